This is an optimization exercise on Yosys and OpenROAD, whose aim is small area, a short achievable clock period and few clock cycles per item, not a production implementation. In this exercise RTL edits were held to simulation tests only and were not proved equivalent to the original. Order is by start time. A run may have started before the one above it ended, and the first run may already hold edits. Not every run is shown, and edits may drop behaviour that the tests do not exercise. In runs 16 to 22 the design's own scripts or RTL, not TritonCTS, make the clock network. The clock input has no modelled driver; a real chip could not lean on it and would need a root buffer or a full tree.

--- flow/config.mk ---
export PLATFORM = sky130hd
export DESIGN_NAME = RCL
export DESIGN_NICKNAME = RCL
export VERILOG_FILES = /design/flow/design.v
export SDC_FILE = /design/flow/constraint.sdc
export NUM_CORES = 4
export LEC_CHECK = 0
export CAP_MARGIN = 20
export CORE_MARGIN = 2
export CORE_UTILIZATION = 40
export SLEW_MARGIN = 20
--- flow/constraint.sdc ---
create_clock -name core_clock -period 80.0 [get_ports {clk}]
set_input_delay 16.0000 -clock core_clock [delete_from_list [all_inputs] [get_ports {clk}]]
set_output_delay 16.0000 -clock core_clock [all_outputs]
set_load 0.01 [all_outputs]
--- flow/design.v ---
module RCL(clk, rst_n, in_valid, coef_Q, coef_L, out_valid, out);
input clk,rst_n,in_valid;
input [4:0] coef_Q,coef_L;
output reg out_valid;
output reg [1:0] out;
reg [4:0] l1, l2, l3, q1, q2, q3;
always @(posedge clk) begin
	l1 <= coef_L; l2 <= l1; l3 <= l2;
	q1 <= coef_Q; q2 <= q1; q3 <= q2;
end
reg v1, v2, t3;
always @(posedge clk or negedge rst_n) begin
	if (!rst_n) begin v1 <= 1'b0; v2 <= 1'b0; t3 <= 1'b0; end
	else begin v1 <= in_valid; v2 <= in_valid & v1; t3 <= in_valid & v2; end
end
wire signed [4:0] a = l3, b = l2, c = l1, m = q3, n = q2;
wire [4:0] k = q1;
wire lt, eq;
always @(posedge clk or negedge rst_n) begin
	if (!rst_n) begin out_valid <= 1'b0; out <= 2'd0; end
	else begin out_valid <= t3; out <= t3 ? {lt, eq} : 2'd0; end
end
wire signed [9:0] am = a*m;
wire signed [9:0] bn = b*n;
wire signed [10:0] s = am + bn + c;
wire [8:0] aa = a*a;
wire [8:0] bb = b*b;
wire [9:0] d = aa + bb;
wire big = !(s[10:7] == 4'b0000 || s[10:7] == 4'b1111);
wire signed [7:0] s8 = s[7:0];
wire [14:0] sq = s8*s8;
wire [13:0] kd = k*d;
assign lt = !big && (sq < kd);
assign eq = !big && (sq == kd);
endmodule
--- flow/run.sh ---
#!/bin/bash
# synth_recipe.tcl (not shown) runs the flow's synth.tcl, then flattens the netlist and writes it again
# the make line also repeats each setting of config.mk as NAME=value (left out here)
make -C /OpenROAD-flow-scripts/flow DESIGN_CONFIG=/design/flow/config.mk WORK_HOME=/design/flow/orfs CLKGATE_MAP_FILE= SYNTH_SCRIPT=/design/flow/synth_recipe.tcl finish
==> results.toml, run 1 <==
[cts]
clk_latency_ns = 0.29
cts_hold_buf = 0
clock_path_buffers = 2
ctsRootBufferMaster = "clkbuf_16"
tritoncts = "yes"
postCtsSetupBuffers = 0
cts-buffers-inserted = 5
clkSlewWorstSetupHoldPaths_ns = 0.06
clock_sink_count = 36
cts.htree.levels = 2
cts-resized-gates = 0

[routing]
maxUsedRoutingLayer = "met4"
initialDrtViolationCount = 183
wl_met2_um = 7420
remaining_drc_errors = 0
drtPass1Iterations = 4
totalWireLength_um = 15000
via_count = 5432
wl_met1_um = 7270
drtAntennaViolNets = 0
via_per_inst = 4.62
wl_per_cell_um = 12.8
dr_wl_met3_um = 309

[job]
maxCapViolations = 0

[global_route]
antenna_found_initial = 0
grt_use_total_pct = 15.5
grt_pass1_wl_um = 27800
overflow = 0
grt_pass1_vias = 6016
grt_max_degree = 16

[yosys]
syn_inst = 895
synth_seq_cells = 36
avgSynthCellArea_um2 = 9.28
async_reset_ff_share_pct = 16.7
synth_cell_types = 43
yosysSeqAreaShare_pct = 9.04
ys_warn_count = 1
synth-edff-count = 0
syn-cell-area_um2 = 8300
synthFlopType = "dfxtp_1"

[setup_path]
reg2reg_from = "l2[4]"
cp_max_fo = 1
r2r_cells = 34
cp_top_family = "buffers and inverters"
r2r_slack_ns = 70.35
r2r-end = "out[0]"
crit_path_end_kind = "output port"
crit_buf_inv = 1
startpoint_type = "register"
cp.required_ns = 64.00
critPathKind = "reg2out"
cp_slowest_cell = "clkdlybuf4s50_1"
critical-path-max-stage-delay_ns = 0.52
arrival_ns = 1.12
path_cells = "clkdlybuf4s50_1"

[layout]
fillers = 2051
final_nets = 1182
final_cell_mix = "inv_1, fa_1, ha_1"
multiInputGateArea_um2 = 6680
n_antenna_cell = 0
drive_above_1_share_pct = 1.54
regArea_um2 = 751
syn_to_final_growth_pct = 7.19
final_common_cell = "inv_1"

[die]
fp.dieH_um = 148
rows = 52
ios = 16
die_w_um = 148
core_area_um2 = 20300
start_util_pct = 40.9
die-area_um2 = 21900

[worst_hold_path]
holdPathStages = 0
hold_path_end = "l2[0]"
hold_start = "l1[0]"
hold_path.class = "reg2reg"

[placed_design]
numPortBuffers = 15
gp_congestion = 0.785
hpwl_um = 13000

[timing]
drv_slew = 0
rsz0062_at_grt = "false"
slew_headroom_pct = 48.0
fin_crit_ns = 17.12
worst_pin_slew_ns = 0.775
finalHoldViolCount = 0
clock_skew_ns = 0.00628
setup_viol = 0
fmax_ghz = 0.0584
period_share_pct = 21.4
tns_ns = 0

[outcome]
outcome = "complete, no violations"
[synth_stat cells (5+ instances only)]
cell | count | area, um2
nor2b_1 | 14 | 87.6
o21a_1 | 5 | 37.5
ha_1 | 112 | 1400
clkbuf_1 | 14 | 52.6
dfrtp_1 | 6 | 150
nor2_1 | 30 | 113
nand2b_1 | 11 | 68.8
a21o_1 | 17 | 128
fa_1 | 151 | 3020
nand2_1 | 61 | 229
dfxtp_1 | 30 | 601
a211oi_1 | 6 | 45.0
inv_1 | 219 | 822
xnor2_1 | 47 | 412
a21oi_1 | 29 | 145
xor2_1 | 18 | 158
o21bai_1 | 7 | 52.6
and2_1 | 76 | 475
o21ai_0 | 8 | 40.0
[kinds of logic (layout without fill, tap and decap cells)]
group,Yosys count,count (layout),share of synthesized area [%]
compound gates,82,82,6.40
xor+xnor,66,66,7.19
fa+ha+maj,263,263,53.3
buf+inv,234,244,10.6
flops,36,36,9.04
other cells,2,4,0.0904
simple gates,212,212,13.4
[metal layers]
| metal | global-route usage [%] | vias up |
|---|---|---|
| li1 | - | 2717 |
| met4 | 1.14 | 0 |
| met2 | 27.0 | 40 |
| met5 | 0 | - |
| met3 | 2.12 | 4 |
| met1 | 21.5 | 2671 |
[worst max-delay path by stage]
stage                   start   endpoint  slack (ns)  cells past startpoint
finish              out_valid  out_valid       62.88                      1
global route           out[0]     out[0]       62.83                      1
CTS                 out_valid  out_valid       62.86                      1
detailed placement  out_valid  out_valid       63.18                      1
global placement    out_valid  out_valid       63.18                      1
floorplan              out[0]     out[0]       63.62                      0
[layout make-up]
class                   instances  share of cell area, %
flip-flops and latches         36                   8.43
well taps                     270                   3.80
repair buffers                 16                   1.77
multi-input cells             627                   75.0
clock inverters                 3                  0.239
inverters                     220                   9.31
clock buffers                   5                   1.41
[through the flow]
| step | hold WS (ns) | area, um2 | instances | setup slack [ns] | utilization [%] |
|---|---|---|---|---|---|
| floorplan | 0.329 | 8310 | 897 | 63.62 | - |
| global placement | 0.390 | 8750 | 1169 | 63.18 | 43.1 |
| detailed placement | 0.381 | 8750 | 1169 | 63.18 | 43.1 |
| CTS | 0.396 | 8900 | 1177 | 62.86 | 43.8 |
| global route | 0.408 | 8900 | 1177 | 62.83 | 43.8 |
| finish | 0.396 | 8900 | 1177 | 62.88 | 43.8 |
[registers in the layout (all words and copies together) (netlist names), 2 cells and up]
name and count:
l1 5, l2 5, l3 5, q1 5, q2 5, q3 5
out 2
Testbench counts, summed over its fixed seeds: cycles 11,992, items 2,400.
Power of run 1 is not shown: default switching activity piles up to over one toggle a cycle in this logic, so the estimate is an artifact.
==> run 2, diff against run 1 <==
==> flow/design.v (replaced) <==
module RCL(
    clk,
    rst_n,
    in_valid,
    coef_Q,
    coef_L,
    out_valid,
    out
);
input clk, rst_n, in_valid;
input [4:0] coef_Q, coef_L;
output reg out_valid;
output reg [1:0] out;
reg [4:0] l1, q1;
reg [9:0] x, d;
reg [1:0] cnt;
wire first = cnt[0] & ~cnt[1];    
wire third = cnt[0] & cnt[1];     
wire [9:0] x_next, d_next;
wire [2:0] s_hi;
wire [14:0] f;
wire n1 = ~(q1[0] | third);
wire n2 = ~(q1[1] & ~third);
wire n3 = ~(q1[2] & ~third);
wire n4 = ~(q1[3] & ~third);
wire n5 = ~(q1[4] & ~third);
wire n6 = (l1[0] & ~n1);
wire n7 = (l1[0] & ~n2);
wire n8 = (l1[0] & ~n3);
wire n9 = (l1[0] & ~n4);
wire n10 = (l1[0] & ~n5);
wire n11 = (l1[1] & ~n1);
wire n12 = (l1[1] & ~n2);
wire n13 = (l1[1] & ~n3);
wire n14 = (l1[1] & ~n4);
wire n15 = (l1[1] & ~n5);
wire n16 = (l1[2] & ~n1);
wire n17 = (l1[2] & ~n2);
wire n18 = (l1[2] & ~n3);
wire n19 = (l1[2] & ~n4);
wire n20 = (l1[2] & ~n5);
wire n21 = (l1[3] & ~n1);
wire n22 = (l1[3] & ~n2);
wire n23 = (l1[3] & ~n3);
wire n24 = (l1[3] & ~n4);
wire n25 = (l1[3] & ~n5);
wire n26 = (l1[4] & ~n1);
wire n27 = (l1[4] & ~n2);
wire n28 = (l1[4] & ~n3);
wire n29 = (l1[4] & ~n4);
wire n30 = (l1[4] & ~n5);
wire n31 = (x[0] & ~first);
wire n32 = (x[1] & ~first);
wire n33 = (x[2] & ~first);
wire n34 = (x[3] & ~first);
wire n35 = ~(x[4] | first);
wire n36 = (x[5] & ~first);
wire n37 = (x[6] & ~first);
wire n38 = (x[7] & ~first);
wire n39 = (x[8] & ~first);
wire n40 = ~(x[9] | first);
wire n41 = n31 ^ n6;
wire n42 = n31 & n6;
wire n43 = n32 ^ n11 ^ n7;
wire n44 = (n32 & n11) | (n32 & n7) | (n11 & n7);
wire n45 = n42 ^ n43;
wire n46 = n42 & n43;
wire n47 = n33 ^ n12 ^ n16;
wire n48 = (n33 & n12) | (n33 & n16) | (n12 & n16);
wire n49 = n8 ^ n44 ^ n47;
wire n50 = (n8 & n44) | (n8 & n47) | (n44 & n47);
wire n51 = n46 ^ n49;
wire n52 = n46 & n49;
wire n53 = n34 ^ n13 ^ n17;
wire n54 = (n34 & n13) | (n34 & n17) | (n13 & n17);
wire n55 = n21 ^ n9 ^ n48;
wire n56 = (n21 & n9) | (n21 & n48) | (n9 & n48);
wire n57 = n53 ^ n50 ^ n55;
wire n58 = (n53 & n50) | (n53 & n55) | (n50 & n55);
wire n59 = n52 ^ n57;
wire n60 = n52 & n57;
wire n61 = n35 ^ n14 ^ n18;
wire n62 = (n35 & n14) | (n35 & n18) | (n14 & n18);
wire n63 = ~n22;
wire n64 = n10 ^ n63 ^ n26;
wire n65 = (n10 & n63) | (n10 & n26) | (n63 & n26);
wire n66 = n54 ^ n61 ^ n56;
wire n67 = (n54 & n61) | (n54 & n56) | (n61 & n56);
wire n68 = n58 ^ n66 ^ n60;
wire n69 = (n58 & n66) | (n58 & n60) | (n66 & n60);
wire n70 = n68 ^ n64;
wire n71 = n68 & ~n64;
wire n72 = n36 ^ n19;
wire n73 = ~(n36 | n19);
wire n74 = n15 ^ n27 ^ n72;
wire n75 = (n15 & n27) | (n15 & n72) | (n27 & n72);
wire n76 = ~n65;
wire n77 = n23 ^ n62 ^ n76;
wire n78 = (n23 & n62) | (n23 & n76) | (n62 & n76);
wire n79 = ~n74;
wire n80 = n79 ^ n77 ^ n67;
wire n81 = (n79 & n77) | (n79 & n67) | (n77 & n67);
wire n82 = n80 ^ n69 ^ n71;
wire n83 = (n80 & n69) | (n80 & n71) | (n69 & n71);
wire n84 = n20 ^ n28 ^ n73;
wire n85 = (n20 & n28) | (n20 & n73) | (n28 & n73);
wire n86 = ~n75;
wire n87 = n37 ^ n24 ^ n86;
wire n88 = (n37 & n24) | (n37 & n86) | (n24 & n86);
wire n89 = ~n84;
wire n90 = n89 ^ n78 ^ n87;
wire n91 = (n89 & n78) | (n89 & n87) | (n78 & n87);
wire n92 = n81 ^ n90 ^ n83;
wire n93 = (n81 & n90) | (n81 & n83) | (n90 & n83);
wire n94 = ~n38;
wire n95 = n94 ^ n25 ^ n29;
wire n96 = (n94 & n25) | (n94 & n29) | (n25 & n29);
wire n97 = ~n88;
wire n98 = n95 ^ n85 ^ n97;
wire n99 = (n95 & n85) | (n95 & n97) | (n85 & n97);
wire n100 = ~n98;
wire n101 = n91 ^ n100 ^ n93;
wire n102 = (n91 & n100) | (n91 & n93) | (n100 & n93);
wire n103 = ~n96;
wire n104 = n39 ^ n30 ^ n103;
wire n105 = (n39 & n30) | (n39 & n103) | (n30 & n103);
wire n106 = ~n99;
wire n107 = n104 ^ n106 ^ n102;
wire n108 = (n104 & n106) | (n104 & n102) | (n106 & n102);
wire n109 = n40 ^ n105;
wire n110 = n108 ^ n109;
wire n111 = ~(l1[0] & l1[1]);
wire n112 = ~(l1[0] & l1[2]);
wire n113 = ~(l1[0] & l1[3]);
wire n114 = ~(l1[0] & l1[4]);
wire n115 = ~(l1[1] & l1[2]);
wire n116 = ~(l1[1] & l1[3]);
wire n117 = ~(l1[1] & l1[4]);
wire n118 = ~(l1[2] & l1[3]);
wire n119 = ~(l1[2] & l1[4]);
wire n120 = ~(l1[3] & l1[4]);
wire n121 = (d[0] & ~first);
wire n122 = (d[1] & ~first);
wire n123 = (d[2] & ~first);
wire n124 = ~(d[3] | first);
wire n125 = ~(d[4] | first);
wire n126 = (d[5] & ~first);
wire n127 = ~(d[6] | first);
wire n128 = ~(d[7] | first);
wire n129 = (d[8] & ~first);
wire n130 = ~(d[9] | first);
wire n131 = l1[0] ^ n121;
wire n132 = l1[0] & n121;
wire n133 = n122 ^ n132;
wire n134 = n122 & n132;
wire n135 = ~n111;
wire n136 = l1[1] ^ n135 ^ n123;
wire n137 = (l1[1] & n135) | (l1[1] & n123) | (n135 & n123);
wire n138 = n136 ^ n134;
wire n139 = n136 & n134;
wire n140 = n124 ^ n137 ^ n139;
wire n141 = (n124 & n137) | (n124 & n139) | (n137 & n139);
wire n142 = n140 ^ n112;
wire n143 = n140 & ~n112;
wire n144 = ~l1[2];
wire n145 = n144 ^ n113 ^ n115;
wire n146 = (n144 & n113) | (n144 & n115) | (n113 & n115);
wire n147 = n125 ^ n141 ^ n143;
wire n148 = (n125 & n141) | (n125 & n143) | (n141 & n143);
wire n149 = n147 ^ n145;
wire n150 = n147 & ~n145;
wire n151 = n114 ^ n126;
wire n152 = ~(n114 | n126);
wire n153 = n116 ^ n151 ^ n146;
wire n154 = (n116 & n151) | (n116 & n146) | (n151 & n146);
wire n155 = ~n153;
wire n156 = n155 ^ n148 ^ n150;
wire n157 = (n155 & n148) | (n155 & n150) | (n148 & n150);
wire n158 = l1[3] ^ n117 ^ n127;
wire n159 = (l1[3] & n117) | (l1[3] & n127) | (n117 & n127);
wire n160 = ~n158;
wire n161 = n118 ^ n152 ^ n160;
wire n162 = (n118 & n152) | (n118 & n160) | (n152 & n160);
wire n163 = ~n157;
wire n164 = n154 ^ n161 ^ n163;
wire n165 = (n154 & n161) | (n154 & n163) | (n161 & n163);
wire n166 = n119 ^ n128 ^ n159;
wire n167 = (n119 & n128) | (n119 & n159) | (n128 & n159);
wire n168 = ~n166;
wire n169 = n168 ^ n162 ^ n165;
wire n170 = (n168 & n162) | (n168 & n165) | (n162 & n165);
wire n171 = l1[4] ^ n120 ^ n129;
wire n172 = (l1[4] & n120) | (l1[4] & n129) | (n120 & n129);
wire n173 = ~n170;
wire n174 = n171 ^ n167 ^ n173;
wire n175 = (n171 & n167) | (n171 & n173) | (n167 & n173);
wire n176 = n130 ^ n172;
wire n177 = n175 ^ n176;
wire n178 = ~(n41 & n45);
wire n179 = ~(n41 & n51);
wire n180 = ~(n41 & n59);
wire n181 = (n41 & ~n70);
wire n182 = ~(n41 & n82);
wire n183 = ~(n41 & n92);
wire n184 = ~(n41 & n101);
wire n185 = ~(n45 & n51);
wire n186 = ~(n45 & n59);
wire n187 = (n45 & ~n70);
wire n188 = ~(n45 & n82);
wire n189 = ~(n45 & n92);
wire n190 = ~(n45 & n101);
wire n191 = ~(n51 & n59);
wire n192 = (n51 & ~n70);
wire n193 = ~(n51 & n82);
wire n194 = ~(n51 & n92);
wire n195 = ~(n51 & n101);
wire n196 = (n59 & ~n70);
wire n197 = ~(n59 & n82);
wire n198 = ~(n59 & n92);
wire n199 = ~(n59 & n101);
wire n200 = (~n70 & n82);
wire n201 = (~n70 & n92);
wire n202 = (~n70 & n101);
wire n203 = ~(n82 & n92);
wire n204 = ~(n82 & n101);
wire n205 = ~(n92 & n101);
wire n206 = ~(q1[0] & d[0]);
wire n207 = ~(q1[0] & d[1]);
wire n208 = ~(q1[0] & d[2]);
wire n209 = (q1[0] & ~d[3]);
wire n210 = (q1[0] & ~d[4]);
wire n211 = ~(q1[0] & d[5]);
wire n212 = (q1[0] & ~d[6]);
wire n213 = (q1[0] & ~d[7]);
wire n214 = ~(q1[0] & d[8]);
wire n215 = (q1[0] & ~d[9]);
wire n216 = ~(q1[1] & d[0]);
wire n217 = ~(q1[1] & d[1]);
wire n218 = ~(q1[1] & d[2]);
wire n219 = (q1[1] & ~d[3]);
wire n220 = (q1[1] & ~d[4]);
wire n221 = ~(q1[1] & d[5]);
wire n222 = (q1[1] & ~d[6]);
wire n223 = (q1[1] & ~d[7]);
wire n224 = ~(q1[1] & d[8]);
wire n225 = (q1[1] & ~d[9]);
wire n226 = ~(q1[2] & d[0]);
wire n227 = ~(q1[2] & d[1]);
wire n228 = ~(q1[2] & d[2]);
wire n229 = (q1[2] & ~d[3]);
wire n230 = (q1[2] & ~d[4]);
wire n231 = ~(q1[2] & d[5]);
wire n232 = (q1[2] & ~d[6]);
wire n233 = (q1[2] & ~d[7]);
wire n234 = ~(q1[2] & d[8]);
wire n235 = (q1[2] & ~d[9]);
wire n236 = ~(q1[3] & d[0]);
wire n237 = ~(q1[3] & d[1]);
wire n238 = ~(q1[3] & d[2]);
wire n239 = (q1[3] & ~d[3]);
wire n240 = (q1[3] & ~d[4]);
wire n241 = ~(q1[3] & d[5]);
wire n242 = (q1[3] & ~d[6]);
wire n243 = (q1[3] & ~d[7]);
wire n244 = ~(q1[3] & d[8]);
wire n245 = (q1[3] & ~d[9]);
wire n246 = ~(q1[4] & d[0]);
wire n247 = ~(q1[4] & d[1]);
wire n248 = ~(q1[4] & d[2]);
wire n249 = (q1[4] & ~d[3]);
wire n250 = (q1[4] & ~d[4]);
wire n251 = ~(q1[4] & d[5]);
wire n252 = (q1[4] & ~d[6]);
wire n253 = (q1[4] & ~d[7]);
wire n254 = ~(q1[4] & d[8]);
wire n255 = (q1[4] & ~d[9]);
wire n256 = n206 ^ n41;
wire n257 = ~(n206 | n41);
wire n258 = n207 ^ n216;
wire n259 = ~(n207 | n216);
wire n260 = n258 ^ n257;
wire n261 = ~(n258 | n257);
wire n262 = n208 ^ n217;
wire n263 = ~(n208 | n217);
wire n264 = ~n226;
wire n265 = n264 ^ n259 ^ n262;
wire n266 = (n264 & n259) | (n264 & n262) | (n259 & n262);
wire n267 = ~n45;
wire n268 = n265 ^ n267 ^ n178;
wire n269 = (n265 & n267) | (n265 & n178) | (n267 & n178);
wire n270 = n261 ^ n268;
wire n271 = n261 & ~n268;
wire n272 = n218 ^ n227;
wire n273 = ~(n218 | n227);
wire n274 = n209 ^ n263 ^ n272;
wire n275 = (n209 & n263) | (n209 & n272) | (n263 & n272);
wire n276 = ~n236;
wire n277 = n276 ^ n266 ^ n274;
wire n278 = (n276 & n266) | (n276 & n274) | (n266 & n274);
wire n279 = n277 ^ n179 ^ n269;
wire n280 = (n277 & n179) | (n277 & n269) | (n179 & n269);
wire n281 = n271 ^ n279;
wire n282 = n271 & ~n279;
wire n283 = n210 ^ n219;
wire n284 = n210 & n219;
wire n285 = n228 ^ n237 ^ n246;
wire n286 = (n228 & n237) | (n228 & n246) | (n237 & n246);
wire n287 = n273 ^ n283 ^ n275;
wire n288 = (n273 & n283) | (n273 & n275) | (n283 & n275);
wire n289 = n278 ^ n287 ^ n185;
wire n290 = (n278 & n287) | (n278 & n185) | (n287 & n185);
wire n291 = n180 ^ n280 ^ n289;
wire n292 = (n180 & n280) | (n180 & n289) | (n280 & n289);
wire n293 = n285 ^ n51 ^ n282;
wire n294 = (n285 & n51) | (n285 & n282) | (n51 & n282);
wire n295 = n293 ^ n291;
wire n296 = n293 & ~n291;
wire n297 = n211 ^ n238 ^ n247;
wire n298 = (n211 & n238) | (n211 & n247) | (n238 & n247);
wire n299 = n220 ^ n229 ^ n284;
wire n300 = (n220 & n229) | (n220 & n284) | (n229 & n284);
wire n301 = ~n299;
wire n302 = n286 ^ n297 ^ n301;
wire n303 = (n286 & n297) | (n286 & n301) | (n297 & n301);
wire n304 = n288 ^ n186 ^ n290;
wire n305 = (n288 & n186) | (n288 & n290) | (n186 & n290);
wire n306 = n302 ^ n181 ^ n294;
wire n307 = (n302 & n181) | (n302 & n294) | (n181 & n294);
wire n308 = ~n296;
wire n309 = n292 ^ n304 ^ n308;
wire n310 = (n292 & n304) | (n292 & n308) | (n304 & n308);
wire n311 = n306 ^ n309;
wire n312 = n306 & ~n309;
wire n313 = n212 ^ n230 ^ n239;
wire n314 = (n212 & n230) | (n212 & n239) | (n230 & n239);
wire n315 = n221 ^ n248 ^ n298;
wire n316 = (n221 & n248) | (n221 & n298) | (n248 & n298);
wire n317 = ~n315;
wire n318 = n313 ^ n300 ^ n317;
wire n319 = (n313 & n300) | (n313 & n317) | (n300 & n317);
wire n320 = ~n318;
wire n321 = n303 ^ n320 ^ n59;
wire n322 = (n303 & n320) | (n303 & n59) | (n320 & n59);
wire n323 = ~n321;
wire n324 = n191 ^ n323 ^ n305;
wire n325 = (n191 & n323) | (n191 & n305) | (n323 & n305);
wire n326 = ~n187;
wire n327 = n326 ^ n324 ^ n182;
wire n328 = (n326 & n324) | (n326 & n182) | (n324 & n182);
wire n329 = ~n307;
wire n330 = n329 ^ n310 ^ n327;
wire n331 = (n329 & n310) | (n329 & n327) | (n310 & n327);
wire n332 = n312 ^ n330;
wire n333 = n312 & ~n330;
wire n334 = n213 ^ n222 ^ n240;
wire n335 = (n213 & n222) | (n213 & n240) | (n222 & n240);
wire n336 = n249 ^ n314 ^ n334;
wire n337 = (n249 & n314) | (n249 & n334) | (n314 & n334);
wire n338 = ~n336;
wire n339 = n231 ^ n316 ^ n338;
wire n340 = (n231 & n316) | (n231 & n338) | (n316 & n338);
wire n341 = ~n319;
wire n342 = n341 ^ n339 ^ n322;
wire n343 = (n341 & n339) | (n341 & n322) | (n339 & n322);
wire n344 = ~n325;
wire n345 = n192 ^ n342 ^ n344;
wire n346 = (n192 & n342) | (n192 & n344) | (n342 & n344);
wire n347 = n188 ^ n183 ^ n328;
wire n348 = (n188 & n183) | (n188 & n328) | (n183 & n328);
wire n349 = ~n345;
wire n350 = n349 ^ n331 ^ n347;
wire n351 = (n349 & n331) | (n349 & n347) | (n331 & n347);
wire n352 = n333 ^ n350;
wire n353 = n333 & ~n350;
wire n354 = n214 ^ n241;
wire n355 = ~(n214 | n241);
wire n356 = n223 ^ n232 ^ n250;
wire n357 = (n223 & n232) | (n223 & n250) | (n232 & n250);
wire n358 = n354 ^ n335 ^ n356;
wire n359 = (n354 & n335) | (n354 & n356) | (n335 & n356);
wire n360 = ~n340;
wire n361 = n337 ^ n358 ^ n360;
wire n362 = (n337 & n358) | (n337 & n360) | (n358 & n360);
wire n363 = ~n196;
wire n364 = n361 ^ n70 ^ n363;
wire n365 = (n361 & n70) | (n361 & n363) | (n70 & n363);
wire n366 = n193 ^ n364 ^ n189;
wire n367 = (n193 & n364) | (n193 & n189) | (n364 & n189);
wire n368 = n343 ^ n346 ^ n184;
wire n369 = (n343 & n346) | (n343 & n184) | (n346 & n184);
wire n370 = n348 ^ n366 ^ n351;
wire n371 = (n348 & n366) | (n348 & n351) | (n366 & n351);
wire n372 = ~n370;
wire n373 = n368 ^ n353 ^ n372;
wire n374 = (n368 & n353) | (n368 & n372) | (n353 & n372);
wire n375 = n215 ^ n233 ^ n242;
wire n376 = (n215 & n233) | (n215 & n242) | (n233 & n242);
wire n377 = n355 ^ n357 ^ n375;
wire n378 = (n355 & n357) | (n355 & n375) | (n357 & n375);
wire n379 = ~n359;
wire n380 = n224 ^ n251 ^ n379;
wire n381 = (n224 & n251) | (n224 & n379) | (n251 & n379);
wire n382 = ~n380;
wire n383 = n377 ^ n382 ^ n362;
wire n384 = (n377 & n382) | (n377 & n362) | (n382 & n362);
wire n385 = n383 ^ n197 ^ n365;
wire n386 = (n383 & n197) | (n383 & n365) | (n197 & n365);
wire n387 = n194 ^ n385 ^ n367;
wire n388 = (n194 & n385) | (n194 & n367) | (n385 & n367);
wire n389 = ~n387;
wire n390 = n190 ^ n369 ^ n389;
wire n391 = (n190 & n369) | (n190 & n389) | (n369 & n389);
wire n392 = ~n371;
wire n393 = n392 ^ n390 ^ n374;
wire n394 = (n392 & n390) | (n392 & n374) | (n390 & n374);
wire n395 = n225 ^ n243;
wire n396 = n225 & n243;
wire n397 = n252 ^ n395 ^ n376;
wire n398 = (n252 & n395) | (n252 & n376) | (n395 & n376);
wire n399 = ~n234;
wire n400 = n399 ^ n378 ^ n397;
wire n401 = (n399 & n378) | (n399 & n397) | (n378 & n397);
wire n402 = ~n381;
wire n403 = n400 ^ n402 ^ n384;
wire n404 = (n400 & n402) | (n400 & n384) | (n402 & n384);
wire n405 = ~n403;
wire n406 = n405 ^ n82 ^ n200;
wire n407 = (n405 & n82) | (n405 & n200) | (n82 & n200);
wire n408 = ~n406;
wire n409 = n198 ^ n408 ^ n386;
wire n410 = (n198 & n408) | (n198 & n386) | (n408 & n386);
wire n411 = ~n195;
wire n412 = n411 ^ n409 ^ n388;
wire n413 = (n411 & n409) | (n411 & n388) | (n409 & n388);
wire n414 = ~n412;
wire n415 = n414 ^ n391 ^ n394;
wire n416 = (n414 & n391) | (n414 & n394) | (n391 & n394);
wire n417 = n235 ^ n253 ^ n396;
wire n418 = (n235 & n253) | (n235 & n396) | (n253 & n396);
wire n419 = ~n244;
wire n420 = n419 ^ n417 ^ n398;
wire n421 = (n419 & n417) | (n419 & n398) | (n417 & n398);
wire n422 = n401 ^ n420 ^ n404;
wire n423 = (n401 & n420) | (n401 & n404) | (n420 & n404);
wire n424 = ~n422;
wire n425 = n424 ^ n201 ^ n407;
wire n426 = (n424 & n201) | (n424 & n407) | (n201 & n407);
wire n427 = ~n410;
wire n428 = n199 ^ n425 ^ n427;
wire n429 = (n199 & n425) | (n199 & n427) | (n425 & n427);
wire n430 = ~n413;
wire n431 = n428 ^ n430 ^ n416;
wire n432 = (n428 & n430) | (n428 & n416) | (n430 & n416);
wire n433 = ~n254;
wire n434 = n245 ^ n433 ^ n418;
wire n435 = (n245 & n433) | (n245 & n418) | (n433 & n418);
wire n436 = n434 ^ n421 ^ n423;
wire n437 = (n434 & n421) | (n434 & n423) | (n421 & n423);
wire n438 = n203 ^ n436 ^ n202;
wire n439 = (n203 & n436) | (n203 & n202) | (n436 & n202);
wire n440 = n92 ^ n426 ^ n429;
wire n441 = (n92 & n426) | (n92 & n429) | (n426 & n429);
wire n442 = ~n438;
wire n443 = n442 ^ n440 ^ n432;
wire n444 = (n442 & n440) | (n442 & n432) | (n440 & n432);
wire n445 = n255 ^ n435 ^ n437;
wire n446 = (n255 & n435) | (n255 & n437) | (n435 & n437);
wire n447 = ~n204;
wire n448 = n447 ^ n445 ^ n439;
wire n449 = (n447 & n445) | (n447 & n439) | (n445 & n439);
wire n450 = ~n448;
wire n451 = n450 ^ n441 ^ n444;
wire n452 = (n450 & n441) | (n450 & n444) | (n441 & n444);
wire n453 = ~n446;
wire n454 = n101 ^ n205 ^ n453;
wire n455 = ~n449;
wire n456 = n454 ^ n455 ^ n452;
assign x_next = {n110, n107, n101, n92, n82, n70, n59, n51, n45, n41};
assign d_next = {n177, n174, n169, n164, n156, n149, n142, n138, n133, n131};
assign s_hi = {~n110, n107, n101};
assign f = {n456, n451, n443, n431, n415, n393, n373, ~n352, ~n332, ~n311, ~n295, ~n281, ~n270, n260, ~n256};
wire big = ~((s_hi == 3'b000) | (s_hi == 3'b111));
wire lt = ~big & f[14];
wire eq = ~big & (f == 15'd0);
always @(posedge clk) begin
	l1 <= coef_L;
	q1 <= coef_Q;
	x <= x_next;
	d <= d_next;
end
always @(posedge clk or negedge rst_n) begin
	if (!rst_n) begin
		cnt <= 2'd0;
		out_valid <= 1'b0;
		out <= 2'd0;
	end else begin
		cnt <= in_valid ? cnt + 2'd1 : 2'd0;
		out_valid <= third;
		out <= third ? {lt, eq} : 2'd0;
	end
end
endmodule
==> run 2 against run 1 <==
Against the previous run: via count is 50% lower; flip-flop and latch count is 1 lower; setup slack worse by 0.056 ns; first-iteration DRC count is 63% lower; maximum frequency is 0.33% lower; largest cell class unchanged.
==> results.toml, run 2 <==
[cts]
clock_path_buffers = 2
clk_latency_ns = 0.30
cts-resized-gates = 0
ctsRootBufferMaster = "clkbuf_8"
postCtsSetupBuffers = 0
clkSlewWorstSetupHoldPaths_ns = 0.09
cts_hold_buf = 0
cts.htree.levels = 2
clock_sink_count = 35
cts-buffers-inserted = 5
tritoncts = "yes"

[yosys]
avgSynthCellArea_um2 = 10.3
synth_top_area_share_pct = 44.6
synth_common_cells = "fa_1, inv_1, and2_1"
synth_seq_cells = 35
synth_top_cell_by_area = "fa_1"
syn-cell-area_um2 = 4450
ys_top_cells_by_area = "fa_1, dfxtp_1, ha_1"
yosysSeqAreaShare_pct = 16.3
async_reset_ff_share_pct = 14.3
yosysMostFrequentCell = "fa_1"
synthFlopType = "dfxtp_1"
syn_inst = 431
synth_cell_types = 25
synth-edff-count = 0
ys_warn_count = 1

[layout]
fillers = 1054
final_nets = 588
fin_util_pct = 44.9
syn_to_final_growth_pct = 9.43
stdcell_area_um2 = 4870
n_antenna_cell = 0
final_cell_mix = "fa_1, inv_1, and2_1"
reg_top3 = "d x10, x x10"
final_common_cell = "fa_1"
drive_above_1_share_pct = 3.13

[outcome]
outcome = "complete, no violations"

[setup_path]
crit_path_end_kind = "output port"
cp_slowest_cell = "clkdlybuf4s50_1"
arrival_ns = 1.18
startpoint_type = "register"
cp_max_fo = 1
critical-path-max-stage-delay_ns = 0.54
crit_buf_inv = 1
path_cells = "clkdlybuf4s50_1"
critPathKind = "reg2out"
cp.required_ns = 64.00
cp_top_family = "buffers and inverters"

[die]
die_w_um = 109
fp.dieH_um = 109
die-area_um2 = 12000
ios = 16
rows = 38
start_util_pct = 41.0
core_area_um2 = 10800

[global_route]
grt_pass1_vias = 3065
grt_max_degree = 22
overflow = 0
grt_pass1_wl_um = 14400
antenna_found_initial = 0
grt_use_total_pct = 15.8

[routing]
totalWireLength_um = 8080
via_count = 2727
drtAntennaViolNets = 0
wl_per_cell_um = 13.7
initialDrtViolationCount = 68
drtPass1Iterations = 4
via_per_inst = 4.64
remaining_drc_errors = 0

[timing]
drv_slew = 0
rsz0062_at_grt = "false"
finalHoldViolCount = 0
tns_ns = 0
fmax_ghz = 0.0582
whs_ns = 0.469
setup_viol = 0
slew_headroom_pct = 69.8
clock_skew_ns = 0.0132
period_share_pct = 21.5
worst_pin_slew_ns = 0.453
fin_crit_ns = 17.18

[placed_design]
gp_congestion = 0.732
hpwl_um = 6660
numPortBuffers = 15
placed_cell_area_um2 = 4750

[job]
maxCapViolations = 0

[worst_hold_path]
hold_path.class = "reg2reg"
[run 2: changes by cell type after synthesis, moves of 27 or more]
cell,before,now
nand2_1,61,26
a21oi_1,29,2
inv_1,219,93
ha_1,112,29
xnor2_1,47,9
fa_1,151,99
[run 2: path summary, 6_finish.rpt]
check	startpoint	slack (ns)	to	cells after the start
min in group asynchronous	rst_n	15.91	out[0]	1
hold / removal	cnt[0]	0.47	cnt[0]	1
setup / recovery	out[1]	62.82	out[1]	1
hold reg to reg	cnt[0]	0.47	cnt[0]	1
max in group asynchronous	rst_n	63.90	cnt[1]	1
setup reg to reg	cnt[0]	70.15	out[0]	29
[run 2: metrics by stage]
stage | worst slack, ns | instances
2_1_floorplan | 63.62 | 431
3_3_place_gp | 63.18 | 580
3_5_place_dp | 63.14 | 580
4_1_cts | 62.80 | 588
5_1_grt | 62.79 | 588
6_report | 62.82 | 588
[run 2: metal layers]
metal  vias up  wire length [um]  GRT usage (%)
li1       1275                 -              -
met1      1421              3590           20.6
met2        24              4230           28.0
met3         7               181           2.31
met4         0                80           3.16
met5         -                 0              0
[run 2: cell families after synthesis]
family	count (synthesis)	synth area share (%)
xor gates and xnor gates	10	1.97
buffers and inverters	100	8.44
muxes	1	0.225
adders and majority gates	128	52.7
AOI/OAI and AO/OA	5	0.647
DFF	35	16.3
and+or+nand+nor	152	19.7
[run 2: final cells by class]
| class | count | area (um2) | area share (%) |
|---|---|---|---|
| clock inverter | 3 | 43.8 | 0.900 |
| tap | 140 | 175 | 3.60 |
| clock buffer | 5 | 68.8 | 1.41 |
| sequential | 35 | 726 | 14.9 |
| inverter | 93 | 349 | 7.17 |
| timing repair buffer | 16 | 158 | 3.24 |
| multi-input combinational | 296 | 3350 | 68.8 |
Testbench counts for the RTL of run 2, summed over its fixed seeds: cycles 11,992, items 2,400.
Power of run 2 is left out for the same reason.
==> run 3, diff against run 2 <==
--- a/flow/design.v
+++ b/flow/design.v
@@ -18,6 +18,7 @@
 wire third = cnt[0] & cnt[1];     
 wire [9:0] x_next, d_next;
 wire [2:0] s_hi;
+wire [6:0] s_lo;
 wire [14:0] f;
 wire n1 = ~(q1[0] | third);
 wire n2 = ~(q1[1] & ~third);
@@ -478,8 +479,9 @@
 assign x_next = {n110, n107, n101, n92, n82, n70, n59, n51, n45, n41};
 assign d_next = {n177, n174, n169, n164, n156, n149, n142, n138, n133, n131};
 assign s_hi = {~n110, n107, n101};
+assign s_lo = {n92, n82, ~n70, n59, n51, n45, n41};
 assign f = {n456, n451, n443, n431, n415, n393, n373, ~n352, ~n332, ~n311, ~n295, ~n281, ~n270, n260, ~n256};
-wire big = ~((s_hi == 3'b000) | (s_hi == 3'b111));
+wire big = ~((s_hi == 3'b000) | ((s_hi == 3'b111) & (s_lo != 7'd0)));
 wire lt = ~big & f[14];
 wire eq = ~big & (f == 15'd0);
 always @(posedge clk) begin
==> run 3 against run 2 <==
Against the previous run: synthesized cell count grew 1.9%; sequential share of layout area is essentially flat; still clean; routed wire length shrank 0.38%; cell area grew 0.15%; non-clock buffer count shrank 1; setup slack gained 0.034 ns.
==> results.toml, run 3 <==
[die]
rows = 38
ios = 16
start_util_pct = 41.3
core_area_um2 = 10900
die_w_um = 110
die-area_um2 = 12100
fp.dieH_um = 110

[timing]
worst_pin_slew_ns = 0.837
setup_viol = 0
drv_slew = 0
fmax_ghz = 0.0583
fin_crit_ns = 17.15
period_share_pct = 21.4
clock_skew_ns = 0.00838
rsz0062_at_grt = "false"
finalHoldViolCount = 0
fin_ws_ns = 62.85
tns_ns = 0
slew_headroom_pct = 44.2

[yosys]
synth_top_cell_by_area = "fa_1"
yosysSeqAreaShare_pct = 16.1
avgSynthCellArea_um2 = 10.2
ys_warn_count = 1
yosysMostFrequentCell = "fa_1"
synth-edff-count = 0
syn-cell-area_um2 = 4490
synth_cell_types = 28
synth_seq_cells = 35
synth_common_cells = "fa_1, inv_1, and2_1"
async_reset_ff_share_pct = 14.3
synthFlopType = "dfxtp_1"
synth_top_area_share_pct = 44.1
syn_inst = 439
ys_top_cells_by_area = "fa_1, dfxtp_1, inv_1"

[layout]
final_nets = 594
fillers = 1052
finalNonFillerCells = 594
final_common_cell = "fa_1"
final_cell_mix = "fa_1, inv_1, and2_1"
stdcell_area_um2 = 4870
syn_to_final_growth_pct = 8.44
n_antenna_cell = 0
reg_top3 = "d x10, x x10"
drive_above_1_share_pct = 3.08

[global_route]
grt_use_total_pct = 15.5
grt_pass1_wl_um = 14500
overflow = 0
grt_pass1_vias = 3095
antenna_found_initial = 0
grt_max_degree = 22

[setup_path]
cp_top_family = "buffers and inverters"
cp_max_fo = 1
r2r_slack_ns = 69.89
cp.required_ns = 64.00
r2r_cells = 29
critical-path-max-stage-delay_ns = 0.53
crit_buf_inv = 1
reg2reg_from = "cnt[1]"
path_cells = "clkdlybuf4s50_1"
critPathKind = "reg2out"
crit_path_start = "out[0]"
crit_path_end_kind = "output port"
arrival_ns = 1.15
r2r-end = "out[0]"
cp_slowest_cell = "clkdlybuf4s50_1"
startpoint_type = "register"

[cts]
clock_sink_count = 35
cts-buffers-inserted = 5
tritoncts = "yes"
cts_hold_buf = 0
clk_latency_ns = 0.29
cts.htree.levels = 2
clkSlewWorstSetupHoldPaths_ns = 0.08
clock_path_buffers = 2
postCtsSetupBuffers = 0
ctsRootBufferMaster = "clkbuf_8"
cts-resized-gates = 0

[routing]
wl_per_cell_um = 13.6
via_per_inst = 4.65
via_count = 2762
drtAntennaViolNets = 0
remaining_drc_errors = 0
drtPass1Iterations = 4
totalWireLength_um = 8050
initialDrtViolationCount = 79

[worst_hold_path]
hold_start = "cnt[0]"
holdPathStages = 1
hold_path_end = "cnt[0]"
hold_path.class = "reg2reg"

[placed_design]
place_inst = 586
placed_cell_area_um2 = 4780
place_ws_ns = 63.16
hpwl_um = 6700
numPortBuffers = 15
gp_congestion = 0.761

[outcome]
outcome = "complete, no violations"

[job]
maxCapViolations = 0
==> run 3: cell families after synthesis <==
kind of cell / after synthesis / share of synthesized area, %
xor gates and xnor gates: 10 / 1.95
and+or+nand+nor: 153 / 19.5
DFF: 35 / 16.1
muxes: 1 / 0.251
buffers and inverters: 106 / 9.02
adders and majority gates: 128 / 52.2
AOI/OAI and AO/OA: 6 / 1.00
==> run 3: cell type report <==
type                       count  area, um2  share of cell area (%)
sequential                    35        726                    14.9
clock buffer                   7       86.3                    1.77
tap                          140        175                    3.59
timing repair buffer          15        150                    3.08
multi-input combinational    298       3360                    69.0
clock inverter                 1       5.00                   0.103
inverter                      98        368                    7.55
==> run 3: worst max path at each step <==
stage | endpoint | slack (ns) | cells after the start
floorplan | out[0] | 63.62 | 0
global placement | out[0] | 63.18 | 1
detailed placement | out[0] | 63.16 | 1
CTS | out[0] | 62.84 | 1
global route | out[0] | 62.81 | 1
finish | out[0] | 62.85 | 1
==> run 3: per-layer routing <==
metal	GRT usage [%]	vias to the layer above	part of all wire, %
li1	-	1293	-
met1	21.2	1439	45
met2	26.9	22	52
met3	1.82	8	1.5
met4	2.80	0	1.1
met5	0	-	0
==> run 3: through the flow <==
stage          util [%]  hold slack, ns
2_1_floorplan         -           0.437
3_3_place_gp       43.9           0.452
3_5_place_dp       43.9           0.462
4_1_cts            44.8           0.473
5_1_grt            44.8           0.493
6_report           44.8           0.467
==> run 3: worst reg2reg max path: cells and delay by family (launching register included) <==
| family | cells | cell delay [ns] |
|---|---|---|
| adders and majority gates | 18 | 8.23 |
| and+or+nand+nor | 6 | 1.11 |
| DFF | 1 | 0.39 |
| buffers and inverters | 5 | 0.25 |
Testbench counts for the RTL of run 3, summed over its fixed seeds: cycles 11,992, items 2,400.
Power of run 3 is left out for the same reason.
==> run 4, diff against run 3 <==
==> flow/design.v (replaced) <==
module RCL(
    clk,
    rst_n,
    in_valid,
    coef_Q,
    coef_L,
    out_valid,
    out
);
input clk, rst_n, in_valid;
input [4:0] coef_Q, coef_L;
output reg out_valid;
output reg [1:0] out;
reg [4:0] l1, q1;
reg [9:0] x, d;
reg [1:0] cnt;
wire first = cnt[0] & ~cnt[1];    
wire third = cnt[0] & cnt[1];     
wire nfirst = ~first;
wire [4:0] qm = third ? 5'd1 : q1;
wire [9:0] x_next, d_next;
wire [2:0] s_hi;
wire [6:0] s_lo;
wire [14:0] f;
wire n1 = ~(x[0] & nfirst);
wire n2 = ~(l1[0] & qm[0]);
wire n3 = n1 ^ n2;
wire n4 = ~(n1 | n2);
wire n5 = ~(x[1] & nfirst);
wire n6 = ~(l1[0] & qm[1]);
wire n7 = ~(l1[1] & qm[0]);
wire n8, n9;
RCL_fa un8 (.a(n5), .b(n6), .c(n7), .s(n8), .co(n9));
wire n10 = ~n4;
wire n11 = n10 ^ n8;
wire n12 = ~(n10 | n8);
wire n13 = ~(x[2] & nfirst);
wire n14 = ~(l1[0] & qm[2]);
wire n15, n16;
RCL_fa un15 (.a(n13), .b(n14), .c(n9), .s(n15), .co(n16));
wire n17 = ~(l1[1] & qm[1]);
wire n18 = ~(l1[2] & qm[0]);
wire n19, n20;
RCL_fa un19 (.a(n17), .b(n18), .c(n15), .s(n19), .co(n20));
wire n21 = ~n12;
wire n22 = n21 ^ n19;
wire n23 = ~(n21 | n19);
wire n24 = ~(x[3] & nfirst);
wire n25, n26;
RCL_fa un25 (.a(n24), .b(n16), .c(n20), .s(n25), .co(n26));
wire n27 = ~(l1[0] & qm[3]);
wire n28 = ~(l1[1] & qm[2]);
wire n29, n30;
RCL_fa un29 (.a(n27), .b(n28), .c(n25), .s(n29), .co(n30));
wire n31 = ~(l1[2] & qm[1]);
wire n32 = ~(l1[3] & qm[0]);
wire n33, n34;
RCL_fa un33 (.a(n31), .b(n32), .c(n29), .s(n33), .co(n34));
wire n35 = ~n23;
wire n36 = n35 ^ n33;
wire n37 = ~(n35 | n33);
wire n38 = ~(x[4] & nfirst);
wire n39 = ~(l1[1] & qm[3]);
wire n40, n41;
RCL_fa un40 (.a(n38), .b(n39), .c(n26), .s(n40), .co(n41));
wire n42, n43;
RCL_fa un42 (.a(n30), .b(n40), .c(n34), .s(n42), .co(n43));
wire n44 = ~(l1[0] & qm[4]);
wire n45 = ~(l1[4] & qm[0]);
wire n46, n47;
RCL_fa un46 (.a(n44), .b(n45), .c(n37), .s(n46), .co(n47));
wire n48 = ~(l1[2] & qm[2]);
wire n49 = ~(l1[3] & qm[1]);
wire n50, n51;
RCL_fa un50 (.a(n48), .b(n49), .c(n42), .s(n50), .co(n51));
wire n52 = ~n46;
wire n53 = n52 ^ n50;
wire n54 = ~(n52 | n50);
wire n55, n56;
RCL_ha un55 (.a(n41), .b(n43), .s(n55), .co(n56));
wire n57 = ~(x[5] & nfirst);
wire n58 = ~(l1[2] & qm[3]);
wire n59 = ~(l1[3] & qm[2]);
wire n60, n61;
RCL_fa un60 (.a(n57), .b(n58), .c(n59), .s(n60), .co(n61));
wire n62, n63;
RCL_fa un62 (.a(n60), .b(n55), .c(n51), .s(n62), .co(n63));
wire n64 = ~(l1[1] & qm[4]);
wire n65, n66;
RCL_fa un65 (.a(n64), .b(n47), .c(n54), .s(n65), .co(n66));
wire n67 = ~(l1[4] & qm[1]);
wire n68 = ~n62;
wire n69, n70;
RCL_fa un69 (.a(n67), .b(n68), .c(n65), .s(n69), .co(n70));
wire n71, n72;
RCL_fa un71 (.a(n61), .b(n56), .c(n63), .s(n71), .co(n72));
wire n73 = ~(l1[2] & qm[4]);
wire n74, n75;
RCL_fa un74 (.a(n73), .b(n66), .c(n70), .s(n74), .co(n75));
wire n76 = ~(x[6] & nfirst);
wire n77 = ~(l1[3] & qm[3]);
wire n78, n79;
RCL_fa un78 (.a(n76), .b(n77), .c(n71), .s(n78), .co(n79));
wire n80 = ~(l1[4] & qm[2]);
wire n81 = ~n78;
wire n82, n83;
RCL_fa un82 (.a(n80), .b(n81), .c(n74), .s(n82), .co(n83));
wire n84 = ~(x[7] & nfirst);
wire n85, n86;
RCL_fa un85 (.a(n84), .b(n72), .c(n79), .s(n85), .co(n86));
wire n87 = ~(l1[3] & qm[4]);
wire n88, n89;
RCL_fa un88 (.a(n87), .b(n75), .c(n83), .s(n88), .co(n89));
wire n90 = ~(l1[4] & qm[3]);
wire n91 = ~n85;
wire n92, n93;
RCL_fa un92 (.a(n90), .b(n91), .c(n88), .s(n92), .co(n93));
wire n94 = ~n86;
wire n95, n96;
RCL_fa un95 (.a(n94), .b(n89), .c(n93), .s(n95), .co(n96));
wire n97 = ~(x[8] & nfirst);
wire n98 = ~(l1[4] & qm[4]);
wire n99 = ~n95;
wire n100, n101;
RCL_fa un100 (.a(n97), .b(n98), .c(n99), .s(n100), .co(n101));
wire n102 = ~(x[9] & nfirst);
wire n103 = n102 ^ n101;
wire n104 = ~n96;
wire n105 = n104 ^ n103;
wire n106 = (d[0] & nfirst);
wire n107, n108;
RCL_ha un107 (.a(l1[0]), .b(n106), .s(n107), .co(n108));
wire n109 = (d[1] & nfirst);
wire n110, n111;
RCL_ha un110 (.a(n109), .b(n108), .s(n110), .co(n111));
wire n112 = (l1[0] & l1[1]);
wire n113, n114;
RCL_fa un113 (.a(l1[1]), .b(n112), .c(n111), .s(n113), .co(n114));
wire n115 = (d[2] & nfirst);
wire n116, n117;
RCL_ha un116 (.a(n115), .b(n113), .s(n116), .co(n117));
wire n118 = (l1[0] & l1[2]);
wire n119, n120;
RCL_fa un119 (.a(n118), .b(n114), .c(n117), .s(n119), .co(n120));
wire n121 = (d[3] & nfirst);
wire n122, n123;
RCL_ha un122 (.a(n121), .b(n119), .s(n122), .co(n123));
wire n124, n125;
RCL_fa un124 (.a(l1[2]), .b(n120), .c(n123), .s(n124), .co(n125));
wire n126 = ~(l1[0] & l1[3]);
wire n127 = ~(l1[1] & l1[2]);
wire n128 = ~(d[4] & nfirst);
wire n129, n130;
RCL_fa un129 (.a(n126), .b(n127), .c(n128), .s(n129), .co(n130));
wire n131 = ~n129;
wire n132, n133;
RCL_ha un132 (.a(n131), .b(n124), .s(n132), .co(n133));
wire n134 = n125 ^ n133;
wire n135 = ~(n125 | n133);
wire n136 = ~(l1[1] & l1[3]);
wire n137, n138;
RCL_fa un137 (.a(n136), .b(n130), .c(n134), .s(n137), .co(n138));
wire n139 = (l1[0] & l1[4]);
wire n140 = ~(~d[5] & nfirst);
wire n141, n142;
RCL_fa un141 (.a(n139), .b(n140), .c(n137), .s(n141), .co(n142));
wire n143, n144;
RCL_fa un143 (.a(n135), .b(n138), .c(n142), .s(n143), .co(n144));
wire n145 = ~(l1[1] & l1[4]);
wire n146 = (l1[2] & l1[3]);
wire n147, n148;
RCL_fa un147 (.a(l1[3]), .b(n145), .c(n146), .s(n147), .co(n148));
wire n149 = ~(~d[6] & nfirst);
wire n150 = ~n147;
wire n151, n152;
RCL_fa un151 (.a(n149), .b(n150), .c(n143), .s(n151), .co(n152));
wire n153 = ~(d[7] & nfirst);
wire n154, n155;
RCL_fa un154 (.a(n153), .b(n144), .c(n152), .s(n154), .co(n155));
wire n156 = ~(l1[2] & l1[4]);
wire n157 = ~n154;
wire n158, n159;
RCL_fa un158 (.a(n156), .b(n148), .c(n157), .s(n158), .co(n159));
wire n160 = ~(l1[3] & l1[4]);
wire n161 = (d[8] & nfirst);
wire n162, n163;
RCL_fa un162 (.a(l1[4]), .b(n160), .c(n161), .s(n162), .co(n163));
wire n164 = ~n155;
wire n165, n166;
RCL_fa un165 (.a(n162), .b(n164), .c(n159), .s(n165), .co(n166));
wire n167 = (d[9] & nfirst);
wire n168 = n167 ^ n163;
wire n169 = ~n168;
wire n170 = n169 ^ n166;
wire n171 = ~(q1[0] & d[0]);
wire n172 = n171 ^ n3;
wire n173 = ~(n171 | n3);
wire n174 = (q1[0] & d[1]);
wire n175, n176;
RCL_ha un175 (.a(n174), .b(n173), .s(n175), .co(n176));
wire n177 = (q1[1] & d[0]);
wire n178 = n177 ^ n175;
wire n179 = ~(n177 | n175);
wire n180 = n11 ^ n179;
wire n181 = ~(n11 | n179);
wire n182 = ~(n3 & n11);
wire n183, n184;
RCL_fa un183 (.a(n182), .b(n176), .c(n180), .s(n183), .co(n184));
wire n185 = ~(q1[0] & d[2]);
wire n186 = ~(q1[1] & d[1]);
wire n187 = ~(q1[2] & d[0]);
wire n188, n189;
RCL_fa un188 (.a(n185), .b(n186), .c(n187), .s(n188), .co(n189));
wire n190 = ~n188;
wire n191 = n190 ^ n183;
wire n192 = ~(n190 | n183);
wire n193 = ~(q1[0] & d[3]);
wire n194 = n193 ^ n189;
wire n195 = ~(n193 | n189);
wire n196, n197;
RCL_fa un196 (.a(n194), .b(n181), .c(n184), .s(n196), .co(n197));
wire n198 = ~(q1[1] & d[2]);
wire n199 = ~(q1[2] & d[1]);
wire n200, n201;
RCL_fa un200 (.a(n198), .b(n199), .c(n192), .s(n200), .co(n201));
wire n202 = ~(q1[3] & d[0]);
wire n203 = ~n196;
wire n204, n205;
RCL_fa un204 (.a(n202), .b(n203), .c(n200), .s(n204), .co(n205));
wire n206 = (n3 & n22);
wire n207, n208;
RCL_ha un207 (.a(n206), .b(n204), .s(n207), .co(n208));
wire n209 = ~(q1[0] & d[4]);
wire n210 = n209 ^ n22;
wire n211 = ~(n209 | n22);
wire n212 = ~(n11 & n22);
wire n213, n214;
RCL_fa un213 (.a(n195), .b(n212), .c(n210), .s(n213), .co(n214));
wire n215 = ~n201;
wire n216, n217;
RCL_fa un216 (.a(n213), .b(n197), .c(n215), .s(n216), .co(n217));
wire n218 = ~(q1[1] & d[3]);
wire n219 = ~(q1[2] & d[2]);
wire n220 = ~(q1[3] & d[1]);
wire n221, n222;
RCL_fa un221 (.a(n218), .b(n219), .c(n220), .s(n221), .co(n222));
wire n223, n224;
RCL_fa un223 (.a(n221), .b(n205), .c(n208), .s(n223), .co(n224));
wire n225 = ~(q1[4] & d[0]);
wire n226 = ~n216;
wire n227, n228;
RCL_fa un227 (.a(n225), .b(n226), .c(n223), .s(n227), .co(n228));
wire n229 = (n3 & n36);
wire n230, n231;
RCL_ha un230 (.a(n229), .b(n227), .s(n230), .co(n231));
wire n232 = ~(q1[1] & d[4]);
wire n233 = ~(q1[2] & d[3]);
wire n234, n235;
RCL_fa un234 (.a(n232), .b(n233), .c(n222), .s(n234), .co(n235));
wire n236 = ~n234;
wire n237, n238;
RCL_fa un237 (.a(n236), .b(n211), .c(n214), .s(n237), .co(n238));
wire n239 = ~(n11 & n36);
wire n240, n241;
RCL_fa un240 (.a(n237), .b(n239), .c(n217), .s(n240), .co(n241));
wire n242 = ~(q1[3] & d[2]);
wire n243, n244;
RCL_fa un243 (.a(n242), .b(n224), .c(n228), .s(n243), .co(n244));
wire n245 = ~(q1[4] & d[1]);
wire n246, n247;
RCL_fa un246 (.a(n245), .b(n231), .c(n243), .s(n246), .co(n247));
wire n248 = ~(n3 & n53);
wire n249 = ~n246;
wire n250, n251;
RCL_fa un250 (.a(n240), .b(n248), .c(n249), .s(n250), .co(n251));
wire n252 = (q1[0] & ~d[5]);
wire n253 = n252 ^ n250;
wire n254 = ~(n252 | n250);
wire n255 = ~(q1[2] & d[4]);
wire n256 = ~(q1[3] & d[3]);
wire n257, n258;
RCL_fa un257 (.a(n255), .b(n256), .c(n235), .s(n257), .co(n258));
wire n259 = ~(q1[4] & d[2]);
wire n260, n261;
RCL_fa un260 (.a(n259), .b(n257), .c(n36), .s(n260), .co(n261));
wire n262 = ~(n22 & n36);
wire n263, n264;
RCL_fa un263 (.a(n238), .b(n262), .c(n241), .s(n263), .co(n264));
wire n265 = ~n263;
wire n266, n267;
RCL_fa un266 (.a(n260), .b(n265), .c(n244), .s(n266), .co(n267));
wire n268 = ~n251;
wire n269, n270;
RCL_fa un269 (.a(n247), .b(n266), .c(n268), .s(n269), .co(n270));
wire n271 = ~(q1[0] & ~d[6]);
wire n272, n273;
RCL_fa un272 (.a(n271), .b(n254), .c(n269), .s(n272), .co(n273));
wire n274 = ~(n11 & n53);
wire n275 = ~(n3 & n69);
wire n276 = ~n272;
wire n277, n278;
RCL_fa un277 (.a(n274), .b(n275), .c(n276), .s(n277), .co(n278));
wire n279 = (q1[1] & ~d[5]);
wire n280 = n279 ^ n277;
wire n281 = ~(n279 | n277);
wire n282 = ~(q1[0] & d[7]);
wire n283, n284;
RCL_fa un283 (.a(n282), .b(n258), .c(n261), .s(n283), .co(n284));
wire n285 = ~(q1[3] & d[4]);
wire n286 = ~(q1[4] & d[3]);
wire n287, n288;
RCL_fa un287 (.a(n285), .b(n286), .c(n283), .s(n287), .co(n288));
wire n289 = ~n264;
wire n290, n291;
RCL_fa un290 (.a(n289), .b(n287), .c(n267), .s(n290), .co(n291));
wire n292 = ~(q1[1] & ~d[6]);
wire n293, n294;
RCL_fa un293 (.a(n292), .b(n290), .c(n270), .s(n293), .co(n294));
wire n295 = ~n278;
wire n296, n297;
RCL_fa un296 (.a(n273), .b(n293), .c(n295), .s(n296), .co(n297));
wire n298 = ~(q1[2] & ~d[5]);
wire n299, n300;
RCL_fa un299 (.a(n298), .b(n281), .c(n296), .s(n299), .co(n300));
wire n301 = ~(n22 & n53);
wire n302 = ~(n11 & n69);
wire n303 = ~(n3 & n82);
wire n304, n305;
RCL_fa un304 (.a(n301), .b(n302), .c(n303), .s(n304), .co(n305));
wire n306 = ~n304;
wire n307, n308;
RCL_ha un307 (.a(n306), .b(n299), .s(n307), .co(n308));
wire n309 = n53 ^ n284;
wire n310 = ~(n53 | n284);
wire n311 = ~(q1[0] & d[8]);
wire n312 = ~(q1[1] & d[7]);
wire n313 = ~(q1[4] & d[4]);
wire n314, n315;
RCL_fa un314 (.a(n311), .b(n312), .c(n313), .s(n314), .co(n315));
wire n316 = ~n309;
wire n317, n318;
RCL_fa un317 (.a(n314), .b(n316), .c(n288), .s(n317), .co(n318));
wire n319 = ~(q1[2] & ~d[6]);
wire n320, n321;
RCL_fa un320 (.a(n319), .b(n317), .c(n291), .s(n320), .co(n321));
wire n322 = ~(n36 & n53);
wire n323 = ~(n22 & n69);
wire n324, n325;
RCL_fa un324 (.a(n322), .b(n323), .c(n305), .s(n324), .co(n325));
wire n326, n327;
RCL_fa un326 (.a(n320), .b(n294), .c(n297), .s(n326), .co(n327));
wire n328, n329;
RCL_fa un328 (.a(n300), .b(n326), .c(n308), .s(n328), .co(n329));
wire n330 = (q1[3] & ~d[5]);
wire n331 = ~(n11 & n82);
wire n332, n333;
RCL_fa un332 (.a(n330), .b(n331), .c(n324), .s(n332), .co(n333));
wire n334 = ~(n3 & n92);
wire n335 = ~n332;
wire n336, n337;
RCL_fa un336 (.a(n334), .b(n335), .c(n328), .s(n336), .co(n337));
wire n338 = ~(q1[0] & d[9]);
wire n339 = ~(q1[1] & d[8]);
wire n340, n341;
RCL_fa un340 (.a(n338), .b(n339), .c(n315), .s(n340), .co(n341));
wire n342 = ~(q1[2] & d[7]);
wire n343, n344;
RCL_fa un343 (.a(n342), .b(n340), .c(n318), .s(n343), .co(n344));
wire n345 = ~n310;
wire n346, n347;
RCL_fa un346 (.a(n345), .b(n343), .c(n321), .s(n346), .co(n347));
wire n348 = ~(n36 & n69);
wire n349 = ~(n22 & n82);
wire n350, n351;
RCL_fa un350 (.a(n348), .b(n349), .c(n325), .s(n350), .co(n351));
wire n352 = ~n346;
wire n353, n354;
RCL_fa un353 (.a(n352), .b(n333), .c(n350), .s(n353), .co(n354));
wire n355, n356;
RCL_fa un355 (.a(n327), .b(n329), .c(n337), .s(n355), .co(n356));
wire n357 = ~(n11 & n92);
wire n358 = ~n353;
wire n359, n360;
RCL_fa un359 (.a(n357), .b(n358), .c(n355), .s(n359), .co(n360));
wire n361 = ~(q1[3] & ~d[6]);
wire n362 = ~(q1[4] & ~d[5]);
wire n363, n364;
RCL_fa un363 (.a(n361), .b(n362), .c(n359), .s(n363), .co(n364));
wire n365 = ~(q1[1] & d[9]);
wire n366 = n365 ^ n341;
wire n367 = ~(n365 | n341);
wire n368 = ~(q1[2] & d[8]);
wire n369, n370;
RCL_fa un369 (.a(n368), .b(n69), .c(n344), .s(n369), .co(n370));
wire n371 = ~(q1[3] & d[7]);
wire n372, n373;
RCL_fa un372 (.a(n371), .b(n369), .c(n347), .s(n372), .co(n373));
wire n374 = ~(n53 & n69);
wire n375, n376;
RCL_fa un375 (.a(n366), .b(n374), .c(n351), .s(n375), .co(n376));
wire n377 = ~(n36 & n82);
wire n378, n379;
RCL_fa un378 (.a(n377), .b(n354), .c(n375), .s(n378), .co(n379));
wire n380, n381;
RCL_fa un380 (.a(n372), .b(n356), .c(n360), .s(n380), .co(n381));
wire n382 = ~(n22 & n92);
wire n383, n384;
RCL_fa un383 (.a(n382), .b(n364), .c(n380), .s(n383), .co(n384));
wire n385 = ~(q1[4] & ~d[6]);
wire n386 = ~n378;
wire n387, n388;
RCL_fa un387 (.a(n385), .b(n386), .c(n383), .s(n387), .co(n388));
wire n389 = ~(q1[2] & d[9]);
wire n390 = ~(q1[3] & d[8]);
wire n391 = ~(q1[4] & d[7]);
wire n392, n393;
RCL_fa un392 (.a(n389), .b(n390), .c(n391), .s(n392), .co(n393));
wire n394, n395;
RCL_fa un394 (.a(n392), .b(n370), .c(n373), .s(n394), .co(n395));
wire n396, n397;
RCL_fa un396 (.a(n367), .b(n376), .c(n379), .s(n396), .co(n397));
wire n398, n399;
RCL_fa un398 (.a(n394), .b(n381), .c(n384), .s(n398), .co(n399));
wire n400 = ~(n36 & n92);
wire n401, n402;
RCL_fa un401 (.a(n400), .b(n388), .c(n398), .s(n401), .co(n402));
wire n403 = ~(n53 & n82);
wire n404 = ~n401;
wire n405, n406;
RCL_fa un405 (.a(n403), .b(n396), .c(n404), .s(n405), .co(n406));
wire n407 = ~(q1[3] & d[9]);
wire n408 = ~(q1[4] & d[8]);
wire n409, n410;
RCL_fa un409 (.a(n407), .b(n408), .c(n393), .s(n409), .co(n410));
wire n411, n412;
RCL_fa un411 (.a(n409), .b(n82), .c(n395), .s(n411), .co(n412));
wire n413, n414;
RCL_fa un413 (.a(n411), .b(n399), .c(n402), .s(n413), .co(n414));
wire n415 = ~(n69 & n82);
wire n416, n417;
RCL_fa un416 (.a(n415), .b(n397), .c(n406), .s(n416), .co(n417));
wire n418 = ~(n53 & n92);
wire n419 = ~n416;
wire n420, n421;
RCL_fa un420 (.a(n418), .b(n413), .c(n419), .s(n420), .co(n421));
wire n422 = ~(q1[4] & d[9]);
wire n423, n424;
RCL_fa un423 (.a(n422), .b(n410), .c(n412), .s(n423), .co(n424));
wire n425, n426;
RCL_fa un425 (.a(n423), .b(n414), .c(n421), .s(n425), .co(n426));
wire n427 = ~(n69 & n92);
wire n428 = ~n417;
wire n429, n430;
RCL_fa un429 (.a(n427), .b(n428), .c(n425), .s(n429), .co(n430));
wire n431 = ~(n82 & n92);
wire n432 = n92 ^ n431 ^ n424;
wire n433 = n432 ^ n426 ^ n430;
wire n434 = ~n100;
assign x_next = {n105, n434, n92, n82, n69, n53, n36, n22, n11, n3};
assign d_next = {n170, n165, n158, n151, n141, n132, n122, n116, n110, n107};
assign s_hi = {n105, ~n100, n92};
assign s_lo = {n82, n69, n53, n36, n22, n11, n3};
assign f = {n433, n429, n420, ~n405, n387, n363, n336, n307, n280, n253, n230, n207, n191, n178, ~n172};
wire big = ~((s_hi == 3'b000) | ((s_hi == 3'b111) & (s_lo != 7'd0)));
wire lt = ~big & f[14];
wire eq = ~big & (f == 15'd0);
always @(posedge clk) begin
	l1 <= coef_L;
	q1 <= coef_Q;
	x <= x_next;
	d <= d_next;
end
always @(posedge clk or negedge rst_n) begin
	if (!rst_n) begin
		cnt <= 2'd0;
		out_valid <= 1'b0;
		out <= 2'd0;
	end else begin
		cnt <= in_valid ? cnt + 2'd1 : 2'd0;
		out_valid <= third;
		out <= third ? {lt, eq} : 2'd0;
	end
end
endmodule
module RCL_fa(a, b, c, s, co);
input a, b, c;
output s, co;
assign s = a ^ b ^ c;
assign co = (a & b) | (a & c) | (b & c);
endmodule
module RCL_ha(a, b, s, co);
input a, b;
output s, co;
assign s = a ^ b;
assign co = a & b;
endmodule
--- a/flow/config.mk
+++ b/flow/config.mk
@@ -9,3 +9,4 @@
 export CORE_MARGIN = 2
 export CORE_UTILIZATION = 40
 export SLEW_MARGIN = 20
+export SYNTH_HIERARCHICAL = 1
==> run 4 against run 3 <==
Against the previous run: still clean; setup slack got worse by 0.0019 ns; first-iteration DRC count is 34% lower; synthesized area decreased by 6.5%; register-to-register slack worse by 6.3 ns; via count is 8.1% lower.
==> results.toml, run 4 <==
[setup_path]
critPathKind = "reg2out"
cp_max_fo = 1
crit_buf_inv = 1
arrival_ns = 1.15
path_cells = "clkdlybuf4s50_1"
critical-path-max-stage-delay_ns = 0.53
cp.required_ns = 64.00
startpoint_type = "register"
cp_slowest_cell = "clkdlybuf4s50_1"
crit_path_end_kind = "output port"
cp_top_family = "buffers and inverters"

[die]
die-area_um2 = 11300
ios = 16
start_util_pct = 40.9
fp.dieH_um = 107
die_w_um = 107
rows = 37
core_area_um2 = 10300

[routing]
via_count = 2539
initialDrtViolationCount = 52
drtPass1Iterations = 4
remaining_drc_errors = 0
wl_per_cell_um = 14.3
via_per_inst = 4.72
totalWireLength_um = 7710
drtAntennaViolNets = 0

[timing]
clock_skew_ns = 0.0140
rsz0062_at_grt = "false"
drv_slew = 0
worst_pin_slew_ns = 0.661
tns_ns = 0
fmax_ghz = 0.0583
setup_viol = 0
fin_crit_ns = 17.15
period_share_pct = 21.4
finalHoldViolCount = 0
slew_headroom_pct = 55.9

[yosys]
synth_seq_cells = 35
synth_cell_types = 28
synth_top_cell_by_area = "fa_1"
ys_top_cells_by_area = "fa_1, dfxtp_1, ha_1"
synth_top_area_share_pct = 49.1
syn-cell-area_um2 = 4200
avgSynthCellArea_um2 = 10.8
synth_common_cells = "fa_1, nand2_1, inv_1"
synthFlopType = "dfxtp_1"
synth-compound-area-share_pct = 0.774
yosysMostFrequentCell = "fa_1"
syn_inst = 390
synth-simple-area-share_pct = 16.8
ys_warn_count = 7
synthMuxAreaShare_pct = 0.238
yosysSeqAreaShare_pct = 17.3
synth_top_family_by_area = "adder cells"
synth-xor-area-share_pct = 1.64
synthAdderAreaFrac_pct = 57.4
async_reset_ff_share_pct = 14.3
synth-edff-count = 0

[placed_design]
gp_congestion = 0.768
numPortBuffers = 15
hpwl_um = 6250
placed_cell_area_um2 = 4480

[cts]
clock_path_buffers = 2
cts-buffers-inserted = 5
tritoncts = "yes"
clkSlewWorstSetupHoldPaths_ns = 0.08
cts.htree.levels = 2
cts-resized-gates = 0
postCtsSetupBuffers = 0
clk_latency_ns = 0.29
clock_sink_count = 35
ctsRootBufferMaster = "clkbuf_8"
cts_hold_buf = 0

[layout]
reg_top3 = "d x10, x x10"
stdcell_area_um2 = 4570
final_cell_mix = "fa_1, nand2_1, inv_1"
drive_above_1_share_pct = 3.23
n_antenna_cell = 0
syn_to_final_growth_pct = 8.69
multiInputGateArea_um2 = 3230
final_common_cell = "fa_1"
final_nets = 545
fillers = 1009
regArea_um2 = 726

[global_route]
grt_pass1_vias = 2774
grt_max_degree = 21
overflow = 0
grt_pass1_wl_um = 13800
antenna_found_initial = 0
grt_use_total_pct = 15.7

[worst_hold_path]
hold_path.class = "reg2reg"

[job]
maxCapViolations = 0

[outcome]
outcome = "complete, no violations"
run 4: changes by cell type after synthesis, moves of 4 or more:
cell and delta:
buf_2 +5, nor2_1 -8, nor2b_1 -23, nand2b_1 +7, nand2_1 +58, and2_1 -39
fa_1 +4, inv_1 -49
run 4: cell type report:
| cell class | instances | share of cell area (%) |
|---|---|---|
| sequential | 35 | 15.9 |
| timing repair buffer | 18 | 3.78 |
| clock buffer | 6 | 1.59 |
| inverter | 49 | 4.03 |
| tap | 136 | 3.73 |
| multi-input combinational | 292 | 70.7 |
| clock inverter | 2 | 0.274 |
run 4: path summary, 6_finish.rpt:
kind,startpoint,end,slack [ns],cells after the start
hold / removal,cnt[0],cnt[0],0.47,1
setup reg to reg,cnt[0],out[0],63.63,47
max in group asynchronous,rst_n,out[1],63.91,1
setup / recovery,out[1],out[1],62.85,1
min in group asynchronous,rst_n,cnt[0],15.91,1
hold reg to reg,cnt[0],cnt[0],0.47,1
run 4: cell families after synthesis:
logic type | count (synthesis)
AOI/OAI and AO/OA | 6
xor gates and xnor gates | 7
adders and majority gates | 131
buffers and inverters | 63
DFF | 35
muxes | 1
and+or+nand+nor | 147
run 4: worst reg2reg max path, delay by kind of cell, from the launching register on:
kind,cells,cell delay (ns)
AND/OR/NAND/NOR,5,1.48
flip-flops,1,0.41
adder cells (fa/ha/maj),33,13.85
buffers and inverters,9,0.53
run 4: per-stage QoR:
stage	util (%)	hold slack (ns)	setup slack [ns]	std cells
after global routing	44.4	0.507	62.81	538
final	44.4	0.470	62.85	538
after detailed placement	43.6	0.468	63.16	530
after CTS	44.4	0.482	62.84	538
after global placement	43.6	0.457	63.17	530
after floorplan	-	0.437	63.62	390
run 4: layer usage:
layer / GRT usage [%] / part of all wire, %
met4: 2.88 / 0.91
met1: 21.6 / 43
met5: 0 / 0
met2: 27.0 / 52
met3: 1.78 / 3.4
run 4: per-module statistics from Yosys (local to each module, per instance):
module | cell area, um2 | flip-flops and latches | cells | copies in the design
RCL | 2020 | 35 | 277 | 1
RCL_fa | 20.0 | 0 | 1 | 103
RCL_ha | 12.5 | 0 | 1 | 10
Testbench counts for the RTL of run 4, summed over its fixed seeds: cycles 11,992, items 2,400.
Power of run 4 is left out for the same reason.
==> run 5, diff against run 4 <==
--- a/flow/config.mk
+++ b/flow/config.mk
@@ -8,5 +8,7 @@
 export CAP_MARGIN = 20
 export CORE_MARGIN = 2
 export CORE_UTILIZATION = 40
+export CTS_CLUSTER_DIAMETER = 500
+export CTS_CLUSTER_SIZE = 50
 export SLEW_MARGIN = 20
 export SYNTH_HIERARCHICAL = 1
==> run 5 against run 4 <==
Against the previous run: highest routed layer unchanged; synthesized cell count unchanged; global-route usage did not move; critical endpoint unchanged; count of clock-buffer cells in the layout stayed put; routed wire length did not move; register-to-register slack hardly changed; worst hold slack unchanged; cell area unchanged; flip-flop and latch count unchanged.
==> results.toml, run 5 <==
[layout]
drive_above_1_share_pct = 3.23
final_nets = 545
final_common_cell = "fa_1"
fillers = 1009
syn_to_final_growth_pct = 8.69
final_cell_mix = "fa_1, nand2_1, inv_1"
reg_top3 = "d x10, x x10"
n_antenna_cell = 0

[setup_path]
cp.required_ns = 64.00
path_cells = "clkdlybuf4s50_1"
cp_num_cells = 1
cp_max_fo = 1
cp_top_family = "buffers and inverters"
startpoint_type = "register"
critPathKind = "reg2out"
arrival_ns = 1.15
r2r_slack_ns = 63.63
crit_buf_inv = 1
critical-path-max-stage-delay_ns = 0.53
crit_path_end_kind = "output port"
cp_slowest_cell = "clkdlybuf4s50_1"
reg2reg_from = "cnt[0]"
r2r_cells = 47
r2r-end = "out[0]"

[routing]
via_count = 2539
remaining_drc_errors = 0
totalWireLength_um = 7710
drtAntennaViolNets = 0
initialDrtViolationCount = 52
via_per_inst = 4.72
drtPass1Iterations = 4
wl_per_cell_um = 14.3

[die]
die_w_um = 107
start_util_pct = 40.9
ios = 16
fp.dieH_um = 107
die-area_um2 = 11300
core_area_um2 = 10300
rows = 37

[timing]
fmax_ghz = 0.0583
slew_headroom_pct = 55.9
tns_ns = 0
worst_pin_slew_ns = 0.661
period_share_pct = 21.4
clock_skew_ns = 0.0140
finalHoldViolCount = 0
rsz0062_at_grt = "false"
setup_viol = 0
drv_slew = 0
fin_crit_ns = 17.15

[cts]
cts.htree.levels = 2
clock_path_buffers = 2
tritoncts = "yes"
postCtsSetupBuffers = 0
cts-buffers-inserted = 5
clkSlewWorstSetupHoldPaths_ns = 0.08
ctsRootBufferMaster = "clkbuf_8"
clk_latency_ns = 0.29
clock_sink_count = 35
cts-resized-gates = 0
cts_hold_buf = 0

[yosys]
yosysSeqAreaShare_pct = 17.3
syn_inst = 390
synthFlopType = "dfxtp_1"
ys_top_cells_by_area = "fa_1, dfxtp_1, ha_1"
yosysMostFrequentCell = "fa_1"
ys_warn_count = 7
async_reset_ff_share_pct = 14.3
synth_common_cells = "fa_1, nand2_1, inv_1"
syn-cell-area_um2 = 4200
synth_seq_cells = 35
synth_top_area_share_pct = 49.1
avgSynthCellArea_um2 = 10.8
synth-edff-count = 0
synth_top_cell_by_area = "fa_1"
synth_cell_types = 28

[global_route]
antenna_found_initial = 0
busiest_layer = "met2"
grtUsageMet1_pct = 21.6
grt_pass1_wl_um = 13800
grt_max_degree = 21
grt_use_met2_pct = 27.0
overflow = 0
grt_use_met3_pct = 1.78
grt_pass1_vias = 2774
grt_use_total_pct = 15.7

[placed_design]
hpwl_um = 6250
numPortBuffers = 15
gp_congestion = 0.768

[worst_hold_path]
holdPathStages = 1
hold_start = "cnt[0]"
hold_path.class = "reg2reg"
hold_path_end = "cnt[0]"

[job]
maxCapViolations = 0

[outcome]
outcome = "complete, no violations"
-- run 5: cell counts after synthesis --
Identical to the previous run, type by type.
-- run 5: per-layer routing --
layer | share of wire (%) | vias up | routed length [um]
li1 | - | 1179 | -
met1 | 43 | 1315 | 3350
met2 | 52 | 38 | 4020
met3 | 3.4 | 7 | 261
met4 | 0.91 | 0 | 70
met5 | 0 | - | 0
-- run 5: logic make-up after synthesis --
group	count (synthesis)	share of synthesized area [%]
AOI/OAI and AO/OA	6	0.774
xor gates and xnor gates	7	1.64
adders and majority gates	131	57.4
buffers and inverters	63	5.86
DFF	35	17.3
muxes	1	0.238
and+or+nand+nor	147	16.8
-- run 5: per-module statistics from Yosys, one instance, submodules excluded --
module  area (um2)  cells inside  flip-flops and latches  copies in the design
RCL           2020           277                      35                     1
RCL_fa        20.0             1                       0                   103
RCL_ha        12.5             1                       0                    10
-- run 5: worst max path at each step --
stage / from / to / slack (ns)
after global routing: out[1] / out[1] / 62.81
after global placement: out[0] / out[0] / 63.17
final: out[1] / out[1] / 62.85
after CTS: out[1] / out[1] / 62.84
after floorplan: out[0] / out[0] / 63.62
after detailed placement: out[1] / out[1] / 63.16
-- run 5: area by class of cell --
class	count	area (um2)	share of cell area [%]
Sequential cell	35	726	15.9
Inverter	49	184	4.03
Clock buffer	6	72.6	1.59
Clock inverter	2	12.5	0.274
Timing Repair Buffer	18	173	3.78
Multi-Input combinational cell	292	3230	70.7
Tap cell	136	170	3.73
-- run 5: metrics by stage --
stage	hold slack [ns]	area (um2)	setup WS (ns)	instances	utilization [%]
floorplan	0.437	4200	63.62	390	-
global placement	0.457	4480	63.17	530	43.6
detailed placement	0.468	4480	63.16	530	43.6
CTS	0.482	4570	62.84	538	44.4
global route	0.507	4570	62.81	538	44.4
finish	0.470	4570	62.85	538	44.4
Power of run 5 is left out for the same reason.
==> run 6, diff against run 5 <==
==> flow/flow/run.sh (new file) <==
#!/bin/bash
# Standard layout, with the port buffers made of sky130_fd_sc_hd__buf_1 cells.
set -euo pipefail
echo 'export BUFFER_PORTS_ARGS = -buffer_cell sky130_fd_sc_hd__buf_1' >> config.mk
bash standard.sh > standard.log 2>&1
==> flow/standard.sh (new file) <==
#!/bin/bash
# synth_recipe.tcl (not shown) runs the flow's synth.tcl, then flattens the netlist and writes it again
# the make line also repeats each setting of config.mk as NAME=value (left out here)
make -C /OpenROAD-flow-scripts/flow DESIGN_CONFIG=/design/flow/config.mk WORK_HOME=/design/flow/orfs CLKGATE_MAP_FILE= SYNTH_SCRIPT=/design/flow/synth_recipe.tcl "${@:-finish}"
--- a/flow/config.mk
+++ b/flow/config.mk
@@ -8,7 +8,6 @@
 export CAP_MARGIN = 20
 export CORE_MARGIN = 2
 export CORE_UTILIZATION = 40
-export CTS_CLUSTER_DIAMETER = 500
-export CTS_CLUSTER_SIZE = 50
 export SLEW_MARGIN = 20
 export SYNTH_HIERARCHICAL = 1
+export BUFFER_PORTS_ARGS = -buffer_cell sky130_fd_sc_hd__buf_1
removed: flow/run.sh
==> run 6 against run 5 <==
Against the previous run: synthesized cell count unchanged; via count up 0.24%; setup slack improved by 0.36 ns; final cell count down 0.19%; non-clock buffer count shrank 1; sequential share of layout area is 0.36 points higher; maximum frequency up 2.1%; die area unchanged; worst hold slack improved by 0.0024 ns; count of clock-buffer cells in the layout is the same.
==> results.toml, run 6 <==
[timing]
tns_ns = 0
slew_headroom_pct = 53.7
period_share_pct = 21.0
worst_pin_slew_ns = 0.693
fin_crit_ns = 16.79
clock_skew_ns = 0.0135
setup_viol = 0
rsz0062_at_grt = "false"
drv_slew = 0
finalHoldViolCount = 0
fmax_ghz = 0.0596
fin_ws_ns = 63.21

[setup_path]
crit_buf_inv = 1
arrival_ns = 0.79
cp_top_family = "flip-flops"
cp_slowest_cell = "dfrtp_1"
crit_path_start = "out[0]"
critical-path-max-stage-delay_ns = 0.36
reg2reg_from = "cnt[0]"
path_cells = "buf_1"
critPathKind = "reg2out"
cp_max_fo = 1
cp.required_ns = 64.00
startpoint_type = "register"
crit_path_end_kind = "output port"

[placed_design]
numPortBuffers = 15
hpwl_um = 6320
gp_congestion = 0.779
place_ws_ns = 63.54
placed_cell_area_um2 = 4380

[yosys]
synth_top_cell_by_area = "fa_1"
synth-xor-area-share_pct = 1.64
synth-compound-area-share_pct = 0.774
async_reset_ff_share_pct = 14.3
synth-simple-area-share_pct = 16.8
avgSynthCellArea_um2 = 10.8
syn-cell-area_um2 = 4200
synth_seq_cells = 35
synthMuxAreaShare_pct = 0.238
yosysMostFrequentCell = "fa_1"
synth_common_cells = "fa_1, nand2_1, inv_1"
synthAdderAreaFrac_pct = 57.4
syn_inst = 390
synth_top_area_share_pct = 49.1
synth-edff-count = 0
ys_top_cells_by_area = "fa_1, dfxtp_1, ha_1"
yosysSeqAreaShare_pct = 17.3
synth_cell_types = 28
synth_top_family_by_area = "adder cells"
synthFlopType = "dfxtp_1"
ys_warn_count = 7

[routing]
drtPass1Iterations = 4
wl_per_cell_um = 14.6
totalWireLength_um = 7820
initialDrtViolationCount = 70
drtAntennaViolNets = 0
remaining_drc_errors = 0
via_per_inst = 4.74
via_count = 2545

[cts]
clock_sink_count = 35
clkSlewWorstSetupHoldPaths_ns = 0.08
cts-resized-gates = 0
tritoncts = "yes"
cts_hold_buf = 0
ctsRootBufferMaster = "clkbuf_8"
clock_path_buffers = 2
clk_latency_ns = 0.31
postCtsSetupBuffers = 0
cts.htree.levels = 2
cts-buffers-inserted = 5

[die]
die_w_um = 107
ios = 16
rows = 37
core_area_um2 = 10300
die-area_um2 = 11300
fp.dieH_um = 107
start_util_pct = 40.9

[worst_hold_path]
hold_start = "cnt[0]"
hold_path.class = "reg2reg"

[global_route]
antenna_found_initial = 0
grt_pass1_vias = 2868
grt_pass1_wl_um = 14000
overflow = 0
grt_max_degree = 21
grt_use_total_pct = 16.1

[layout]
final_common_cell = "fa_1"
stdcell_area_um2 = 4470
reg_top3 = "d x10, x x10"
final_cell_mix = "fa_1, nand2_1, inv_1"
final_nets = 544
n_antenna_cell = 0
syn_to_final_growth_pct = 6.28
drive_above_1_share_pct = 2.99

[outcome]
outcome = "complete, no violations"

[job]
maxCapViolations = 0
-- run 6: cell counts after synthesis --
Identical to the previous run, type by type.
-- run 6: final cells by class --
type / count / area, um2
inverters: 49 / 184
fillers: 1037 / 5810
multi-input cells: 292 / 3230
well taps: 136 / 170
flip-flops and latches: 35 / 726
repair buffers: 17 / 71.3
clock inverters: 2 / 12.5
clock buffers: 6 / 72.6
-- run 6: per-module statistics from Yosys, one instance, submodules excluded --
module  cells  flip-flops and latches
RCL_ha      1                       0
RCL_fa      1                       0
RCL       277                      35
-- run 6: logic make-up after synthesis --
kind of cell,after synthesis
and+or+nand+nor,147
buffers and inverters,63
DFF,35
adders and majority gates,131
AOI/OAI and AO/OA,6
xor gates and xnor gates,7
muxes,1
-- run 6: layer usage --
| layer | global-route usage [%] | wire length, um | share of wire, % | up-vias |
|---|---|---|---|---|
| met5 | 0 | 0 | 0 | - |
| met4 | 3.90 | 89 | 1.1 | 0 |
| met3 | 2.27 | 172 | 2.2 | 7 |
| met2 | 28.3 | 4070 | 52 | 22 |
| met1 | 21.1 | 3490 | 45 | 1335 |
| li1 | - | - | - | 1181 |
-- run 6: worst paths after layout --
kind | to | slack [ns] | cells after the start
worst max register to register | out[0] | 63.86 | 47
worst min register to register | cnt[0] | 0.47 | 1
worst min-delay path | cnt[0] | 0.47 | 1
worst max-delay path | out[0] | 63.21 | 1
min in group asynchronous | out[1] | 15.53 | 1
max in group asynchronous | cnt[1] | 64.25 | 1
-- run 6: through the flow --
step	util, %	hold slack, ns	instances
detailed placement	42.6	0.467	529
finish	43.5	0.472	537
global route	43.5	0.518	537
floorplan	-	0.437	390
CTS	43.5	0.478	537
global placement	42.6	0.455	529
Power of run 6 is left out for the same reason.
==> run 7, diff against run 6 <==
==> flow/flow/run.sh (replaced) <==
#!/bin/bash
# Standard layout, with the port buffers made of sky130_fd_sc_hd__buf_2 cells.
set -euo pipefail
echo 'export BUFFER_PORTS_ARGS = -buffer_cell sky130_fd_sc_hd__buf_2' >> config.mk
bash standard.sh > standard.log 2>&1
--- a/flow/config.mk
+++ b/flow/config.mk
@@ -10,4 +10,4 @@
 export CORE_UTILIZATION = 40
 export SLEW_MARGIN = 20
 export SYNTH_HIERARCHICAL = 1
-export BUFFER_PORTS_ARGS = -buffer_cell sky130_fd_sc_hd__buf_1
+export BUFFER_PORTS_ARGS = -buffer_cell sky130_fd_sc_hd__buf_2
==> run 7 against run 6 <==
Against the previous run: count of clock-buffer cells in the layout unchanged; worst hold slack worse by 0.011 ns; maximum frequency hardly changed; die area stayed put; synthesized area stayed put; critical path depth is the same; critical path type unchanged; critical endpoint is now out[1].
==> results.toml, run 7 <==
[global_route]
overflow = 0
grt_max_degree = 21
grt_use_total_pct = 15.9
antenna_found_initial = 0
grt_pass1_wl_um = 13800
grt_pass1_vias = 2850

[setup_path]
cp_max_fo = 1
crit_buf_inv = 1
r2r_slack_ns = 63.75
path_cells = "buf_2"
cp_slowest_cell = "dfrtp_1"
critPathKind = "reg2out"
r2r_cells = 47
cp_top_family = "flip-flops"
arrival_ns = 0.80
crit_path_end_kind = "output port"
reg2reg_from = "cnt[0]"
critical-path-max-stage-delay_ns = 0.36
startpoint_type = "register"
r2r-end = "out[0]"
cp.required_ns = 64.00

[routing]
remaining_drc_errors = 0
drtAntennaViolNets = 0
via_per_inst = 4.75
drtPass1Iterations = 4
wl_per_cell_um = 14.6
via_count = 2553
initialDrtViolationCount = 100
totalWireLength_um = 7860

[layout]
finalNonFillerCells = 538
syn_to_final_growth_pct = 6.91
n_antenna_cell = 0
reg_top3 = "d x10, x x10"
stdcell_area_um2 = 4490
fillers = 1011
drive_above_1_share_pct = 6.97
final_common_cell = "fa_1"
final_nets = 545
final_cell_mix = "fa_1, nand2_1, inv_1"

[die]
rows = 37
start_util_pct = 40.9
ios = 16
fp.dieH_um = 107
die-area_um2 = 11300
core_area_um2 = 10300
die_w_um = 107

[placed_design]
place_ws_ns = 63.53
placed_cell_area_um2 = 4410
hpwl_um = 6360
numPortBuffers = 15
gp_congestion = 0.786
place_inst = 530

[timing]
tns_ns = 0
period_share_pct = 21.0
rsz0062_at_grt = "false"
fmax_ghz = 0.0595
drv_slew = 0
slew_headroom_pct = 55.6
setup_viol = 0
worst_pin_slew_ns = 0.666
fin_crit_ns = 16.80
clock_skew_ns = 0.0142
finalHoldViolCount = 0
fin_ws_ns = 63.20

[cts]
clk_latency_ns = 0.30
cts.htree.levels = 2
tritoncts = "yes"
cts_hold_buf = 0
cts-resized-gates = 0
clock_sink_count = 35
ctsRootBufferMaster = "clkbuf_8"
cts-buffers-inserted = 5
postCtsSetupBuffers = 0
clkSlewWorstSetupHoldPaths_ns = 0.09
clock_path_buffers = 2

[yosys]
ys_warn_count = 7
synth_top_family_by_area = "adder cells"
yosysSeqAreaShare_pct = 17.3
synth-compound-area-share_pct = 0.774
synthMuxAreaShare_pct = 0.238
synth-simple-area-share_pct = 16.8
syn-cell-area_um2 = 4200
synth-edff-count = 0
async_reset_ff_share_pct = 14.3
synthAdderAreaFrac_pct = 57.4
synth_seq_cells = 35
synth_cell_types = 28
syn_inst = 390
ys_top_cells_by_area = "fa_1, dfxtp_1, ha_1"
synth_common_cells = "fa_1, nand2_1, inv_1"
yosysMostFrequentCell = "fa_1"
synth_top_area_share_pct = 49.1
synthFlopType = "dfxtp_1"
avgSynthCellArea_um2 = 10.8
synth_top_cell_by_area = "fa_1"
synth-xor-area-share_pct = 1.64

[worst_hold_path]
hold_path.class = "reg2reg"
holdPathStages = 1
hold_path_end = "cnt[0]"
hold_start = "cnt[0]"

[job]
maxCapViolations = 0

[outcome]
outcome = "complete, no violations"
## run 7: cell counts after synthesis
Identical to the previous run, type by type.
## run 7: stage by stage
stage               hold WS (ns)  utilization [%]
finish                     0.461             43.7
CTS                        0.470             43.7
global route               0.503             43.7
detailed placement         0.459             42.9
floorplan                  0.437                -
global placement           0.456             42.9
## run 7: cells by family after synthesis
kind of cell	Yosys count
and+or+nand+nor	147
adders and majority gates	131
buffers and inverters	63
DFF	35
xor gates and xnor gates	7
AOI/OAI and AO/OA	6
muxes	1
## run 7: worst max-delay path by stage
| stage | from | to | cells after the start |
|---|---|---|---|
| 2_1_floorplan | out[0] | out[0] | 0 |
| 3_3_place_gp | out[0] | out[0] | 1 |
| 3_5_place_dp | out[1] | out[1] | 1 |
| 4_1_cts | out[1] | out[1] | 1 |
| 5_1_grt | cnt[0] | out[0] | 47 |
| 6_report | out[1] | out[1] | 1 |
## run 7: final cells by class
| cell class | count | area (um2) | area share, % |
|---|---|---|---|
| inverter | 49 | 184 | 4.09 |
| multi-input combinational | 292 | 3230 | 71.9 |
| sequential | 35 | 726 | 16.2 |
| clock inverter | 2 | 12.5 | 0.278 |
| timing repair buffer | 18 | 97.6 | 2.17 |
| clock buffer | 6 | 72.6 | 1.62 |
| tap | 136 | 170 | 3.79 |
## run 7: per-layer routing
metal	track usage, %	vias up	routed length [um]
li1	-	1178	-
met1	20.2	1330	3470
met2	27.8	38	4080
met3	2.58	7	189
met4	4.92	0	117
met5	0	-	0
## run 7: Yosys stat by module (local to each module, per instance)
module | times used | flops+latches | area [um2]
RCL | 1 | 35 | 2020
RCL_fa | 103 | 0 | 20.0
RCL_ha | 10 | 0 | 12.5
Power of run 7 is left out for the same reason.
==> run 8, diff against run 7 <==
==> flow/design.v (replaced) <==
module RCL(
    clk,
    rst_n,
    in_valid,
    coef_Q,
    coef_L,
    out_valid,
    out
);
input clk, rst_n, in_valid;
input [4:0] coef_Q, coef_L;
output reg out_valid;
output reg [1:0] out;
reg [4:0] l1, q1;
reg [9:0] x, d;
reg [1:0] cnt;
wire first = cnt[0] & ~cnt[1];    
wire third = cnt[0] & cnt[1];     
wire nfirst = ~first;
wire [4:0] qm = third ? 5'd1 : q1;
wire [9:0] x_next, d_next;
wire [2:0] s_hi;
wire [6:0] s_lo;
wire [14:0] f;
wire n1 = ~(x[0] & nfirst);
wire n2 = ~(l1[0] & qm[0]);
wire n3;
RCL_x2 un3 (.a(n1), .b(n2), .y(n3));
wire n4 = ~(x[1] & nfirst);
wire n5 = ~(l1[0] & qm[1]);
wire n6 = ~(l1[1] & qm[0]);
wire n7, n8;
RCL_fa un7 (.a(n4), .b(n5), .c(n6), .s(n7), .co(n8));
wire n9 = ~(n1 | n2);
wire n10;
RCL_xn un10 (.a(n9), .b(n7), .y(n10));
wire n11 = ~(x[2] & nfirst);
wire n12 = ~(l1[0] & qm[2]);
wire n13, n14;
RCL_fa un13 (.a(n11), .b(n12), .c(n8), .s(n13), .co(n14));
wire n15 = ~(l1[1] & qm[1]);
wire n16 = ~(l1[2] & qm[0]);
wire n17, n18;
RCL_fa un17 (.a(n15), .b(n16), .c(n13), .s(n17), .co(n18));
wire n19 = (n9 & ~n7);
wire n20;
RCL_xn un20 (.a(n19), .b(n17), .y(n20));
wire n21 = ~(x[3] & nfirst);
wire n22, n23;
RCL_fa un22 (.a(n21), .b(n14), .c(n18), .s(n22), .co(n23));
wire n24 = ~(l1[0] & qm[3]);
wire n25 = ~(l1[1] & qm[2]);
wire n26, n27;
RCL_fa un26 (.a(n24), .b(n25), .c(n22), .s(n26), .co(n27));
wire n28 = ~(l1[2] & qm[1]);
wire n29 = ~(l1[3] & qm[0]);
wire n30, n31;
RCL_fa un30 (.a(n28), .b(n29), .c(n26), .s(n30), .co(n31));
wire n32 = (n19 & ~n17);
wire n33;
RCL_xn un33 (.a(n32), .b(n30), .y(n33));
wire n34 = ~(x[4] & nfirst);
wire n35 = ~(l1[1] & qm[3]);
wire n36, n37;
RCL_fa un36 (.a(n34), .b(n35), .c(n23), .s(n36), .co(n37));
wire n38, n39;
RCL_fa un38 (.a(n27), .b(n36), .c(n31), .s(n38), .co(n39));
wire n40 = ~(l1[2] & qm[2]);
wire n41 = ~(l1[3] & qm[1]);
wire n42, n43;
RCL_fa un42 (.a(n40), .b(n41), .c(n38), .s(n42), .co(n43));
wire n44 = ~(l1[0] & qm[4]);
wire n45 = ~(l1[4] & qm[0]);
wire n46 = ~n42;
wire n47, n48;
RCL_fa un47 (.a(n44), .b(n45), .c(n46), .s(n47), .co(n48));
wire n49 = (n32 & ~n30);
wire n50;
RCL_x2 un50 (.a(n49), .b(n47), .y(n50));
wire n51 = ~(l1[2] & qm[3]);
wire n52 = ~(l1[3] & qm[2]);
wire n53, n54;
RCL_fa un53 (.a(n51), .b(n52), .c(n43), .s(n53), .co(n54));
wire n55 = ~(l1[1] & qm[4]);
wire n56 = ~(l1[4] & qm[1]);
wire n57, n58;
RCL_fa un57 (.a(n55), .b(n56), .c(n48), .s(n57), .co(n58));
wire n59 = ~(n49 & n47);
wire n60 = ~n57;
wire n61, n62;
RCL_fa un61 (.a(n53), .b(n59), .c(n60), .s(n61), .co(n62));
wire n63 = ~(~x[5] & nfirst);
wire n64;
RCL_x2 un64 (.a(n37), .b(n39), .y(n64));
wire n65, n66;
RCL_fa un65 (.a(n63), .b(n64), .c(n61), .s(n65), .co(n66));
wire n67 = ~(x[6] & nfirst);
wire n68 = ~(l1[3] & qm[3]);
wire n69, n70;
RCL_fa un69 (.a(n67), .b(n68), .c(n54), .s(n69), .co(n70));
wire n71, n72;
RCL_fa un71 (.a(n69), .b(n62), .c(n66), .s(n71), .co(n72));
wire n73 = ~(l1[2] & qm[4]);
wire n74 = ~(l1[4] & qm[2]);
wire n75, n76;
RCL_fa un75 (.a(n73), .b(n74), .c(n58), .s(n75), .co(n76));
wire n77 = ~(n37 & n39);
wire n78 = ~n71;
wire n79, n80;
RCL_fa un79 (.a(n77), .b(n75), .c(n78), .s(n79), .co(n80));
wire n81 = ~(x[7] & nfirst);
wire n82, n83;
RCL_fa un82 (.a(n81), .b(n70), .c(n72), .s(n82), .co(n83));
wire n84 = ~(l1[3] & qm[4]);
wire n85, n86;
RCL_fa un85 (.a(n84), .b(n76), .c(n80), .s(n85), .co(n86));
wire n87 = ~(l1[4] & qm[3]);
wire n88 = ~n82;
wire n89, n90;
RCL_fa un89 (.a(n87), .b(n88), .c(n85), .s(n89), .co(n90));
wire n91 = ~n83;
wire n92, n93;
RCL_fa un92 (.a(n91), .b(n86), .c(n90), .s(n92), .co(n93));
wire n94 = ~(x[8] & nfirst);
wire n95 = ~(l1[4] & qm[4]);
wire n96 = ~n92;
wire n97, n98;
RCL_fa un97 (.a(n94), .b(n95), .c(n96), .s(n97), .co(n98));
wire n99 = ~(x[9] & nfirst);
wire n100;
RCL_xn un100 (.a(n99), .b(n98), .y(n100));
wire n101;
RCL_x2 un101 (.a(n93), .b(n100), .y(n101));
wire n102 = ~(d[0] & nfirst);
wire n103;
RCL_xn un103 (.a(l1[0]), .b(n102), .y(n103));
wire n104 = ~(d[1] & nfirst);
wire n105 = (l1[0] & ~n102);
wire n106;
RCL_xn un106 (.a(n104), .b(n105), .y(n106));
wire n107 = ~l1[1];
wire n108 = ~(l1[0] & l1[1]);
wire n109 = ~(d[2] & nfirst);
wire n110, n111;
RCL_fa un110 (.a(n107), .b(n108), .c(n109), .s(n110), .co(n111));
wire n112 = (~n104 & n105);
wire n113;
RCL_xn un113 (.a(n110), .b(n112), .y(n113));
wire n114 = ~(l1[0] & l1[2]);
wire n115 = ~(d[3] & nfirst);
wire n116, n117;
RCL_fa un116 (.a(n114), .b(n115), .c(n111), .s(n116), .co(n117));
wire n118 = (~n110 & n112);
wire n119;
RCL_xn un119 (.a(n116), .b(n118), .y(n119));
wire n120 = ~l1[2];
wire n121 = ~(l1[0] & l1[3]);
wire n122, n123;
RCL_fa un122 (.a(n120), .b(n121), .c(n117), .s(n122), .co(n123));
wire n124 = ~(l1[1] & l1[2]);
wire n125 = ~(d[4] & nfirst);
wire n126, n127;
RCL_fa un126 (.a(n124), .b(n125), .c(n122), .s(n126), .co(n127));
wire n128 = (~n116 & n118);
wire n129;
RCL_xn un129 (.a(n128), .b(n126), .y(n129));
wire n130 = (l1[0] & l1[4]);
wire n131 = ~(l1[1] & l1[3]);
wire n132 = ~(d[5] & nfirst);
wire n133, n134;
RCL_fa un133 (.a(n130), .b(n131), .c(n132), .s(n133), .co(n134));
wire n135 = ~(n128 & ~n126);
wire n136;
RCL_x2 un136 (.a(n123), .b(n127), .y(n136));
wire n137, n138;
RCL_fa un137 (.a(n133), .b(n135), .c(n136), .s(n137), .co(n138));
wire n139 = ~l1[3];
wire n140, n141;
RCL_fa un140 (.a(n139), .b(n134), .c(n138), .s(n140), .co(n141));
wire n142 = ~(l1[2] & l1[3]);
wire n143 = ~(d[6] & nfirst);
wire n144, n145;
RCL_fa un144 (.a(n142), .b(n143), .c(n140), .s(n144), .co(n145));
wire n146 = ~(l1[1] & l1[4]);
wire n147 = ~(n123 & n127);
wire n148 = ~n144;
wire n149, n150;
RCL_fa un149 (.a(n146), .b(n147), .c(n148), .s(n149), .co(n150));
wire n151 = ~(d[7] & nfirst);
wire n152, n153;
RCL_fa un152 (.a(n151), .b(n141), .c(n145), .s(n152), .co(n153));
wire n154 = ~(l1[2] & l1[4]);
wire n155 = ~n152;
wire n156, n157;
RCL_fa un156 (.a(n154), .b(n155), .c(n150), .s(n156), .co(n157));
wire n158 = ~(l1[3] & l1[4]);
wire n159, n160;
RCL_fa un159 (.a(l1[4]), .b(n158), .c(n157), .s(n159), .co(n160));
wire n161 = ~(d[8] & nfirst);
wire n162 = ~n159;
wire n163, n164;
RCL_fa un163 (.a(n161), .b(n153), .c(n162), .s(n163), .co(n164));
wire n165 = ~(d[9] & nfirst);
wire n166;
RCL_xn un166 (.a(n165), .b(n164), .y(n166));
wire n167;
RCL_x2 un167 (.a(n160), .b(n166), .y(n167));
wire n168 = ~(q1[0] & d[0]);
wire n169;
RCL_xn un169 (.a(n168), .b(n3), .y(n169));
wire n170 = ~(q1[0] & d[1]);
wire n171 = ~(q1[1] & d[0]);
wire n172;
RCL_xn un172 (.a(n170), .b(n171), .y(n172));
wire n173 = ~(n168 | n3);
wire n174;
RCL_xn un174 (.a(n172), .b(n173), .y(n174));
wire n175 = ~(q1[0] & d[2]);
wire n176 = ~(q1[1] & d[1]);
wire n177 = ~(q1[2] & d[0]);
wire n178 = ~(~n170 & ~n171);
wire n179, n180;
RCL_fa un179 (.a(n176), .b(n177), .c(n178), .s(n179), .co(n180));
wire n181 = (n3 & n10);
wire n182 = (n172 & ~n173);
wire n183, n184;
RCL_fa un183 (.a(n179), .b(n181), .c(n182), .s(n183), .co(n184));
wire n185;
RCL_xn un185 (.a(n175), .b(n10), .y(n185));
wire n186;
RCL_x2 un186 (.a(n185), .b(n183), .y(n186));
wire n187 = ~(q1[0] & d[3]);
wire n188 = ~(q1[1] & d[2]);
wire n189 = ~(q1[2] & d[1]);
wire n190, n191;
RCL_fa un190 (.a(n187), .b(n188), .c(n189), .s(n190), .co(n191));
wire n192 = ~(q1[3] & d[0]);
wire n193 = ~(~n175 & ~n10);
wire n194, n195;
RCL_fa un194 (.a(n192), .b(n190), .c(n193), .s(n194), .co(n195));
wire n196 = ~n194;
wire n197 = ~(n185 & n183);
wire n198 = ~(n3 & n20);
wire n199, n200;
RCL_fa un199 (.a(n196), .b(n197), .c(n198), .s(n199), .co(n200));
wire n201;
RCL_xn un201 (.a(n180), .b(n184), .y(n201));
wire n202;
RCL_xn un202 (.a(n201), .b(n199), .y(n202));
wire n203 = ~(q1[0] & d[4]);
wire n204 = ~(q1[1] & d[3]);
wire n205, n206;
RCL_fa un205 (.a(n203), .b(n204), .c(n20), .s(n205), .co(n206));
wire n207 = ~(q1[2] & d[2]);
wire n208 = ~(q1[3] & d[1]);
wire n209, n210;
RCL_fa un209 (.a(n207), .b(n208), .c(n205), .s(n209), .co(n210));
wire n211 = ~(n180 | n184);
wire n212 = ~(n10 & n20);
wire n213, n214;
RCL_fa un213 (.a(n211), .b(n212), .c(n200), .s(n213), .co(n214));
wire n215 = ~(q1[4] & d[0]);
wire n216 = ~n213;
wire n217, n218;
RCL_fa un217 (.a(n215), .b(n209), .c(n216), .s(n217), .co(n218));
wire n219 = (n201 & ~n199);
wire n220 = (n3 & n33);
wire n221, n222;
RCL_fa un221 (.a(n219), .b(n220), .c(n217), .s(n221), .co(n222));
wire n223;
RCL_xn un223 (.a(n191), .b(n195), .y(n223));
wire n224;
RCL_x2 un224 (.a(n223), .b(n221), .y(n224));
wire n225 = ~(q1[0] & d[5]);
wire n226 = ~(q1[1] & d[4]);
wire n227, n228;
RCL_fa un227 (.a(n225), .b(n226), .c(n206), .s(n227), .co(n228));
wire n229 = ~(q1[2] & d[3]);
wire n230, n231;
RCL_fa un230 (.a(n229), .b(n210), .c(n227), .s(n230), .co(n231));
wire n232 = ~(q1[3] & d[2]);
wire n233, n234;
RCL_fa un233 (.a(n232), .b(n230), .c(n218), .s(n233), .co(n234));
wire n235 = ~(q1[4] & d[1]);
wire n236, n237;
RCL_fa un236 (.a(n235), .b(n222), .c(n233), .s(n236), .co(n237));
wire n238 = ~(n191 | n195);
wire n239 = ~(n10 & n33);
wire n240, n241;
RCL_fa un240 (.a(n238), .b(n214), .c(n239), .s(n240), .co(n241));
wire n242 = ~(n223 & n221);
wire n243 = ~n236;
wire n244, n245;
RCL_fa un244 (.a(n240), .b(n242), .c(n243), .s(n244), .co(n245));
wire n246 = ~(n3 & n50);
wire n247;
RCL_x2 un247 (.a(n246), .b(n244), .y(n247));
wire n248 = ~(q1[0] & d[6]);
wire n249, n250;
RCL_fa un249 (.a(n248), .b(n228), .c(n33), .s(n249), .co(n250));
wire n251 = ~(q1[1] & d[5]);
wire n252, n253;
RCL_fa un252 (.a(n251), .b(n231), .c(n249), .s(n252), .co(n253));
wire n254 = ~(q1[2] & d[4]);
wire n255, n256;
RCL_fa un255 (.a(n254), .b(n234), .c(n252), .s(n255), .co(n256));
wire n257 = ~(q1[3] & d[3]);
wire n258, n259;
RCL_fa un258 (.a(n257), .b(n237), .c(n255), .s(n258), .co(n259));
wire n260 = ~(n20 & n33);
wire n261, n262;
RCL_fa un261 (.a(n260), .b(n241), .c(n245), .s(n261), .co(n262));
wire n263 = ~(q1[4] & d[2]);
wire n264 = ~(n246 | n244);
wire n265, n266;
RCL_fa un265 (.a(n263), .b(n258), .c(n264), .s(n265), .co(n266));
wire n267 = ~(n10 & n50);
wire n268 = ~n265;
wire n269, n270;
RCL_fa un269 (.a(n267), .b(n261), .c(n268), .s(n269), .co(n270));
wire n271 = (n3 & ~n65);
wire n272;
RCL_xn un272 (.a(n271), .b(n269), .y(n272));
wire n273 = ~(q1[0] & d[7]);
wire n274, n275;
RCL_fa un274 (.a(n273), .b(n250), .c(n253), .s(n274), .co(n275));
wire n276 = ~(q1[1] & d[6]);
wire n277, n278;
RCL_fa un277 (.a(n276), .b(n256), .c(n274), .s(n277), .co(n278));
wire n279 = ~(q1[2] & d[5]);
wire n280, n281;
RCL_fa un280 (.a(n279), .b(n259), .c(n277), .s(n280), .co(n281));
wire n282 = ~(q1[3] & d[4]);
wire n283, n284;
RCL_fa un283 (.a(n282), .b(n280), .c(n266), .s(n283), .co(n284));
wire n285 = ~(n20 & n50);
wire n286, n287;
RCL_fa un286 (.a(n285), .b(n262), .c(n270), .s(n286), .co(n287));
wire n288 = ~(q1[4] & d[3]);
wire n289 = ~n286;
wire n290, n291;
RCL_fa un290 (.a(n288), .b(n283), .c(n289), .s(n290), .co(n291));
wire n292 = (n10 & ~n65);
wire n293 = (n271 & ~n269);
wire n294, n295;
RCL_fa un294 (.a(n292), .b(n293), .c(n290), .s(n294), .co(n295));
wire n296 = ~(n3 & n79);
wire n297;
RCL_xn un297 (.a(n296), .b(n294), .y(n297));
wire n298 = ~(q1[0] & d[8]);
wire n299 = ~(q1[1] & d[7]);
wire n300 = ~(q1[2] & d[6]);
wire n301, n302;
RCL_fa un301 (.a(n298), .b(n299), .c(n300), .s(n301), .co(n302));
wire n303, n304;
RCL_fa un303 (.a(n301), .b(n278), .c(n281), .s(n303), .co(n304));
wire n305 = ~(q1[3] & d[5]);
wire n306, n307;
RCL_fa un306 (.a(n305), .b(n303), .c(n284), .s(n306), .co(n307));
wire n308 = ~(n33 & n50);
wire n309 = ~n306;
wire n310, n311;
RCL_fa un310 (.a(n308), .b(n309), .c(n287), .s(n310), .co(n311));
wire n312 = ~(q1[4] & d[4]);
wire n313, n314;
RCL_fa un313 (.a(n312), .b(n291), .c(n295), .s(n313), .co(n314));
wire n315 = ~n310;
wire n316 = ~(n3 & n89);
wire n317, n318;
RCL_fa un317 (.a(n315), .b(n316), .c(n313), .s(n317), .co(n318));
wire n319 = (n20 & ~n65);
wire n320 = (n10 & n79);
wire n321, n322;
RCL_fa un321 (.a(n319), .b(n320), .c(n317), .s(n321), .co(n322));
wire n323;
RCL_xn un323 (.a(n275), .b(n50), .y(n323));
wire n324 = (~n296 & n294);
wire n325, n326;
RCL_fa un325 (.a(n323), .b(n324), .c(n321), .s(n325), .co(n326));
wire n327 = ~(q1[0] & d[9]);
wire n328 = ~(q1[1] & d[8]);
wire n329, n330;
RCL_fa un329 (.a(n327), .b(n328), .c(n302), .s(n329), .co(n330));
wire n331 = ~(q1[2] & d[7]);
wire n332, n333;
RCL_fa un332 (.a(n331), .b(n329), .c(n304), .s(n332), .co(n333));
wire n334 = ~(q1[3] & d[6]);
wire n335, n336;
RCL_fa un335 (.a(n334), .b(n332), .c(n307), .s(n335), .co(n336));
wire n337 = ~(n275 | n50);
wire n338 = ~(n20 & n79);
wire n339, n340;
RCL_fa un339 (.a(n337), .b(n338), .c(n311), .s(n339), .co(n340));
wire n341, n342;
RCL_fa un341 (.a(n335), .b(n314), .c(n318), .s(n341), .co(n342));
wire n343, n344;
RCL_fa un343 (.a(n322), .b(n341), .c(n326), .s(n343), .co(n344));
wire n345 = ~(q1[4] & d[5]);
wire n346 = ~n339;
wire n347, n348;
RCL_fa un347 (.a(n345), .b(n346), .c(n343), .s(n347), .co(n348));
wire n349 = (n33 & ~n65);
wire n350 = ~(n10 & n89);
wire n351, n352;
RCL_fa un351 (.a(n349), .b(n350), .c(n347), .s(n351), .co(n352));
wire n353 = ~(q1[1] & d[9]);
wire n354 = ~(q1[2] & d[8]);
wire n355 = ~(q1[3] & d[7]);
wire n356 = ~(q1[4] & d[6]);
wire n357, n358;
RCL_fa un357 (.a(n354), .b(n355), .c(n356), .s(n357), .co(n358));
wire n359, n360;
RCL_fa un359 (.a(n357), .b(n333), .c(n336), .s(n359), .co(n360));
wire n361 = ~(n33 & n79);
wire n362, n363;
RCL_fa un362 (.a(n65), .b(n361), .c(n340), .s(n362), .co(n363));
wire n364, n365;
RCL_fa un364 (.a(n359), .b(n342), .c(n344), .s(n364), .co(n365));
wire n366, n367;
RCL_fa un366 (.a(n348), .b(n364), .c(n352), .s(n366), .co(n367));
wire n368 = ~(n20 & n89);
wire n369 = ~n362;
wire n370, n371;
RCL_fa un370 (.a(n368), .b(n369), .c(n366), .s(n370), .co(n371));
wire n372;
RCL_xn un372 (.a(n353), .b(n330), .y(n372));
wire n373 = (n50 & ~n65);
wire n374, n375;
RCL_fa un374 (.a(n372), .b(n373), .c(n370), .s(n374), .co(n375));
wire n376 = ~(q1[2] & d[9]);
wire n377 = ~(q1[3] & d[8]);
wire n378, n379;
RCL_fa un378 (.a(n376), .b(n377), .c(n358), .s(n378), .co(n379));
wire n380 = ~(q1[4] & d[7]);
wire n381, n382;
RCL_fa un381 (.a(n380), .b(n378), .c(n360), .s(n381), .co(n382));
wire n383, n384;
RCL_fa un383 (.a(n381), .b(n365), .c(n367), .s(n383), .co(n384));
wire n385, n386;
RCL_fa un385 (.a(n371), .b(n383), .c(n375), .s(n385), .co(n386));
wire n387 = ~(n353 | n330);
wire n388 = ~(n50 & n79);
wire n389, n390;
RCL_fa un389 (.a(n387), .b(n388), .c(n363), .s(n389), .co(n390));
wire n391 = ~(n33 & n89);
wire n392 = ~n389;
wire n393, n394;
RCL_fa un393 (.a(n391), .b(n392), .c(n385), .s(n393), .co(n394));
wire n395, n396;
RCL_fa un395 (.a(n379), .b(n79), .c(n382), .s(n395), .co(n396));
wire n397 = ~(q1[3] & d[9]);
wire n398, n399;
RCL_fa un398 (.a(n397), .b(n395), .c(n384), .s(n398), .co(n399));
wire n400, n401;
RCL_fa un400 (.a(n398), .b(n386), .c(n394), .s(n400), .co(n401));
wire n402 = ~(q1[4] & d[8]);
wire n403 = ~(n50 & n89);
wire n404, n405;
RCL_fa un404 (.a(n402), .b(n403), .c(n400), .s(n404), .co(n405));
wire n406 = (~n65 & n79);
wire n407 = ~n390;
wire n408, n409;
RCL_fa un408 (.a(n406), .b(n407), .c(n404), .s(n408), .co(n409));
wire n410, n411;
RCL_fa un410 (.a(n396), .b(n399), .c(n401), .s(n410), .co(n411));
wire n412, n413;
RCL_fa un412 (.a(n405), .b(n410), .c(n409), .s(n412), .co(n413));
wire n414 = ~(q1[4] & d[9]);
wire n415 = ~(~n65 & n89);
wire n416, n417;
RCL_fa un416 (.a(n414), .b(n415), .c(n412), .s(n416), .co(n417));
wire n418 = n89 ^ n411 ^ n413;
wire n419 = ~(n79 & n89);
wire n420 = n419 ^ n417 ^ n418;
wire n421 = ~n97;
wire n422 = ~n137;
wire n423 = ~n163;
assign x_next = {n101, n421, n89, n79, n65, n50, n33, n20, n10, n3};
assign d_next = {n167, n423, n156, n149, n422, n129, n119, n113, n106, n103};
assign s_hi = {n101, ~n97, n89};
assign s_lo = {n79, ~n65, n50, n33, n20, n10, n3};
assign f = {n420, n416, n408, n393, n374, n351, n325, n297, n272, n247, n224, n202, n186, n174, n169};
wire big = ~((s_hi == 3'b000) | ((s_hi == 3'b111) & (s_lo != 7'd0)));
wire lt = ~big & f[14];
wire eq = ~big & (f == 15'd0);
always @(posedge clk) begin
	l1 <= coef_L;
	q1 <= coef_Q;
	x <= x_next;
	d <= d_next;
end
always @(posedge clk or negedge rst_n) begin
	if (!rst_n) begin
		cnt <= 2'd0;
		out_valid <= 1'b0;
		out <= 2'd0;
	end else begin
		cnt <= in_valid ? cnt + 2'd1 : 2'd0;
		out_valid <= third;
		out <= third ? {lt, eq} : 2'd0;
	end
end
endmodule
module RCL_fa(a, b, c, s, co);
input a, b, c;
output s, co;
assign s = a ^ b ^ c;
assign co = (a & b) | (a & c) | (b & c);
endmodule
module RCL_x2(a, b, y);
input a, b;
output y;
assign y = a ^ b;
endmodule
module RCL_xn(a, b, y);
input a, b;
output y;
assign y = ~(a ^ b);
endmodule
module RCL_ha(a, b, s, co);
input a, b;
output s, co;
assign s = a ^ b;
assign co = a & b;
endmodule
==> flow/flow/run.sh (replaced) <==
#!/bin/bash
# Standard layout, with the port buffers made of sky130_fd_sc_hd__buf_1 cells.
set -euo pipefail
echo 'export BUFFER_PORTS_ARGS = -buffer_cell sky130_fd_sc_hd__buf_1' >> config.mk
bash standard.sh > standard.log 2>&1
--- a/flow/config.mk
+++ b/flow/config.mk
@@ -10,4 +10,4 @@
 export CORE_UTILIZATION = 40
 export SLEW_MARGIN = 20
 export SYNTH_HIERARCHICAL = 1
-export BUFFER_PORTS_ARGS = -buffer_cell sky130_fd_sc_hd__buf_2
+export BUFFER_PORTS_ARGS = -buffer_cell sky130_fd_sc_hd__buf_1
==> run 8 against run 7 <==
Against the previous run: first-iteration DRC count shrank 23%; utilization grew 0.23 points; largest cell class unchanged; critical path depth grew 40; count of clock-buffer cells in the layout is the same; non-clock buffer count grew 3; flip-flop and latch count is the same; sequential share of layout area grew 0.063 points; register-to-register slack lost 1.1 ns; worst hold slack gained 0.011 ns.
==> results.toml, run 8 <==
[yosys]
avgSynthCellArea_um2 = 10.5
synth_cell_types = 31
synth_common_cells = "fa_1, nand2_1, dfxtp_1, inv_1, xnor2_1"
syn-cell-area_um2 = 4140
syn_inst = 395
yosysSeqAreaShare_pct = 17.5
synth-edff-count = 0
synthFlopType = "dfxtp_1"
ys_warn_count = 7
synth_top_area_share_pct = 49.8
yosysMostFrequentCell = "fa_1"
synth_seq_cells = 35
ys_top_cells_by_area = "fa_1, dfxtp_1, nand2_1"
synth_top_cell_by_area = "fa_1"
async_reset_ff_share_pct = 14.3

[setup_path]
arrival_ns = 17.53
cp_slowest_cell = "xnor2_1"
r2r-end = "out[0]"
r2r_cells = 41
critPathKind = "reg2reg"
startpoint_type = "register"
cp_max_fo = 13
reg2reg_from = "cnt[0]"
critical-path-max-stage-delay_ns = 0.69
cp.required_ns = 80.19
crit_path_end_kind = "register"
crit_path_frequent_cell = "fa_1"
r2r_slack_ns = 62.66

[routing]
initialDrtViolationCount = 77
drtAntennaViolNets = 0
via_count = 2647
via_per_inst = 4.83
drtPass1Iterations = 4
totalWireLength_um = 8370
remaining_drc_errors = 0
wl_per_cell_um = 15.3

[global_route]
grt_pass1_vias = 2947
grt_max_degree = 21
overflow = 0
antenna_found_initial = 0
grt_pass1_wl_um = 14900
grt_use_total_pct = 17.2

[layout]
n_antenna_cell = 0
final_nets = 529
final_common_cell = "fa_1"
regArea_um2 = 726
multiInputGateArea_um2 = 3250
fillers = 1011
finalNonFillerCells = 548
reg_top3 = "d x10, x x10"
final_cell_mix = "fa_1, nand2_1, inv_1, dfxtp_1, xnor2_1"
syn_to_final_growth_pct = 8.13
drive_above_1_share_pct = 4.61

[cts]
postCtsSetupBuffers = 0
cts_hold_buf = 0
tritoncts = "yes"
clk_latency_ns = 0.29
clkSlewWorstSetupHoldPaths_ns = 0.08
cts.htree.levels = 2
cts-resized-gates = 0
ctsRootBufferMaster = "clkbuf_8"
clock_path_buffers = 2
cts-buffers-inserted = 5
clock_sink_count = 35

[timing]
clock_skew_ns = 0.0108
fmax_ghz = 0.0577
tns_ns = 0
finalHoldViolCount = 0
worst_pin_slew_ns = 0.821
drv_slew = 0
setup_viol = 0
rsz0062_at_grt = "false"
period_share_pct = 21.7
slew_headroom_pct = 44.9
fin_crit_ns = 17.34

[placed_design]
hpwl_um = 6840
gp_congestion = 0.831
place_inst = 540
numPortBuffers = 15

[job]
maxCapViolations = 0

[die]
rows = 37
start_util_pct = 40.6
fp.dieH_um = 106
die_w_um = 106
core_area_um2 = 10200
die-area_um2 = 11200
ios = 16

[worst_hold_path]
holdPathStages = 1
hold_path_end = "cnt[0]"
hold_path.class = "reg2reg"
hold_start = "cnt[0]"

[outcome]
outcome = "complete, no violations"
run 8: cell count changes after synthesis, sizes merged, moves of 2 or more:
cell    delta
or3        +3
nand2     +15
inv       -19
ha        -26
clkbuf     +3
xnor2     +16
nor4b      -2
and2       -6
nor2      +11
xor2       +8
or4        +2
buf        -5
nor2b      -2
run 8: how the worst max path moves through the flow:
stage            from  endpoint  slack [ns]
6_report       cnt[0]    out[0]       62.66
5_1_grt        cnt[0]    out[0]       62.10
4_1_cts        cnt[0]    out[0]       62.57
3_5_place_dp   cnt[0]    out[0]       62.64
3_3_place_gp   cnt[0]    out[0]       63.07
2_1_floorplan  cnt[0]    out[0]       63.48
run 8: layout make-up:
class	count	share of cell area [%]
clock buffer	6	1.85
clock inverter	2	0.783
inverter	30	2.52
multi-input combinational	318	72.6
sequential	35	16.2
tap	136	3.80
timing repair buffer	21	2.26
run 8: Yosys stat by module (local to each module, per instance):
module	copies in the design	flip-flops and latches
RCL_x2	9	0
RCL_xn	21	0
RCL_fa	103	0
RCL	1	35
run 8: critical path, delay by kind of cell (launching register included):
kind / cells / cell delay, ns
DFF: 1 / 0.40
xor gates and xnor gates: 1 / 0.69
adders and majority gates: 33 / 14.84
AOI/OAI and AO/OA: 1 / 0.37
buffers and inverters: 2 / 0.10
and+or+nand+nor: 4 / 0.85
run 8: layer usage:
metal	global-route usage (%)	vias up	wire length, um
met1	23.9	1393	4020
met5	0	-	0
met4	3.10	0	55
met3	2.60	7	170
li1	-	1219	-
met2	29.0	28	4120
run 8: kinds of logic (layout without fill, tap and decap cells):
kind of cell    Yosys count  in the layout  share of synthesized area, %
fa+ha+maj               105            105                          50.4
buf+inv                  42             59                          3.99
compound gates            9              9                          1.66
flops                    35             35                          17.5
simple gates            172            172                          19.3
xor+xnor                 32             32                          7.10
run 8: through the flow:
stage | util, % | area, um2 | hold slack (ns) | worst slack, ns
floorplan | - | 4140 | 0.437 | 63.48
global placement | 42.8 | 4360 | 0.448 | 63.07
detailed placement | 42.8 | 4360 | 0.460 | 62.64
CTS | 43.9 | 4480 | 0.472 | 62.57
global route | 43.9 | 4480 | 0.490 | 62.10
finish | 43.9 | 4480 | 0.471 | 62.66
Testbench counts for the RTL of run 8, summed over its fixed seeds: cycles 11,992, items 2,400.
Power of run 8 is left out for the same reason.
==> run 9, diff against run 8 <==
==> flow/design.v (replaced) <==
module RCL(
    clk,
    rst_n,
    in_valid,
    coef_Q,
    coef_L,
    out_valid,
    out
);
input clk, rst_n, in_valid;
input [4:0] coef_Q, coef_L;
output reg out_valid;
output reg [1:0] out;
reg [4:0] l1, q1;
reg [9:0] x, d;
reg [1:0] cnt;
wire first = cnt[0] & ~cnt[1];    
wire third = cnt[0] & cnt[1];     
wire nfirst = ~first;
wire [4:0] qm = third ? 5'd1 : q1;
wire [9:0] x_next, d_next;
wire [2:0] s_hi;
wire [6:0] s_lo;
wire [14:0] f;
wire n1 = ~(x[0] & nfirst);
wire n2 = ~(l1[0] & qm[0]);
wire n3;
RCL_x2 un3 (.a(n1), .b(n2), .y(n3));
wire n4 = ~(x[1] & nfirst);
wire n5 = ~(l1[0] & qm[1]);
wire n6 = ~(l1[1] & qm[0]);
wire n7, n8;
RCL_fa un7 (.a(n4), .b(n5), .c(n6), .s(n7), .co(n8));
wire n9 = ~(n1 | n2);
wire n10;
RCL_xn un10 (.a(n9), .b(n7), .y(n10));
wire n11 = ~(l1[0] & qm[2]);
wire n12 = ~(l1[1] & qm[1]);
wire n13, n14;
RCL_fa un13 (.a(n11), .b(n12), .c(n8), .s(n13), .co(n14));
wire n15 = ~(x[2] & nfirst);
wire n16 = ~(l1[2] & qm[0]);
wire n17, n18;
RCL_fa un17 (.a(n15), .b(n16), .c(n13), .s(n17), .co(n18));
wire n19 = (n9 & ~n7);
wire n20;
RCL_xn un20 (.a(n19), .b(n17), .y(n20));
wire n21 = ~(l1[0] & qm[3]);
wire n22, n23;
RCL_fa un22 (.a(n21), .b(n14), .c(n18), .s(n22), .co(n23));
wire n24 = ~(x[3] & nfirst);
wire n25 = ~(l1[2] & qm[1]);
wire n26 = ~(l1[3] & qm[0]);
wire n27, n28;
RCL_fa un27 (.a(n24), .b(n25), .c(n26), .s(n27), .co(n28));
wire n29 = ~(l1[1] & qm[2]);
wire n30, n31;
RCL_fa un30 (.a(n29), .b(n27), .c(n22), .s(n30), .co(n31));
wire n32 = (n19 & ~n17);
wire n33;
RCL_xn un33 (.a(n32), .b(n30), .y(n33));
wire n34 = ~(l1[2] & qm[2]);
wire n35 = ~(l1[3] & qm[1]);
wire n36, n37;
RCL_fa un36 (.a(n34), .b(n35), .c(n28), .s(n36), .co(n37));
wire n38, n39;
RCL_fa un38 (.a(n36), .b(n23), .c(n31), .s(n38), .co(n39));
wire n40 = (x[4] & nfirst);
wire n41 = ~(l1[0] & qm[4]);
wire n42 = ~(l1[4] & qm[0]);
wire n43, n44;
RCL_fa un43 (.a(n40), .b(n41), .c(n42), .s(n43), .co(n44));
wire n45 = ~(l1[1] & qm[3]);
wire n46 = ~n43;
wire n47, n48;
RCL_fa un47 (.a(n45), .b(n46), .c(n38), .s(n47), .co(n48));
wire n49 = (n32 & ~n30);
wire n50;
RCL_xn un50 (.a(n49), .b(n47), .y(n50));
wire n51 = ~(l1[4] & qm[1]);
wire n52 = ~(l1[2] & qm[3]);
wire n53 = ~(l1[3] & qm[2]);
wire n54, n55;
RCL_fa un54 (.a(n52), .b(n53), .c(n37), .s(n54), .co(n55));
wire n56, n57;
RCL_fa un56 (.a(n54), .b(n39), .c(n48), .s(n56), .co(n57));
wire n58 = (~x[5] & nfirst);
wire n59 = ~(l1[1] & qm[4]);
wire n60;
RCL_xn un60 (.a(n51), .b(n44), .y(n60));
wire n61, n62;
RCL_fa un61 (.a(n58), .b(n59), .c(n60), .s(n61), .co(n62));
wire n63 = ~n61;
wire n64 = ~(n49 & ~n47);
wire n65, n66;
RCL_fa un65 (.a(n63), .b(n64), .c(n56), .s(n65), .co(n66));
wire n67 = ~(l1[2] & qm[4]);
wire n68 = ~(l1[4] & qm[2]);
wire n69, n70;
RCL_fa un69 (.a(n67), .b(n68), .c(n62), .s(n69), .co(n70));
wire n71, n72;
RCL_fa un71 (.a(n55), .b(n57), .c(n66), .s(n71), .co(n72));
wire n73 = ~(~x[6] & nfirst);
wire n74 = ~(l1[3] & qm[3]);
wire n75 = ~(n51 | n44);
wire n76, n77;
RCL_fa un76 (.a(n73), .b(n74), .c(n75), .s(n76), .co(n77));
wire n78 = ~n69;
wire n79, n80;
RCL_fa un79 (.a(n76), .b(n78), .c(n71), .s(n79), .co(n80));
wire n81 = ~(l1[3] & qm[4]);
wire n82 = ~(l1[4] & qm[3]);
wire n83, n84;
RCL_fa un83 (.a(n81), .b(n82), .c(n70), .s(n83), .co(n84));
wire n85, n86;
RCL_fa un85 (.a(n77), .b(n72), .c(n80), .s(n85), .co(n86));
wire n87 = ~(~x[7] & nfirst);
wire n88 = ~n83;
wire n89, n90;
RCL_fa un89 (.a(n87), .b(n88), .c(n85), .s(n89), .co(n90));
wire n91 = (~x[8] & nfirst);
wire n92 = (l1[4] & qm[4]);
wire n93, n94;
RCL_fa un93 (.a(n91), .b(n92), .c(n84), .s(n93), .co(n94));
wire n95 = ~n93;
wire n96, n97;
RCL_fa un96 (.a(n95), .b(n86), .c(n90), .s(n96), .co(n97));
wire n98 = (x[9] & nfirst);
wire n99;
RCL_xn un99 (.a(n98), .b(n94), .y(n99));
wire n100;
RCL_xn un100 (.a(n99), .b(n97), .y(n100));
wire n101 = ~(d[0] & nfirst);
wire n102;
RCL_xn un102 (.a(l1[0]), .b(n101), .y(n102));
wire n103 = ~(d[1] & nfirst);
wire n104 = (l1[0] & ~n101);
wire n105;
RCL_xn un105 (.a(n103), .b(n104), .y(n105));
wire n106 = ~l1[1];
wire n107 = ~(l1[0] & l1[1]);
wire n108 = ~(d[2] & nfirst);
wire n109, n110;
RCL_fa un109 (.a(n106), .b(n107), .c(n108), .s(n109), .co(n110));
wire n111 = (~n103 & n104);
wire n112;
RCL_xn un112 (.a(n109), .b(n111), .y(n112));
wire n113 = ~(l1[0] & l1[2]);
wire n114 = ~(d[3] & nfirst);
wire n115, n116;
RCL_fa un115 (.a(n113), .b(n114), .c(n110), .s(n115), .co(n116));
wire n117 = (~n109 & n111);
wire n118;
RCL_xn un118 (.a(n115), .b(n117), .y(n118));
wire n119 = ~(l1[0] & l1[3]);
wire n120 = ~(l1[1] & l1[2]);
wire n121, n122;
RCL_fa un121 (.a(n119), .b(n120), .c(n116), .s(n121), .co(n122));
wire n123 = ~l1[2];
wire n124 = ~(d[4] & nfirst);
wire n125, n126;
RCL_fa un125 (.a(n123), .b(n124), .c(n121), .s(n125), .co(n126));
wire n127 = (~n115 & n117);
wire n128;
RCL_xn un128 (.a(n127), .b(n125), .y(n128));
wire n129 = (l1[0] & l1[4]);
wire n130 = ~(l1[1] & l1[3]);
wire n131 = ~(d[5] & nfirst);
wire n132, n133;
RCL_fa un132 (.a(n129), .b(n130), .c(n131), .s(n132), .co(n133));
wire n134 = ~(n127 & ~n125);
wire n135;
RCL_x2 un135 (.a(n122), .b(n126), .y(n135));
wire n136, n137;
RCL_fa un136 (.a(n132), .b(n134), .c(n135), .s(n136), .co(n137));
wire n138 = ~l1[3];
wire n139 = ~(d[6] & nfirst);
wire n140, n141;
RCL_fa un140 (.a(n138), .b(n139), .c(n133), .s(n140), .co(n141));
wire n142 = ~(l1[2] & l1[3]);
wire n143, n144;
RCL_fa un143 (.a(n142), .b(n140), .c(n137), .s(n143), .co(n144));
wire n145 = ~(l1[1] & l1[4]);
wire n146 = ~(n122 & n126);
wire n147 = ~n143;
wire n148, n149;
RCL_fa un148 (.a(n145), .b(n146), .c(n147), .s(n148), .co(n149));
wire n150 = ~(d[7] & nfirst);
wire n151, n152;
RCL_fa un151 (.a(n150), .b(n141), .c(n144), .s(n151), .co(n152));
wire n153 = ~(l1[2] & l1[4]);
wire n154 = ~n151;
wire n155, n156;
RCL_fa un155 (.a(n153), .b(n154), .c(n149), .s(n155), .co(n156));
wire n157 = ~(l1[3] & l1[4]);
wire n158 = (d[8] & nfirst);
wire n159, n160;
RCL_fa un159 (.a(l1[4]), .b(n157), .c(n158), .s(n159), .co(n160));
wire n161 = ~n152;
wire n162, n163;
RCL_fa un162 (.a(n159), .b(n161), .c(n156), .s(n162), .co(n163));
wire n164 = (d[9] & nfirst);
wire n165;
RCL_xn un165 (.a(n164), .b(n160), .y(n165));
wire n166;
RCL_x2 un166 (.a(n165), .b(n163), .y(n166));
wire n167 = ~(q1[0] & d[0]);
wire n168;
RCL_xn un168 (.a(n167), .b(n3), .y(n168));
wire n169 = ~(q1[0] & d[1]);
wire n170 = ~(q1[1] & d[0]);
wire n171;
RCL_xn un171 (.a(n169), .b(n170), .y(n171));
wire n172 = ~(n167 | n3);
wire n173;
RCL_xn un173 (.a(n171), .b(n172), .y(n173));
wire n174 = ~(q1[0] & d[2]);
wire n175 = ~(q1[1] & d[1]);
wire n176 = ~(q1[2] & d[0]);
wire n177 = ~(~n169 & ~n170);
wire n178, n179;
RCL_fa un178 (.a(n175), .b(n176), .c(n177), .s(n178), .co(n179));
wire n180 = (n3 & n10);
wire n181 = (n171 & ~n172);
wire n182, n183;
RCL_fa un182 (.a(n178), .b(n180), .c(n181), .s(n182), .co(n183));
wire n184;
RCL_xn un184 (.a(n174), .b(n10), .y(n184));
wire n185;
RCL_x2 un185 (.a(n184), .b(n182), .y(n185));
wire n186 = ~(q1[1] & d[2]);
wire n187 = ~(q1[2] & d[1]);
wire n188 = ~(q1[3] & d[0]);
wire n189, n190;
RCL_fa un189 (.a(n186), .b(n187), .c(n188), .s(n189), .co(n190));
wire n191 = ~(q1[0] & d[3]);
wire n192 = ~(~n174 & ~n10);
wire n193, n194;
RCL_fa un193 (.a(n191), .b(n189), .c(n192), .s(n193), .co(n194));
wire n195 = ~n193;
wire n196 = ~(n184 & n182);
wire n197 = ~(n3 & n20);
wire n198, n199;
RCL_fa un198 (.a(n195), .b(n196), .c(n197), .s(n198), .co(n199));
wire n200;
RCL_xn un200 (.a(n179), .b(n183), .y(n200));
wire n201;
RCL_xn un201 (.a(n200), .b(n198), .y(n201));
wire n202 = ~(q1[0] & d[4]);
wire n203 = ~(q1[1] & d[3]);
wire n204, n205;
RCL_fa un204 (.a(n203), .b(n194), .c(n20), .s(n204), .co(n205));
wire n206 = ~(q1[2] & d[2]);
wire n207 = ~(q1[3] & d[1]);
wire n208 = ~(q1[4] & d[0]);
wire n209, n210;
RCL_fa un209 (.a(n206), .b(n207), .c(n208), .s(n209), .co(n210));
wire n211 = ~n199;
wire n212, n213;
RCL_fa un212 (.a(n209), .b(n204), .c(n211), .s(n212), .co(n213));
wire n214 = ~(n179 | n183);
wire n215 = ~(n10 & n20);
wire n216 = ~(n3 & n33);
wire n217, n218;
RCL_fa un217 (.a(n214), .b(n215), .c(n216), .s(n217), .co(n218));
wire n219 = ~(n200 & ~n198);
wire n220 = ~n212;
wire n221, n222;
RCL_fa un221 (.a(n219), .b(n220), .c(n217), .s(n221), .co(n222));
wire n223;
RCL_xn un223 (.a(n202), .b(n190), .y(n223));
wire n224;
RCL_xn un224 (.a(n223), .b(n221), .y(n224));
wire n225 = ~(q1[0] & d[5]);
wire n226 = ~(q1[2] & d[3]);
wire n227, n228;
RCL_fa un227 (.a(n225), .b(n226), .c(n210), .s(n227), .co(n228));
wire n229 = ~(q1[1] & d[4]);
wire n230, n231;
RCL_fa un230 (.a(n229), .b(n227), .c(n205), .s(n230), .co(n231));
wire n232 = ~(q1[3] & d[2]);
wire n233, n234;
RCL_fa un233 (.a(n232), .b(n230), .c(n213), .s(n233), .co(n234));
wire n235 = ~(n202 | n190);
wire n236, n237;
RCL_fa un236 (.a(n235), .b(n218), .c(n222), .s(n236), .co(n237));
wire n238 = ~n233;
wire n239 = ~(n3 & n50);
wire n240, n241;
RCL_fa un240 (.a(n238), .b(n239), .c(n236), .s(n240), .co(n241));
wire n242 = ~(n10 & n33);
wire n243 = ~(n223 & ~n221);
wire n244, n245;
RCL_fa un244 (.a(n242), .b(n243), .c(n240), .s(n244), .co(n245));
wire n246 = ~(q1[4] & d[1]);
wire n247;
RCL_xn un247 (.a(n246), .b(n244), .y(n247));
wire n248 = ~(q1[0] & d[6]);
wire n249 = ~(q1[2] & d[4]);
wire n250, n251;
RCL_fa un250 (.a(n248), .b(n249), .c(n228), .s(n250), .co(n251));
wire n252, n253;
RCL_fa un252 (.a(n250), .b(n33), .c(n231), .s(n252), .co(n253));
wire n254 = ~(q1[1] & d[5]);
wire n255 = ~(q1[3] & d[3]);
wire n256 = ~(q1[4] & d[2]);
wire n257, n258;
RCL_fa un257 (.a(n254), .b(n255), .c(n256), .s(n257), .co(n258));
wire n259, n260;
RCL_fa un259 (.a(n257), .b(n252), .c(n234), .s(n259), .co(n260));
wire n261, n262;
RCL_fa un261 (.a(n237), .b(n241), .c(n245), .s(n261), .co(n262));
wire n263 = ~(n20 & n33);
wire n264 = ~(n10 & n50);
wire n265 = ~n259;
wire n266, n267;
RCL_fa un266 (.a(n263), .b(n264), .c(n265), .s(n266), .co(n267));
wire n268 = ~(n246 & ~n244);
wire n269, n270;
RCL_fa un269 (.a(n266), .b(n268), .c(n261), .s(n269), .co(n270));
wire n271 = (n3 & ~n65);
wire n272;
RCL_xn un272 (.a(n271), .b(n269), .y(n272));
wire n273 = ~(q1[1] & d[6]);
wire n274, n275;
RCL_fa un274 (.a(n273), .b(n258), .c(n251), .s(n274), .co(n275));
wire n276 = ~(q1[2] & d[5]);
wire n277 = ~(q1[3] & d[4]);
wire n278 = ~(q1[4] & d[3]);
wire n279, n280;
RCL_fa un279 (.a(n276), .b(n277), .c(n278), .s(n279), .co(n280));
wire n281 = ~(q1[0] & d[7]);
wire n282, n283;
RCL_fa un282 (.a(n281), .b(n279), .c(n274), .s(n282), .co(n283));
wire n284, n285;
RCL_fa un284 (.a(n282), .b(n253), .c(n260), .s(n284), .co(n285));
wire n286, n287;
RCL_fa un286 (.a(n267), .b(n262), .c(n270), .s(n286), .co(n287));
wire n288 = (n20 & n50);
wire n289 = (n10 & ~n65);
wire n290, n291;
RCL_fa un290 (.a(n288), .b(n284), .c(n289), .s(n290), .co(n291));
wire n292 = (n271 & ~n269);
wire n293 = ~n286;
wire n294, n295;
RCL_fa un294 (.a(n290), .b(n292), .c(n293), .s(n294), .co(n295));
wire n296 = (n3 & ~n79);
wire n297;
RCL_x2 un297 (.a(n296), .b(n294), .y(n297));
wire n298 = ~(q1[1] & d[7]);
wire n299 = ~(q1[3] & d[5]);
wire n300, n301;
RCL_fa un300 (.a(n299), .b(n275), .c(n283), .s(n300), .co(n301));
wire n302 = ~(q1[0] & d[8]);
wire n303 = ~(q1[2] & d[6]);
wire n304 = ~(q1[4] & d[4]);
wire n305, n306;
RCL_fa un305 (.a(n302), .b(n303), .c(n304), .s(n305), .co(n306));
wire n307, n308;
RCL_fa un307 (.a(n305), .b(n300), .c(n50), .s(n307), .co(n308));
wire n309, n310;
RCL_fa un309 (.a(n307), .b(n285), .c(n291), .s(n309), .co(n310));
wire n311 = ~(n33 & n50);
wire n312 = ~n309;
wire n313, n314;
RCL_fa un313 (.a(n311), .b(n312), .c(n287), .s(n313), .co(n314));
wire n315 = ~n295;
wire n316 = ~(n296 & n294);
wire n317, n318;
RCL_fa un317 (.a(n313), .b(n315), .c(n316), .s(n317), .co(n318));
wire n319 = ~(n20 & ~n65);
wire n320 = ~(n10 & ~n79);
wire n321, n322;
RCL_fa un321 (.a(n319), .b(n320), .c(n317), .s(n321), .co(n322));
wire n323;
RCL_x2 un323 (.a(n298), .b(n280), .y(n323));
wire n324 = (n3 & ~n89);
wire n325, n326;
RCL_fa un325 (.a(n323), .b(n324), .c(n321), .s(n325), .co(n326));
wire n327 = ~(q1[1] & d[8]);
wire n328 = ~(q1[2] & d[7]);
wire n329, n330;
RCL_fa un329 (.a(n327), .b(n328), .c(n306), .s(n329), .co(n330));
wire n331 = ~(q1[0] & d[9]);
wire n332 = ~(q1[4] & d[5]);
wire n333, n334;
RCL_fa un333 (.a(n331), .b(n332), .c(n329), .s(n333), .co(n334));
wire n335, n336;
RCL_fa un335 (.a(n333), .b(n301), .c(n308), .s(n335), .co(n336));
wire n337 = ~(q1[3] & d[6]);
wire n338, n339;
RCL_fa un338 (.a(n337), .b(n335), .c(n310), .s(n338), .co(n339));
wire n340 = ~(n298 | n280);
wire n341, n342;
RCL_fa un341 (.a(n340), .b(n314), .c(n318), .s(n341), .co(n342));
wire n343, n344;
RCL_fa un343 (.a(n322), .b(n341), .c(n326), .s(n343), .co(n344));
wire n345 = (n33 & ~n65);
wire n346 = (n20 & ~n79);
wire n347, n348;
RCL_fa un347 (.a(n345), .b(n346), .c(n338), .s(n347), .co(n348));
wire n349 = (n10 & ~n89);
wire n350 = ~n347;
wire n351, n352;
RCL_fa un351 (.a(n349), .b(n350), .c(n343), .s(n351), .co(n352));
wire n353 = ~(q1[1] & d[9]);
wire n354 = ~(q1[2] & d[8]);
wire n355 = ~(q1[4] & d[6]);
wire n356, n357;
RCL_fa un356 (.a(n353), .b(n354), .c(n355), .s(n356), .co(n357));
wire n358 = ~(q1[3] & d[7]);
wire n359, n360;
RCL_fa un359 (.a(n358), .b(n356), .c(n336), .s(n359), .co(n360));
wire n361 = ~n65;
wire n362, n363;
RCL_fa un362 (.a(n361), .b(n359), .c(n339), .s(n362), .co(n363));
wire n364 = (n33 & ~n79);
wire n365, n366;
RCL_fa un365 (.a(n364), .b(n348), .c(n362), .s(n365), .co(n366));
wire n367, n368;
RCL_fa un367 (.a(n342), .b(n344), .c(n352), .s(n367), .co(n368));
wire n369 = (n50 & ~n65);
wire n370 = ~(n20 & ~n89);
wire n371, n372;
RCL_fa un371 (.a(n369), .b(n370), .c(n365), .s(n371), .co(n372));
wire n373;
RCL_xn un373 (.a(n330), .b(n334), .y(n373));
wire n374 = ~n367;
wire n375, n376;
RCL_fa un375 (.a(n373), .b(n371), .c(n374), .s(n375), .co(n376));
wire n377 = ~(q1[2] & d[9]);
wire n378 = ~(q1[4] & d[7]);
wire n379, n380;
RCL_fa un379 (.a(n377), .b(n378), .c(n357), .s(n379), .co(n380));
wire n381 = ~(q1[3] & d[8]);
wire n382 = ~(~n330 & ~n334);
wire n383, n384;
RCL_fa un383 (.a(n381), .b(n379), .c(n382), .s(n383), .co(n384));
wire n385, n386;
RCL_fa un385 (.a(n383), .b(n360), .c(n363), .s(n385), .co(n386));
wire n387, n388;
RCL_fa un387 (.a(n366), .b(n385), .c(n372), .s(n387), .co(n388));
wire n389 = ~n368;
wire n390, n391;
RCL_fa un390 (.a(n387), .b(n389), .c(n376), .s(n390), .co(n391));
wire n392 = (n50 & ~n79);
wire n393 = ~(n33 & ~n89);
wire n394, n395;
RCL_fa un394 (.a(n392), .b(n393), .c(n390), .s(n394), .co(n395));
wire n396 = ~(q1[4] & d[8]);
wire n397, n398;
RCL_fa un397 (.a(n396), .b(n380), .c(n384), .s(n397), .co(n398));
wire n399, n400;
RCL_fa un399 (.a(n397), .b(n386), .c(n388), .s(n399), .co(n400));
wire n401 = ~(q1[3] & d[9]);
wire n402 = ~n79;
wire n403 = ~(n65 | n79);
wire n404, n405;
RCL_fa un404 (.a(n401), .b(n402), .c(n403), .s(n404), .co(n405));
wire n406 = ~(n50 & ~n89);
wire n407, n408;
RCL_fa un407 (.a(n404), .b(n406), .c(n399), .s(n407), .co(n408));
wire n409, n410;
RCL_fa un409 (.a(n407), .b(n391), .c(n395), .s(n409), .co(n410));
wire n411 = ~(q1[4] & d[9]);
wire n412, n413;
RCL_fa un412 (.a(n411), .b(n398), .c(n405), .s(n412), .co(n413));
wire n414, n415;
RCL_fa un414 (.a(n412), .b(n400), .c(n408), .s(n414), .co(n415));
wire n416 = ~(~n65 & ~n89);
wire n417, n418;
RCL_fa un417 (.a(n416), .b(n414), .c(n410), .s(n417), .co(n418));
wire n419 = ~(n79 | n89);
wire n420 = ~n413;
wire n421 = n89 ^ n419 ^ n420;
wire n422 = ~n421;
wire n423 = n422 ^ n415 ^ n418;
wire n424 = ~n136;
assign x_next = {n100, n96, n89, n79, n65, n50, n33, n20, n10, n3};
assign d_next = {n166, n162, n155, n148, n424, n128, n118, n112, n105, n102};
assign s_hi = {n100, ~n96, ~n89};
assign s_lo = {~n79, ~n65, n50, n33, n20, n10, n3};
assign f = {n423, n417, n409, n394, n375, ~n351, ~n325, n297, n272, n247, n224, n201, n185, n173, n168};
wire big = ~((s_hi == 3'b000) | ((s_hi == 3'b111) & (s_lo != 7'd0)));
wire lt = ~big & f[14];
wire eq = ~big & (f == 15'd0);
always @(posedge clk) begin
	l1 <= coef_L;
	q1 <= coef_Q;
	x <= x_next;
	d <= d_next;
end
always @(posedge clk or negedge rst_n) begin
	if (!rst_n) begin
		cnt <= 2'd0;
		out_valid <= 1'b0;
		out <= 2'd0;
	end else begin
		cnt <= in_valid ? cnt + 2'd1 : 2'd0;
		out_valid <= third;
		out <= third ? {lt, eq} : 2'd0;
	end
end
endmodule
module RCL_fa(a, b, c, s, co);
input a, b, c;
output s, co;
assign s = a ^ b ^ c;
assign co = (a & b) | (a & c) | (b & c);
endmodule
module RCL_x2(a, b, y);
input a, b;
output y;
assign y = a ^ b;
endmodule
module RCL_xn(a, b, y);
input a, b;
output y;
assign y = ~(a ^ b);
endmodule
module RCL_ha(a, b, s, co);
input a, b;
output s, co;
assign s = a ^ b;
assign co = a & b;
endmodule
==> run 9 against run 8 <==
Against the previous run: global-route usage up 0.084 points; count of clock-buffer cells in the layout down 1; maximum frequency up 3.3%; synthesized cell count down 0.76%; worst hold slack better by 0.0084 ns; utilization up 0.27 points; critical path type is now reg2out; critical endpoint is now out[0].
==> results.toml, run 9 <==
[outcome]
outcome = "complete, no violations"

[yosys]
synth_seq_cells = 35
avgSynthCellArea_um2 = 10.6
ys_warn_count = 7
synth_cell_types = 30
syn_inst = 392
async_reset_ff_share_pct = 14.3
yosysSeqAreaShare_pct = 17.5
ys_top_cells_by_area = "fa_1, dfxtp_1, nand2_1"
syn-cell-area_um2 = 4150
synth_common_cells = "fa_1, nand2_1, dfxtp_1"
yosysMostFrequentCell = "fa_1"
synth_top_cell_by_area = "fa_1"
synth-edff-count = 0
synthFlopType = "dfxtp_1"
synth_top_area_share_pct = 49.7

[routing]
drtAntennaViolNets = 0
wl_per_cell_um = 14.9
via_per_inst = 4.80
remaining_drc_errors = 0
via_count = 2633
initialDrtViolationCount = 103
totalWireLength_um = 8170
drtPass1Iterations = 4

[layout]
final_common_cell = "fa_1"
syn_to_final_growth_pct = 8.63
reg_top3 = "d x10, x x10"
final_nets = 529
fillers = 995
n_antenna_cell = 0
drive_above_1_share_pct = 5.58
final_cell_mix = "fa_1, nand2_1, dfxtp_1"

[setup_path]
arrival_ns = 0.79
critPathKind = "reg2out"
cp_slowest_cell = "dfrtp_1"
reg2reg_from = "cnt[0]"
startpoint_type = "register"
critical-path-max-stage-delay_ns = 0.38
path_cells = "buf_1"
r2r-end = "out[0]"
r2r_slack_ns = 65.86
crit_path_end_kind = "output port"
cp.required_ns = 64.00
crit_path_start = "out[0]"
r2r_cells = 37
crit_end = "out[0]"
cp_max_fo = 1
crit_buf_inv = 1
cp_top_family = "flip-flops"
cp_num_cells = 1

[timing]
drv_slew = 0
slew_headroom_pct = 54.8
rsz0062_at_grt = "false"
fin_crit_ns = 16.79
worst_pin_slew_ns = 0.677
fmax_ghz = 0.0596
clock_skew_ns = 0.00560
period_share_pct = 21.0
setup_viol = 0
tns_ns = 0
finalHoldViolCount = 0

[cts]
clkSlewWorstSetupHoldPaths_ns = 0.08
cts_hold_buf = 0
cts-resized-gates = 0
postCtsSetupBuffers = 0
cts-buffers-inserted = 5
clock_sink_count = 35
clk_latency_ns = 0.29
tritoncts = "yes"
ctsRootBufferMaster = "clkbuf_8"
cts.htree.levels = 2
clock_path_buffers = 2

[worst_hold_path]
hold_start = "cnt[0]"
hold_path.class = "reg2reg"

[die]
start_util_pct = 40.7
rows = 37
ios = 16
core_area_um2 = 10200
die-area_um2 = 11200
die_w_um = 106
fp.dieH_um = 106

[global_route]
grt_pass1_vias = 3065
grt_max_degree = 22
antenna_found_initial = 0
overflow = 0
grt_use_total_pct = 17.3
grt_pass1_wl_um = 15200

[placed_design]
gp_congestion = 0.795
hpwl_um = 6570
numPortBuffers = 15

[job]
maxCapViolations = 0
run 9: worst min path at each step:
stage | endpoint | slack (ns) | cells past startpoint
after floorplan | cnt[0] | 0.44 | 1
after global placement | cnt[0] | 0.45 | 1
after detailed placement | cnt[0] | 0.47 | 1
after CTS | cnt[0] | 0.48 | 1
after global routing | cnt[0] | 0.50 | 1
final | cnt[0] | 0.48 | 1
run 9: metal layers:
metal | routed length [um] | up-vias | global-route usage (%) | part of all wire [%]
met5 | 0 | - | 0 | 0
met4 | 109 | 0 | 4.42 | 1.3
met3 | 197 | 9 | 2.41 | 2.4
met2 | 4020 | 37 | 28.2 | 49
met1 | 3850 | 1370 | 24.4 | 47
li1 | - | 1217 | - | -
run 9: worst register-to-register path, delay by kind of cell, from the launching register on:
family / cells / cell delay [ns]
adders and majority gates: 26 / 11.51
DFF: 1 / 0.41
AOI/OAI and AO/OA: 1 / 0.41
xor gates and xnor gates: 1 / 0.18
buffers and inverters: 3 / 0.31
and+or+nand+nor: 6 / 1.19
run 9: per-stage QoR:
stage	utilization (%)	std cells	hold slack [ns]	setup slack, ns	instance area [um2]
2_1_floorplan	-	392	0.437	63.62	4150
3_3_place_gp	43.0	540	0.450	63.54	4380
3_5_place_dp	43.0	540	0.468	63.54	4380
4_1_cts	44.1	548	0.483	63.20	4500
5_1_grt	44.2	548	0.500	63.19	4500
6_report	44.2	548	0.480	63.21	4500
run 9: kinds of logic after synthesis:
group / after synthesis / share of synthesized area (%)
and+or+nand+nor: 173 / 20.0
adders and majority gates: 105 / 50.3
buffers and inverters: 38 / 3.44
DFF: 35 / 17.5
xor gates and xnor gates: 32 / 7.09
AOI/OAI and AO/OA: 9 / 1.60
run 9: layout make-up:
type | count | area (um2) | share of cell area [%]
clock buffers | 5 | 68.8 | 1.53
clock inverters | 3 | 43.8 | 0.972
inverters | 29 | 109 | 2.42
multi-input cells | 319 | 3280 | 72.9
flip-flops and latches | 35 | 726 | 16.1
well taps | 136 | 170 | 3.78
repair buffers | 21 | 101 | 2.25
run 9: modules after synthesis, one instance, submodules excluded:
module	copies in the design	flip-flops and latches	cells inside	cell area, um2
RCL_xn	24	0	1	8.76
RCL	1	35	259	1820
RCL_x2	6	0	1	8.76
RCL_fa	103	0	1	20.0
Testbench counts for the RTL of run 9, summed over its fixed seeds: cycles 11,992, items 2,400.
Power of run 9 is left out for the same reason.
==> run 10, diff against run 9 <==
--- a/flow/config.mk
+++ b/flow/config.mk
@@ -8,6 +8,7 @@
 export CAP_MARGIN = 20
 export CORE_MARGIN = 2
 export CORE_UTILIZATION = 40
+export GPL_TIMING_DRIVEN = 0
 export SLEW_MARGIN = 20
 export SYNTH_HIERARCHICAL = 1
 export BUFFER_PORTS_ARGS = -buffer_cell sky130_fd_sc_hd__buf_1
==> run 10 against run 9 <==
Against the previous run: synthesized area is the same; flip-flop and latch count is the same; non-clock buffer count grew 3; still clean on timing, DRC and antenna; highest routed layer unchanged; register-to-register slack lost 0.41 ns; final cell count grew 0.55%; setup slack lost 0.0036 ns; cell area shrank 0.33%; largest cell class unchanged.
==> results.toml, run 10 <==
[yosys]
synth_top_area_share_pct = 49.7
syn_inst = 392
ys_top_cells_by_area = "fa_1, dfxtp_1, nand2_1"
synth_cell_types = 30
synthMuxAreaShare_pct = 0
yosysMostFrequentCell = "fa_1"
synth-edff-count = 0
synthAdderAreaFrac_pct = 50.3
yosysSeqAreaShare_pct = 17.5
syn-cell-area_um2 = 4150
synth-xor-area-share_pct = 7.09
avgSynthCellArea_um2 = 10.6
synth_top_cell_by_area = "fa_1"
synth-compound-area-share_pct = 1.60
synth_seq_cells = 35
synthFlopType = "dfxtp_1"
synth_top_family_by_area = "adder cells"
synth_common_cells = "fa_1, nand2_1, dfxtp_1"
ys_warn_count = 7
synth-simple-area-share_pct = 20.0
async_reset_ff_share_pct = 14.3

[timing]
setup_viol = 0
fin_crit_ns = 16.79
drv_slew = 0
clock_skew_ns = 0.00669
fmax_ghz = 0.0596
finalHoldViolCount = 0
rsz0062_at_grt = "false"
whs_ns = 0.472
slew_headroom_pct = 31.0
tns_ns = 0
fin_ws_ns = 63.21
worst_pin_slew_ns = 1.03
period_share_pct = 21.0

[placed_design]
place_ws_ns = 63.52
numPortBuffers = 15
hpwl_um = 6880
gp_congestion = 0.805

[cts]
clock_sink_count = 35
cts_hold_buf = 0
clkSlewWorstSetupHoldPaths_ns = 0.08
clk_latency_ns = 0.29
cts.htree.levels = 2
tritoncts = "yes"
cts-buffers-inserted = 5
ctsRootBufferMaster = "clkbuf_8"
postCtsSetupBuffers = 0
clock_path_buffers = 2
cts-resized-gates = 0

[routing]
drtPass1Iterations = 4
remaining_drc_errors = 0
via_per_inst = 4.88
via_count = 2687
drtAntennaViolNets = 0
wl_per_cell_um = 15.4
totalWireLength_um = 8490
initialDrtViolationCount = 97

[layout]
final_nets = 532
reg_top3 = "d x10, x x10"
regArea_um2 = 726
fillers = 1028
multiInputGateArea_um2 = 3310
n_antenna_cell = 0
fin_util_pct = 44.1
final_cell_mix = "fa_1, nand2_1, dfxtp_1"
drive_above_1_share_pct = 4.58
final_common_cell = "fa_1"
syn_to_final_growth_pct = 8.27

[die]
fp.dieH_um = 106
rows = 37
die_w_um = 106
start_util_pct = 40.7
core_area_um2 = 10200
ios = 16
die-area_um2 = 11200

[setup_path]
r2r_cells = 37
cp_slowest_cell = "dfrtp_1"
crit_buf_inv = 1
critical-path-max-stage-delay_ns = 0.38
cp_num_cells = 1
path_cells = "buf_1"
reg2reg_from = "cnt[0]"
cp.required_ns = 64.00
arrival_ns = 0.79
r2r_slack_ns = 65.45
r2r-end = "out[0]"
crit_path_end_kind = "output port"
crit_end = "out[0]"
crit_path_start = "out[0]"
startpoint_type = "register"
cp_top_family = "flip-flops"
cp_max_fo = 1
critPathKind = "reg2out"

[job]
maxCapViolations = 0

[global_route]
grt_use_total_pct = 17.7
grt_pass1_wl_um = 15500
overflow = 0
antenna_found_initial = 0
grt_pass1_vias = 3147
grt_max_degree = 13

[worst_hold_path]
hold_start = "cnt[0]"
hold_path.class = "reg2reg"

[outcome]
outcome = "complete, no violations"
[run 10: cell counts after synthesis]
Identical to the previous run, type by type.
[run 10: how the worst min path moves through the flow]
stage / endpoint / cells past startpoint
finish: cnt[0] / 1
global route: cnt[0] / 1
CTS: cnt[0] / 1
detailed placement: cnt[0] / 1
global placement: cnt[0] / 1
floorplan: cnt[0] / 1
[run 10: cell families (layout without fill, tap and decap cells)]
logic type / after synthesis / after routing
and+or+nand+nor: 173 / 173
AOI/OAI and AO/OA: 9 / 9
xor gates and xnor gates: 32 / 32
buffers and inverters: 38 / 61
DFF: 35 / 35
adders and majority gates: 105 / 105
[run 10: area by class of cell]
class                   count  area share [%]
plain buffers               9           0.753
clock buffers               6            1.62
clock inverters             2           0.307
inverters                  29            2.43
multi-input cells         319            73.7
flip-flops and latches     35            16.2
well taps                 136            3.79
repair buffers             15            1.25
[run 10: per-stage QoR]
| step | cell area, um2 | instances |
|---|---|---|
| 4_1_cts | 4460 | 551 |
| 3_5_place_dp | 4370 | 543 |
| 5_1_grt | 4490 | 551 |
| 6_report | 4490 | 551 |
| 3_3_place_gp | 4370 | 543 |
| 2_1_floorplan | 4150 | 392 |
[run 10: routing by layer]
metal	vias to the layer above	global-route usage, %	share of wire (%)
li1	1220	-	-
met4	0	3.95	1.4
met2	65	29.5	49
met3	11	3.09	4.3
met1	1391	24.3	45
met5	-	0	0
[run 10: modules after synthesis, one instance, submodules excluded]
module,flip-flops and latches,copies in the design
RCL_fa,0,103
RCL_x2,0,6
RCL,35,1
RCL_xn,0,24
Power of run 10 is left out for the same reason.
==> run 11, diff against run 10 <==
==> flow/flow/run.sh (replaced) <==
#!/bin/bash
# Standard layout, with the port buffers made of sky130_fd_sc_hd__buf_1 cells
# and a clock tree without dummy loads.
set -euo pipefail
echo 'export BUFFER_PORTS_ARGS = -buffer_cell sky130_fd_sc_hd__buf_1' >> config.mk
export CTS_ARGS="-sink_clustering_enable -repair_clock_nets -dont_use_dummy_load"
bash standard.sh > standard.log 2>&1
==> run 11 against run 10 <==
Against the previous run: first-iteration DRC count grew 12%; still clean on timing, DRC and antenna; register-to-register slack lost 0.02 ns; via count shrank 0.48%; sequential share of layout area grew 0.063 points; non-clock buffer count is the same; synthesized cell count is the same; global-route usage is essentially flat; critical path depth is the same; maximum frequency is essentially flat.
==> results.toml, run 11 <==
[timing]
tns_ns = 0
fin_ws_ns = 63.21
fin_crit_ns = 16.79
worst_pin_slew_ns = 1.04
fmax_ghz = 0.0596
setup_viol = 0
whs_ns = 0.469
slew_headroom_pct = 30.2
rsz0062_at_grt = "false"
clock_skew_ns = 0.0169
finalHoldViolCount = 0
period_share_pct = 21.0
drv_slew = 0

[setup_path]
cp_max_fo = 1
arrival_ns = 0.79
cp.required_ns = 64.00
path_cells = "buf_1"
cp_top_family = "flip-flops"
critical-path-max-stage-delay_ns = 0.38
crit_buf_inv = 1
startpoint_type = "register"
crit_path_end_kind = "output port"
cp_slowest_cell = "dfrtp_1"
critPathKind = "reg2out"

[yosys]
synth_cell_types = 30
yosysMostFrequentCell = "fa_1"
avgSynthCellArea_um2 = 10.6
synth_seq_cells = 35
syn_inst = 392
synth_common_cells = "fa_1, nand2_1, dfxtp_1"
syn-cell-area_um2 = 4150
synth-edff-count = 0
yosysSeqAreaShare_pct = 17.5
synth_top_area_share_pct = 49.7
synth_top_cell_by_area = "fa_1"
synthFlopType = "dfxtp_1"
ys_top_cells_by_area = "fa_1, dfxtp_1, nand2_1"
async_reset_ff_share_pct = 14.3
ys_warn_count = 7

[cts]
clock_sink_count = 35
postCtsSetupBuffers = 0
cts_hold_buf = 0
clock_path_buffers = 2
cts-buffers-inserted = 5
ctsRootBufferMaster = "clkbuf_8"
cts.htree.levels = 2
cts-resized-gates = 0
clk_latency_ns = 0.28
tritoncts = "yes"
clkSlewWorstSetupHoldPaths_ns = 0.07

[global_route]
grtUsageMet1_pct = 24.1
grt_use_met3_pct = 3.46
grt_use_met2_pct = 29.4
busiest_layer = "met2"
grt_max_degree = 12
antenna_found_initial = 0
overflow = 0
grt_pass1_vias = 3138
grt_use_total_pct = 17.7
grt_pass1_wl_um = 15500

[layout]
final_nets = 532
fillers = 1029
final_cell_mix = "fa_1, nand2_1, dfxtp_1"
reg_top3 = "d x10, x x10"
drive_above_1_share_pct = 4.13
final_common_cell = "fa_1"
finalNonFillerCells = 548
multiInputGateArea_um2 = 3310
regArea_um2 = 726
syn_to_final_growth_pct = 7.85
n_antenna_cell = 0

[routing]
wl_per_cell_um = 15.4
via_per_inst = 4.88
totalWireLength_um = 8450
remaining_drc_errors = 0
initialDrtViolationCount = 109
via_count = 2674
drtAntennaViolNets = 0
drtPass1Iterations = 4

[placed_design]
place_ws_ns = 63.52
gp_congestion = 0.805
place_inst = 543
numPortBuffers = 15
hpwl_um = 6880

[die]
die-area_um2 = 11200
die_w_um = 106
start_util_pct = 40.7
ios = 16
fp.dieH_um = 106
rows = 37
core_area_um2 = 10200

[job]
maxCapViolations = 0

[outcome]
outcome = "complete, no violations"

[worst_hold_path]
hold_path.class = "reg2reg"
==> run 11: area by class of cell <==
class                      count  area share [%]
sequential                    35            16.2
clock buffer                   5            1.54
buffer                         9           0.756
inverter                      29            2.43
timing repair buffer          15            1.26
multi-input combinational    319            74.0
tap                          136            3.81
==> run 11: cells by family (layout without fill, tap and decap cells) <==
group	count (synthesis)	in the layout	share of synthesized area (%)
xor+xnor	32	32	7.09
fa+ha+maj	105	105	50.3
compound gates	9	9	1.60
simple gates	173	173	20.0
flops	35	35	17.5
buf+inv	38	58	3.44
==> run 11: per-module statistics from Yosys (local to each module, per instance) <==
module  flops+latches  times used
RCL                35           1
RCL_fa              0         103
RCL_x2              0           6
RCL_xn              0          24
==> run 11: per-layer routing <==
metal / part of all wire, % / routed length, um
met1: 45 / 3780
met3: 5.2 / 436
met2: 49 / 4170
met5: 0 / 0
met4: 0.78 / 66
==> run 11: worst paths after layout <==
kind	end	slack [ns]	cells after the start	from
min reg2reg	cnt[0]	0.47	1	cnt[0]
min	cnt[0]	0.47	1	cnt[0]
max	out[0]	63.21	1	out[0]
max reg2reg	out[0]	65.43	37	cnt[0]
max in group asynchronous	out_valid	64.24	1	rst_n
min in group asynchronous	cnt[1]	15.55	1	rst_n
==> run 11: through the flow <==
step	instance area, um2	utilization [%]
4_1_cts	4440	43.6
5_1_grt	4470	43.9
3_5_place_dp	4370	42.9
6_report	4470	43.9
2_1_floorplan	4150	-
3_3_place_gp	4370	42.9
Power of run 11 is left out for the same reason.
==> run 12, diff against run 11 <==
==> flow/flow/run.sh (replaced) <==
#!/bin/bash
# Standard layout, with the port buffers made of sky130_fd_sc_hd__buf_1 cells
# and a clock tree without dummy loads, in larger sink clusters.
set -euo pipefail
echo 'export BUFFER_PORTS_ARGS = -buffer_cell sky130_fd_sc_hd__buf_1' >> config.mk
export CTS_ARGS="-sink_clustering_enable -repair_clock_nets -dont_use_dummy_load -sink_clustering_size 40 -sink_clustering_max_diameter 500 -balance_levels"
bash standard.sh > standard.log 2>&1
==> run 12 against run 11 <==
Against the previous run: final cell count is the same; via count did not move; synthesized cell count is the same; cell area is the same; worst hold slack did not move; still clean.
==> results.toml, run 12 <==
[setup_path]
arrival_ns = 0.79
critical-path-max-stage-delay_ns = 0.38
path_cells = "buf_1"
cp.required_ns = 64.00
crit_buf_inv = 1
r2r_slack_ns = 65.43
cp_top_family = "flip-flops"
startpoint_type = "register"
cp_max_fo = 1
critPathKind = "reg2out"
cp_slowest_cell = "dfrtp_1"
crit_path_end_kind = "output port"

[yosys]
synth_seq_cells = 35
syn-cell-area_um2 = 4150
synth_top_area_share_pct = 49.7
synth_top_cell_by_area = "fa_1"
ys_warn_count = 7
synth_common_cells = "fa_1, nand2_1, dfxtp_1"
syn_inst = 392
synthFlopType = "dfxtp_1"
avgSynthCellArea_um2 = 10.6
synth-edff-count = 0
async_reset_ff_share_pct = 14.3
synth_cell_types = 30
yosysSeqAreaShare_pct = 17.5
ys_top_cells_by_area = "fa_1, dfxtp_1, nand2_1"
yosysMostFrequentCell = "fa_1"

[routing]
totalWireLength_um = 8450
remaining_drc_errors = 0
wl_per_cell_um = 15.4
initialDrtViolationCount = 109
via_per_inst = 4.88
drtPass1Iterations = 4
via_count = 2674
drtAntennaViolNets = 0

[timing]
finalHoldViolCount = 0
drv_slew = 0
setup_viol = 0
rsz0062_at_grt = "false"
slew_headroom_pct = 30.2
fin_crit_ns = 16.79
fmax_ghz = 0.0596
worst_pin_slew_ns = 1.04
period_share_pct = 21.0
clock_skew_ns = 0.0169
tns_ns = 0

[cts]
cts_hold_buf = 0
cts-resized-gates = 0
cts.htree.levels = 2
ctsRootBufferMaster = "clkbuf_8"
tritoncts = "yes"
cts-buffers-inserted = 5
clock_sink_count = 35
postCtsSetupBuffers = 0
clk_latency_ns = 0.28
clock_path_buffers = 2
clkSlewWorstSetupHoldPaths_ns = 0.07

[die]
die_w_um = 106
start_util_pct = 40.7
core_area_um2 = 10200
die-area_um2 = 11200
ios = 16
rows = 37
fp.dieH_um = 106

[placed_design]
hpwl_um = 6880
numPortBuffers = 15
gp_congestion = 0.805

[global_route]
grt_use_met2_pct = 29.4
grt_use_total_pct = 17.7
grtUsageMet1_pct = 24.1
antenna_found_initial = 0
grt_max_degree = 12
overflow = 0
grt_use_met3_pct = 3.46
busiest_layer = "met2"
grt_pass1_vias = 3138
grt_pass1_wl_um = 15500

[layout]
reg_top3 = "d x10, x x10"
fin_util_pct = 43.9
final_common_cell = "fa_1"
final_cell_mix = "fa_1, nand2_1, dfxtp_1"
drive_above_1_share_pct = 4.13
syn_to_final_growth_pct = 7.85
final_nets = 532
n_antenna_cell = 0
fillers = 1029

[worst_hold_path]
hold_path.class = "reg2reg"

[outcome]
outcome = "complete, no violations"

[job]
maxCapViolations = 0
[run 12: routing by layer]
layer	up-vias	routed length (um)
li1	1219	-
met1	1384	3780
met2	64	4170
met3	7	436
met4	0	66
met5	-	0
[run 12: cell type report]
class / instances / area, um2 / area share, %
Buffer: 9 / 33.8 / 0.756
Clock buffer: 5 / 68.8 / 1.54
Inverter: 29 / 109 / 2.43
Multi-Input combinational cell: 319 / 3310 / 74.0
Sequential cell: 35 / 726 / 16.2
Tap cell: 136 / 170 / 3.81
Timing Repair Buffer: 15 / 56.3 / 1.26
[run 12: per-module statistics from Yosys, one instance, submodules excluded]
module,area (um2),cells inside,flip-flops and latches
RCL_xn,8.76,1,0
RCL,1820,259,35
RCL_fa,20.0,1,0
RCL_x2,8.76,1,0
[run 12: per-stage QoR]
stage | setup slack [ns] | area, um2 | instances | hold WS, ns
floorplan | 63.62 | 4150 | 392 | 0.437
global placement | 63.53 | 4370 | 543 | 0.449
detailed placement | 63.52 | 4370 | 543 | 0.466
CTS | 63.20 | 4440 | 548 | 0.477
global route | 63.16 | 4470 | 548 | 0.510
finish | 63.21 | 4470 | 548 | 0.469
[run 12: cells by family after synthesis]
logic type	count (synthesis)	share of synthesized area (%)
simple gates	173	20.0
fa+ha+maj	105	50.3
buf+inv	38	3.44
flops	35	17.5
xor+xnor	32	7.09
compound gates	9	1.60
[run 12: final timing paths]
path | startpoint | end | depth (start not counted)
worst max-delay path | out[0] | out[0] | 1
worst max register to register | cnt[0] | out[0] | 37
min in group asynchronous | rst_n | cnt[1] | 1
max in group asynchronous | rst_n | out_valid | 1
worst min register to register | cnt[0] | cnt[0] | 1
worst min-delay path | cnt[0] | cnt[0] | 1
Power of run 12 is left out for the same reason.
==> run 13, diff against run 12 <==
==> flow/design.v (replaced) <==
module RCL(
    clk,
    rst_n,
    in_valid,
    coef_Q,
    coef_L,
    out_valid,
    out
);
input clk, rst_n, in_valid;
input [4:0] coef_Q, coef_L;
output reg out_valid;
output reg [1:0] out;
reg [4:0] l1, q1;
reg [9:0] x, d;
reg [1:0] cnt;
wire first = cnt[0] & ~cnt[1];    
wire third = cnt[0] & cnt[1];     
wire nfirst = ~first;
wire [4:0] qm = third ? 5'd1 : q1;
wire [9:0] x_next, d_next;
wire [2:0] s_hi;
wire [6:0] s_lo;
wire [14:0] f;
wire n1 = (~x[0] & nfirst);
wire n2 = ~(l1[0] & qm[0]);
wire n3;
RCL_xn un3 (.a(n1), .b(n2), .y(n3));
wire n4 = ~(~x[1] & nfirst);
wire n5 = ~(l1[0] & qm[1]);
wire n6 = ~(l1[1] & qm[0]);
wire n7, n8;
RCL_fa un7 (.a(n4), .b(n5), .c(n6), .s(n7), .co(n8));
wire n9 = (n1 & ~n2);
wire n10;
RCL_xn un10 (.a(n9), .b(n7), .y(n10));
wire n11 = ~(l1[0] & qm[2]);
wire n12 = ~(l1[1] & qm[1]);
wire n13, n14;
RCL_fa un13 (.a(n11), .b(n12), .c(n8), .s(n13), .co(n14));
wire n15 = ~(l1[2] & qm[0]);
wire n16 = ~(n9 & ~n7);
wire n17, n18;
RCL_fa un17 (.a(n15), .b(n16), .c(n13), .s(n17), .co(n18));
wire n19 = (~x[2] & nfirst);
wire n20;
RCL_xn un20 (.a(n19), .b(n17), .y(n20));
wire n21 = ~(l1[0] & qm[3]);
wire n22, n23;
RCL_fa un22 (.a(n21), .b(n14), .c(n18), .s(n22), .co(n23));
wire n24 = ~(l1[2] & qm[1]);
wire n25 = ~(l1[3] & qm[0]);
wire n26, n27;
RCL_fa un26 (.a(n24), .b(n25), .c(n22), .s(n26), .co(n27));
wire n28 = ~(l1[1] & qm[2]);
wire n29 = ~(n19 & ~n17);
wire n30, n31;
RCL_fa un30 (.a(n28), .b(n29), .c(n26), .s(n30), .co(n31));
wire n32 = (~x[3] & nfirst);
wire n33;
RCL_xn un33 (.a(n32), .b(n30), .y(n33));
wire n34 = ~(l1[1] & qm[3]);
wire n35 = ~(l1[2] & qm[2]);
wire n36 = ~(l1[3] & qm[1]);
wire n37, n38;
RCL_fa un37 (.a(n34), .b(n35), .c(n36), .s(n37), .co(n38));
wire n39, n40;
RCL_fa un39 (.a(n37), .b(n23), .c(n27), .s(n39), .co(n40));
wire n41 = ~(~x[4] & nfirst);
wire n42, n43;
RCL_fa un42 (.a(n41), .b(n31), .c(n39), .s(n42), .co(n43));
wire n44 = ~(l1[0] & qm[4]);
wire n45 = ~(l1[4] & qm[0]);
wire n46 = ~n42;
wire n47, n48;
RCL_fa un47 (.a(n44), .b(n45), .c(n46), .s(n47), .co(n48));
wire n49 = (n32 & ~n30);
wire n50;
RCL_x2 un50 (.a(n49), .b(n47), .y(n50));
wire n51 = ~(l1[3] & qm[2]);
wire n52 = ~(l1[2] & qm[3]);
wire n53, n54;
RCL_fa un53 (.a(n52), .b(n40), .c(n43), .s(n53), .co(n54));
wire n55 = (~x[5] & nfirst);
wire n56 = ~(l1[1] & qm[4]);
wire n57 = ~(l1[4] & qm[1]);
wire n58, n59;
RCL_fa un58 (.a(n55), .b(n56), .c(n57), .s(n58), .co(n59));
wire n60 = ~n53;
wire n61, n62;
RCL_fa un61 (.a(n58), .b(n60), .c(n48), .s(n61), .co(n62));
wire n63;
RCL_xn un63 (.a(n51), .b(n38), .y(n63));
wire n64 = (n49 & n47);
wire n65, n66;
RCL_fa un65 (.a(n63), .b(n64), .c(n61), .s(n65), .co(n66));
wire n67 = ~(l1[2] & qm[4]);
wire n68 = ~(l1[4] & qm[2]);
wire n69, n70;
RCL_fa un69 (.a(n67), .b(n68), .c(n59), .s(n69), .co(n70));
wire n71, n72;
RCL_fa un71 (.a(n69), .b(n62), .c(n66), .s(n71), .co(n72));
wire n73 = (~x[6] & nfirst);
wire n74 = (l1[3] & qm[3]);
wire n75 = ~(n51 & n38);
wire n76, n77;
RCL_fa un76 (.a(n73), .b(n74), .c(n75), .s(n76), .co(n77));
wire n78 = ~n54;
wire n79, n80;
RCL_fa un79 (.a(n76), .b(n78), .c(n71), .s(n79), .co(n80));
wire n81 = ~(l1[3] & qm[4]);
wire n82, n83;
RCL_fa un82 (.a(n81), .b(n70), .c(n77), .s(n82), .co(n83));
wire n84 = (~x[7] & nfirst);
wire n85 = ~(l1[4] & qm[3]);
wire n86, n87;
RCL_fa un86 (.a(n84), .b(n85), .c(n82), .s(n86), .co(n87));
wire n88, n89;
RCL_fa un88 (.a(n86), .b(n72), .c(n80), .s(n88), .co(n89));
wire n90 = (l1[4] & qm[4]);
wire n91, n92;
RCL_fa un91 (.a(n90), .b(n83), .c(n87), .s(n91), .co(n92));
wire n93 = (x[8] & nfirst);
wire n94, n95;
RCL_fa un94 (.a(n93), .b(n91), .c(n89), .s(n94), .co(n95));
wire n96 = (x[9] & nfirst);
wire n97;
RCL_xn un97 (.a(n96), .b(n92), .y(n97));
wire n98;
RCL_x2 un98 (.a(n97), .b(n95), .y(n98));
wire n99 = ~n3;
wire n100 = ~n10;
wire n101 = ~n20;
wire n102 = ~n33;
wire n103 = ~n50;
wire n104 = ~n65;
wire n105 = ~n79;
wire n106 = ~n88;
wire n107 = ~(d[0] & nfirst);
wire n108;
RCL_xn un108 (.a(l1[0]), .b(n107), .y(n108));
wire n109 = ~(d[1] & nfirst);
wire n110 = (l1[0] & ~n107);
wire n111;
RCL_xn un111 (.a(n109), .b(n110), .y(n111));
wire n112 = ~l1[1];
wire n113 = ~(l1[0] & l1[1]);
wire n114 = ~(d[2] & nfirst);
wire n115, n116;
RCL_fa un115 (.a(n112), .b(n113), .c(n114), .s(n115), .co(n116));
wire n117 = (~n109 & n110);
wire n118;
RCL_xn un118 (.a(n115), .b(n117), .y(n118));
wire n119 = ~(l1[0] & l1[2]);
wire n120 = ~(d[3] & nfirst);
wire n121, n122;
RCL_fa un121 (.a(n119), .b(n120), .c(n116), .s(n121), .co(n122));
wire n123 = (~n115 & n117);
wire n124;
RCL_xn un124 (.a(n121), .b(n123), .y(n124));
wire n125 = ~(l1[0] & l1[3]);
wire n126 = ~(l1[1] & l1[2]);
wire n127, n128;
RCL_fa un127 (.a(n125), .b(n126), .c(n122), .s(n127), .co(n128));
wire n129 = ~l1[2];
wire n130 = ~(d[4] & nfirst);
wire n131, n132;
RCL_fa un131 (.a(n129), .b(n130), .c(n127), .s(n131), .co(n132));
wire n133 = (~n121 & n123);
wire n134;
RCL_xn un134 (.a(n133), .b(n131), .y(n134));
wire n135 = ~(l1[0] & l1[4]);
wire n136 = (l1[1] & l1[3]);
wire n137 = (~d[5] & nfirst);
wire n138, n139;
RCL_fa un138 (.a(n135), .b(n136), .c(n137), .s(n138), .co(n139));
wire n140 = (n133 & ~n131);
wire n141;
RCL_xn un141 (.a(n128), .b(n132), .y(n141));
wire n142, n143;
RCL_fa un142 (.a(n138), .b(n140), .c(n141), .s(n142), .co(n143));
wire n144 = ~(l1[1] & l1[4]);
wire n145, n146;
RCL_fa un145 (.a(l1[3]), .b(n144), .c(n139), .s(n145), .co(n146));
wire n147 = ~(n128 & n132);
wire n148, n149;
RCL_fa un148 (.a(n145), .b(n147), .c(n143), .s(n148), .co(n149));
wire n150 = (l1[2] & l1[3]);
wire n151 = (d[6] & nfirst);
wire n152, n153;
RCL_fa un152 (.a(n150), .b(n151), .c(n148), .s(n152), .co(n153));
wire n154, n155;
RCL_fa un154 (.a(n146), .b(n149), .c(n153), .s(n154), .co(n155));
wire n156 = ~(l1[2] & l1[4]);
wire n157 = (d[7] & nfirst);
wire n158, n159;
RCL_fa un158 (.a(n156), .b(n157), .c(n154), .s(n158), .co(n159));
wire n160 = ~(l1[3] & l1[4]);
wire n161 = (d[8] & nfirst);
wire n162, n163;
RCL_fa un162 (.a(l1[4]), .b(n160), .c(n161), .s(n162), .co(n163));
wire n164, n165;
RCL_fa un164 (.a(n162), .b(n155), .c(n159), .s(n164), .co(n165));
wire n166 = (d[9] & nfirst);
wire n167;
RCL_xn un167 (.a(n166), .b(n163), .y(n167));
wire n168;
RCL_x2 un168 (.a(n167), .b(n165), .y(n168));
wire n169 = (q1[0] & d[0]);
wire n170;
RCL_xn un170 (.a(n169), .b(n99), .y(n170));
wire n171 = ~(q1[0] & d[1]);
wire n172 = ~(q1[1] & d[0]);
wire n173;
RCL_xn un173 (.a(n171), .b(n172), .y(n173));
wire n174 = ~(n169 & n99);
wire n175;
RCL_x2 un175 (.a(n173), .b(n174), .y(n175));
wire n176 = ~(n173 & n174);
wire n177 = ~(q1[0] & d[2]);
wire n178 = ~(q1[1] & d[1]);
wire n179 = ~(q1[2] & d[0]);
wire n180, n181;
RCL_fa un180 (.a(n177), .b(n178), .c(n179), .s(n180), .co(n181));
wire n182 = ~(~n171 & ~n172);
wire n183 = ~(n99 | n100);
wire n184, n185;
RCL_fa un184 (.a(n182), .b(n180), .c(n183), .s(n184), .co(n185));
wire n186;
RCL_xn un186 (.a(n100), .b(n176), .y(n186));
wire n187;
RCL_x2 un187 (.a(n186), .b(n184), .y(n187));
wire n188 = ~(q1[1] & d[2]);
wire n189 = ~(q1[2] & d[1]);
wire n190 = ~(q1[3] & d[0]);
wire n191, n192;
RCL_fa un191 (.a(n188), .b(n189), .c(n190), .s(n191), .co(n192));
wire n193 = ~(q1[0] & d[3]);
wire n194 = ~(n100 & n176);
wire n195, n196;
RCL_fa un195 (.a(n193), .b(n191), .c(n194), .s(n195), .co(n196));
wire n197 = (n186 & n184);
wire n198 = ~(n99 | n101);
wire n199, n200;
RCL_fa un199 (.a(n197), .b(n195), .c(n198), .s(n199), .co(n200));
wire n201;
RCL_xn un201 (.a(n181), .b(n185), .y(n201));
wire n202;
RCL_x2 un202 (.a(n201), .b(n199), .y(n202));
wire n203 = ~(q1[0] & d[4]);
wire n204 = ~(q1[1] & d[3]);
wire n205 = ~(q1[3] & d[1]);
wire n206 = ~(q1[4] & d[0]);
wire n207, n208;
RCL_fa un207 (.a(n204), .b(n205), .c(n206), .s(n207), .co(n208));
wire n209 = ~(q1[2] & d[2]);
wire n210, n211;
RCL_fa un210 (.a(n209), .b(n207), .c(n196), .s(n210), .co(n211));
wire n212 = ~(n100 | n101);
wire n213, n214;
RCL_fa un213 (.a(n212), .b(n210), .c(n200), .s(n213), .co(n214));
wire n215 = ~(n201 & n199);
wire n216 = ~n213;
wire n217, n218;
RCL_fa un217 (.a(n101), .b(n215), .c(n216), .s(n217), .co(n218));
wire n219 = ~(n181 | n185);
wire n220 = ~(~n99 & ~n102);
wire n221, n222;
RCL_fa un221 (.a(n219), .b(n220), .c(n217), .s(n221), .co(n222));
wire n223;
RCL_xn un223 (.a(n203), .b(n192), .y(n223));
wire n224;
RCL_xn un224 (.a(n223), .b(n221), .y(n224));
wire n225 = ~(q1[1] & d[4]);
wire n226 = ~(q1[4] & d[1]);
wire n227, n228;
RCL_fa un227 (.a(n225), .b(n226), .c(n208), .s(n227), .co(n228));
wire n229, n230;
RCL_fa un229 (.a(n227), .b(n211), .c(n214), .s(n229), .co(n230));
wire n231 = ~(q1[0] & ~d[5]);
wire n232 = ~(q1[2] & d[3]);
wire n233 = ~(q1[3] & d[2]);
wire n234, n235;
RCL_fa un234 (.a(n231), .b(n232), .c(n233), .s(n234), .co(n235));
wire n236 = ~(n100 | n102);
wire n237, n238;
RCL_fa un237 (.a(n234), .b(n236), .c(n229), .s(n237), .co(n238));
wire n239 = ~n237;
wire n240, n241;
RCL_fa un240 (.a(n218), .b(n239), .c(n222), .s(n240), .co(n241));
wire n242 = ~(n203 | n192);
wire n243 = ~(~n99 & ~n103);
wire n244, n245;
RCL_fa un244 (.a(n242), .b(n243), .c(n240), .s(n244), .co(n245));
wire n246 = (n223 & ~n221);
wire n247;
RCL_xn un247 (.a(n246), .b(n244), .y(n247));
wire n248 = ~(q1[4] & d[2]);
wire n249, n250;
RCL_fa un249 (.a(n248), .b(n235), .c(n228), .s(n249), .co(n250));
wire n251 = ~(q1[0] & d[6]);
wire n252 = ~(q1[2] & d[4]);
wire n253 = ~(q1[3] & d[3]);
wire n254, n255;
RCL_fa un254 (.a(n251), .b(n252), .c(n253), .s(n254), .co(n255));
wire n256, n257;
RCL_fa un256 (.a(n254), .b(n249), .c(n230), .s(n256), .co(n257));
wire n258 = ~n102;
wire n259, n260;
RCL_fa un259 (.a(n258), .b(n238), .c(n256), .s(n259), .co(n260));
wire n261 = ~n259;
wire n262, n263;
RCL_fa un262 (.a(n261), .b(n241), .c(n245), .s(n262), .co(n263));
wire n264 = ~(n101 | n102);
wire n265 = ~(n100 | n103);
wire n266 = ~(n99 | n104);
wire n267, n268;
RCL_fa un267 (.a(n264), .b(n265), .c(n266), .s(n267), .co(n268));
wire n269 = ~(q1[1] & ~d[5]);
wire n270 = ~n262;
wire n271, n272;
RCL_fa un271 (.a(n269), .b(n270), .c(n267), .s(n271), .co(n272));
wire n273 = (n246 & ~n244);
wire n274;
RCL_x2 un274 (.a(n273), .b(n271), .y(n274));
wire n275 = ~(q1[1] & d[6]);
wire n276, n277;
RCL_fa un276 (.a(n275), .b(n255), .c(n250), .s(n276), .co(n277));
wire n278, n279;
RCL_fa un278 (.a(n276), .b(n257), .c(n260), .s(n278), .co(n279));
wire n280 = ~(q1[0] & d[7]);
wire n281 = ~(q1[3] & d[4]);
wire n282 = ~(q1[4] & d[3]);
wire n283, n284;
RCL_fa un283 (.a(n280), .b(n281), .c(n282), .s(n283), .co(n284));
wire n285, n286;
RCL_fa un285 (.a(n283), .b(n278), .c(n268), .s(n285), .co(n286));
wire n287 = ~(n101 | n103);
wire n288, n289;
RCL_fa un288 (.a(n287), .b(n272), .c(n285), .s(n288), .co(n289));
wire n290 = ~(n100 | n104);
wire n291 = ~n263;
wire n292, n293;
RCL_fa un292 (.a(n290), .b(n291), .c(n288), .s(n292), .co(n293));
wire n294 = ~(q1[2] & ~d[5]);
wire n295 = ~(n99 | n105);
wire n296, n297;
RCL_fa un296 (.a(n294), .b(n295), .c(n292), .s(n296), .co(n297));
wire n298 = ~(n273 & n271);
wire n299;
RCL_xn un299 (.a(n298), .b(n296), .y(n299));
wire n300 = ~(q1[1] & d[7]);
wire n301 = ~(q1[0] & d[8]);
wire n302 = ~(q1[2] & d[6]);
wire n303 = ~(q1[4] & d[4]);
wire n304, n305;
RCL_fa un304 (.a(n301), .b(n302), .c(n303), .s(n304), .co(n305));
wire n306 = ~(q1[3] & ~d[5]);
wire n307, n308;
RCL_fa un307 (.a(n306), .b(n304), .c(n277), .s(n307), .co(n308));
wire n309 = ~(n102 | n103);
wire n310, n311;
RCL_fa un310 (.a(n307), .b(n309), .c(n279), .s(n310), .co(n311));
wire n312 = ~(n101 | n104);
wire n313, n314;
RCL_fa un313 (.a(n312), .b(n310), .c(n286), .s(n313), .co(n314));
wire n315, n316;
RCL_fa un315 (.a(n289), .b(n313), .c(n293), .s(n315), .co(n316));
wire n317 = ~n103;
wire n318, n319;
RCL_fa un318 (.a(n317), .b(n297), .c(n315), .s(n318), .co(n319));
wire n320 = ~(n100 | n105);
wire n321 = (~n298 & n296);
wire n322, n323;
RCL_fa un322 (.a(n320), .b(n321), .c(n318), .s(n322), .co(n323));
wire n324;
RCL_xn un324 (.a(n300), .b(n284), .y(n324));
wire n325 = ~(~n99 & ~n106);
wire n326, n327;
RCL_fa un326 (.a(n324), .b(n325), .c(n322), .s(n326), .co(n327));
wire n328 = ~(q1[1] & d[8]);
wire n329 = ~(q1[2] & d[7]);
wire n330, n331;
RCL_fa un330 (.a(n328), .b(n329), .c(n305), .s(n330), .co(n331));
wire n332 = ~(q1[3] & d[6]);
wire n333, n334;
RCL_fa un333 (.a(n332), .b(n330), .c(n308), .s(n333), .co(n334));
wire n335 = ~(q1[0] & d[9]);
wire n336, n337;
RCL_fa un336 (.a(n335), .b(n333), .c(n311), .s(n336), .co(n337));
wire n338 = ~(n101 | n105);
wire n339, n340;
RCL_fa un339 (.a(n336), .b(n338), .c(n314), .s(n339), .co(n340));
wire n341, n342;
RCL_fa un341 (.a(n339), .b(n316), .c(n319), .s(n341), .co(n342));
wire n343, n344;
RCL_fa un343 (.a(n323), .b(n341), .c(n327), .s(n343), .co(n344));
wire n345 = ~(q1[4] & ~d[5]);
wire n346 = ~(~n300 & ~n284);
wire n347 = ~(n102 | n104);
wire n348, n349;
RCL_fa un348 (.a(n345), .b(n346), .c(n347), .s(n348), .co(n349));
wire n350 = ~(~n100 & ~n106);
wire n351, n352;
RCL_fa un351 (.a(n348), .b(n350), .c(n343), .s(n351), .co(n352));
wire n353 = ~(q1[2] & d[8]);
wire n354 = ~(q1[1] & d[9]);
wire n355 = ~(q1[3] & d[7]);
wire n356 = ~(q1[4] & d[6]);
wire n357, n358;
RCL_fa un357 (.a(n354), .b(n355), .c(n356), .s(n357), .co(n358));
wire n359, n360;
RCL_fa un359 (.a(n357), .b(n349), .c(n337), .s(n359), .co(n360));
wire n361 = ~n104;
wire n362, n363;
RCL_fa un362 (.a(n334), .b(n361), .c(n359), .s(n362), .co(n363));
wire n364 = ~(n102 | n105);
wire n365, n366;
RCL_fa un365 (.a(n364), .b(n362), .c(n340), .s(n365), .co(n366));
wire n367, n368;
RCL_fa un367 (.a(n365), .b(n342), .c(n344), .s(n367), .co(n368));
wire n369 = ~(n103 | n104);
wire n370, n371;
RCL_fa un370 (.a(n369), .b(n352), .c(n367), .s(n370), .co(n371));
wire n372;
RCL_xn un372 (.a(n353), .b(n331), .y(n372));
wire n373 = ~(~n101 & ~n106);
wire n374, n375;
RCL_fa un374 (.a(n372), .b(n373), .c(n370), .s(n374), .co(n375));
wire n376 = ~(q1[2] & d[9]);
wire n377 = ~(q1[4] & d[7]);
wire n378, n379;
RCL_fa un378 (.a(n376), .b(n377), .c(n358), .s(n378), .co(n379));
wire n380 = ~(q1[3] & d[8]);
wire n381 = ~(~n353 & ~n331);
wire n382, n383;
RCL_fa un382 (.a(n380), .b(n378), .c(n381), .s(n382), .co(n383));
wire n384, n385;
RCL_fa un384 (.a(n382), .b(n360), .c(n363), .s(n384), .co(n385));
wire n386 = ~(n103 | n105);
wire n387, n388;
RCL_fa un387 (.a(n386), .b(n384), .c(n366), .s(n387), .co(n388));
wire n389, n390;
RCL_fa un389 (.a(n387), .b(n368), .c(n371), .s(n389), .co(n390));
wire n391 = ~(~n102 & ~n106);
wire n392, n393;
RCL_fa un392 (.a(n391), .b(n375), .c(n389), .s(n392), .co(n393));
wire n394 = ~(q1[4] & d[8]);
wire n395, n396;
RCL_fa un395 (.a(n394), .b(n379), .c(n383), .s(n395), .co(n396));
wire n397, n398;
RCL_fa un397 (.a(n395), .b(n385), .c(n388), .s(n397), .co(n398));
wire n399 = ~(q1[3] & d[9]);
wire n400 = ~n105;
wire n401 = ~(n104 | n105);
wire n402, n403;
RCL_fa un402 (.a(n399), .b(n400), .c(n401), .s(n402), .co(n403));
wire n404, n405;
RCL_fa un404 (.a(n402), .b(n397), .c(n390), .s(n404), .co(n405));
wire n406 = ~(~n103 & ~n106);
wire n407, n408;
RCL_fa un407 (.a(n406), .b(n393), .c(n404), .s(n407), .co(n408));
wire n409 = ~(q1[4] & d[9]);
wire n410, n411;
RCL_fa un410 (.a(n409), .b(n396), .c(n403), .s(n410), .co(n411));
wire n412 = ~(~n104 & ~n106);
wire n413, n414;
RCL_fa un413 (.a(n412), .b(n410), .c(n398), .s(n413), .co(n414));
wire n415, n416;
RCL_fa un415 (.a(n413), .b(n405), .c(n408), .s(n415), .co(n416));
wire n417 = ~(n105 | n106);
wire n418 = ~n411;
wire n419 = n106 ^ n417 ^ n418;
wire n420 = ~n419;
wire n421 = n420 ^ n414 ^ n416;
wire n422 = ~n142;
assign x_next = {n98, n94, n106, n105, n104, n103, n102, n101, n100, n99};
assign d_next = {n168, n164, n158, n152, n422, n134, n124, n118, n111, n108};
assign s_hi = {n98, n94, ~n106};
assign s_lo = {~n105, ~n104, ~n103, ~n102, ~n101, ~n100, ~n99};
assign f = {n421, n415, n407, n392, n374, n351, n326, n299, n274, n247, n224, n202, n187, n175, n170};
wire big = ~((s_hi == 3'b000) | ((s_hi == 3'b111) & (s_lo != 7'd0)));
wire lt = ~big & f[14];
wire eq = ~big & (f == 15'd0);
always @(posedge clk) begin
	l1 <= coef_L;
	q1 <= coef_Q;
	x <= x_next;
	d <= d_next;
end
always @(posedge clk or negedge rst_n) begin
	if (!rst_n) begin
		cnt <= 2'd0;
		out_valid <= 1'b0;
		out <= 2'd0;
	end else begin
		cnt <= in_valid ? cnt + 2'd1 : 2'd0;
		out_valid <= third;
		out <= third ? {lt, eq} : 2'd0;
	end
end
endmodule
module RCL_fa(a, b, c, s, co);
input a, b, c;
output s, co;
assign s = a ^ b ^ c;
assign co = (a & b) | (a & c) | (b & c);
endmodule
module RCL_x2(a, b, y);
input a, b;
output y;
assign y = a ^ b;
endmodule
module RCL_xn(a, b, y);
input a, b;
output y;
assign y = ~(a ^ b);
endmodule
module RCL_ha(a, b, s, co);
input a, b;
output s, co;
assign s = a ^ b;
assign co = a & b;
endmodule
==> flow/flow/run.sh (replaced) <==
#!/bin/bash
# Standard layout, with the port buffers made of sky130_fd_sc_hd__buf_1 cells
# and a clock tree without dummy loads.
set -euo pipefail
echo 'export BUFFER_PORTS_ARGS = -buffer_cell sky130_fd_sc_hd__buf_1' >> config.mk
export CTS_ARGS="-sink_clustering_enable -repair_clock_nets -dont_use_dummy_load"
bash standard.sh > standard.log 2>&1
==> run 13 against run 12 <==
Against the previous run: final cell count shrank 1.5%; cell area fell by 1.9%; die area down 1.2%; still clean on timing, DRC and antenna; utilization up 0.55 points; clock skew is 0.0028 ns higher; routed wire length decreased by 1.9%; setup slack about the same; count of clock-buffer cells in the layout did not move.
==> results.toml, run 13 <==
[job]
maxCapViolations = 0

[setup_path]
startpoint_type = "register"
cp_max_fo = 1
path_cells = "buf_1"
critPathKind = "reg2out"
r2r_slack_ns = 65.44
crit_buf_inv = 1
cp_top_family = "flip-flops"
crit_path_end_kind = "output port"
critical-path-max-stage-delay_ns = 0.37
arrival_ns = 0.79
cp_slowest_cell = "dfrtp_1"
cp.required_ns = 64.00

[timing]
slew_headroom_pct = 53.0
drv_slew = 0
setup_viol = 0
worst_pin_slew_ns = 0.703
fin_crit_ns = 16.79
period_share_pct = 21.0
clock_skew_ns = 0.0196
finalHoldViolCount = 0
fmax_ghz = 0.0596
rsz0062_at_grt = "false"
tns_ns = 0

[yosys]
synthFlopType = "dfxtp_1"
syn-cell-area_um2 = 4090
synth_common_cells = "fa_1, nand2_1, dfxtp_1, nor2_1, xnor2_1"
synth_top_cell_by_area = "fa_1"
yosysSeqAreaShare_pct = 17.7
syn_inst = 387
synth-edff-count = 0
synth_top_area_share_pct = 50.4
yosysMostFrequentCell = "fa_1"
async_reset_ff_share_pct = 14.3
ys_top_cells_by_area = "fa_1, dfxtp_1, nand2_1"
synth_cell_types = 33
ys_warn_count = 7
avgSynthCellArea_um2 = 10.6
synth_seq_cells = 35

[outcome]
outcome = "complete, no violations"

[global_route]
grt_use_total_pct = 17.2
grt_pass1_wl_um = 14600
antenna_found_initial = 0
overflow = 0
grt_max_degree = 12
grt_pass1_vias = 3032

[routing]
totalWireLength_um = 8290
wl_per_cell_um = 15.3
initialDrtViolationCount = 90
remaining_drc_errors = 0
drtPass1Iterations = 4
drtAntennaViolNets = 0
via_count = 2645
via_per_inst = 4.90

[layout]
n_antenna_cell = 0
final_common_cell = "fa_1"
fillers = 991
drive_above_1_share_pct = 3.19
syn_to_final_growth_pct = 7.12
reg_top3 = "d x10, x x10"
final_cell_mix = "fa_1, nand2_1, nor2_1, dfxtp_1, xnor2_1"
final_nets = 527

[die]
die-area_um2 = 11100
fp.dieH_um = 105
ios = 16
start_util_pct = 41.5
rows = 36
core_area_um2 = 9860
die_w_um = 105

[placed_design]
hpwl_um = 6870
gp_congestion = 0.856
numPortBuffers = 15

[cts]
postCtsSetupBuffers = 0
cts.htree.levels = 2
clock_sink_count = 35
clk_latency_ns = 0.29
cts_hold_buf = 0
ctsRootBufferMaster = "clkbuf_8"
tritoncts = "yes"
cts-buffers-inserted = 5
cts-resized-gates = 0
clkSlewWorstSetupHoldPaths_ns = 0.07
clock_path_buffers = 2

[worst_hold_path]
hold_path.class = "reg2reg"
-- run 13: changes by cell type in the layout (fill, tap and decap cells not counted), sizes merged, moves of 3 or more --
| cell | change |
|---|---|
| nor2 | +15 |
| inv | -8 |
| nand2 | -8 |
| nand2b | -8 |
| nor2b | -7 |
| clkbuf | +3 |
| nor4 | +3 |
-- run 13: worst paths after layout --
kind / start / to / depth (start not counted)
max: out[0] / out[0] / 1
min: l1[0] / d[0] / 1
max reg2reg: cnt[0] / out[0] / 36
min reg2reg: l1[0] / d[0] / 1
max in group asynchronous: rst_n / out[0] / 1
min in group asynchronous: rst_n / out_valid / 1
-- run 13: layer usage --
metal / vias up / track usage, % / share of wire [%]
met5: - / 0 / 0
met4: 0 / 4.38 / 1.6
met3: 11 / 3.31 / 4.3
met2: 42 / 29.6 / 51
met1: 1377 / 22.2 / 44
li1: 1215 / - / -
-- run 13: per-stage QoR --
stage / instance area, um2 / worst slack, ns / cells / utilization (%) / hold slack (ns)
floorplan: 4090 / 63.62 / 387 / - / 0.421
global placement: 4320 / 63.53 / 535 / 43.7 / 0.442
detailed placement: 4320 / 63.53 / 535 / 43.7 / 0.445
CTS: 4380 / 63.19 / 540 / 44.4 / 0.453
global route: 4380 / 63.17 / 540 / 44.4 / 0.468
finish: 4380 / 63.21 / 540 / 44.4 / 0.448
-- run 13: area by class of cell --
type	instances	area, um2	share of cell area [%]
Buffer	14	61.3	1.40
Clock buffer	5	68.8	1.57
Inverter	22	82.6	1.88
Multi-Input combinational cell	316	3220	73.5
Sequential cell	35	726	16.6
Tap cell	133	166	3.80
Timing Repair Buffer	15	56.3	1.28
-- run 13: cell families (layout without fill, tap and decap cells) --
family | Yosys count | in the layout | share of synthesized area, %
xor gates and xnor gates | 32 | 32 | 7.18
adders and majority gates | 105 | 105 | 51.0
and+or+nand+nor | 170 | 170 | 18.9
buffers and inverters | 36 | 56 | 3.52
AOI/OAI and AO/OA | 9 | 9 | 1.68
DFF | 35 | 35 | 17.7
-- run 13: per-module statistics from Yosys (local to each module, per instance) --
module  flip-flops and latches  copies in the design  cells
RCL_fa                       0                   103      1
RCL_x2                       0                     7      1
RCL                         35                     1    254
RCL_xn                       0                    23      1
Testbench counts for the RTL of run 13, summed over its fixed seeds: cycles 11,992, items 2,400.
Power of run 13 is left out for the same reason.
==> run 14, diff against run 13 <==
==> flow/flow/run.sh (replaced) <==
#!/bin/bash
# Standard layout, with the port buffers made of sky130_fd_sc_hd__buf_1 cells
# and the clock tree built with the arguments below.
set -euo pipefail
echo 'export BUFFER_PORTS_ARGS = -buffer_cell sky130_fd_sc_hd__buf_1' >> config.mk
export CTS_ARGS="-repair_clock_nets -dont_use_dummy_load -root_buf sky130_fd_sc_hd__clkbuf_16 -buf_list sky130_fd_sc_hd__clkbuf_16"
bash standard.sh > standard.log 2>&1
==> run 14 against run 13 <==
Against the previous run: still clean; global-route usage rose by 0.12 points; worst hold slack got worse by 0.0023 ns; first-iteration DRC count up 16%; critical endpoint unchanged.
==> results.toml, run 14 <==
[cts]
tritoncts = "yes"
ctsRootBufferMaster = "clkbuf_16"
clock_sink_count = 35
cts-buffers-inserted = 5
cts-resized-gates = 0
cts.htree.levels = 2
cts_hold_buf = 0
clock_path_buffers = 2
clkSlewWorstSetupHoldPaths_ns = 0.05
clk_latency_ns = 0.28
postCtsSetupBuffers = 0

[timing]
finalHoldViolCount = 0
tns_ns = 0
fmax_ghz = 0.0596
rsz0062_at_grt = "false"
slew_headroom_pct = 53.2
setup_viol = 0
worst_pin_slew_ns = 0.700
clock_skew_ns = 0.0159
fin_crit_ns = 16.77
period_share_pct = 21.0
drv_slew = 0

[layout]
final_common_cell = "fa_1"
n_antenna_cell = 0
drive_above_1_share_pct = 3.19
final_cell_mix = "fa_1, nand2_1, nor2_1, dfxtp_1, xnor2_1"
syn_to_final_growth_pct = 8.50
finalNonFillerCells = 540
reg_top3 = "d x10, x x10"
fillers = 982
final_nets = 527
fin_util_pct = 45.0

[die]
core_area_um2 = 9860
rows = 36
start_util_pct = 41.5
die_w_um = 105
ios = 16
fp.dieH_um = 105
die-area_um2 = 11100

[yosys]
synth_top_cell_by_area = "fa_1"
synth_seq_cells = 35
yosysMostFrequentCell = "fa_1"
ys_warn_count = 7
avgSynthCellArea_um2 = 10.6
synth_top_area_share_pct = 50.4
synth_common_cells = "fa_1, nand2_1, dfxtp_1, nor2_1, xnor2_1"
synth-edff-count = 0
async_reset_ff_share_pct = 14.3
yosysSeqAreaShare_pct = 17.7
syn_inst = 387
ys_top_cells_by_area = "fa_1, dfxtp_1, nand2_1"
synth_cell_types = 33
synthFlopType = "dfxtp_1"
syn-cell-area_um2 = 4090

[global_route]
overflow = 0
grt_pass1_vias = 3034
grt_pass1_wl_um = 14600
grt_use_total_pct = 17.3
grt_max_degree = 12
antenna_found_initial = 0

[setup_path]
cp_slowest_cell = "dfrtp_1"
crit_path_end_kind = "output port"
r2r_slack_ns = 65.41
arrival_ns = 0.77
critical-path-max-stage-delay_ns = 0.36
cp.required_ns = 64.00
path_cells = "buf_1"
startpoint_type = "register"
cp_top_family = "flip-flops"
cp_max_fo = 1
crit_buf_inv = 1
critPathKind = "reg2out"

[outcome]
outcome = "complete, no violations"

[routing]
drtPass1Iterations = 4
initialDrtViolationCount = 104
remaining_drc_errors = 0
drtAntennaViolNets = 0
totalWireLength_um = 8340
wl_per_cell_um = 15.5
via_per_inst = 4.91
via_count = 2653

[placed_design]
gp_congestion = 0.856
hpwl_um = 6870
numPortBuffers = 15
place_inst = 535

[job]
maxCapViolations = 0

[worst_hold_path]
hold_path.class = "reg2reg"
-- run 14: cell counts after synthesis --
No cell type changed its count.
-- run 14: layout make-up --
class | count | area (um2) | area share (%)
multi-input cells | 316 | 3220 | 72.6
flip-flops and latches | 35 | 726 | 16.3
well taps | 133 | 166 | 3.75
clock buffers | 5 | 125 | 2.82
inverters | 22 | 82.6 | 1.86
plain buffers | 14 | 61.3 | 1.38
repair buffers | 15 | 56.3 | 1.27
-- run 14: path summary, 6_finish.rpt --
path,cells past startpoint,to,startpoint
setup reg to reg,36,out[0],cnt[0]
max in group asynchronous,1,out[0],rst_n
min in group asynchronous,1,out_valid,rst_n
hold / removal,1,d[0],l1[0]
hold reg to reg,1,d[0],l1[0]
setup / recovery,1,out[0],out[0]
-- run 14: kinds of logic (layout without fill, tap and decap cells) --
kind of cell	after synthesis	in the layout	synth area share [%]
buf+inv	36	56	3.52
simple gates	170	170	18.9
compound gates	9	9	1.68
xor+xnor	32	32	7.18
flops	35	35	17.7
fa+ha+maj	105	105	51.0
-- run 14: per-stage QoR --
step | cell area [um2] | worst slack [ns] | hold WS, ns
finish | 4440 | 63.23 | 0.445
global route | 4440 | 63.20 | 0.467
CTS | 4440 | 63.22 | 0.452
detailed placement | 4320 | 63.53 | 0.445
global placement | 4320 | 63.53 | 0.442
floorplan | 4090 | 63.62 | 0.421
-- run 14: modules after synthesis (local to each module, per instance) --
module,copies in the design,cell area [um2],flops+latches
RCL_fa,103,20.0,0
RCL,1,1770,35
RCL_xn,23,8.76,0
RCL_x2,7,8.76,0
-- run 14: routing by layer --
layer	vias up	global-route usage [%]	share of wire [%]
met4	0	4.86	2.1
met1	1374	22.1	43
met2	50	29.8	50
li1	1216	-	-
met3	13	3.49	4.8
met5	-	0	0
Power of run 14 is left out for the same reason.
==> run 15, diff against run 14 <==
==> flow/flow/run.sh (replaced) <==
#!/bin/bash
# Standard layout, with the port buffers made of sky130_fd_sc_hd__buf_1 cells
# and the clock tree built with the arguments below.
set -euo pipefail
echo 'export BUFFER_PORTS_ARGS = -buffer_cell sky130_fd_sc_hd__buf_1' >> config.mk
export CTS_ARGS="-sink_clustering_enable -repair_clock_nets -dont_use_dummy_load -sink_clustering_levels 1 -sink_clustering_size 40 -sink_clustering_max_diameter 1000 -root_buf sky130_fd_sc_hd__clkbuf_16 -buf_list sky130_fd_sc_hd__clkbuf_16"
bash standard.sh > standard.log 2>&1
==> run 15 against run 14 <==
Against the previous run: utilization unchanged; routed wire length unchanged; count of clock-buffer cells in the layout unchanged; worst hold slack unchanged; maximum frequency unchanged; critical path type unchanged; critical path depth unchanged; synthesized cell count unchanged; highest routed layer unchanged; clock skew unchanged; flip-flop and latch count unchanged; die area unchanged; global-route usage unchanged; sequential share of layout area unchanged.
==> results.toml, run 15 <==
[yosys]
synth_common_cells = "fa_1, nand2_1, dfxtp_1, nor2_1, xnor2_1"
ys_warn_count = 7
syn_inst = 387
synthFlopType = "dfxtp_1"
ys_top_cells_by_area = "fa_1, dfxtp_1, nand2_1"
yosysMostFrequentCell = "fa_1"
synth-edff-count = 0
synth_seq_cells = 35
avgSynthCellArea_um2 = 10.6
synth_top_area_share_pct = 50.4
async_reset_ff_share_pct = 14.3
synth_cell_types = 33
yosysSeqAreaShare_pct = 17.7
syn-cell-area_um2 = 4090
synth_top_cell_by_area = "fa_1"

[setup_path]
r2r_cells = 36
cp_top_family = "flip-flops"
cp_max_fo = 1
path_cells = "buf_1"
cp_slowest_cell = "dfrtp_1"
crit_buf_inv = 1
crit_path_end_kind = "output port"
startpoint_type = "register"
r2r-end = "out[0]"
reg2reg_from = "cnt[0]"
critical-path-max-stage-delay_ns = 0.36
r2r_slack_ns = 65.41
arrival_ns = 0.77
critPathKind = "reg2out"
cp.required_ns = 64.00
cp_num_cells = 1

[placed_design]
place_inst = 535
hpwl_um = 6870
numPortBuffers = 15
gp_congestion = 0.856

[layout]
final_cell_mix = "fa_1, nand2_1, nor2_1, dfxtp_1, xnor2_1"
reg_top3 = "d x10, x x10"
finalNonFillerCells = 540
drive_above_1_share_pct = 3.19
final_nets = 527
syn_to_final_growth_pct = 8.50
n_antenna_cell = 0
fillers = 982
final_common_cell = "fa_1"

[cts]
clock_sink_count = 35
cts_hold_buf = 0
ctsRootBufferMaster = "clkbuf_16"
clk_latency_ns = 0.28
clock_path_buffers = 2
tritoncts = "yes"
cts-buffers-inserted = 5
cts.htree.levels = 2
postCtsSetupBuffers = 0
cts-resized-gates = 0
clkSlewWorstSetupHoldPaths_ns = 0.05

[timing]
setup_viol = 0
drv_slew = 0
worst_pin_slew_ns = 0.700
tns_ns = 0
slew_headroom_pct = 53.2
period_share_pct = 21.0
fin_crit_ns = 16.77
rsz0062_at_grt = "false"
fmax_ghz = 0.0596
finalHoldViolCount = 0
clock_skew_ns = 0.0159

[routing]
drtAntennaViolNets = 0
via_per_inst = 4.91
wl_per_cell_um = 15.5
via_count = 2653
remaining_drc_errors = 0
drtPass1Iterations = 4
initialDrtViolationCount = 104
totalWireLength_um = 8340

[global_route]
overflow = 0
grt_pass1_wl_um = 14600
grt_pass1_vias = 3034
antenna_found_initial = 0
grt_max_degree = 12
grt_use_total_pct = 17.3

[die]
die-area_um2 = 11100
ios = 16
start_util_pct = 41.5
rows = 36
core_area_um2 = 9860
die_w_um = 105
fp.dieH_um = 105

[outcome]
outcome = "complete, no violations"

[job]
maxCapViolations = 0

[worst_hold_path]
hold_path_end = "d[0]"
hold_start = "l1[0]"
hold_path.class = "reg2reg"
holdPathStages = 1
## run 15: worst max path at each step
stage	startpoint	to
floorplan	out[0]	out[0]
global placement	out[1]	out[1]
detailed placement	out[0]	out[0]
CTS	out[0]	out[0]
global route	out[0]	out[0]
finish	out[0]	out[0]
## run 15: logic make-up after synthesis
| kind of cell | count (synthesis) | synth area share (%) |
|---|---|---|
| AO/OA/AOI/OAI | 9 | 1.68 |
| XOR/XNOR | 32 | 7.18 |
| adder cells (fa/ha/maj) | 105 | 51.0 |
| buffers and inverters | 36 | 3.52 |
| flip-flops | 35 | 17.7 |
| AND/OR/NAND/NOR | 170 | 18.9 |
## run 15: layout make-up
class,count,area [um2],share of cell area [%]
Tap cell,133,166,3.75
Inverter,22,82.6,1.86
Multi-Input combinational cell,316,3220,72.6
Clock buffer,5,125,2.82
Timing Repair Buffer,15,56.3,1.27
Sequential cell,35,726,16.3
Buffer,14,61.3,1.38
## run 15: per-module statistics from Yosys, one instance, submodules excluded
module / cells / cell area (um2) / copies in the design / flip-flops and latches
RCL_xn: 1 / 8.76 / 23 / 0
RCL_fa: 1 / 20.0 / 103 / 0
RCL: 254 / 1770 / 1 / 35
RCL_x2: 1 / 8.76 / 7 / 0
## run 15: routing by layer
layer / global-route usage (%) / routed length [um] / share of wire (%)
met5: 0 / 0 / 0
met4: 4.86 / 174 / 2.1
met3: 3.49 / 401 / 4.8
met2: 29.8 / 4160 / 50
met1: 22.1 / 3600 / 43
## run 15: per-stage QoR
step / instance area (um2) / setup WS (ns) / utilization (%) / hold WS, ns
2_1_floorplan: 4090 / 63.62 / - / 0.421
3_3_place_gp: 4320 / 63.53 / 43.7 / 0.442
3_5_place_dp: 4320 / 63.53 / 43.7 / 0.445
4_1_cts: 4440 / 63.22 / 45.0 / 0.452
5_1_grt: 4440 / 63.20 / 45.0 / 0.467
6_report: 4440 / 63.23 / 45.0 / 0.445
Power of run 15 is left out for the same reason.
==> run 16, diff against run 15 <==
==> flow/flow/run.sh (replaced) <==
#!/bin/bash
# Standard layout, with the port buffers made of sky130_fd_sc_hd__buf_1 cells
# and the clock tree replaced by one clock buffer (flow/one_clock_buffer.tcl).
set -euo pipefail
here=$(pwd)
echo 'export BUFFER_PORTS_ARGS = -buffer_cell sky130_fd_sc_hd__buf_1' >> config.mk
export POST_CTS_TCL="$here/flow/one_clock_buffer.tcl"
bash standard.sh > standard.log 2>&1
==> flow/flow/one_clock_buffer.tcl (new file) <==
# Runs after ORFS's clock tree synthesis (POST_CTS_TCL hook). The design has
# few registers, so the tree is replaced by one level of clock buffers: the
# clock port drives CLOCK_BUFS buffers, each of which drives the clock pins of
# the registers nearest to it (the registers split by x coordinate).
set nbuf 2
set bufcell sky130_fd_sc_hd__clkbuf_8
set block [ord::get_db_block]
set db [ord::get_db]
set clk_net [[$block findBTerm clk] getNet]

# the clock tree's buffers and dummy loads, and the nets they drive
set tree_insts {}
set tree_nets {}
foreach inst [$block getInsts] {
  set name [$inst getName]
  if { [string match "clkbuf_*" $name] || [string match "clkload*" $name] } {
    lappend tree_insts $inst
    set out [$inst findITerm X]
    if { $out == "NULL" } { set out [$inst findITerm Y] }
    if { $out != "NULL" && [$out getNet] != "NULL" } { lappend tree_nets [$out getNet] }
  }
}

set regs {}
foreach inst [$block getInsts] {
  if { [string match "sky130_fd_sc_hd__df*" [[$inst getMaster] getName]] } {
    lappend regs [list [lindex [$inst getLocation] 0] $inst]
  }
}
set regs [lsort -integer -index 0 $regs]
set n [llength $regs]
foreach inst $tree_insts { odb::dbInst_destroy $inst }
foreach net $tree_nets { odb::dbNet_destroy $net }

set master [$db findMaster $bufcell]
for { set b 0 } { $b < $nbuf } { incr b } {
  set lo [expr { $b * $n / $nbuf }]
  set hi [expr { ($b + 1) * $n / $nbuf }]
  set net [odb::dbNet_create $block clknet_$b]
  $net setSigType CLOCK
  set sx 0
  set sy 0
  foreach r [lrange $regs $lo [expr { $hi - 1 }]] {
    set inst [lindex $r 1]
    set it [$inst findITerm CLK]
    $it disconnect
    $it connect $net
    set loc [$inst getLocation]
    incr sx [lindex $loc 0]
    incr sy [lindex $loc 1]
  }
  set buf [odb::dbInst_create $block $master clkbuf_$b]
  [$buf findITerm A] connect $clk_net
  [$buf findITerm X] connect $net
  set k [expr { $hi - $lo }]
  $buf setLocation [expr { $sx / $k }] [expr { $sy / $k }]
  $buf setPlacementStatus PLACED
}
puts "one_clock_buffer: $n registers on $nbuf buffers, removed [llength $tree_insts] tree cells"
detailed_placement
estimate_parasitics -placement
report_clock_skew
==> run 16 against run 15 <==
Against the previous run: utilization shrank 0.99 points; worst hold slack gained 0.011 ns; die area is the same; flip-flop and latch count is the same; final cell count shrank 0.56%; routed wire length shrank 1.8%.
==> results.toml, run 16 <==
[placed_design]
hpwl_um = 6870
numPortBuffers = 15
gp_congestion = 0.856

[yosys]
synth-edff-count = 0
synth-simple-area-share_pct = 18.9
ys_top_cells_by_area = "fa_1, dfxtp_1, nand2_1"
ys_warn_count = 7
synthFlopType = "dfxtp_1"
synth_common_cells = "fa_1, nand2_1, dfxtp_1, nor2_1, xnor2_1"
syn_inst = 387
synth-xor-area-share_pct = 7.18
synthAdderAreaFrac_pct = 51.0
synth_seq_cells = 35
yosysMostFrequentCell = "fa_1"
synth_cell_types = 33
synth_top_cell_by_area = "fa_1"
synthMuxAreaShare_pct = 0
async_reset_ff_share_pct = 14.3
synth_top_area_share_pct = 50.4
syn-cell-area_um2 = 4090
yosysSeqAreaShare_pct = 17.7
synth_top_family_by_area = "adder cells"
avgSynthCellArea_um2 = 10.6
synth-compound-area-share_pct = 1.68

[layout]
final_nets = 524
multiInputGateArea_um2 = 3220
final_common_cell = "fa_1"
reg_top3 = "d x10, x x10"
drive_above_1_share_pct = 2.48
fillers = 995
syn_to_final_growth_pct = 6.11
final_cell_mix = "fa_1, nand2_1, nor2_1, dfxtp_1, xnor2_1"
n_antenna_cell = 0
regArea_um2 = 726

[setup_path]
cp_top_family = "flip-flops"
cp.required_ns = 64.00
cp_slowest_cell = "dfrtp_1"
cp_max_fo = 1
r2r_slack_ns = 65.38
r2r_cells = 36
crit_path_end_kind = "output port"
critical-path-max-stage-delay_ns = 0.38
critPathKind = "reg2out"
path_cells = "buf_1"
r2r-end = "out[0]"
reg2reg_from = "cnt[0]"
arrival_ns = 0.66
crit_buf_inv = 1
startpoint_type = "register"

[outcome]
outcome = "complete, no violations"

[timing]
drv_slew = 0
setup_viol = 0
finalHoldViolCount = 0
rsz0062_at_grt = "false"
tns_ns = 0
slew_headroom_pct = 51.3
period_share_pct = 20.8
fin_crit_ns = 16.66
fmax_ghz = 0.0600
worst_pin_slew_ns = 0.728
clock_skew_ns = 0.0158

[die]
rows = 36
die_w_um = 105
fp.dieH_um = 105
start_util_pct = 41.5
core_area_um2 = 9860
die-area_um2 = 11100
ios = 16

[routing]
initialDrtViolationCount = 83
remaining_drc_errors = 0
via_count = 2620
totalWireLength_um = 8190
wl_per_cell_um = 15.3
drtPass1Iterations = 5
via_per_inst = 4.88
drtAntennaViolNets = 0

[global_route]
antenna_found_initial = 0
grt_pass1_wl_um = 14500
grt_max_degree = 19
grt_pass1_vias = 3021
grt_use_total_pct = 16.7
overflow = 0

[worst_hold_path]
hold_path.class = "reg2reg"
hold_path_end = "d[0]"
holdPathStages = 1
hold_start = "l1[0]"

[cts]
clock_sink_count = 35
clkSlewWorstSetupHoldPaths_ns = 0.12
clk_latency_ns = 0.17

[job]
maxCapViolations = 0
[run 16: cell count changes in the layout (fill, tap and decap cells not counted)]
cell       delta
clkbuf_16     -5
clkbuf_8      +2
[run 16: worst reg2reg max path: cells and delay by family, from the launching register on]
family | cells | cell delay, ns
AO/OA/AOI/OAI | 1 | 0.40
XOR/XNOR | 1 | 0.53
adder cells (fa/ha/maj) | 25 | 10.83
buffers and inverters | 4 | 0.87
flip-flops | 1 | 0.41
AND/OR/NAND/NOR | 5 | 1.45
[run 16: per-module statistics from Yosys (local to each module, per instance)]
| module | copies in the design | cells | flip-flops and latches | cell area (um2) |
|---|---|---|---|---|
| RCL | 1 | 254 | 35 | 1770 |
| RCL_fa | 103 | 1 | 0 | 20.0 |
| RCL_xn | 23 | 1 | 0 | 8.76 |
| RCL_x2 | 7 | 1 | 0 | 8.76 |
[run 16: worst max path at each step]
stage               slack [ns]     end  depth (start not counted)  startpoint
floorplan                63.62  out[0]                          0      out[0]
global placement         63.53  out[1]                          1      out[1]
global route             63.31  out[0]                          1      out[0]
detailed placement       63.53  out[0]                          1      out[0]
finish                   63.34  out[0]                          1      out[0]
[run 16: layout make-up]
type	count	share of cell area, %
tap	133	3.83
buffer	16	2.05
inverter	22	1.90
multi-input combinational	316	74.2
sequential	35	16.7
timing repair buffer	15	1.30
[run 16: cells by family (layout without fill, tap and decap cells)]
kind of cell,Yosys count,count (layout)
AOI/OAI and AO/OA,9,9
DFF,35,35
adders and majority gates,105,105
and+or+nand+nor,170,170
xor gates and xnor gates,32,32
buffers and inverters,36,53
[run 16: per-stage QoR]
stage / cell area [um2] / util, % / cells / setup WS [ns] / hold slack, ns
finish: 4340 / 44.0 / 537 / 63.34 / 0.456
global route: 4340 / 44.0 / 537 / 63.31 / 0.479
detailed placement: 4320 / 43.7 / 535 / 63.53 / 0.445
global placement: 4320 / 43.7 / 535 / 63.53 / 0.442
floorplan: 4090 / - / 387 / 63.62 / 0.421
[run 16: routing by layer]
| layer | vias to the layer above | routed length [um] | GRT usage [%] |
|---|---|---|---|
| met5 | - | 0 | 0 |
| met4 | 0 | 154 | 3.52 |
| met3 | 11 | 293 | 1.62 |
| met2 | 38 | 4160 | 29.7 |
| met1 | 1361 | 3590 | 22.2 |
| li1 | 1210 | - | - |
Power of run 16 is left out for the same reason.
==> run 17, diff against run 16 <==
--- a/flow/flow/one_clock_buffer.tcl
+++ b/flow/flow/one_clock_buffer.tcl
@@ -2,7 +2,7 @@
 # few registers, so the tree is replaced by one level of clock buffers: the
 # clock port drives CLOCK_BUFS buffers, each of which drives the clock pins of
 # the registers nearest to it (the registers split by x coordinate).
-set nbuf 2
+set nbuf 3
 set bufcell sky130_fd_sc_hd__clkbuf_8
 set block [ord::get_db_block]
 set db [ord::get_db]
==> run 17 against run 16 <==
Against the previous run: sequential share of layout area fell by 0.053 points; register-to-register slack improved by 0.05 ns; global-route usage increased by 0.13 points; die area unchanged; routed wire length rose by 0.28%; synthesized cell count is the same; first-iteration DRC count rose by 2.4%.
==> results.toml, run 17 <==
[layout]
drive_above_1_share_pct = 2.72
syn_to_final_growth_pct = 6.45
final_common_cell = "fa_1"
final_nets = 525
reg_top3 = "d x10, x x10"
n_antenna_cell = 0
final_cell_mix = "fa_1, nand2_1, nor2_1, dfxtp_1, xnor2_1"

[setup_path]
crit_path_start = "out[0]"
r2r_cells = 36
crit_path_end_kind = "output port"
critical-path-max-stage-delay_ns = 0.37
arrival_ns = 0.62
reg2reg_from = "cnt[0]"
path_cells = "buf_1"
r2r-end = "out[0]"
crit_end = "out[0]"
cp_slowest_cell = "dfrtp_1"
r2r_slack_ns = 65.43
cp_num_cells = 1
crit_buf_inv = 1
cp_max_fo = 1
cp.required_ns = 64.00
critPathKind = "reg2out"
startpoint_type = "register"
cp_top_family = "flip-flops"

[global_route]
overflow = 0
grt_pass1_vias = 3039
grt_use_total_pct = 16.8
grt_max_degree = 13
grt_pass1_wl_um = 14600
antenna_found_initial = 0

[yosys]
synth_seq_cells = 35
synth_common_cells = "fa_1, nand2_1, dfxtp_1, nor2_1, xnor2_1"
ys_top_cells_by_area = "fa_1, dfxtp_1, nand2_1"
syn-cell-area_um2 = 4090
yosysSeqAreaShare_pct = 17.7
synth_top_cell_by_area = "fa_1"
yosysMostFrequentCell = "fa_1"
synthFlopType = "dfxtp_1"
avgSynthCellArea_um2 = 10.6
async_reset_ff_share_pct = 14.3
syn_inst = 387
synth-edff-count = 0
synth_top_area_share_pct = 50.4
ys_warn_count = 7
synth_cell_types = 33

[routing]
totalWireLength_um = 8220
wl_per_cell_um = 15.3
via_per_inst = 4.88
via_count = 2624
drtAntennaViolNets = 0
initialDrtViolationCount = 85
remaining_drc_errors = 0
drtPass1Iterations = 4

[die]
fp.dieH_um = 105
core_area_um2 = 9860
die-area_um2 = 11100
rows = 36
ios = 16
die_w_um = 105
start_util_pct = 41.5

[outcome]
outcome = "complete, no violations"

[timing]
fmax_ghz = 0.0602
clock_skew_ns = 0.0182
slew_headroom_pct = 54.1
finalHoldViolCount = 0
tns_ns = 0
rsz0062_at_grt = "false"
setup_viol = 0
worst_pin_slew_ns = 0.687
drv_slew = 0
fin_crit_ns = 16.62
period_share_pct = 20.8

[placed_design]
numPortBuffers = 15
gp_congestion = 0.856
hpwl_um = 6870

[cts]
clock_sink_count = 35
clk_latency_ns = 0.15
clkSlewWorstSetupHoldPaths_ns = 0.09

[worst_hold_path]
hold_path.class = "reg2reg"

[job]
maxCapViolations = 0
[run 17: cell counts after synthesis]
No cell type changed its count.
[run 17: kinds of logic after synthesis]
family                   count (synthesis)  share of synthesized area, %
buffers and inverters                   36                          3.52
adder cells (fa/ha/maj)                105                          51.0
AO/OA/AOI/OAI                            9                          1.68
XOR/XNOR                                32                          7.18
AND/OR/NAND/NOR                        170                          18.9
flip-flops                              35                          17.7
[run 17: layout make-up]
type / count / area, um2
Sequential cell: 35 / 726
Timing Repair Buffer: 15 / 56.3
Tap cell: 133 / 166
Buffer: 17 / 103
Multi-Input combinational cell: 316 / 3220
Inverter: 22 / 82.6
Fill cell: 994 / 5510
[run 17: per-module statistics from Yosys, one instance, submodules excluded]
module / flip-flops and latches / cells
RCL: 35 / 254
RCL_fa: 0 / 1
RCL_x2: 0 / 1
RCL_xn: 0 / 1
[run 17: worst min-delay path by stage]
| stage | from | depth (start not counted) | to | slack [ns] |
|---|---|---|---|---|
| after floorplan | l1[0] | 1 | d[0] | 0.42 |
| final | l1[0] | 1 | d[0] | 0.45 |
| after detailed placement | l1[0] | 1 | d[0] | 0.44 |
| after global routing | l1[0] | 1 | d[0] | 0.47 |
| after global placement | l1[0] | 1 | d[0] | 0.44 |
[run 17: metrics by stage]
stage                     instances  util (%)  cell area [um2]  setup slack, ns  hold slack [ns]
after floorplan                 387         -             4090            63.62            0.421
after global placement          535      43.7             4320            63.53            0.442
after detailed placement        535      43.7             4320            63.53            0.445
after global routing            538      44.2             4360            63.35            0.475
final                           538      44.2             4360            63.38            0.451
[run 17: routing by layer]
| metal | track usage, % | wire, um |
|---|---|---|
| met1 | 22.0 | 3640 |
| met3 | 2.00 | 229 |
| met4 | 3.81 | 159 |
| met2 | 30.0 | 4190 |
| met5 | 0 | 0 |
Power of run 17 is left out for the same reason.
==> run 18, diff against run 17 <==
--- a/flow/flow/one_clock_buffer.tcl
+++ b/flow/flow/one_clock_buffer.tcl
@@ -2,7 +2,7 @@
 # few registers, so the tree is replaced by one level of clock buffers: the
 # clock port drives CLOCK_BUFS buffers, each of which drives the clock pins of
 # the registers nearest to it (the registers split by x coordinate).
-set nbuf 3
+set nbuf 2
 set bufcell sky130_fd_sc_hd__clkbuf_8
 set block [ord::get_db_block]
 set db [ord::get_db]
--- a/flow/config.mk
+++ b/flow/config.mk
@@ -7,7 +7,7 @@
 export LEC_CHECK = 0
 export CAP_MARGIN = 20
 export CORE_MARGIN = 2
-export CORE_UTILIZATION = 40
+export CORE_UTILIZATION = 65
 export GPL_TIMING_DRIVEN = 0
 export SLEW_MARGIN = 20
 export SYNTH_HIERARCHICAL = 1
==> run 18 against run 17 <==
Against the previous run: sequential share of layout area grew 0.34 points; register-to-register slack lost 0.24 ns; highest routed layer unchanged; first-iteration DRC count up 31%; routed wire length up 2.2%; utilization grew 27 points; synthesized cell count is the same; critical endpoint unchanged; still clean; final cell count decreased by 11%.
==> results.toml, run 18 <==
[setup_path]
arrival_ns = 0.66
reg2reg_from = "cnt[0]"
critical-path-max-stage-delay_ns = 0.38
critPathKind = "reg2out"
path_cells = "buf_1"
startpoint_type = "register"
cp_slowest_cell = "dfrtp_1"
crit_buf_inv = 1
crit_path_end_kind = "output port"
r2r-end = "out[0]"
r2r_cells = 36
cp.required_ns = 64.00
cp_max_fo = 1
cp_top_family = "flip-flops"
r2r_slack_ns = 65.19

[global_route]
overflow = 0
grt_pass1_vias = 3179
antenna_found_initial = 0
grt_use_total_pct = 27.4
grt_max_degree = 19
grt_pass1_wl_um = 14900

[worst_hold_path]
hold_path.class = "reg2reg"
hold_start = "l1[0]"
holdPathStages = 1
hold_path_end = "d[0]"

[layout]
final_cell_mix = "fa_1, nand2_1, nor2_1, dfxtp_1, xnor2_1"
fillers = 465
reg_top3 = "d x10, x x10"
final_nets = 524
multiInputGateArea_um2 = 3220
regArea_um2 = 726
drive_above_1_share_pct = 2.48
syn_to_final_growth_pct = 4.34
n_antenna_cell = 0
final_common_cell = "fa_1"

[yosys]
yosysSeqAreaShare_pct = 17.7
syn_inst = 387
ys_warn_count = 7
synth_common_cells = "fa_1, nand2_1, dfxtp_1, nor2_1, xnor2_1"
syn-cell-area_um2 = 4090
synth_cell_types = 33
synth_seq_cells = 35
synth-edff-count = 0
synth_top_cell_by_area = "fa_1"
ys_top_cells_by_area = "fa_1, dfxtp_1, nand2_1"
yosysMostFrequentCell = "fa_1"
synth_top_area_share_pct = 50.4
async_reset_ff_share_pct = 14.3
avgSynthCellArea_um2 = 10.6
synthFlopType = "dfxtp_1"

[die]
ios = 16
fp.dieH_um = 83.4
die-area_um2 = 6950
die_w_um = 83.4
rows = 28
core_area_um2 = 5990
start_util_pct = 68.3

[timing]
rsz0062_at_grt = "false"
clock_skew_ns = 0.0178
period_share_pct = 20.8
setup_viol = 0
fin_crit_ns = 16.66
tns_ns = 0
slew_headroom_pct = 53.0
whs_ns = 0.467
fmax_ghz = 0.0600
finalHoldViolCount = 0
drv_slew = 0
worst_pin_slew_ns = 0.702

[routing]
initialDrtViolationCount = 111
wl_per_cell_um = 17.5
via_count = 2704
drtAntennaViolNets = 0
via_per_inst = 5.65
remaining_drc_errors = 0
totalWireLength_um = 8400
drtPass1Iterations = 7

[cts]
clock_sink_count = 35
clkSlewWorstSetupHoldPaths_ns = 0.12
clk_latency_ns = 0.17

[placed_design]
numPortBuffers = 15
gp_congestion = 0.827
hpwl_um = 6930

[outcome]
outcome = "complete, no violations"

[job]
maxCapViolations = 0
## run 18: cell count changes in the layout (fill, tap and decap cells not counted), sizes merged
| cell | change |
|---|---|
| clkbuf | -1 |
## run 18: modules after synthesis, one instance, submodules excluded
module	flops+latches	area, um2	cells inside
RCL_xn	0	8.76	1
RCL	35	1770	254
RCL_fa	0	20.0	1
RCL_x2	0	8.76	1
## run 18: metal layers
metal	wire length (um)	global-route usage (%)	vias to the layer above
li1	-	-	1206
met1	3250	34.8	1408
met2	4460	49.4	82
met3	577	4.97	8
met4	114	5.96	0
met5	0	0	-
## run 18: cell type report
type	count	area share, %
Tap cell	75	2.20
Inverter	22	1.93
Timing Repair Buffer	15	1.32
Multi-Input combinational cell	316	75.5
Sequential cell	35	17.0
Buffer	16	2.08
## run 18: kinds of logic (layout without fill, tap and decap cells)
group           count (synthesis)  in the layout  synth area share [%]
simple gates                  170            170                  18.9
fa+ha+maj                     105            105                  51.0
buf+inv                        36             53                  3.52
flops                          35             35                  17.7
xor+xnor                       32             32                  7.18
compound gates                  9              9                  1.68
## run 18: through the flow
| step | instance area, um2 | std cells | setup WS (ns) | utilization, % |
|---|---|---|---|---|
| floorplan | 4090 | 387 | 63.62 | - |
| global route | 4270 | 479 | 63.32 | 71.3 |
| global placement | 4240 | 477 | 63.53 | 70.8 |
| finish | 4270 | 479 | 63.34 | 71.3 |
| detailed placement | 4240 | 477 | 63.53 | 70.8 |
## run 18: worst max-delay path by stage
stage | from | endpoint | slack [ns] | cells after the start
after floorplan | out[0] | out[0] | 63.62 | 0
after global placement | out[0] | out[0] | 63.53 | 1
after detailed placement | out[0] | out[0] | 63.53 | 1
after global routing | out[0] | out[0] | 63.32 | 1
final | out[0] | out[0] | 63.34 | 1
Power of run 18 is left out for the same reason.
==> run 19, diff against run 18 <==
--- a/flow/flow/one_clock_buffer.tcl
+++ b/flow/flow/one_clock_buffer.tcl
@@ -2,7 +2,7 @@
 # few registers, so the tree is replaced by one level of clock buffers: the
 # clock port drives CLOCK_BUFS buffers, each of which drives the clock pins of
 # the registers nearest to it (the registers split by x coordinate).
-set nbuf 2
+set nbuf 3
 set bufcell sky130_fd_sc_hd__clkbuf_8
 set block [ord::get_db_block]
 set db [ord::get_db]
==> run 19 against run 18 <==
Against the previous run: flip-flop and latch count stayed put; routed wire length rose by 0.15%; die area stayed put; largest cell class unchanged; sequential share of layout area fell by 0.055 points; critical path depth did not move; still clean on timing, DRC and antenna; clock skew down 0.0016 ns.
==> results.toml, run 19 <==
[placed_design]
gp_congestion = 0.827
numPortBuffers = 15
hpwl_um = 6930
place_inst = 477

[setup_path]
r2r_slack_ns = 65.28
r2r-end = "out[0]"
reg2reg_from = "cnt[0]"
path_cells = "buf_1"
arrival_ns = 0.62
critPathKind = "reg2out"
startpoint_type = "register"
cp_top_family = "flip-flops"
crit_buf_inv = 1
cp_slowest_cell = "dfrtp_1"
cp_max_fo = 1
critical-path-max-stage-delay_ns = 0.36
cp.required_ns = 64.00
crit_path_end_kind = "output port"
r2r_cells = 36
crit_path_start = "out[0]"

[yosys]
synth_seq_cells = 35
avgSynthCellArea_um2 = 10.6
synth_cell_types = 33
synth_common_cells = "fa_1, nand2_1, dfxtp_1, nor2_1, xnor2_1"
synth_top_area_share_pct = 50.4
synth_top_cell_by_area = "fa_1"
synth-edff-count = 0
synthMuxAreaShare_pct = 0
synth-compound-area-share_pct = 1.68
ys_warn_count = 7
synthAdderAreaFrac_pct = 51.0
synth-simple-area-share_pct = 18.9
syn-cell-area_um2 = 4090
ys_top_cells_by_area = "fa_1, dfxtp_1, nand2_1"
synth-xor-area-share_pct = 7.18
yosysMostFrequentCell = "fa_1"
async_reset_ff_share_pct = 14.3
yosysSeqAreaShare_pct = 17.7
syn_inst = 387
synth_top_family_by_area = "adder cells"
synthFlopType = "dfxtp_1"

[layout]
finalNonFillerCells = 480
n_antenna_cell = 0
final_common_cell = "fa_1"
final_nets = 525
fin_util_pct = 71.5
reg_top3 = "d x10, x x10"
syn_to_final_growth_pct = 4.68
final_cell_mix = "fa_1, nand2_1, nor2_1, dfxtp_1, xnor2_1"
fillers = 461
regArea_um2 = 726
multiInputGateArea_um2 = 3220
drive_above_1_share_pct = 2.72

[die]
ios = 16
fp.dieH_um = 83.4
die_w_um = 83.4
core_area_um2 = 5990
die-area_um2 = 6950
rows = 28
start_util_pct = 68.3

[routing]
wl_per_cell_um = 17.5
via_count = 2700
via_per_inst = 5.63
totalWireLength_um = 8410
initialDrtViolationCount = 148
remaining_drc_errors = 0
drtAntennaViolNets = 0
drtPass1Iterations = 4

[outcome]
outcome = "complete, no violations"

[job]
maxCapViolations = 0

[global_route]
grt_pass1_wl_um = 14900
grt_max_degree = 13
grt_pass1_vias = 3211
overflow = 0
grt_use_total_pct = 27.6
antenna_found_initial = 0

[timing]
slew_headroom_pct = 55.7
rsz0062_at_grt = "false"
tns_ns = 0
setup_viol = 0
finalHoldViolCount = 0
worst_pin_slew_ns = 0.662
fin_crit_ns = 16.62
fmax_ghz = 0.0602
drv_slew = 0
period_share_pct = 20.8
clock_skew_ns = 0.0162

[cts]
clk_latency_ns = 0.15
clock_sink_count = 35
clkSlewWorstSetupHoldPaths_ns = 0.08

[worst_hold_path]
hold_start = "l1[0]"
hold_path_end = "d[0]"
holdPathStages = 1
hold_path.class = "reg2reg"
## run 19: cell type report
type	count	share of cell area [%]
tap	75	2.19
sequential	35	16.9
buffer	17	2.39
multi-input combinational	316	75.2
timing repair buffer	15	1.31
inverter	22	1.93
## run 19: cell families after synthesis
logic type | count (synthesis)
and+or+nand+nor | 170
AOI/OAI and AO/OA | 9
DFF | 35
adders and majority gates | 105
xor gates and xnor gates | 32
buffers and inverters | 36
## run 19: worst max path at each step
stage / end / slack [ns] / cells past startpoint
finish: out[0] / 63.38 / 1
global placement: out[0] / 63.53 / 1
global route: out[0] / 63.36 / 1
detailed placement: out[0] / 63.53 / 1
floorplan: out[0] / 63.62 / 0
## run 19: per-module statistics from Yosys, one instance, submodules excluded
module	flip-flops and latches	area [um2]
RCL	35	1770
RCL_fa	0	20.0
RCL_x2	0	8.76
RCL_xn	0	8.76
## run 19: per-layer routing
layer | GRT usage [%] | part of all wire, %
met1 | 34.8 | 40
met2 | 49.6 | 52
met3 | 5.37 | 6.2
met4 | 6.41 | 1.9
met5 | 0 | 0
## run 19: per-stage QoR
step           setup slack (ns)  hold WS (ns)  area, um2
2_1_floorplan             63.62         0.421       4090
6_report                  63.38         0.461       4280
5_1_grt                   63.36         0.493       4280
3_5_place_dp              63.53         0.465       4240
3_3_place_gp              63.53         0.426       4240
Power of run 19 is left out for the same reason.
==> run 20, diff against run 19 <==
--- a/flow/flow/run.sh
+++ b/flow/flow/run.sh
@@ -4,5 +4,6 @@
 set -euo pipefail
 here=$(pwd)
 echo 'export BUFFER_PORTS_ARGS = -buffer_cell sky130_fd_sc_hd__buf_1' >> config.mk
+echo 'export REMOVE_ABC_BUFFERS = 1' >> config.mk
 export POST_CTS_TCL="$here/flow/one_clock_buffer.tcl"
 bash standard.sh > standard.log 2>&1
--- a/flow/config.mk
+++ b/flow/config.mk
@@ -12,3 +12,4 @@
 export SLEW_MARGIN = 20
 export SYNTH_HIERARCHICAL = 1
 export BUFFER_PORTS_ARGS = -buffer_cell sky130_fd_sc_hd__buf_1
+export REMOVE_ABC_BUFFERS = 1
==> run 20 against run 19 <==
Against the previous run: sequential share of layout area rose by 0.25 points; highest routed layer unchanged; flip-flop and latch count did not move; routed wire length fell by 7.1%; critical path type unchanged; final cell count fell by 2.9%; global-route usage fell by 2.4 points; register-to-register slack improved by 0.36 ns; via count fell by 4.1%; utilization fell by 1.0 points; worst hold slack improved by 0.014 ns; largest cell class unchanged; setup slack got worse by 0.013 ns.
==> results.toml, run 20 <==
[die]
start_util_pct = 68.3
core_area_um2 = 5990
die-area_um2 = 6950
die_w_um = 83.4
rows = 28
fp.dieH_um = 83.4
ios = 16

[global_route]
overflow = 0
grt_use_total_pct = 25.2
grt_pass1_wl_um = 13700
grt_max_degree = 25
grt_pass1_vias = 2883
antenna_found_initial = 0

[routing]
totalWireLength_um = 7820
initialDrtViolationCount = 125
drtPass1Iterations = 4
drtAntennaViolNets = 0
via_per_inst = 5.56
wl_per_cell_um = 16.8
via_count = 2589
remaining_drc_errors = 0

[worst_hold_path]
hold_path.class = "reg2reg"
holdPathStages = 1
hold_path_end = "cnt[0]"
hold_start = "cnt[0]"

[timing]
rsz0062_at_grt = "false"
tns_ns = 0
clock_skew_ns = 0.0151
drv_slew = 0
slew_headroom_pct = 46.7
fmax_ghz = 0.0601
worst_pin_slew_ns = 0.800
period_share_pct = 20.8
setup_viol = 0
fin_crit_ns = 16.63
finalHoldViolCount = 0

[layout]
final_nets = 511
final_cell_mix = "fa_1, nand2_1, nor2_1, dfxtp_1, xnor2_1"
drive_above_1_share_pct = 2.30
n_antenna_cell = 0
reg_top3 = "d x10, x x10"
final_common_cell = "fa_1"
syn_to_final_growth_pct = 3.18

[yosys]
synth_cell_types = 33
synth_top_area_share_pct = 50.4
ys_top_cells_by_area = "fa_1, dfxtp_1, nand2_1"
syn-cell-area_um2 = 4090
yosysMostFrequentCell = "fa_1"
avgSynthCellArea_um2 = 10.6
syn_inst = 387
synth_seq_cells = 35
synth_common_cells = "fa_1, nand2_1, dfxtp_1, nor2_1, xnor2_1"
synthFlopType = "dfxtp_1"
async_reset_ff_share_pct = 14.3
yosysSeqAreaShare_pct = 17.7
synth-edff-count = 0
synth_top_cell_by_area = "fa_1"
ys_warn_count = 7

[placed_design]
hpwl_um = 6450
numPortBuffers = 15
gp_congestion = 0.845

[setup_path]
r2r_slack_ns = 65.64
r2r_cells = 34
arrival_ns = 0.63
cp_max_fo = 1
startpoint_type = "register"
cp.required_ns = 64.00
path_cells = "buf_1"
reg2reg_from = "cnt[0]"
cp_slowest_cell = "dfrtp_1"
crit_path_end_kind = "output port"
r2r-end = "out[0]"
critical-path-max-stage-delay_ns = 0.37
cp_top_family = "flip-flops"
crit_buf_inv = 1
critPathKind = "reg2out"

[cts]
clock_sink_count = 35
clk_latency_ns = 0.15
clkSlewWorstSetupHoldPaths_ns = 0.07

[outcome]
outcome = "complete, no violations"

[job]
maxCapViolations = 0
## run 20: cell counts after synthesis
Identical to the previous run, type by type.
## run 20: metal layers
metal | global-route usage, % | wire (um)
met4 | 3.13 | 64
met3 | 4.57 | 404
met5 | 0 | 0
met1 | 32.8 | 3040
met2 | 45.6 | 4310
## run 20: final cells by class
| type | count | area [um2] |
|---|---|---|
| Inverter | 22 | 82.6 |
| Timing Repair Buffer | 15 | 56.3 |
| Buffer | 3 | 41.3 |
| Multi-Input combinational cell | 316 | 3220 |
| Fill cell | 473 | 1770 |
| Tap cell | 75 | 93.8 |
| Sequential cell | 35 | 726 |
## run 20: how the worst max path moves through the flow
stage           start      to  slack [ns]  cells after the start
6_report       out[1]  out[1]       63.37                      1
5_1_grt        out[1]  out[1]       63.33                      1
3_5_place_dp   out[1]  out[1]       63.52                      1
3_3_place_gp   out[1]  out[1]       63.54                      1
2_1_floorplan  out[0]  out[0]       63.62                      0
## run 20: cell families (layout without fill, tap and decap cells)
logic type,count (synthesis),after routing,share of synthesized area (%)
xor gates and xnor gates,32,32,7.18
and+or+nand+nor,170,170,18.9
adders and majority gates,105,105,51.0
AOI/OAI and AO/OA,9,9,1.68
DFF,35,35,17.7
buffers and inverters,36,40,3.52
## run 20: Yosys stat by module, one instance, submodules excluded
module	area [um2]	times used	cells inside
RCL	1770	1	254
RCL_fa	20.0	103	1
RCL_x2	8.76	7	1
RCL_xn	8.76	23	1
## run 20: metrics by stage
| stage | worst slack (ns) | instance area, um2 | hold slack [ns] | util [%] | std cells |
|---|---|---|---|---|---|
| finish | 63.37 | 4220 | 0.475 | 70.5 | 466 |
| global route | 63.33 | 4220 | 0.498 | 70.5 | 466 |
| detailed placement | 63.52 | 4180 | 0.473 | 69.8 | 463 |
| global placement | 63.54 | 4180 | 0.456 | 69.8 | 463 |
| floorplan | 63.62 | 4030 | 0.437 | - | 373 |
Power of run 20 is left out for the same reason.
==> run 21, diff against run 20 <==
==> flow/flow/run.sh (replaced) <==
#!/bin/bash
# Standard layout, with the port buffers made of sky130_fd_sc_hd__buf_1 cells
# and the clock tree replaced by one level of clock buffers
# (flow/one_clock_buffer.tcl). Buffers that synthesis added are removed at
# floorplan (REMOVE_ABC_BUFFERS).
set -euo pipefail
here=$(pwd)
echo 'export BUFFER_PORTS_ARGS = -buffer_cell sky130_fd_sc_hd__buf_1' >> config.mk
echo 'export REMOVE_ABC_BUFFERS = 1' >> config.mk
export POST_CTS_TCL="$here/flow/one_clock_buffer.tcl"
bash standard.sh > standard.log 2>&1
==> run 21 against run 20 <==
Against the previous run: still clean on timing, DRC and antenna; maximum frequency unchanged; sequential share of layout area unchanged; register-to-register slack about the same; synthesized area unchanged; critical path depth unchanged; clock skew unchanged; final cell count unchanged; cell area unchanged; critical path type unchanged.
==> results.toml, run 21 <==
[setup_path]
critPathKind = "reg2out"
cp_num_cells = 1
r2r_cells = 34
crit_path_end_kind = "output port"
cp.required_ns = 64.00
critical-path-max-stage-delay_ns = 0.37
path_cells = "buf_1"
crit_buf_inv = 1
cp_max_fo = 1
cp_slowest_cell = "dfrtp_1"
startpoint_type = "register"
cp_top_family = "flip-flops"
arrival_ns = 0.63

[yosys]
syn-cell-area_um2 = 4090
yosysSeqAreaShare_pct = 17.7
synthFlopType = "dfxtp_1"
synth_seq_cells = 35
ys_warn_count = 7
ys_top_cells_by_area = "fa_1, dfxtp_1, nand2_1"
yosysMostFrequentCell = "fa_1"
syn_inst = 387
avgSynthCellArea_um2 = 10.6
synth_top_cell_by_area = "fa_1"
async_reset_ff_share_pct = 14.3
synth_common_cells = "fa_1, nand2_1, dfxtp_1, nor2_1, xnor2_1"
synth_cell_types = 33
synth_top_area_share_pct = 50.4
synth-edff-count = 0

[routing]
remaining_drc_errors = 0
via_count = 2589
wl_met1_um = 3040
maxUsedRoutingLayer = "met4"
wl_met2_um = 4310
wl_per_cell_um = 16.8
via_per_inst = 5.56
totalWireLength_um = 7820
drtPass1Iterations = 4
drtAntennaViolNets = 0
dr_wl_met3_um = 404
initialDrtViolationCount = 125

[die]
die_w_um = 83.4
start_util_pct = 68.3
die-area_um2 = 6950
fp.dieH_um = 83.4
rows = 28
core_area_um2 = 5990
ios = 16

[outcome]
outcome = "complete, no violations"

[worst_hold_path]
hold_path.class = "reg2reg"
holdPathStages = 1

[global_route]
grt_max_degree = 25
antenna_found_initial = 0
grt_pass1_vias = 2883
overflow = 0
grt_use_total_pct = 25.2
grt_pass1_wl_um = 13700

[timing]
setup_viol = 0
drv_slew = 0
clock_skew_ns = 0.0151
fin_crit_ns = 16.63
rsz0062_at_grt = "false"
finalHoldViolCount = 0
period_share_pct = 20.8
tns_ns = 0
worst_pin_slew_ns = 0.800
slew_headroom_pct = 46.7
fmax_ghz = 0.0601

[placed_design]
numPortBuffers = 15
hpwl_um = 6450
gp_congestion = 0.845

[job]
maxCapViolations = 0

[layout]
n_antenna_cell = 0
regArea_um2 = 726
reg_top3 = "d x10, x x10"
final_nets = 511
drive_above_1_share_pct = 2.30
final_common_cell = "fa_1"
syn_to_final_growth_pct = 3.18
fillers = 473
fin_util_pct = 70.5
final_cell_mix = "fa_1, nand2_1, nor2_1, dfxtp_1, xnor2_1"
multiInputGateArea_um2 = 3220

[cts]
clkSlewWorstSetupHoldPaths_ns = 0.07
clk_latency_ns = 0.15
clock_sink_count = 35
[run 21: cell counts in the layout (fill, tap and decap cells not counted)]
Identical to the previous run, type by type.
[run 21: kinds of logic after synthesis]
group           after synthesis  synth area share, %
flops                        35                 17.7
buf+inv                      36                 3.52
simple gates                170                 18.9
fa+ha+maj                   105                 51.0
xor+xnor                     32                 7.18
compound gates                9                 1.68
[run 21: modules after synthesis, one instance, submodules excluded]
| module | cells inside | cell area (um2) | flops+latches | times used |
|---|---|---|---|---|
| RCL_xn | 1 | 8.76 | 0 | 23 |
| RCL_fa | 1 | 20.0 | 0 | 103 |
| RCL | 254 | 1770 | 35 | 1 |
| RCL_x2 | 1 | 8.76 | 0 | 7 |
[run 21: final cells by class]
class	instances	area share (%)
Timing Repair Buffer	15	1.33
Inverter	22	1.96
Buffer	3	0.978
Sequential cell	35	17.2
Tap cell	75	2.22
Multi-Input combinational cell	316	76.3
[run 21: path summary, 6_finish.rpt]
path	from	end	slack (ns)
setup / recovery	out[1]	out[1]	63.37
hold / removal	cnt[0]	cnt[0]	0.48
setup reg to reg	cnt[0]	out[0]	65.64
hold reg to reg	cnt[0]	cnt[0]	0.48
max in group asynchronous	rst_n	cnt[0]	64.10
min in group asynchronous	rst_n	out_valid	15.68
[run 21: metal layers]
metal	global-route usage [%]	vias up
li1	-	1183
met1	32.8	1344
met2	45.6	54
met3	4.57	8
met4	3.13	0
met5	0	-
[run 21: through the flow]
step | cells | instance area, um2 | worst slack [ns] | hold slack [ns]
after floorplan | 373 | 4030 | 63.62 | 0.437
after global placement | 463 | 4180 | 63.54 | 0.456
after detailed placement | 463 | 4180 | 63.52 | 0.473
after global routing | 466 | 4220 | 63.33 | 0.498
final | 466 | 4220 | 63.37 | 0.475
Power of run 21 is left out for the same reason.
==> run 22, diff against run 21 <==
--- a/flow/flow/one_clock_buffer.tcl
+++ b/flow/flow/one_clock_buffer.tcl
@@ -1,9 +1,9 @@
 # Runs after ORFS's clock tree synthesis (POST_CTS_TCL hook). The design has
 # few registers, so the tree is replaced by one level of clock buffers: the
-# clock port drives CLOCK_BUFS buffers, each of which drives the clock pins of
+# clock port drives nbuf buffers, each of which drives the clock pins of
 # the registers nearest to it (the registers split by x coordinate).
-set nbuf 3
-set bufcell sky130_fd_sc_hd__clkbuf_8
+set nbuf 4
+set bufcell sky130_fd_sc_hd__clkbuf_4
 set block [ord::get_db_block]
 set db [ord::get_db]
 set clk_net [[$block findBTerm clk] getNet]
==> run 22 against run 21 <==
Against the previous run: setup slack worse by 0.043 ns; clock skew is 0.017 ns higher; final cell count is 0.21% higher; synthesized area stayed put; via count stayed put; global-route usage hardly changed; maximum frequency is 0.25% lower; flip-flop and latch count stayed put; cell area is 0.27% lower; critical path depth stayed put; register-to-register slack hardly changed; critical path type unchanged; highest routed layer unchanged.
==> results.toml, run 22 <==
[job]
maxCapViolations = 0

[die]
ios = 16
start_util_pct = 68.3
die_w_um = 83.4
fp.dieH_um = 83.4
core_area_um2 = 5990
die-area_um2 = 6950
rows = 28

[worst_hold_path]
holdPathStages = 1
hold_path.class = "reg2reg"
hold_start = "cnt[0]"
hold_path_end = "cnt[0]"

[yosys]
ys_warn_count = 7
synth_cell_types = 33
synth_top_cell_by_area = "fa_1"
synth_top_area_share_pct = 50.4
synth-edff-count = 0
synth_seq_cells = 35
async_reset_ff_share_pct = 14.3
avgSynthCellArea_um2 = 10.6
syn-cell-area_um2 = 4090
synth_common_cells = "fa_1, nand2_1, dfxtp_1, nor2_1, xnor2_1"
yosysMostFrequentCell = "fa_1"
ys_top_cells_by_area = "fa_1, dfxtp_1, nand2_1"
synthFlopType = "dfxtp_1"
syn_inst = 387
yosysSeqAreaShare_pct = 17.7

[timing]
finalHoldViolCount = 0
drv_slew = 0
fin_crit_ns = 16.68
period_share_pct = 20.8
fmax_ghz = 0.0600
fin_ws_ns = 63.32
clock_skew_ns = 0.0321
worst_pin_slew_ns = 0.800
slew_headroom_pct = 46.7
setup_viol = 0
rsz0062_at_grt = "false"
tns_ns = 0

[setup_path]
critPathKind = "reg2out"
r2r_slack_ns = 65.65
crit_path_end_kind = "output port"
critical-path-max-stage-delay_ns = 0.38
startpoint_type = "register"
path_cells = "buf_1"
r2r-end = "out[0]"
cp_max_fo = 1
r2r_cells = 34
cp_slowest_cell = "dfrtp_1"
crit_buf_inv = 1
cp_top_family = "flip-flops"
cp.required_ns = 64.00
arrival_ns = 0.68
reg2reg_from = "cnt[0]"

[global_route]
antenna_found_initial = 0
overflow = 0
grt_max_degree = 25
grt_use_total_pct = 25.2
grt_pass1_vias = 2881
grt_pass1_wl_um = 13700

[routing]
wl_per_cell_um = 16.9
via_per_inst = 5.54
via_count = 2589
totalWireLength_um = 7880
remaining_drc_errors = 0
drtPass1Iterations = 4
initialDrtViolationCount = 132
drtAntennaViolNets = 0

[cts]
clk_latency_ns = 0.18
clock_sink_count = 35
clkSlewWorstSetupHoldPaths_ns = 0.12

[layout]
syn_to_final_growth_pct = 2.90
final_common_cell = "fa_1"
final_cell_mix = "fa_1, nand2_1, nor2_1, dfxtp_1, xnor2_1"
n_antenna_cell = 0
fin_util_pct = 70.3
final_nets = 512
reg_top3 = "d x10, x x10"
drive_above_1_share_pct = 2.55

[placed_design]
gp_congestion = 0.845
hpwl_um = 6450
numPortBuffers = 15
place_ws_ns = 63.52

[outcome]
outcome = "complete, no violations"
-- run 22: cell types whose count changed in the layout (fill, tap and decap cells not counted) --
cell      change
clkbuf_4      +4
clkbuf_8      -3
-- run 22: routing by layer --
layer,global-route usage [%],part of all wire [%],vias to the layer above
li1,-,-,1183
met5,0,0,-
met4,3.73,0.75,0
met1,33.1,40,1349
met2,45.8,54,50
met3,3.68,4.6,7
-- run 22: how the worst max path moves through the flow --
stage,startpoint,endpoint,depth (start not counted)
3_5_place_dp,out[1],out[1],1
6_report,out[0],out[0],1
5_1_grt,out_valid,out_valid,1
2_1_floorplan,out[0],out[0],0
3_3_place_gp,out[1],out[1],1
-- run 22: worst reg2reg max path: cells and delay by family, from the launching register on --
| kind | cells | cell delay (ns) |
|---|---|---|
| fa+ha+maj | 25 | 11.19 |
| compound gates | 1 | 0.38 |
| simple gates | 4 | 1.32 |
| xor+xnor | 1 | 0.49 |
| flops | 1 | 0.41 |
| buf+inv | 3 | 0.54 |
-- run 22: logic make-up (layout without fill, tap and decap cells) --
family | after synthesis | in the layout | synth area share (%)
xor+xnor | 32 | 32 | 7.18
simple gates | 170 | 170 | 18.9
flops | 35 | 35 | 17.7
compound gates | 9 | 9 | 1.68
buf+inv | 36 | 41 | 3.52
fa+ha+maj | 105 | 105 | 51.0
-- run 22: through the flow --
stage          cell area [um2]  cells  hold slack [ns]
3_3_place_gp              4180    463            0.456
2_1_floorplan             4030    373            0.437
3_5_place_dp              4180    463            0.473
6_report                  4210    467            0.479
5_1_grt                   4210    467            0.500
-- run 22: Yosys stat by module, one instance, submodules excluded --
module | flip-flops and latches | cells | cell area [um2] | times used
RCL | 35 | 254 | 1770 | 1
RCL_fa | 0 | 1 | 20.0 | 103
RCL_x2 | 0 | 1 | 8.76 | 7
RCL_xn | 0 | 1 | 8.76 | 23
-- run 22: final cells by class --
type | count | area (um2)
Timing Repair Buffer | 15 | 56.3
Fill cell | 471 | 1780
Inverter | 22 | 82.6
Tap cell | 75 | 93.8
Multi-Input combinational cell | 316 | 3220
Buffer | 4 | 30.0
Sequential cell | 35 | 726
Power of run 22 is left out for the same reason.

what the ideal ports hide:
No port has a modelled driver above. Below, the same layouts with a new extraction and two added sets of constraints.
Step 1 assumes that a clkbuf_16 drives the clock port and a buf_2 every other input.
Step 2 times the ports against the registers' clock, not the clock port: input delays grow and output delays shrink by t, the midpoint of the rising clock arrivals with the driver on.
a / b / c = ideal ports / drivers / drivers and shift; a / b = the first two.
run | t, ns | slack for setup (ns) | latest minus earliest clock arrival (ns) | cell pins on the clock port's net
run 1 | 0.320 | 62.876 / 62.840 / 63.160 | 0.007 / 0.008 | 1
run 2 | 0.325 | 62.820 / 62.791 / 63.116 | 0.013 / 0.013 | 1
run 3 | 0.318 | 62.854 / 62.825 / 63.142 | 0.009 / 0.009 | 1
run 4 | 0.313 | 62.852 / 62.822 / 63.135 | 0.014 / 0.014 | 1
run 5 | 0.313 | 62.852 / 62.822 / 63.135 | 0.014 / 0.014 | 1
run 6 | 0.330 | 63.208 / 63.181 / 63.511 | 0.013 / 0.014 | 1
run 7 | 0.329 | 63.200 / 63.166 / 63.495 | 0.014 / 0.014 | 1
run 8 | 0.321 | 62.656 / 62.656 / 62.656 | 0.011 / 0.011 | 1
run 9 | 0.314 | 63.213 / 63.184 / 63.498 | 0.006 / 0.005 | 1
run 10 | 0.309 | 63.209 / 63.181 / 63.490 | 0.007 / 0.007 | 1
run 11 | 0.302 | 63.213 / 63.185 / 63.488 | 0.017 / 0.017 | 1
run 12 | 0.302 | 63.213 / 63.185 / 63.488 | 0.017 / 0.017 | 1
run 13 | 0.311 | 63.213 / 63.187 / 63.498 | 0.019 / 0.020 | 1
run 14 | 0.306 | 63.230 / 63.200 / 63.506 | 0.016 / 0.016 | 1
run 15 | 0.306 | 63.230 / 63.200 / 63.506 | 0.016 / 0.016 | 1
run 16 | 0.199 | 63.340 / 63.304 / 63.502 | 0.016 / 0.015 | 2
run 17 | 0.185 | 63.377 / 63.331 / 63.516 | 0.018 / 0.018 | 3
run 18 | 0.205 | 63.345 / 63.303 / 63.508 | 0.018 / 0.018 | 2
run 19 | 0.187 | 63.381 / 63.331 / 63.518 | 0.017 / 0.016 | 3
run 20 | 0.182 | 63.367 / 63.323 / 63.505 | 0.016 / 0.015 | 3
run 21 | 0.182 | 63.367 / 63.323 / 63.505 | 0.016 / 0.015 | 3
run 22 | 0.203 | 63.325 / 63.282 / 63.485 | 0.032 / 0.032 | 4
After both steps setup and hold are still met in every run listed.
